Source: an optimization exercise on an open RTL-to-GDS flow (aim: small area). Production flows keep margins and buffers that such runs may drop. Where RTL was checked, it was by simulation tests only, not by an equivalence proof against the original. Order is by start time. A run may have started before the one above it ended, and the first run may already hold edits. The series may have gaps, and a smaller design here may also do less where the tests do not look. The RTL of run 6 was laid out without a check of its function.

### design/flow/config.mk
export PLATFORM = sky130hd
export DESIGN_NAME = vision_top
export DESIGN_NICKNAME = vision_top
export VERILOG_FILES = /design/flow/design.v
export SDC_FILE = /design/flow/constraint.sdc
export NUM_CORES = 4
export LEC_CHECK = 0
export CAP_MARGIN = 20
export CORE_MARGIN = 2
export CORE_UTILIZATION = 40
export PLACE_DENSITY = 0.6
export SLEW_MARGIN = 20
### design/flow/constraint.sdc
create_clock -name core_clock -period 10.0 [get_ports {clk}]
set_input_delay 2.0000 -clock core_clock [delete_from_list [all_inputs] [get_ports {clk}]]
set_output_delay 2.0000 -clock core_clock [all_outputs]
set_load 0.01 [all_outputs]
### design/flow/design.v
module Core (
	input	i_clk,
	input	i_rst,
	input  [2:0] user_direction,
	input	reset,
	input  [1:0] Yes_or_no,
	output logic finish,
	output [1:0] random_direction,
	output [3:0] o_size,
	output	done,
	output logic [2:0] state_to_VGA,
	output  astigmatism_result,
	output  color_test_result,
	output logic start_to_send
);
logic [3:0] state_w, state_r;
logic [1:0] random_direction_w, random_direction_r;
logic [1:0] counter_w, counter_r;
logic [3:0] size_w, size_r;
logic done_w, done_r, astigmatism_w, astigmatism_r, color_test_w, color_test_r;
localparam s_user_id = 6;
localparam start = 0;
localparam O = 1;
localparam X = 2;
localparam OO = 3;
localparam XO = 4;
localparam XX = 5;
localparam astigmatism_test = 7;
localparam s_astigmatism_result = 8;
localparam color_test = 9;
localparam final_result = 10;
localparam up = 3'b000;
localparam down = 3'b001;
localparam left = 3'b010;
localparam right = 3'b011;
localparam No_signal = 3'b100;
assign random_direction = random_direction_r;
assign o_size = size_r;
assign done = done_r;
assign astigmatism_result = astigmatism_r;
assign color_test_result = color_test_r;
always_comb begin
	state_w = state_r;
	random_direction_w = random_direction_r;
	size_w = size_r;
	astigmatism_w = astigmatism_r;
	color_test_w = color_test_r;
	case (state_r) 
		s_user_id : begin
			if (Yes_or_no == 2'b10) begin
				state_w = start;
			end
			else begin
				state_w = state_r;
			end
		end
		start : begin
			if (reset == 1) begin
				state_w = state_r;
			end
			else if (user_direction == No_signal) begin
				state_w = state_r;
				random_direction_w = random_direction_r;
			end
			else if (user_direction[1:0] == random_direction_r) begin
				state_w = O;
				random_direction_w = counter_r;
			end	
			else begin
				state_w = X;
				random_direction_w = counter_r;
			end
		end
		O : begin
			if (reset == 1) begin
				state_w = start;
			end
			else if (user_direction == No_signal) begin
				state_w = state_r;
				random_direction_w = random_direction_r;
			end
			else if (user_direction[1:0] == random_direction_r) begin
				state_w = OO;
				size_w = size_r + 1;
				random_direction_w = counter_r;
			end
			else begin
				state_w = X;
				random_direction_w = counter_r;
			end
		end
		X : begin
			if (reset == 1) begin
				state_w = start;
			end
			else if (user_direction == No_signal) begin
				state_w = state_r;
				random_direction_w = random_direction_r;
			end
			else if (user_direction[1:0] == random_direction_r) begin
				state_w = XO;
				random_direction_w = counter_r;
			end
			else begin
				state_w = XX;
				if (size_r != 4'b0000)
					size_w = size_r - 1;
				else
					size_w = size_r;
				random_direction_w = counter_r;
			end
		end
		OO : begin
			if (reset == 1) begin
				state_w = start;
			end
			else if (size_r == 4'b1100) begin
				state_w = XX;
			end
			else if (user_direction == No_signal) begin
				state_w = state_r;
				random_direction_w = random_direction_r;
			end
			else if (user_direction[1:0] == random_direction_r) begin
				state_w = O;
				random_direction_w = counter_r;
			end
			else begin
				state_w = X;
				random_direction_w = counter_r;
			end
		end
		XO : begin
			if (reset == 1) begin
				state_w = start;
			end
			else if (user_direction == No_signal) begin
				state_w = state_r;
				random_direction_w = random_direction_r;
			end
			else if (user_direction[1:0] == random_direction_r) begin
				state_w = OO;
				size_w = size_r + 1;
				random_direction_w = counter_r;
			end
			else begin
				state_w = XX;
				random_direction_w = counter_r;
				if (size_r != 4'b0000)
					size_w = size_r - 1;
				else
					size_w = size_r;
			end
		end
		XX : begin
			if (reset == 1)
				state_w = start;
			else if (Yes_or_no == 2'b10)
				state_w = astigmatism_test;
			else
				state_w = state_r;
		end
		astigmatism_test : begin
			if (Yes_or_no != 2'b00)
				state_w = s_astigmatism_result;
			else
				state_w = state_r;
		end
		s_astigmatism_result : begin
			if (Yes_or_no != 2'b00)
				state_w = color_test;
			else
				state_w = state_r;
		end
		color_test : begin
			if (Yes_or_no != 2'b00)
				state_w = final_result;
			else
				state_w = state_r;
		end
		final_result : begin
			if (reset == 1)
				state_w = s_user_id;
			else
				state_w = state_r;
		end
	endcase
	finish = 0;
	if (counter_r == 2'b11)
		counter_w = 0;
	else
		counter_w = counter_r + 1;
	if (state_r == s_user_id) begin
		done_w = done_r;
		state_to_VGA = 3'b000;
		astigmatism_w = 0;
		start_to_send = 0;
		color_test_w = 0;
	end
	else if (state_r == start) begin
		size_w = 4'b0000;
		done_w = 0;
		state_to_VGA = 3'b001;
		start_to_send = 0;
	end
	else if (state_r == O) begin
		done_w = done_r;
		state_to_VGA = 3'b001;
		start_to_send = 0;
	end
	else if (state_r == X) begin
		done_w = done_r;
		state_to_VGA = 3'b001;
		start_to_send = 0;
	end
	else if (state_r == OO) begin
		start_to_send = 0;
		state_to_VGA = 3'b001;
		if (size_r == 4'b1100) begin
			done_w = 1;
		end
		else begin
			done_w = done_r;
		end
	end
	else if (state_r == XO) begin
		start_to_send = 0;
		done_w = done_r;
		state_to_VGA = 3'b001;
	end
	else if (state_r == XX) begin
		start_to_send = 0;
		state_to_VGA = 3'b001;
		done_w = 1;
	end
	else if (state_r == astigmatism_test) begin
		state_to_VGA = 3'b010;
		start_to_send = 0;
		done_w = done_r;
		if (Yes_or_no == 2'b10) 
			astigmatism_w = 1;
		else
			astigmatism_w = 0;
	end
	else if (state_r == s_astigmatism_result)begin
		state_to_VGA = 3'b011;
		start_to_send = 0;
		done_w = done_r;
	end
	else if (state_r == color_test)begin
		state_to_VGA = 3'b100;
		start_to_send = 0;
		done_w = done_r;
		if (Yes_or_no == 2'b10)
			color_test_w = 1;
		else
			color_test_w = 0;
	end
	else begin
		state_to_VGA = 3'b101;
		finish = 1;
		start_to_send = 1;
		done_w = done_r;
	end
end
always_ff @(posedge i_clk or negedge i_rst) begin
	if (!i_rst) begin
		state_r <= s_user_id;
		random_direction_r <= 2'b00;
		size_r <= 4'b0000;
		counter_r <= 2'b00;
		done_r <= 0;
		astigmatism_r <= 0;
		color_test_r <= 0;
	end
	else begin
		state_r <= state_w;
		random_direction_r <= random_direction_w;
		size_r <= size_w;
		counter_r <= counter_w;
		done_r <= done_w;
		astigmatism_r <= astigmatism_w;
		color_test_r <= color_test_w;
	end
end
endmodule
module Virtual_IR (
	input i_clk,
	input i_rst,
	input i_1,
	input i_2,
	input i_3,
	input i_4,
	input i_5,
	input i_6,
	input i_7,
	input i_8,
	input i_9,
	input i_0,
	input i_A,
	input i_B,
	input i_reset_sw,
	input i_finish,
	output o_rst,
	output [2:0] o_direction,
	output [1:0] YesOrNo_to_core,
	output [3:0] o_ID1,
	output [3:0] o_ID2,
	output [3:0] o_ID3,
	output [3:0] o_ID4
);
logic [3:0] state_r, state_w;
logic [2:0] o_direction_r, o_direction_w;
logic       o_rst_r, o_rst_w;
logic [1:0] o_yesno_r, o_yesno_w;
logic [3:0] num1_r, num1_w, num2_r, num2_w, num3_r, num3_w, num4_r, num4_w;
localparam INPUT_ID1   = 0;
localparam INPUT_ID2   = 1;
localparam INPUT_ID3   = 2;
localparam INPUT_ID4   = 3;
localparam WAIT_YES    = 4;
localparam NO_SIGNAL   = 5;
localparam UP          = 6;
localparam DOWN        = 7;
localparam LEFT        = 8;
localparam RIGHT       = 9;
localparam YES         = 10;
localparam NO          = 11;
assign o_direction = o_direction_r;
assign o_rst = o_rst_r;
assign YesOrNo_to_core = o_yesno_r;
assign o_ID1 = num1_r;
assign o_ID2 = num2_r;
assign o_ID3 = num3_r;
assign o_ID4 = num4_r;
always_comb begin
	case(state_r)
		INPUT_ID1: begin
			if(i_1 == 1) begin
				state_w = INPUT_ID2;
				o_direction_w = 3'b100;
				o_rst_w = 0;
				o_yesno_w = 2'b00;
				num1_w = 4'b0001;
				num2_w = 4'b0000;
				num3_w = 4'b0000;
				num4_w = 4'b0000;
			end
			else if(i_2 == 1) begin
				state_w = INPUT_ID2;
				o_direction_w = 3'b100;
				o_rst_w = 0;
				o_yesno_w = 2'b00;
				num1_w = 4'b0010;
				num2_w = 4'b0000;
				num3_w = 4'b0000;
				num4_w = 4'b0000;
			end
			else if(i_3 == 1) begin
				state_w = INPUT_ID2;
				o_direction_w = 3'b100;
				o_rst_w = 0;
				o_yesno_w = 2'b00;
				num1_w = 4'b0011;
				num2_w = 4'b0000;
				num3_w = 4'b0000;
				num4_w = 4'b0000;
			end
			else if(i_4 == 1) begin
				state_w = INPUT_ID2;
				o_direction_w = 3'b100;
				o_rst_w = 0;
				o_yesno_w = 2'b00;
				num1_w = 4'b0100;
				num2_w = 4'b0000;
				num3_w = 4'b0000;
				num4_w = 4'b0000;
			end
			else if(i_5 == 1) begin
				state_w = INPUT_ID2;
				o_direction_w = 3'b100;
				o_rst_w = 0;
				o_yesno_w = 2'b00;
				num1_w = 4'b0101;
				num2_w = 4'b0000;
				num3_w = 4'b0000;
				num4_w = 4'b0000;
			end
			else if(i_6 == 1) begin
				state_w = INPUT_ID2;
				o_direction_w = 3'b100;
				o_rst_w = 0;
				o_yesno_w = 2'b00;
				num1_w = 4'b0110;
				num2_w = 4'b0000;
				num3_w = 4'b0000;
				num4_w = 4'b0000;
			end
			else if(i_7 == 1) begin
				state_w = INPUT_ID2;
				o_direction_w = 3'b100;
				o_rst_w = 0;
				o_yesno_w = 2'b00;
				num1_w = 4'b0111;
				num2_w = 4'b0000;
				num3_w = 4'b0000;
				num4_w = 4'b0000;
			end
			else if(i_8 == 1) begin
				state_w = INPUT_ID2;
				o_direction_w = 3'b100;
				o_rst_w = 0;
				o_yesno_w = 2'b00;
				num1_w = 4'b1000;
				num2_w = 4'b0000;
				num3_w = 4'b0000;
				num4_w = 4'b0000;
			end
			else if(i_9 == 1) begin
				state_w = INPUT_ID2;
				o_direction_w = 3'b100;
				o_rst_w = 0;
				o_yesno_w = 2'b00;
				num1_w = 4'b1001;
				num2_w = 4'b0000;
				num3_w = 4'b0000;
				num4_w = 4'b0000;
			end
			else if(i_0 == 1) begin
				state_w = INPUT_ID2;
				o_direction_w = 3'b100;
				o_rst_w = 0;
				o_yesno_w = 2'b00;
				num1_w = 4'b1010;
				num2_w = 4'b0000;
				num3_w = 4'b0000;
				num4_w = 4'b0000;
			end
			else if(i_reset_sw == 1) begin
				state_w = INPUT_ID1;
				o_direction_w = 3'b100;
				o_rst_w = 1;
				o_yesno_w = 2'b00;
				num1_w = 4'b0000;
				num2_w = 4'b0000;
				num3_w = 4'b0000;
				num4_w = 4'b0000;
			end
			else begin
				state_w = state_r;
				o_direction_w = o_direction_r;
				o_rst_w = 0;
				o_yesno_w = 2'b00;
				num1_w = num1_r;
				num2_w = num2_r;
				num3_w = num3_r;
				num4_w = num4_r;
			end
		end
		INPUT_ID2: begin
			if(i_1 == 1) begin
				state_w = INPUT_ID3;
				o_direction_w = 3'b100;
				o_rst_w = 0;
				o_yesno_w = 2'b00;
				num1_w = num1_r;
				num2_w = 4'b0001;
				num3_w = 4'b0000;
				num4_w = 4'b0000;
			end
			else if(i_2 == 1) begin
				state_w = INPUT_ID3;
				o_direction_w = 3'b100;
				o_rst_w = 0;
				o_yesno_w = 2'b00;
				num1_w = num1_r;
				num2_w = 4'b0010;
				num3_w = 4'b0000;
				num4_w = 4'b0000;
			end
			else if(i_3 == 1) begin
				state_w = INPUT_ID3;
				o_direction_w = 3'b100;
				o_rst_w = 0;
				o_yesno_w = 2'b00;
				num1_w = num1_r;
				num2_w = 4'b0011;
				num3_w = 4'b0000;
				num4_w = 4'b0000;
			end
			else if(i_4 == 1) begin
				state_w = INPUT_ID3;
				o_direction_w = 3'b100;
				o_rst_w = 0;
				o_yesno_w = 2'b00;
				num1_w = num1_r;
				num2_w = 4'b0100;
				num3_w = 4'b0000;
				num4_w = 4'b0000;
			end
			else if(i_5 == 1) begin
				state_w = INPUT_ID3;
				o_direction_w = 3'b100;
				o_rst_w = 0;
				o_yesno_w = 2'b00;
				num1_w = num1_r;
				num2_w = 4'b0101;
				num3_w = 4'b0000;
				num4_w = 4'b0000;
			end
			else if(i_6 == 1) begin
				state_w = INPUT_ID3;
				o_direction_w = 3'b100;
				o_rst_w = 0;
				o_yesno_w = 2'b00;
				num1_w = num1_r;
				num2_w = 4'b0110;
				num3_w = 4'b0000;
				num4_w = 4'b0000;
			end
			else if(i_7 == 1) begin
				state_w = INPUT_ID3;
				o_direction_w = 3'b100;
				o_rst_w = 0;
				o_yesno_w = 2'b00;
				num1_w = num1_r;
				num2_w = 4'b0111;
				num3_w = 4'b0000;
				num4_w = 4'b0000;
			end
			else if(i_8 == 1) begin
				state_w = INPUT_ID3;
				o_direction_w = 3'b100;
				o_rst_w = 0;
				o_yesno_w = 2'b00;
				num1_w = num1_r;
				num2_w = 4'b1000;
				num3_w = 4'b0000;
				num4_w = 4'b0000;
			end
			else if(i_9 == 1) begin
				state_w = INPUT_ID3;
				o_direction_w = 3'b100;
				o_rst_w = 0;
				o_yesno_w = 2'b00;
				num1_w = num1_r;
				num2_w = 4'b1001;
				num3_w = 4'b0000;
				num4_w = 4'b0000;
			end
			else if(i_0 == 1) begin
				state_w = INPUT_ID3;
				o_direction_w = 3'b100;
				o_rst_w = 0;
				o_yesno_w = 2'b00;
				num1_w = num1_r;
				num2_w = 4'b1010;
				num3_w = 4'b0000;
				num4_w = 4'b0000;
			end
			else if(i_reset_sw == 1) begin
				state_w = INPUT_ID1;
				o_direction_w = 3'b100;
				o_rst_w = 1;
				o_yesno_w = 2'b00;
				num1_w = 4'b0000;
				num2_w = 4'b0000;
				num3_w = 4'b0000;
				num4_w = 4'b0000;
			end
			else begin
				state_w = state_r;
				o_direction_w = o_direction_r;
				o_rst_w = 0;
				o_yesno_w = 2'b00;
				num1_w = num1_r;
				num2_w = num2_r;
				num3_w = num3_r;
				num4_w = num4_r;
			end
		end
		INPUT_ID3: begin
			if(i_1 == 1) begin
				state_w = INPUT_ID4;
				o_direction_w = 3'b100;
				o_rst_w = 0;
				o_yesno_w = 2'b00;
				num1_w = num1_r;
				num2_w = num2_r;
				num3_w = 4'b0001;
				num4_w = 4'b0000;
			end
			else if(i_2 == 1) begin
				state_w = INPUT_ID4;
				o_direction_w = 3'b100;
				o_rst_w = 0;
				o_yesno_w = 2'b00;
				num1_w = num1_r;
				num2_w = num2_r;
				num3_w = 4'b0010;
				num4_w = 4'b0000;
			end
			else if(i_3 == 1) begin
				state_w = INPUT_ID4;
				o_direction_w = 3'b100;
				o_rst_w = 0;
				o_yesno_w = 2'b00;
				num1_w = num1_r;
				num2_w = num2_r;
				num3_w = 4'b0011;
				num4_w = 4'b0000;
			end
			else if(i_4 == 1) begin
				state_w = INPUT_ID4;
				o_direction_w = 3'b100;
				o_rst_w = 0;
				o_yesno_w = 2'b00;
				num1_w = num1_r;
				num2_w = num2_r;
				num3_w = 4'b0100;
				num4_w = 4'b0000;
			end
			else if(i_5 == 1) begin
				state_w = INPUT_ID4;
				o_direction_w = 3'b100;
				o_rst_w = 0;
				o_yesno_w = 2'b00;
				num1_w = num1_r;
				num2_w = num2_r;
				num3_w = 4'b0101;
				num4_w = 4'b0000;
			end
			else if(i_6 == 1) begin
				state_w = INPUT_ID4;
				o_direction_w = 3'b100;
				o_rst_w = 0;
				o_yesno_w = 2'b00;
				num1_w = num1_r;
				num2_w = num2_r;
				num3_w = 4'b0110;
				num4_w = 4'b0000;
			end
			else if(i_7 == 1) begin
				state_w = INPUT_ID4;
				o_direction_w = 3'b100;
				o_rst_w = 0;
				o_yesno_w = 2'b00;
				num1_w = num1_r;
				num2_w = num2_r;
				num3_w = 4'b0111;
				num4_w = 4'b0000;
			end
			else if(i_8 == 1) begin
				state_w = INPUT_ID4;
				o_direction_w = 3'b100;
				o_rst_w = 0;
				o_yesno_w = 2'b00;
				num1_w = num1_r;
				num2_w = num2_r;
				num3_w = 4'b1000;
				num4_w = 4'b0000;
			end
			else if(i_9 == 1) begin
				state_w = INPUT_ID4;
				o_direction_w = 3'b100;
				o_rst_w = 0;
				o_yesno_w = 2'b00;
				num1_w = num1_r;
				num2_w = num2_r;
				num3_w = 4'b1001;
				num4_w = 4'b0000;
			end
			else if(i_0 == 1) begin
				state_w = INPUT_ID4;
				o_direction_w = 3'b100;
				o_rst_w = 0;
				o_yesno_w = 2'b00;
				num1_w = num1_r;
				num2_w = num2_r;
				num3_w = 4'b1010;
				num4_w = 4'b0000;
			end
			else if(i_reset_sw == 1) begin
				state_w = INPUT_ID1;
				o_direction_w = 3'b100;
				o_rst_w = 1;
				o_yesno_w = 2'b00;
				num1_w = 4'b0000;
				num2_w = 4'b0000;
				num3_w = 4'b0000;
				num4_w = 4'b0000;
			end
			else begin
				state_w = state_r;
				o_direction_w = o_direction_r;
				o_rst_w = 0;
				o_yesno_w = 2'b00;
				num1_w = num1_r;
				num2_w = num2_r;
				num3_w = num3_r;
				num4_w = num4_r;
			end		
		end
		INPUT_ID4: begin
			if(i_1 == 1) begin
				state_w = WAIT_YES;
				o_direction_w = 3'b100;
				o_rst_w = 0;
				o_yesno_w = 2'b00;
				num1_w = num1_r;
				num2_w = num2_r;
				num3_w = num3_r;
				num4_w = 4'b0001;
			end
			else if(i_2 == 1) begin
				state_w = WAIT_YES;
				o_direction_w = 3'b100;
				o_rst_w = 0;
				o_yesno_w = 2'b00;
				num1_w = num1_r;
				num2_w = num2_r;
				num3_w = num3_r;
				num4_w = 4'b0010;
			end
			else if(i_3 == 1) begin
				state_w = WAIT_YES;
				o_direction_w = 3'b100;
				o_rst_w = 0;
				o_yesno_w = 2'b00;
				num1_w = num1_r;
				num2_w = num2_r;
				num3_w = num3_r;
				num4_w = 4'b0011;
			end
			else if(i_4 == 1) begin
				state_w = WAIT_YES;
				o_direction_w = 3'b100;
				o_rst_w = 0;
				o_yesno_w = 2'b00;
				num1_w = num1_r;
				num2_w = num2_r;
				num3_w = num3_r;
				num4_w = 4'b0100;
			end
			else if(i_5 == 1) begin
				state_w = WAIT_YES;
				o_direction_w = 3'b100;
				o_rst_w = 0;
				o_yesno_w = 2'b00;
				num1_w = num1_r;
				num2_w = num2_r;
				num3_w = num3_r;
				num4_w = 4'b0101;
			end
			else if(i_6 == 1) begin
				state_w = WAIT_YES;
				o_direction_w = 3'b100;
				o_rst_w = 0;
				o_yesno_w = 2'b00;
				num1_w = num1_r;
				num2_w = num2_r;
				num3_w = num3_r;
				num4_w = 4'b0110;
			end
			else if(i_7 == 1) begin
				state_w = WAIT_YES;
				o_direction_w = 3'b100;
				o_rst_w = 0;
				o_yesno_w = 2'b00;
				num1_w = num1_r;
				num2_w = num2_r;
				num3_w = num3_r;
				num4_w = 4'b0111;
			end
			else if(i_8 == 1) begin
				state_w = WAIT_YES;
				o_direction_w = 3'b100;
				o_rst_w = 0;
				o_yesno_w = 2'b00;
				num1_w = num1_r;
				num2_w = num2_r;
				num3_w = num3_r;
				num4_w = 4'b1000;
			end
			else if(i_9 == 1) begin
				state_w = WAIT_YES;
				o_direction_w = 3'b100;
				o_rst_w = 0;
				o_yesno_w = 2'b00;
				num1_w = num1_r;
				num2_w = num2_r;
				num3_w = num3_r;
				num4_w = 4'b1001;
			end
			else if(i_0 == 1) begin
				state_w = WAIT_YES;
				o_direction_w = 3'b100;
				o_rst_w = 0;
				o_yesno_w = 2'b00;
				num1_w = num1_r;
				num2_w = num2_r;
				num3_w = num3_r;
				num4_w = 4'b1010;
			end
			else if(i_reset_sw == 1) begin
				state_w = INPUT_ID1;
				o_direction_w = 3'b100;;
				o_rst_w = 1;
				o_yesno_w = 2'b00;
				num1_w = 4'b0000;
				num2_w = 4'b0000;
				num3_w = 4'b0000;
				num4_w = 4'b0000;
			end
			else begin
				state_w = state_r;
				o_direction_w = o_direction_r;
				o_rst_w = 0;
				o_yesno_w = 2'b00;
				num1_w = num1_r;
				num2_w = num2_r;
				num3_w = num3_r;
				num4_w = num4_r;
			end
		end
		WAIT_YES: begin
			if(i_A == 1) begin
				state_w = NO_SIGNAL;
				o_direction_w = o_direction_r;
				o_rst_w = 0;
				o_yesno_w = 2'b10;
				num1_w = num1_r;
				num2_w = num2_r;
				num3_w = num3_r;
				num4_w = num4_r;
			end
			else if(i_reset_sw == 1) begin
				state_w = INPUT_ID1;
				o_direction_w = o_direction_r;
				o_rst_w = 1;
				o_yesno_w = 2'b00;
				num1_w = 4'b0000;
				num2_w = 4'b0000;
				num3_w = 4'b0000;
				num4_w = 4'b0000;
			end
			else begin
				state_w = state_r;
				o_direction_w = o_direction_r;
				o_rst_w = 0;
				o_yesno_w = 2'b00;
				num1_w = num1_r;
				num2_w = num2_r;
				num3_w = num3_r;
				num4_w = num4_r;
			end
		end
		NO_SIGNAL: begin
			if(i_2 == 1 && i_finish == 0) begin
				state_w = UP;
				o_direction_w = 3'b000;
				o_rst_w = 0;
				o_yesno_w = 2'b00;
				num1_w = num1_r;
				num2_w = num2_r;
				num3_w = num3_r;
				num4_w = num4_r;
			end
			else if(i_8 == 1 && i_finish == 0) begin
				state_w = DOWN;
				o_direction_w = 3'b001;
				o_rst_w = 0;
				o_yesno_w = 2'b00;
				num1_w = num1_r;
				num2_w = num2_r;
				num3_w = num3_r;
				num4_w = num4_r;
			end
			else if(i_4 == 1 && i_finish == 0) begin
				state_w = LEFT;
				o_direction_w = 3'b010;
				o_rst_w = 0;
				o_yesno_w = 2'b00;
				num1_w = num1_r;
				num2_w = num2_r;
				num3_w = num3_r;
				num4_w = num4_r;
			end
			else if(i_6 == 1 && i_finish == 0) begin
				state_w = RIGHT;
				o_direction_w = 3'b011;
				o_rst_w = 0;
				o_yesno_w = 2'b00;
				num1_w = num1_r;
				num2_w = num2_r;
				num3_w = num3_r;
				num4_w = num4_r;
			end
			else if(i_A == 1 && i_finish == 0) begin
				state_w = YES;
				o_direction_w = o_direction_r;
				o_rst_w = 0;
				o_yesno_w = 2'b10;
				num1_w = num1_r;
				num2_w = num2_r;
				num3_w = num3_r;
				num4_w = num4_r;
			end
			else if(i_B == 1 && i_finish == 0) begin
				state_w = NO;
				o_direction_w = o_direction_r;
				o_rst_w = 0;
				o_yesno_w = 2'b01;
				num1_w = num1_r;
				num2_w = num2_r;
				num3_w = num3_r;
				num4_w = num4_r;
			end
			else if(i_reset_sw == 1 && i_finish == 0) begin
				state_w = NO_SIGNAL;
				o_direction_w = 3'b100;
				o_rst_w = 1;
				o_yesno_w = 2'b00;
				num1_w = num1_r;
				num2_w = num2_r;
				num3_w = num3_r;
				num4_w = num4_r;
			end
			else if(i_reset_sw == 1 && i_finish == 1) begin
				state_w = INPUT_ID1;
				o_direction_w = 3'b100;
				o_rst_w = 1;
				o_yesno_w = 2'b00;
				num1_w = 4'b0000;
				num2_w = 4'b0000;
				num3_w = 4'b0000;
				num4_w = 4'b0000;
			end
			else begin
				state_w = state_r;
				o_direction_w = o_direction_r;
				o_rst_w = 0;
				o_yesno_w = 2'b00;
				num1_w = num1_r;
				num2_w = num2_r;
				num3_w = num3_r;
				num4_w = num4_r;
			end
		end
		UP: begin
			state_w = NO_SIGNAL;
			o_direction_w = 3'b100;
			o_rst_w = 0;
			o_yesno_w = 2'b00;
			num1_w = num1_r;
			num2_w = num2_r;
			num3_w = num3_r;
			num4_w = num4_r;
		end
		DOWN:  begin
			state_w = NO_SIGNAL;
			o_direction_w = 3'b100;
			o_rst_w = 0;
			o_yesno_w = 2'b00;
			num1_w = num1_r;
			num2_w = num2_r;
			num3_w = num3_r;
			num4_w = num4_r;
		end
		LEFT:  begin
			state_w = NO_SIGNAL;
			o_direction_w = 3'b100;
			o_rst_w = 0;
			o_yesno_w = 2'b00;
			num1_w = num1_r;
			num2_w = num2_r;
			num3_w = num3_r;
			num4_w = num4_r;
		end
		RIGHT:  begin
			state_w = NO_SIGNAL;
			o_direction_w = 3'b100;
			o_rst_w = 0;
			o_yesno_w = 2'b00;
			num1_w = num1_r;
			num2_w = num2_r;
			num3_w = num3_r;
			num4_w = num4_r;
		end
		YES: begin
			state_w = NO_SIGNAL;
			o_direction_w = 3'b100;
			o_rst_w = 0;
			o_yesno_w = 2'b00;
			num1_w = num1_r;
			num2_w = num2_r;
			num3_w = num3_r;
			num4_w = num4_r;
		end
		NO: begin
			state_w = NO_SIGNAL;
			o_direction_w = 3'b100;
			o_rst_w = 0;
			o_yesno_w = 2'b00;
			num1_w = num1_r;
			num2_w = num2_r;
			num3_w = num3_r;
			num4_w = num4_r;
		end
		default: begin
			state_w = state_r;
			o_direction_w = o_direction_r;
			o_rst_w = o_rst_r;
			o_yesno_w = o_yesno_r;
			num1_w = num1_r;
			num2_w = num2_r;
			num3_w = num3_r;
			num4_w = num4_r;
		end
	endcase
end
always_ff @(posedge i_clk or negedge i_rst) begin
	if (!i_rst) begin
		state_r <= INPUT_ID1;
		o_direction_r <= 3'b100;
		o_rst_r <= 0;
		o_yesno_r <= 1'b00;
		num1_r <= 4'b0000;
		num2_r <= 4'b0000;
		num3_r <= 4'b0000;
		num4_r <= 4'b0000;
	end
	else begin
		state_r <= state_w;
		o_direction_r <= o_direction_w;
		o_rst_r <= o_rst_w;
		o_yesno_r <= o_yesno_w;
		num1_r <= num1_w;
		num2_r <= num2_w;
		num3_r <= num3_w;
		num4_r <= num4_w;
	end
end
endmodule
module vga_time_generator(
input       pixel_clk,
input       i_rst,
input [11:0]h_disp,
input [11:0]h_fporch,
input [11:0]h_sync,   
input [11:0]h_bporch,
input [11:0]v_disp,
input [11:0]v_fporch,
input [11:0]v_sync,   
input [11:0]v_bporch,
output     vga_hs,
output     vga_vs,
output     vga_blank,
output  reg[11:0]CounterY,
output  reg[11:0]CounterX
);
wire [11:0]h_total;
assign h_total = h_disp+h_fporch+h_sync+h_bporch;	
reg [11:0]h_counter;
reg VGA_HS_o;
reg VGA_BLANK_HS_o;
reg VGA_HS_n;
reg VGA_BLANK_HS_n;
always @(posedge pixel_clk or negedge i_rst)begin
if (!i_rst) h_counter <= 0;
else if (h_counter  < (h_total-1) ) h_counter <= h_counter+1;
else h_counter <= 0;
end
always @(*)begin
{VGA_BLANK_HS_n,VGA_HS_n}={VGA_BLANK_HS_o,VGA_HS_o};
case(h_counter)
                        0:{VGA_BLANK_HS_n,VGA_HS_n}=2'b01;
                 h_fporch:{VGA_BLANK_HS_n,VGA_HS_n}=2'b00;
          h_fporch+h_sync:{VGA_BLANK_HS_n,VGA_HS_n}=2'b01;
 h_fporch+h_sync+h_bporch:{VGA_BLANK_HS_n,VGA_HS_n}=2'b11;
endcase
end
always @(posedge pixel_clk or negedge i_rst)begin
if (!i_rst) {VGA_BLANK_HS_o,VGA_HS_o} <= 2'b01;
else {VGA_BLANK_HS_o,VGA_HS_o} <= {VGA_BLANK_HS_n,VGA_HS_n};
end
wire hs_rise;
assign hs_rise = ~VGA_HS_o & VGA_HS_n;
wire [11:0]v_total;
assign v_total = v_disp+v_fporch+v_sync+v_bporch;
reg [11:0]v_counter;
reg VGA_VS_o;
reg VGA_BLANK_VS_o;
always @(posedge pixel_clk or negedge i_rst)begin
if (!i_rst) v_counter <= 0;
else if (hs_rise) begin
if (v_counter < (v_total-1)) v_counter <= v_counter+1; 
else v_counter <= 0;
end
end
always @(posedge pixel_clk or negedge i_rst)begin
if (!i_rst) {VGA_BLANK_VS_o,VGA_VS_o} <= 2'b01;
else if (hs_rise) begin
case(v_counter)
                        0:{VGA_BLANK_VS_o,VGA_VS_o} <= 2'b01;
                 v_fporch:{VGA_BLANK_VS_o,VGA_VS_o} <= 2'b00;
          v_fporch+v_sync:{VGA_BLANK_VS_o,VGA_VS_o} <= 2'b01;
 v_fporch+v_sync+v_bporch:{VGA_BLANK_VS_o,VGA_VS_o} <= 2'b11;
endcase
end
end
assign vga_hs=VGA_HS_o;
assign vga_vs=VGA_VS_o;
assign vga_blank=VGA_BLANK_VS_o & VGA_BLANK_HS_o;
always @(posedge pixel_clk or negedge i_rst)begin
if (!i_rst) CounterX <= 0;
else if(!VGA_BLANK_HS_o)CounterX <= 0;
else CounterX <= CounterX+1;
end
always @(posedge pixel_clk or negedge i_rst)begin
if (!i_rst) CounterY <= 0;
else if (hs_rise) begin
if(!VGA_BLANK_VS_o)CounterY <= 0;
else CounterY <= CounterY+1;
end
end
endmodule
module VGA_SHOW_E (
	input i_clk,
	input i_rst,
	input [11:0] x,
	input [11:0] y,
	input [3:0] i_size,
	input [1:0] i_direction,
	input i_done,
	input [2:0] i_state,
	input astigmatism_or_not,
	input color_test_result,
	input [3:0] i_ID_0,
	input [3:0] i_ID_1,
	input [3:0] i_ID_2,
	input [3:0] i_ID_3,
	output o_e_chart_color
);
localparam ZERO_ONE = 0;
localparam ZERO_TWO = 1;
localparam ZERO_THREE = 2;
localparam ZERO_FOUR = 3;
localparam ZERO_FIVE = 4;
localparam ZERO_SIX = 5;
localparam ZERO_SEVEN = 6;
localparam ZERO_EIGHT = 7;
localparam ZERO_NINE = 8;
localparam ONE_ZERO = 9;
localparam ONE_TWO = 10;
localparam ONE_FIVE = 11;
localparam TWO_ZERO = 12;
localparam UP = 0;
localparam DOWN = 1;
localparam LEFT = 2;
localparam RIGHT = 3;
localparam USER_ID = 0;
localparam VISION = 1;
localparam ASTIGMATISM = 2;
localparam ASTIG_DETECT = 3;
localparam COLOR_BLIND_DETECT = 5;
localparam ZERO = 10;
localparam ONE = 1;
localparam TWO = 2;
localparam THREE = 3;
localparam FOUR = 4;
localparam FIVE = 5;
localparam SIX = 6;
localparam SEVEN = 7;
localparam EIGHT = 8;
localparam NINE = 9;
logic  o_e_chart_color_r, o_e_chart_color_w;
assign o_e_chart_color = o_e_chart_color_r;
task point_up;
	input [6:0] weight;
	input [4:0] string_up;
	input [4:0] string_middle;
	input [4:0] string_down;
	input [4:0] interval;
	input [11:0] translator_x;
	input [11:0] translator_y;
	if(x >= translator_x && x <= (translator_x + weight) &&  y>= translator_y && y <= (translator_y + weight)) begin
		if(((x >= (translator_x + string_up) && x <= (translator_x + string_up + interval)) || (x >= (translator_x + weight - string_down - interval) && x <= (translator_x + weight - string_down))) && y <= (translator_y + weight - string_up))
			o_e_chart_color_w = 1;
		else 
			o_e_chart_color_w = 0;		
	end
	else 
		o_e_chart_color_w = 1;	 
endtask
task point_down;
	input [6:0] weight;
	input [4:0] string_up;
	input [4:0] string_middle;
	input [4:0] string_down;
	input [4:0] interval;
	input [11:0] translator_x;
	input [11:0] translator_y;
	if(x >= translator_x && x <= (translator_x + weight) &&  y>= translator_y && y <= (translator_y + weight)) begin
		if(((x >= (translator_x + string_up) && x <= (translator_x + string_up + interval)) || (x >= (translator_x + weight - string_down - interval) && x <= (translator_x + weight - string_down))) && y >= (translator_y + string_up))
			o_e_chart_color_w = 1;
		else
			o_e_chart_color_w = 0;
	end
	else 
		o_e_chart_color_w = 1;	
endtask
task point_left;
	input [6:0] weight;
	input [4:0] string_up;
	input [4:0] string_middle;
	input [4:0] string_down;
	input [4:0] interval;
	input [11:0] translator_x;
	input [11:0] translator_y;
	if(x >= translator_x && x <= (translator_x + weight) &&  y>= translator_y && y <= (translator_y + weight)) begin
		if(((y >= (translator_y + string_up) && y <= (translator_y + string_up + interval)) || (y >= (translator_y + weight - string_down - interval) && y <= (translator_y + weight - string_down))) && x <= (translator_x + weight - string_up))
			o_e_chart_color_w = 1;
		else
			o_e_chart_color_w = 0;	
	end
	else 
		o_e_chart_color_w = 1;	
endtask
task point_right;
	input [6:0] weight;
	input [4:0] string_up;
	input [4:0] string_middle;
	input [4:0] string_down;
	input [4:0] interval;
	input [11:0] translator_x;
	input [11:0] translator_y;
	if(x >= translator_x && x <= (translator_x + weight) &&  y>= translator_y && y <= (translator_y + weight)) begin
		if(((y >= (translator_y + string_up) && y <= (translator_y + string_up + interval)) || (y >= (translator_y + weight - string_down - interval) && y <= (translator_y + weight - string_down))) && x >= (translator_x + string_up))
			o_e_chart_color_w = 1;
		else
			o_e_chart_color_w = 0;	
	end
	else 
		o_e_chart_color_w = 1;	
endtask							 
task user_id_number;
	input [3:0] id;
	input [11:0] translator_x;
	case(id)
		ZERO: begin	
			if(x >= (translator_x + 6) && x <= (translator_x + 33) && y >= 207 && y <= 274)
				o_e_chart_color_w = 1;
			else
				o_e_chart_color_w = 0;
		end
		ONE: begin
			if(x >= (translator_x + 17) && x <= (translator_x + 22))
				o_e_chart_color_w = 0;
			else
				o_e_chart_color_w = 1;
		end
		TWO: begin
			if((y >= 207 && y <= 237 && x <= (translator_x + 33)) || (y >= 244 && y <= 274 && x >= (translator_x + 6)))
				o_e_chart_color_w = 1;
			else 
				o_e_chart_color_w = 0;
		end
		THREE: begin
			if(((y >= 207 && y <= 237) || (y >= 244 && y <= 274)) && x <= (translator_x + 33))
				o_e_chart_color_w = 1;
			else 
				o_e_chart_color_w = 0;
		end
		FOUR: begin
			if(y >= 221 && x >= (translator_x + 17) && x <= (translator_x + 22))
				o_e_chart_color_w = 0;
			else if( y <= 243 && x <= (translator_x + 5))
				o_e_chart_color_w = 0;
			else if(((x >= (translator_x + 6) && x <= (translator_x + 21)) || (x >= (translator_x + 23))) && y <= 243 && y >= 238)
				o_e_chart_color_w = 0;
			else 
				o_e_chart_color_w = 1;
		end
		FIVE: begin 
			if((y >= 207 && y <= 237 && x >= (translator_x + 6)) || (y >= 244 && y <= 274 && x <= (translator_x + 33)))
				o_e_chart_color_w = 1;
			else 
				o_e_chart_color_w = 0;
		end
		SIX: begin
			if(y >= 207 && y <= 237 && x >= (translator_x + 6))
				o_e_chart_color_w = 1;
			else if (x >= (translator_x + 6) && x <= (translator_x + 33) && y >= 244 && y <= 274)
				o_e_chart_color_w = 1;
			else
				o_e_chart_color_w = 0;
		end
		SEVEN: begin 
			if(y <= 206 || (y >= 207 && x >= (translator_x + 34)))
				o_e_chart_color_w = 0;
			else
				o_e_chart_color_w = 1;
		end
		EIGHT: begin
			if (x >= (translator_x + 6) && x <= (translator_x + 33) && ((y >= 244 && y <= 274) || (y >= 207 && y <= 237)))
				o_e_chart_color_w = 1;
			else
				o_e_chart_color_w = 0; 
		end
		NINE: begin
			if(y >= 244 && y <= 274 && x <= (translator_x + 33))
				o_e_chart_color_w = 1;
			else if(y >= 207 && y <= 237 && x >= (translator_x + 6) && x <= (translator_x + 33))
				o_e_chart_color_w = 1;
			else 
				o_e_chart_color_w = 0;
		end
	endcase 
endtask
task show_0_1;
	if(x > 200 && x <= 300 && y > 140 && y <= 146)      
		o_e_chart_color_w = 0;
	else if(x > 200 && x <= 206 && y > 146 && y <= 237) 
		o_e_chart_color_w = 0;
	else if(x > 294 && x <= 300 && y > 146 && y <= 237) 
		o_e_chart_color_w = 0;
	else if(x > 200 && x <= 206 && y > 243 && y <= 334) 
		o_e_chart_color_w = 0;
	else if(x > 294 && x <= 300 && y > 243 && y <= 334) 
		o_e_chart_color_w = 0;
	else if(x > 200 && x <= 300 && y > 334 && y <= 340) 
		o_e_chart_color_w = 0;
	else if(x > 384 && x <= 390 && y > 146 && y <= 237) 
		o_e_chart_color_w = 0;
	else if(x > 384 && x <= 390 && y > 243 && y <= 334) 
		o_e_chart_color_w = 0;
	else if(x >= 317 && x <=322 && y > 334 && y <= 340) 
		o_e_chart_color_w = 0;
	else 
		o_e_chart_color_w = 1;
endtask
task show_0_2;
	if(x > 200 && x <= 300 && y > 140 && y <= 146)      
		o_e_chart_color_w = 0;
	else if(x > 200 && x <= 206 && y > 146 && y <= 237) 
		o_e_chart_color_w = 0;
	else if(x > 294 && x <= 300 && y > 146 && y <= 237) 
		o_e_chart_color_w = 0;
	else if(x > 200 && x <= 206 && y > 243 && y <= 334) 
		o_e_chart_color_w = 0;
	else if(x > 294 && x <= 300 && y > 243 && y <= 334) 
		o_e_chart_color_w = 0;
	else if(x > 200 && x <= 300 && y > 334 && y <= 340) 
		o_e_chart_color_w = 0;
	else if(x > 340 && x <= 440 && y > 140 && y <= 146) 
		o_e_chart_color_w = 0;
	else if(x > 434 && x <= 440 && y > 146 && y <= 237) 
		o_e_chart_color_w = 0;
	else if(x > 340 && x <= 440 && y > 237 && y <= 243) 
		o_e_chart_color_w = 0;
	else if(x > 340 && x <= 346 && y > 243 && y <= 334) 
		o_e_chart_color_w = 0;
	else if(x > 340 && x <= 440 && y > 334 && y <= 340) 
		o_e_chart_color_w = 0;
	else if(x >= 317 && x <=322 && y > 334 && y <= 340) 
		o_e_chart_color_w = 0;
	else 
		o_e_chart_color_w = 1;
endtask
task show_0_3;
	if(x > 200 && x <= 300 && y > 140 && y <= 146)      
		o_e_chart_color_w = 0;
	else if(x > 200 && x <= 206 && y > 146 && y <= 237) 
		o_e_chart_color_w = 0;
	else if(x > 294 && x <= 300 && y > 146 && y <= 237) 
		o_e_chart_color_w = 0;
	else if(x > 200 && x <= 206 && y > 243 && y <= 334) 
		o_e_chart_color_w = 0;
	else if(x > 294 && x <= 300 && y > 243 && y <= 334) 
		o_e_chart_color_w = 0;
	else if(x > 200 && x <= 300 && y > 334 && y <= 340) 
		o_e_chart_color_w = 0;
	else if(x > 340 && x <= 440 && y > 140 && y <= 146) 
		o_e_chart_color_w = 0;
	else if(x > 434 && x <= 440 && y > 146 && y <= 237) 
		o_e_chart_color_w = 0;
	else if(x > 340 && x <= 440 && y > 237 && y <= 243) 
		o_e_chart_color_w = 0;
	else if(x > 434 && x <= 440 && y > 243 && y <= 334) 
		o_e_chart_color_w = 0;
	else if(x > 340 && x <= 440 && y > 334 && y <= 340) 
		o_e_chart_color_w = 0;
	else if(x >= 317 && x <=322 && y > 334 && y <= 340) 
		o_e_chart_color_w = 0;
	else 
		o_e_chart_color_w = 1;
endtask
task show_0_4;
	if(x > 200 && x <= 300 && y > 140 && y <= 146)      
		o_e_chart_color_w = 0;
	else if(x > 200 && x <= 206 && y > 146 && y <= 237) 
		o_e_chart_color_w = 0;
	else if(x > 294 && x <= 300 && y > 146 && y <= 237) 
		o_e_chart_color_w = 0;
	else if(x > 200 && x <= 206 && y > 243 && y <= 334) 
		o_e_chart_color_w = 0;
	else if(x > 294 && x <= 300 && y > 243 && y <= 334) 
		o_e_chart_color_w = 0;
	else if(x > 200 && x <= 300 && y > 334 && y <= 340) 
		o_e_chart_color_w = 0;
	else if(x > 340 && x <= 346 && y > 146 && y <= 237) 
		o_e_chart_color_w = 0;
	else if(x > 434 && x <= 440 && y > 146 && y <= 237) 
		o_e_chart_color_w = 0;
	else if(x > 340 && x <= 440 && y > 237 && y <= 243) 
		o_e_chart_color_w = 0;
	else if(x > 434 && x <= 440 && y > 243 && y <= 334) 
		o_e_chart_color_w = 0;
	else if(x >= 317 && x <=322 && y > 334 && y <= 340) 
		o_e_chart_color_w = 0;
	else 
		o_e_chart_color_w = 1;
endtask
task show_0_5;
	if(x > 200 && x <= 300 && y > 140 && y <= 146)      
		o_e_chart_color_w = 0;
	else if(x > 200 && x <= 206 && y > 146 && y <= 237) 
		o_e_chart_color_w = 0;
	else if(x > 294 && x <= 300 && y > 146 && y <= 237) 
		o_e_chart_color_w = 0;
	else if(x > 200 && x <= 206 && y > 243 && y <= 334) 
		o_e_chart_color_w = 0;
	else if(x > 294 && x <= 300 && y > 243 && y <= 334) 
		o_e_chart_color_w = 0;
	else if(x > 200 && x <= 300 && y > 334 && y <= 340) 
		o_e_chart_color_w = 0;
	else if(x > 340 && x <= 440 && y > 140 && y <= 146) 
		o_e_chart_color_w = 0;
	else if(x > 340 && x <= 346 && y > 146 && y <= 237) 
		o_e_chart_color_w = 0;
	else if(x > 340 && x <= 440 && y > 237 && y <= 243) 
		o_e_chart_color_w = 0;
	else if(x > 434 && x <= 440 && y > 243 && y <= 334) 
		o_e_chart_color_w = 0;
	else if(x > 340 && x <= 440 && y > 334 && y <= 340) 
		o_e_chart_color_w = 0;
	else if(x >= 317 && x <=322 && y > 334 && y <= 340) 
		o_e_chart_color_w = 0;
	else 
		o_e_chart_color_w = 1;
endtask
task show_0_6;
	if(x > 200 && x <= 300 && y > 140 && y <= 146)      
		o_e_chart_color_w = 0;
	else if(x > 200 && x <= 206 && y > 146 && y <= 237) 
		o_e_chart_color_w = 0;
	else if(x > 294 && x <= 300 && y > 146 && y <= 237) 
		o_e_chart_color_w = 0;
	else if(x > 200 && x <= 206 && y > 243 && y <= 334) 
		o_e_chart_color_w = 0;
	else if(x > 294 && x <= 300 && y > 243 && y <= 334) 
		o_e_chart_color_w = 0;
	else if(x > 200 && x <= 300 && y > 334 && y <= 340) 
		o_e_chart_color_w = 0;
	else if(x > 340 && x <= 440 && y > 140 && y <= 146) 
		o_e_chart_color_w = 0;
	else if(x > 340 && x <= 346 && y > 146 && y <= 237) 
		o_e_chart_color_w = 0;
	else if(x > 340 && x <= 440 && y > 237 && y <= 243) 
		o_e_chart_color_w = 0;
	else if(x > 340 && x <= 346 && y > 243 && y <= 334) 
		o_e_chart_color_w = 0;
	else if(x > 434 && x <= 440 && y > 243 && y <= 334) 
		o_e_chart_color_w = 0;
	else if(x > 340 && x <= 440 && y > 334 && y <= 340) 
		o_e_chart_color_w = 0;
	else if(x >= 317 && x <=322 && y > 334 && y <= 340) 
		o_e_chart_color_w = 0;
	else 
		o_e_chart_color_w = 1;
endtask
task show_0_7;
	if(x > 200 && x <= 300 && y > 140 && y <= 146)      
		o_e_chart_color_w = 0;
	else if(x > 200 && x <= 206 && y > 146 && y <= 237) 
		o_e_chart_color_w = 0;
	else if(x > 294 && x <= 300 && y > 146 && y <= 237) 
		o_e_chart_color_w = 0;
	else if(x > 200 && x <= 206 && y > 243 && y <= 334) 
		o_e_chart_color_w = 0;
	else if(x > 294 && x <= 300 && y > 243 && y <= 334) 
		o_e_chart_color_w = 0;
	else if(x > 200 && x <= 300 && y > 334 && y <= 340) 
		o_e_chart_color_w = 0;
	else if(x > 340 && x <= 440 && y > 140 && y <= 146) 
		o_e_chart_color_w = 0;
	else if(x > 434 && x <= 440 && y > 146 && y <= 237) 
		o_e_chart_color_w = 0;
	else if(x > 434 && x <= 440 && y > 243 && y <= 334) 
		o_e_chart_color_w = 0;
	else if(x >= 317 && x <=322 && y > 334 && y <= 340) 
		o_e_chart_color_w = 0;
	else 
		o_e_chart_color_w = 1;
endtask
task show_0_8;
	if(x > 200 && x <= 300 && y > 140 && y <= 146)      
		o_e_chart_color_w = 0;
	else if(x > 200 && x <= 206 && y > 146 && y <= 237) 
		o_e_chart_color_w = 0;
	else if(x > 294 && x <= 300 && y > 146 && y <= 237) 
		o_e_chart_color_w = 0;
	else if(x > 200 && x <= 206 && y > 243 && y <= 334) 
		o_e_chart_color_w = 0;
	else if(x > 294 && x <= 300 && y > 243 && y <= 334) 
		o_e_chart_color_w = 0;
	else if(x > 200 && x <= 300 && y > 334 && y <= 340) 
		o_e_chart_color_w = 0;
	else if(x > 340 && x <= 440 && y > 140 && y <= 146) 
		o_e_chart_color_w = 0;
	else if(x > 340 && x <= 346 && y > 146 && y <= 237) 
		o_e_chart_color_w = 0;
	else if(x > 434 && x <= 440 && y > 146 && y <= 237) 
		o_e_chart_color_w = 0;
	else if(x > 340 && x <= 440 && y > 237 && y <= 243) 
		o_e_chart_color_w = 0;
	else if(x > 340 && x <= 346 && y > 243 && y <= 334) 
		o_e_chart_color_w = 0;
	else if(x > 434 && x <= 440 && y > 243 && y <= 334) 
		o_e_chart_color_w = 0;
	else if(x > 340 && x <= 440 && y > 334 && y <= 340) 
		o_e_chart_color_w = 0;
	else if(x >= 317 && x <=322 && y > 334 && y <= 340) 
		o_e_chart_color_w = 0;
	else 
		o_e_chart_color_w = 1;
endtask
task show_0_9;
	if(x > 200 && x <= 300 && y > 140 && y <= 146)      
		o_e_chart_color_w = 0;
	else if(x > 200 && x <= 206 && y > 146 && y <= 237) 
		o_e_chart_color_w = 0;
	else if(x > 294 && x <= 300 && y > 146 && y <= 237) 
		o_e_chart_color_w = 0;
	else if(x > 200 && x <= 206 && y > 243 && y <= 334) 
		o_e_chart_color_w = 0;
	else if(x > 294 && x <= 300 && y > 243 && y <= 334) 
		o_e_chart_color_w = 0;
	else if(x > 200 && x <= 300 && y > 334 && y <= 340) 
		o_e_chart_color_w = 0;
	else if(x > 340 && x <= 440 && y > 140 && y <= 146) 
		o_e_chart_color_w = 0;
	else if(x > 340 && x <= 346 && y > 146 && y <= 237) 
		o_e_chart_color_w = 0;
	else if(x > 434 && x <= 440 && y > 146 && y <= 237) 
		o_e_chart_color_w = 0;
	else if(x > 340 && x <= 440 && y > 237 && y <= 243) 
		o_e_chart_color_w = 0;
	else if(x > 434 && x <= 440 && y > 243 && y <= 334) 
		o_e_chart_color_w = 0;
	else if(x > 340 && x <= 440 && y > 334 && y <= 340) 
		o_e_chart_color_w = 0;
	else if(x >= 317 && x <=322 && y > 334 && y <= 340) 
		o_e_chart_color_w = 0;
	else 
		o_e_chart_color_w = 1;
endtask
task show_1_0;
	if(x > 244 && x <= 250 && y > 146 && y <= 237)      
		o_e_chart_color_w = 0;
	else if(x > 244 && x <= 250 && y > 243 && y <= 334) 
		o_e_chart_color_w = 0;
	else if(x > 340 && x <= 440 && y > 140 && y <= 146) 
		o_e_chart_color_w = 0;
	else if(x > 340 && x <= 346 && y > 146 && y <= 237) 
		o_e_chart_color_w = 0;
	else if(x > 434 && x <= 440 && y > 146 && y <= 237) 
		o_e_chart_color_w = 0;
	else if(x > 340 && x <= 346 && y > 243 && y <= 334) 
		o_e_chart_color_w = 0;
	else if(x > 434 && x <= 440 && y > 243 && y <= 334) 
		o_e_chart_color_w = 0;
	else if(x > 340 && x <= 440 && y > 334 && y <= 340) 
		o_e_chart_color_w = 0;
	else if(x >= 317 && x <=322 && y > 334 && y <= 340) 
		o_e_chart_color_w = 0;
	else 
		o_e_chart_color_w = 1;
endtask
task show_1_2;
	if(x > 244 && x <= 250 && y > 146 && y <= 237)      
		o_e_chart_color_w = 0;
	else if(x > 244 && x <= 250 && y > 243 && y <= 334) 
		o_e_chart_color_w = 0;
	else if(x > 340 && x <= 440 && y > 140 && y <= 146) 
		o_e_chart_color_w = 0;
	else if(x > 434 && x <= 440 && y > 146 && y <= 237) 
		o_e_chart_color_w = 0;
	else if(x > 340 && x <= 440 && y > 237 && y <= 243) 
		o_e_chart_color_w = 0;
	else if(x > 340 && x <= 346 && y > 243 && y <= 334) 
		o_e_chart_color_w = 0;
	else if(x > 340 && x <= 440 && y > 334 && y <= 340) 
		o_e_chart_color_w = 0;
	else if(x >= 317 && x <=322 && y > 334 && y <= 340) 
		o_e_chart_color_w = 0;
	else 
		o_e_chart_color_w = 1;
endtask
task show_1_5;
	if(x > 244 && x <= 250 && y > 146 && y <= 237)      
		o_e_chart_color_w = 0;
	else if(x > 244 && x <= 250 && y > 243 && y <= 334) 
		o_e_chart_color_w = 0;
	else if(x > 340 && x <= 440 && y > 140 && y <= 146) 
		o_e_chart_color_w = 0;
	else if(x > 340 && x <= 346 && y > 146 && y <= 237) 
		o_e_chart_color_w = 0;
	else if(x > 340 && x <= 440 && y > 237 && y <= 243) 
		o_e_chart_color_w = 0;
	else if(x > 434 && x <= 440 && y > 243 && y <= 334) 
		o_e_chart_color_w = 0;
	else if(x > 340 && x <= 440 && y > 334 && y <= 340) 
		o_e_chart_color_w = 0;
	else if(x >= 317 && x <=322 && y > 334 && y <= 340) 
		o_e_chart_color_w = 0;
	else 
		o_e_chart_color_w = 1;
endtask
task show_2_0;
	if(x > 200 && x <= 300 && y > 140 && y <= 146)      
		o_e_chart_color_w = 0;
	else if(x > 294 && x <= 300 && y > 146 && y <= 237) 
		o_e_chart_color_w = 0;
	else if(x > 200 && x <= 300 && y > 237 && y <= 243) 
		o_e_chart_color_w = 0;
	else if(x > 200 && x <= 206 && y > 243 && y <= 334) 
		o_e_chart_color_w = 0;
	else if(x > 200 && x <= 300 && y > 334 && y <= 340) 
		o_e_chart_color_w = 0;
	else if(x > 340 && x <= 440 && y > 140 && y <= 146) 
		o_e_chart_color_w = 0;
	else if(x > 340 && x <= 346 && y > 146 && y <= 237) 
		o_e_chart_color_w = 0;
	else if(x > 434 && x <= 440 && y > 146 && y <= 237) 
		o_e_chart_color_w = 0;
	else if(x > 340 && x <= 346 && y > 243 && y <= 334) 
		o_e_chart_color_w = 0;
	else if(x > 434 && x <= 440 && y > 243 && y <= 334) 
		o_e_chart_color_w = 0;
	else if(x > 340 && x <= 440 && y > 334 && y <= 340) 
		o_e_chart_color_w = 0;
	else if(x >= 317 && x <=322 && y > 334 && y <= 340) 
		o_e_chart_color_w = 0;
	else 
		o_e_chart_color_w = 1;
endtask
always_comb begin
	o_e_chart_color_w = o_e_chart_color_r;
	case (i_state)
		USER_ID: begin
			if(((x >= 51 && x <= 56) || (x >= 85 && x <= 90)) && (y >= 201 && y <=274))
				o_e_chart_color_w = 0;
			else if ((y >= 274 && y <=280) && (x >= 51 && x <= 90))
				o_e_chart_color_w = 0;
			else if((x >= 101 && x <= 140) && (y >= 201 && y <=280)) begin
				if ((x >= 106 && y >= 207 && y <= 237) || (x <= 134 && y >= 244 && y <= 273))
					o_e_chart_color_w = 1;
				else
					o_e_chart_color_w = 0;
			end
			else if((x >= 151 && x <= 190) && (y >= 201 && y <=280)) begin 
				if (x >= 156 && ((y >= 207 && y <=237) ||(y >= 244 && y <= 273) ))
					o_e_chart_color_w = 1;
				else
					o_e_chart_color_w = 0;
			end
			else if((x >= 201 && x <= 206) && (y >= 201 && y <=280))
				o_e_chart_color_w = 0;
			else if((x >= 207 && x <= 240) && (y >= 201 && y <=243)) begin
				if(x <= 234 && y >= 207 && y <=237)
					o_e_chart_color_w = 1;
				else
					o_e_chart_color_w = 0;
			end
			else if((x >= 207 && x <= 240) && (y-x >= 35) && (y-x <= 43)) begin
				if(y <= 280)
					o_e_chart_color_w = 0;
				else 
					o_e_chart_color_w = 1;
			end
			else if((x >= 261 && x <= 300) && ((y >= 201 && y <=207) || (y >= 274 && y <=280)))
				o_e_chart_color_w = 0;
			else if((x >= 277 && x <= 283) && (y >= 208 && y <=273))
				o_e_chart_color_w = 0;
			else if((x >= 344 && x <= 350) && (y >= 201 && y <=280))
				o_e_chart_color_w = 0;	
			else if(y >= 237 && y <=280 && x >=311 && x<=344) begin
				if(y >= 243 && y <=274 && x >= 317)
					o_e_chart_color_w = 1;
				else
					o_e_chart_color_w = 0;
			end
			else if(x >= 372 && x <= 378 && ((y >= 218 && y <= 224) || (y >= 256 && y <= 262)))
				o_e_chart_color_w = 0;
			else if ( y>=201 && y <= 280 && x >= 401 && x <= 590) begin
				if((i_ID_0 >= 1 && i_ID_0 <= 10) && (i_ID_1 == 0 || i_ID_1 >= 11) && (i_ID_2 == 0 || i_ID_2 >= 11) && (i_ID_3 == 0 || i_ID_3 >= 11)) begin
					if(y>=276 && y <= 280 && ((x >= 551 && x <= 590)|| ( x >= 501 && x <= 540 ) || ( x >= 451 && x <= 490 )))
						o_e_chart_color_w = 0;
					else if(y >= 201 && y <= 280 && x >= 401 && x <= 440) 
						user_id_number(i_ID_0, 401);
					else
						o_e_chart_color_w = 1;
				end
				else if((i_ID_0 >= 1 && i_ID_0 <= 10) && (i_ID_1 >= 1 && i_ID_1 <= 10) && (i_ID_2 == 0 || i_ID_2 >= 11) && (i_ID_3 == 0 || i_ID_3 >= 11)) begin
					if(y>=276 && y <= 280 && ((x >= 551 && x <= 590) || ( x >= 501 && x <= 540 )))
						o_e_chart_color_w = 0;	
					else if(y >= 201 && y <= 280 && x >= 401 && x <= 440) begin
						user_id_number(i_ID_0, 401);
					end
					else if(y >= 201 && y <= 280 && x >= 451 && x <= 490) begin
						user_id_number(i_ID_1, 451);
					end					
					else 
						o_e_chart_color_w = 1;
				end
				else if((i_ID_0 >= 1 && i_ID_0 <= 10) && (i_ID_1 >= 1 && i_ID_1 <= 10) && (i_ID_2 >= 1 && i_ID_2 <= 10) && (i_ID_3 == 0 || i_ID_3 >= 11)) begin
					if(y>=276 && y <= 280 && (x >= 551 && x <= 590))
						o_e_chart_color_w = 0;	
					else if(y >= 201 && y <= 280 && x >= 401 && x <= 440) begin
						user_id_number(i_ID_0, 401);
					end
					else if(y >= 201 && y <= 280 && x >= 451 && x <= 490) begin
						user_id_number(i_ID_1, 451);
					end						
					else if(y >= 201 && y <= 280 && x >= 501 && x <= 540) begin
						user_id_number(i_ID_2, 501);									
					end
					else 
						o_e_chart_color_w = 1;
				end
				else if((i_ID_0 >= 1 && i_ID_0 <= 10) && (i_ID_1 >= 1 && i_ID_1 <= 10) && (i_ID_2 >= 1 && i_ID_2 <= 10) && (i_ID_3 >= 1 && i_ID_3 <= 10)) begin
					if(y >= 201 && y <= 280 && x >= 401 && x <= 440) begin
						user_id_number(i_ID_0, 401);
					end
					else if(y >= 201 && y <= 280 && x >= 451 && x <= 490) begin
						user_id_number(i_ID_1, 451);
					end						
					else if(y >= 201 && y <= 280 && x >= 501 && x <= 540) begin
						user_id_number(i_ID_2, 501);									
					end
					else if(y >= 201 && y <= 280 && x >= 551 && x <= 590) begin
						user_id_number(i_ID_3, 551);
					end
					else
						o_e_chart_color_w = 1;
				end
				else begin
					if(y>=276 && y <= 280 && ((x >= 551 && x <= 590)|| ( x >= 501 && x <= 540 ) || (x >= 451 && x <= 490) || (x >= 401 && x <= 440)))
						o_e_chart_color_w = 0;
					else
						o_e_chart_color_w = 1;
				end
			end
			else 
				o_e_chart_color_w = 1;
		end
		VISION: begin
			case(i_size)
				ZERO_ONE: begin
					if(i_done == 1) begin
						show_0_1;
					end
					else begin
						case(i_direction)
							UP: 
								point_up(120,24,24,24,24,40,180);
							DOWN:
								point_down(120,24,24,24,24,40,180);
							LEFT:
								point_left(120,24,24,24,24,40,180);
							RIGHT:
								point_right(120,24,24,24,24,40,180);
						endcase
					end
					end
				ZERO_TWO: begin
					if(i_done == 1) begin
						show_0_2();
					end
					else begin
						case(i_direction)
							UP: 
								point_up(60,12,12,12,12,40,180);
							DOWN:
								point_down(60,12,12,12,12,40,180);
							LEFT:
								point_left(60,12,12,12,12,40,180);
							RIGHT:
								point_right(60,12,12,12,12,40,180);
						endcase
					end
					end
				ZERO_THREE: begin
					if(i_done == 1) begin
						show_0_3();
					end
					else begin		
						case(i_direction)
							UP: 
								point_up(40,8,8,8,8,40,180);
							DOWN:
								point_down(40,8,8,8,8,40,180);
							LEFT:
								point_left(40,8,8,8,8,40,180);
							RIGHT:
								point_right(40,8,8,8,8,40,180);
						endcase
					end
					end
				ZERO_FOUR: begin
					if(i_done == 1) begin
						show_0_4();
					end
					else begin	
					case(i_direction)
						UP: 
							point_up(30,6,6,6,6,40,180);
						DOWN:
							point_down(30,6,6,6,6,40,180);
						LEFT:
							point_left(30,6,6,6,6,40,180);
						RIGHT:
							point_right(30,6,6,6,6,40,180);
					endcase
					end
					end
				ZERO_FIVE: begin
					if(i_done == 1) begin
						show_0_5();
					end
					else begin
					case(i_direction)
						UP: 
							point_up(24,5,4,5,5,40,180);
						DOWN:
							point_down(24,5,4,5,5,40,180);
						LEFT:
							point_left(24,5,4,5,5,40,180);
						RIGHT:
							point_right(24,5,4,5,5,40,180);
					endcase
					end
					end
				ZERO_SIX: begin
					if(i_done == 1) begin
						show_0_6();
					end
					else begin
					case(i_direction)
						UP: 
							point_up(20,4,4,4,4,40,180);
						DOWN:
							point_down(20,4,4,4,4,40,180);
						LEFT:
							point_left(20,4,4,4,4,40,180);
						RIGHT:
							point_right(20,4,4,4,4,40,180);
					endcase
					end
					end
				ZERO_SEVEN: begin
					if(i_done == 1) begin
						show_0_7();
					end
					else begin
					case(i_direction)
						UP: 
							point_up(17,3,3,3,4,40,180);
						DOWN:
							point_down(17,3,3,3,4,40,180);
						LEFT:
							point_left(17,3,3,3,4,40,180);
						RIGHT:
							point_right(17,3,3,3,4,40,180);
					endcase
					end
					end
				ZERO_EIGHT: begin
					if(i_done == 1) begin
						show_0_8();
					end
					else begin
					case(i_direction)
						UP: 
							point_up(15,3,3,3,3,40,180);
						DOWN:
							point_down(15,3,3,3,3,40,180);
						LEFT:
							point_left(15,3,3,3,3,40,180);
						RIGHT:
							point_right(15,3,3,3,3,40,180);
					endcase
					end
					end
				ZERO_NINE:begin
					if(i_done == 1) begin
						show_0_9();
					end
					else begin
					case(i_direction)
						UP: 
							point_up(13,3,3,3,2,40,180);
						DOWN:
							point_down(13,3,3,3,2,40,180);
						LEFT:
							point_left(13,3,3,3,2,40,180);
						RIGHT:
							point_right(13,3,3,3,2,40,180);
					endcase
					end
					end
				ONE_ZERO: begin
					if(i_done == 1) begin
						show_1_0();
					end
					else begin
					case(i_direction)
						UP: 
							point_up(12,2,2,2,3,40,180);
						DOWN:
							point_down(12,2,2,2,3,40,180);
						LEFT:
							point_left(12,2,2,2,3,40,180);
						RIGHT:
							point_right(12,2,2,2,3,40,180);
					endcase
					end
					end
				ONE_TWO: begin
					if(i_done == 1) begin
						show_1_2();
					end
					else begin
					case(i_direction)
						UP: 
							point_up(10,2,2,2,2,40,180);
						DOWN:
							point_down(10,2,2,2,2,40,180);
						LEFT:
							point_left(10,2,2,2,2,40,180);
						RIGHT:
							point_right(10,2,2,2,2,40,180);
					endcase
					end
					end
				ONE_FIVE: begin
					if(i_done == 1) begin
						show_1_5();
					end
					else begin
					case(i_direction)
						UP: 
							point_up(8,2,2,2,1,40,180);
						DOWN:
							point_down(8,2,2,2,1,40,180);
						LEFT:
							point_left(8,2,2,2,1,40,180);
						RIGHT:
							point_right(8,2,2,2,1,40,180);
					endcase
					end
					end
				TWO_ZERO: begin
					if(i_done == 1) begin
						show_2_0();
					end
					else begin
					case(i_direction)
						UP: 
							point_up(6,1,2,1,1,40,180);
						DOWN:
							point_down(6,1,2,1,1,40,180);
						LEFT:
							point_left(6,1,2,1,1,40,180);
						RIGHT:
							point_right(6,1,2,1,1,40,180);
					endcase
					end
					end
				default: 
					o_e_chart_color_w = 100;    
			endcase
		end
		ASTIGMATISM: begin
			if(((x >= 312 && x <=314) || (x >= 318 && x <=320) || (x >= 324 && x <=326)) && (y >= 282 || y<=198))
				o_e_chart_color_w = 0;
			else if (((y >= 232 && y <=235) || (y >= 239 && y <=242) || (y >= 246 && y <=249)) && (x >= 355 || x<=285))
				o_e_chart_color_w = 0;
			else if ((((x-y) >= 68 && (x-y) <= 72) || ((x-y) >= 78 && (x-y) <= 82) || ((x-y) >= 88 && (x-y) <= 92)) )
				o_e_chart_color_w = 0;
			else if ((((x+y) >= 548 && (x+y) <= 552) || ((x+y) >= 558 && (x+y) <= 562) || ((x+y) >= 568 && (x+y) <= 572)))
				o_e_chart_color_w = 0;
			else 
				o_e_chart_color_w = 1;
		end
		ASTIG_DETECT: begin
			if(~astigmatism_or_not) begin
				if(x >= 280 && x <=360 && y <= 295 && y >= 185) begin
					if(x >= 320 && y <= 225 && (x+y) >= 538 && (x+y) <= 548)
						o_e_chart_color_w = 0;
					else if(x <= 320 && y <= 225 && (x-y) <= 98 && (x-y) >= 88)
						o_e_chart_color_w = 0;
					else if (x <= 323 && x >= 317 && y >= 225)
						o_e_chart_color_w = 0;
					else 
						o_e_chart_color_w = 1;
				end
				else
					o_e_chart_color_w = 1;
			end
			else begin
				if(x >= 265 && x <=375 && y <= 294 && y >= 186) begin
					if(x <= 272 || x >=368)
						o_e_chart_color_w = 0;
					else if((x-y) >= 74 && (x-y) <= 86)
						o_e_chart_color_w = 0;
					else
						o_e_chart_color_w = 1;
				end
				else
					o_e_chart_color_w = 1;
			end
		end
		COLOR_BLIND_DETECT: begin
			if(~color_test_result) begin
				if(x >= 280 && x <=360 && y <= 295 && y >= 185) begin
					if(x >= 320 && y <= 225 && (x+y) >= 538 && (x+y) <= 548)
						o_e_chart_color_w = 0;
					else if(x <= 320 && y <= 225 && (x-y) <= 98 && (x-y) >= 88)
						o_e_chart_color_w = 0;
					else if (x <= 323 && x >= 317 && y >= 225)
						o_e_chart_color_w = 0;
					else 
						o_e_chart_color_w = 1;
				end
				else
					o_e_chart_color_w = 1;
			end
			else begin
				if(x >= 265 && x <=375 && y <= 294 && y >= 186) begin
					if(x <= 272 || x >=368)
						o_e_chart_color_w = 0;
					else if((x-y) >= 74 && (x-y) <= 86)
						o_e_chart_color_w = 0;
					else
						o_e_chart_color_w = 1;
				end
				else
					o_e_chart_color_w = 1;
			end
		end
		default: 
			o_e_chart_color_w = 100;
	endcase
end
always_ff @(posedge i_clk or negedge i_rst) begin
	if (~i_rst) begin
		o_e_chart_color_r <= 255;
	end else begin
		o_e_chart_color_r <= o_e_chart_color_w;
	end
end
endmodule
module vga_top(
	input i_clk,
	input i_rst,
	input [3:0] i_size,
	input [1:0]	i_direction,
	input i_done,					 
	input [3:0] ID1,
	input [3:0] ID2,
	input [3:0] ID3,
	input [3:0] ID4,
	input [2:0] state_to_vga,
	input astigmatism_or_not,
	input color_test_result,
	output vga_sync,	
	output vga_h_sync,
	output vga_v_sync,
	output inDisplayArea,	
	output [7:0] vga_R,				 
	output [7:0] vga_G, 				
	output [7:0] vga_B
);
	logic [11:0] CounterX;
	logic [11:0] CounterY;
	logic pixel_show;
	logic [7:0] vga_R_buffer_w, vga_R_buffer_r, vga_G_buffer_w, vga_G_buffer_r, vga_B_buffer_w, vga_B_buffer_r;
	assign  vga_sync=1;	
	assign	vga_R = vga_R_buffer_r;
	assign	vga_G = vga_G_buffer_r;
	assign	vga_B = vga_B_buffer_r;
always_comb begin
	vga_R_buffer_w = vga_R_buffer_r;
	vga_G_buffer_w = vga_G_buffer_r;
	vga_B_buffer_w = vga_B_buffer_r;
	if(pixel_show && inDisplayArea) begin
		vga_R_buffer_w = 255;
		vga_B_buffer_w = 255;
		vga_G_buffer_w = 255;
	end
	else begin
		vga_R_buffer_w = 0;
		vga_B_buffer_w = 0;
		vga_G_buffer_w = 0;		
	end
end
	vga_time_generator vga0(
		.pixel_clk(i_clk),
		.i_rst    (i_rst),
		.h_disp   (640),
		.h_fporch (16),
		.h_sync   (96), 
		.h_bporch (48),
		.v_disp   (480),
		.v_fporch (10),
		.v_sync   (2),
		.v_bporch (33),
		.vga_hs   (vga_h_sync),
		.vga_vs   (vga_v_sync),
		.vga_blank(inDisplayArea),
		.CounterY(CounterY),
		.CounterX(CounterX) 
	);
	VGA_SHOW_E vga_show_0(
		.i_clk(i_clk),		
		.i_rst(i_rst),   				
		.x(CounterX),
		.y(CounterY),
		.i_size(i_size),
		.i_direction(i_direction),
		.i_done(i_done),
		.i_state(state_to_vga),
		.astigmatism_or_not(astigmatism_or_not),
		.color_test_result(color_test_result),		
		.i_ID_0(ID1),
		.i_ID_1(ID2),
		.i_ID_2(ID3),
		.i_ID_3(ID4),
		.o_e_chart_color(pixel_show) 	
	);
always_ff @(posedge i_clk or negedge i_rst) begin
	if (!i_rst) begin
		vga_R_buffer_r <= 0;
		vga_B_buffer_r <= 0;
		vga_G_buffer_r <= 0;
	end
	else begin
		vga_R_buffer_r <= vga_R_buffer_w;
		vga_B_buffer_r <= vga_B_buffer_w;
		vga_G_buffer_r <= vga_G_buffer_w;
	end
end
endmodule
module vision_top (
	input        clk,
	input        rst_n,
	input        key_0,
	input        key_1,
	input        key_2,
	input        key_3,
	input        key_4,
	input        key_5,
	input        key_6,
	input        key_7,
	input        key_8,
	input        key_9,
	input        key_A,
	input        key_B,
	input        key_reset,
	output       vga_hs,
	output       vga_vs,
	output       vga_de,
	output [7:0] vga_R,
	output [7:0] vga_G,
	output [7:0] vga_B,
	output [3:0] id1,
	output [3:0] id2,
	output [3:0] id3,
	output [3:0] id4,
	output [3:0] vision_size,
	output       vision_done,
	output       astigmatism_result,
	output       color_test_result,
	output       result_ready
);
	logic       ir_rst;
	logic [2:0] ir_direction;
	logic [1:0] ir_yesno;
	logic       core_finish;
	logic [1:0] core_direction;
	logic [2:0] core_state;
	Virtual_IR virtual_ir0 (
		.i_clk           (clk),
		.i_rst           (rst_n),
		.i_1             (key_1),
		.i_2             (key_2),
		.i_3             (key_3),
		.i_4             (key_4),
		.i_5             (key_5),
		.i_6             (key_6),
		.i_7             (key_7),
		.i_8             (key_8),
		.i_9             (key_9),
		.i_0             (key_0),
		.i_A             (key_A),
		.i_B             (key_B),
		.i_reset_sw      (key_reset),
		.i_finish        (core_finish),
		.o_rst           (ir_rst),
		.o_direction     (ir_direction),
		.YesOrNo_to_core (ir_yesno),
		.o_ID1           (id1),
		.o_ID2           (id2),
		.o_ID3           (id3),
		.o_ID4           (id4)
	);
	Core core0 (
		.i_clk              (clk),
		.i_rst              (rst_n),
		.user_direction     (ir_direction),
		.reset              (ir_rst),
		.Yes_or_no          (ir_yesno),
		.finish             (core_finish),
		.random_direction   (core_direction),
		.o_size             (vision_size),
		.done               (vision_done),
		.state_to_VGA       (core_state),
		.astigmatism_result (astigmatism_result),
		.color_test_result  (color_test_result),
		.start_to_send      (result_ready)
	);
	vga_top vga0 (
		.i_clk              (clk),
		.i_rst              (rst_n),
		.i_size             (vision_size),
		.i_direction        (core_direction),
		.i_done             (vision_done),
		.ID1                (id1),
		.ID2                (id2),
		.ID3                (id3),
		.ID4                (id4),
		.state_to_vga       (core_state),
		.astigmatism_or_not (astigmatism_result),
		.color_test_result  (color_test_result),
		.vga_sync           (),
		.vga_h_sync         (vga_hs),
		.vga_v_sync         (vga_vs),
		.inDisplayArea      (vga_de),
		.vga_R              (vga_R),
		.vga_G              (vga_G),
		.vga_B              (vga_B)
	);
endmodule
### design/flow/run.sh
#!/bin/bash
# synth_recipe.tcl (not shown) runs the flow's synth.tcl, then flattens the netlist and writes it again
# the make line also repeats each setting of config.mk as NAME=value (left out here)
make -C /OpenROAD-flow-scripts/flow DESIGN_CONFIG=/design/flow/config.mk WORK_HOME=/design/flow/orfs CLKGATE_MAP_FILE= SYNTH_SCRIPT=/design/flow/synth_recipe.tcl finish
==> summary.txt, run 1 <==
root buffer cell: clkbuf_16
asr flop ratio synth: 100.0%
DRT iter0 DRCs: 2935
die height: 196.6 um
Setup violations, final: 0
Primary FF master, synth: dfrtp_1
hold buffer count at cts: 0
headroom to the max-slew limit: 20.78%
Clock Pin Slew Worst Setup and Hold Paths: 80 ps
R2R cell count: 14
pin count of the biggest net entering global routing: 58
sequential cell area: 2385 um2
first-pass detailed-route iteration total: 9
Post-synth EDFFs: 0
Min-Delay Path Depth: 1
full die area: 38650 um2
min cycle time layout: 4826 ps
Syn Area/Cell: 6.815 um2
slowest CP cell: a2bb2oi_2
Worst path max stage delay: 710 ps
Worst setup SP type: flip-flop
clock sink total: 95
die width: 196.6 um
first-pass GRT wire length: 103300 um
Vias/cell: 6.998
Synth cell types: 110
FP Rows: 70
Synth Instances: 2177
Layout Nets: 2171
unrepaired setup endpoints after global routing: no
Req. time, crit path: 10310 ps
boundary pin count: 66
WHS: 457.0 ps
register bit count reported by yosys: 95
Antenna Violating Nets Remaining: 0
vias in the first global route: 16.29k
layout cell share with drive strength beyond 1: 4.853%
fmax: 207.2 MHz
routability cong.: 1.097
class of the worst hold path: reg2reg
number of synthesis warnings: 13
Clock Skews: 12.53 ps
CP Data Arrival Time: 5130 ps
CP Max Fanout: 24
Core ar.: 36610 um2
total track usage: 34.74%
final wirelength: 68630 um
Worst setup EP type: flip-flop
post-cts resize count: 0
post-synthesis sequential area ratio: 16.07%
total global routing overflow: 0
n_diodes: 0
DR vias: 17.98k
final instance area: 15730 um2
# H-tree levels: 3
Setup Crit Path Kind: reg2reg
Least-Margin Pin Slew: 1155 ps
Starting Density: 40.53%
initial antenna violation count: 1
area grow syn2layout: 5.996%
HPWL after DPL: 51330 um
area taken by multi-input logic gates: 11310 um2
number of I/O port buffers: 65
Mapped Area: 14840 um2
Final period util: 48.26%
average wire per standard cell: 26.70 um
Max Cap Viol: 0
crit path cell chain: buf_4, clkinv_1, ha_1, and3b_1, o2111ai_1, a2bb2oi_2, nor2_1, and3_1, o31a_1, nor4_1, a211o_1, a211oi_1, o211ai_1, nand4_1
Clock Path Buffers: 2
Worst-Skew Late Latency: 390 ps
TNS Setup: 0 ps
CTS tree: yes
Hold Vio Cnt, Final: 0
outcome: complete, no violations
DRC viols: 0
placed instance area: 15420 um2
post-CTS setup buffer count: 0
Pins Over Slew Limit: 0
Filler cells: 3820
TritonCTS Buffers: 9
-- worst max-delay path: cells and delay by family, from the launching register on --
kind / cells / cell delay, ps
compound gates: 6 / 1710
simple gates: 5 / 1430
buf+inv: 2 / 710
fa+ha+maj: 1 / 550
flops: 1 / 320
-- layer usage --
metal | up-vias | GRT usage (%) | wire [um]
li1 | 8000 | - | -
met2 | 1295 | 48.90 | 27720
met5 | - | 0 | 11
met1 | 8451 | 49.69 | 29350
met3 | 236 | 9.343 | 8343
met4 | 2 | 14.37 | 3202
-- sequential cells by signal, indices dropped and copies added, names as in the netlist, 2 cells and up --
name	cells
virtual_ir0.num4_r	4
virtual_ir0.num3_r	4
vga0.vga0.CounterY	12
vga0.vga0.v_counter	12
vga0.vga0.h_counter	12
vga0.vga0.CounterX	12
virtual_ir0.state_r	4
core0.state_r	4
virtual_ir0.o_direction_r	3
virtual_ir0.o_yesno_r	2
virtual_ir0.num2_r	4
virtual_ir0.num1_r	4
core0.random_direction_r	2
core0.counter_r	2
core0.size_r	4
-- logic make-up (layout without fill, tap and decap cells) --
kind of cell               count (synthesis)  count (layout)  share of synthesized area (%)
AOI/OAI and AO/OA                        773             773                          34.77
xor gates and xnor gates                  51              51                          3.011
adders and majority gates                 59              59                          5.127
buffers and inverters                    261             185                          7.742
DFF                                       95              95                          16.07
muxes                                     13              13                         0.9108
other                                      1               2                        0.02528
and+or+nand+nor                          924             924                          32.34
-- metrics by stage --
step	std cells	worst slack, ps	util [%]
floorplan	2178	6057	-
global placement	2554	5354	42.12
detailed placement	2554	5298	42.12
CTS	2570	5333	42.94
global route	2570	5028	42.96
finish	2570	5174	42.96
-- cell usage in the layout (no fill, tap or decap), types with 38 or more instances in the layout --
master and n:
nor2_1 238, nor4_1 39, dfrtp_1 89, o21ai_0 187
nand2_1 198, clkdlybuf4s50_1 64, inv_1 69, nor3_1 69
a21oi_1 174, ha_1 56, nand3_1 92, nand4_1 41
a31oi_1 38
-- path summary, 6_finish.rpt --
path | startpoint | end | slack (ps)
min in group asynchronous | rst_n | vga0.vga0.v_counter[1] | 1600
hold / removal | core0.counter_r[0] | core0.counter_r[0] | 460
setup reg to reg | vga0.vga0.CounterY[1] | vga0.vga_show_0.o_e_chart_color_r | 5170
max in group asynchronous | rst_n | virtual_ir0.num4_r[3] | 7190
hold reg to reg | core0.counter_r[0] | core0.counter_r[0] | 460
setup / recovery | vga0.vga0.CounterY[1] | vga0.vga_show_0.o_e_chart_color_r | 5170
-- synth_stat cells, drive strengths merged, types with 16 or more instances --
library cell | count | area (um2)
or3 | 21 | 131.4
o31ai | 26 | 200.2
clkbuf | 111 | 417.9
o22ai | 20 | 125.1
o2111ai | 17 | 155.1
o21ai | 199 | 996.0
nand3 | 92 | 460.4
dfrtp | 89 | 2227
xor2 | 16 | 140.1
nor4 | 45 | 336.6
and2 | 31 | 193.9
nand4 | 41 | 256.5
buf | 74 | 445.4
o211ai | 24 | 180.2
a21o | 30 | 225.2
a21oi | 174 | 870.8
nand2 | 198 | 743.2
ha | 56 | 700.7
nor3 | 72 | 375.4
a31oi | 39 | 250.2
a211oi | 34 | 265.3
nor2b | 33 | 206.5
nor4b | 18 | 185.2
nand2b | 29 | 181.4
xnor2 | 35 | 306.5
inv | 70 | 262.8
nor2 | 239 | 899.6
and3 | 22 | 137.6
-- cell type report --
class / instances / share of cell area (%)
Multi-Input combinational cell: 1822 / 71.94
Sequential cell: 95 / 15.16
Timing Repair Buffer: 93 / 5.458
Tap cell: 468 / 3.723
Inverter: 76 / 1.814
Clock buffer: 9 / 1.432
Clock inverter: 7 / 0.4694
Power of run 1 is not shown: the default activity estimate is doubtful for this run.
==> inputs of run 2 (changes only) <==
==> design/flow/design.v (replaced) <==
module Core (
	input	i_clk,
	input	i_rst,
	input  [2:0] user_direction,
	input	reset,
	input  [1:0] Yes_or_no,
	input  [1:0] i_phase,
	output logic finish,
	output [1:0] random_direction,
	output [3:0] o_size,
	output	done,
	output logic [2:0] state_to_VGA,
	output  astigmatism_result,
	output  color_test_result,
	output logic start_to_send
);
logic [3:0] state_w, state_r;
logic [1:0] random_direction_w, random_direction_r;
logic [1:0] counter_r;
assign counter_r = i_phase;
logic [3:0] size_w, size_r;
logic done_w, done_r, astigmatism_w, astigmatism_r, color_test_w, color_test_r;
localparam s_user_id = 6;
localparam start = 0;
localparam O = 1;
localparam X = 2;
localparam OO = 3;
localparam XO = 4;
localparam XX = 5;
localparam astigmatism_test = 7;
localparam s_astigmatism_result = 8;
localparam color_test = 9;
localparam final_result = 10;
localparam up = 3'b000;
localparam down = 3'b001;
localparam left = 3'b010;
localparam right = 3'b011;
localparam No_signal = 3'b100;
assign random_direction = random_direction_r;
assign o_size = size_r;
assign done = done_r;
assign astigmatism_result = astigmatism_r;
assign color_test_result = color_test_r;
always_comb begin
	state_w = state_r;
	random_direction_w = random_direction_r;
	size_w = size_r;
	astigmatism_w = astigmatism_r;
	color_test_w = color_test_r;
	case (state_r) 
		s_user_id : begin
			if (Yes_or_no == 2'b10) begin
				state_w = start;
			end
			else begin
				state_w = state_r;
			end
		end
		start : begin
			if (reset == 1) begin
				state_w = state_r;
			end
			else if (user_direction == No_signal) begin
				state_w = state_r;
				random_direction_w = random_direction_r;
			end
			else if (user_direction[1:0] == random_direction_r) begin
				state_w = O;
				random_direction_w = counter_r;
			end	
			else begin
				state_w = X;
				random_direction_w = counter_r;
			end
		end
		O : begin
			if (reset == 1) begin
				state_w = start;
			end
			else if (user_direction == No_signal) begin
				state_w = state_r;
				random_direction_w = random_direction_r;
			end
			else if (user_direction[1:0] == random_direction_r) begin
				state_w = OO;
				size_w = size_r + 1;
				random_direction_w = counter_r;
			end
			else begin
				state_w = X;
				random_direction_w = counter_r;
			end
		end
		X : begin
			if (reset == 1) begin
				state_w = start;
			end
			else if (user_direction == No_signal) begin
				state_w = state_r;
				random_direction_w = random_direction_r;
			end
			else if (user_direction[1:0] == random_direction_r) begin
				state_w = XO;
				random_direction_w = counter_r;
			end
			else begin
				state_w = XX;
				if (size_r != 4'b0000)
					size_w = size_r - 1;
				else
					size_w = size_r;
				random_direction_w = counter_r;
			end
		end
		OO : begin
			if (reset == 1) begin
				state_w = start;
			end
			else if (size_r == 4'b1100) begin
				state_w = XX;
			end
			else if (user_direction == No_signal) begin
				state_w = state_r;
				random_direction_w = random_direction_r;
			end
			else if (user_direction[1:0] == random_direction_r) begin
				state_w = O;
				random_direction_w = counter_r;
			end
			else begin
				state_w = X;
				random_direction_w = counter_r;
			end
		end
		XO : begin
			if (reset == 1) begin
				state_w = start;
			end
			else if (user_direction == No_signal) begin
				state_w = state_r;
				random_direction_w = random_direction_r;
			end
			else if (user_direction[1:0] == random_direction_r) begin
				state_w = OO;
				size_w = size_r + 1;
				random_direction_w = counter_r;
			end
			else begin
				state_w = XX;
				random_direction_w = counter_r;
				if (size_r != 4'b0000)
					size_w = size_r - 1;
				else
					size_w = size_r;
			end
		end
		XX : begin
			if (reset == 1)
				state_w = start;
			else if (Yes_or_no == 2'b10)
				state_w = astigmatism_test;
			else
				state_w = state_r;
		end
		astigmatism_test : begin
			if (Yes_or_no != 2'b00)
				state_w = s_astigmatism_result;
			else
				state_w = state_r;
		end
		s_astigmatism_result : begin
			if (Yes_or_no != 2'b00)
				state_w = color_test;
			else
				state_w = state_r;
		end
		color_test : begin
			if (Yes_or_no != 2'b00)
				state_w = final_result;
			else
				state_w = state_r;
		end
		final_result : begin
			if (reset == 1)
				state_w = s_user_id;
			else
				state_w = state_r;
		end
	endcase
	finish = 0;
	if (state_r == s_user_id) begin
		done_w = done_r;
		state_to_VGA = 3'b000;
		astigmatism_w = 0;
		start_to_send = 0;
		color_test_w = 0;
	end
	else if (state_r == start) begin
		size_w = 4'b0000;
		done_w = 0;
		state_to_VGA = 3'b001;
		start_to_send = 0;
	end
	else if (state_r == O) begin
		done_w = done_r;
		state_to_VGA = 3'b001;
		start_to_send = 0;
	end
	else if (state_r == X) begin
		done_w = done_r;
		state_to_VGA = 3'b001;
		start_to_send = 0;
	end
	else if (state_r == OO) begin
		start_to_send = 0;
		state_to_VGA = 3'b001;
		if (size_r == 4'b1100) begin
			done_w = 1;
		end
		else begin
			done_w = done_r;
		end
	end
	else if (state_r == XO) begin
		start_to_send = 0;
		done_w = done_r;
		state_to_VGA = 3'b001;
	end
	else if (state_r == XX) begin
		start_to_send = 0;
		state_to_VGA = 3'b001;
		done_w = 1;
	end
	else if (state_r == astigmatism_test) begin
		state_to_VGA = 3'b010;
		start_to_send = 0;
		done_w = done_r;
		if (Yes_or_no == 2'b10) 
			astigmatism_w = 1;
		else
			astigmatism_w = 0;
	end
	else if (state_r == s_astigmatism_result)begin
		state_to_VGA = 3'b011;
		start_to_send = 0;
		done_w = done_r;
	end
	else if (state_r == color_test)begin
		state_to_VGA = 3'b100;
		start_to_send = 0;
		done_w = done_r;
		if (Yes_or_no == 2'b10)
			color_test_w = 1;
		else
			color_test_w = 0;
	end
	else begin
		state_to_VGA = 3'b101;
		finish = 1;
		start_to_send = 1;
		done_w = done_r;
	end
end
always_ff @(posedge i_clk or negedge i_rst) begin
	if (!i_rst) begin
		state_r <= s_user_id;
		random_direction_r <= 2'b00;
		size_r <= 4'b0000;
		done_r <= 0;
		astigmatism_r <= 0;
		color_test_r <= 0;
	end
	else begin
		state_r <= state_w;
		random_direction_r <= random_direction_w;
		size_r <= size_w;
		done_r <= done_w;
		astigmatism_r <= astigmatism_w;
		color_test_r <= color_test_w;
	end
end
endmodule
module Virtual_IR (
	input i_clk,
	input i_rst,
	input i_1,
	input i_2,
	input i_3,
	input i_4,
	input i_5,
	input i_6,
	input i_7,
	input i_8,
	input i_9,
	input i_0,
	input i_A,
	input i_B,
	input i_reset_sw,
	input i_finish,
	output o_rst,
	output [2:0] o_direction,
	output [1:0] YesOrNo_to_core,
	output [3:0] o_ID1,
	output [3:0] o_ID2,
	output [3:0] o_ID3,
	output [3:0] o_ID4
);
logic [3:0] state_r, state_w;
logic [2:0] o_direction_r, o_direction_w;
logic       o_rst_r, o_rst_w;
logic [1:0] o_yesno_r, o_yesno_w;
logic [3:0] num1_r, num1_w, num2_r, num2_w, num3_r, num3_w, num4_r, num4_w;
localparam INPUT_ID1   = 0;
localparam INPUT_ID2   = 1;
localparam INPUT_ID3   = 2;
localparam INPUT_ID4   = 3;
localparam WAIT_YES    = 4;
localparam NO_SIGNAL   = 5;
localparam UP          = 6;
localparam DOWN        = 7;
localparam LEFT        = 8;
localparam RIGHT       = 9;
localparam YES         = 10;
localparam NO          = 11;
assign o_direction = o_direction_r;
assign o_rst = o_rst_r;
assign YesOrNo_to_core = o_yesno_r;
assign o_ID1 = num1_r;
assign o_ID2 = num2_r;
assign o_ID3 = num3_r;
assign o_ID4 = num4_r;
always_comb begin
	case(state_r)
		INPUT_ID1: begin
			if(i_1 == 1) begin
				state_w = INPUT_ID2;
				o_direction_w = 3'b100;
				o_rst_w = 0;
				o_yesno_w = 2'b00;
				num1_w = 4'b0001;
				num2_w = 4'b0000;
				num3_w = 4'b0000;
				num4_w = 4'b0000;
			end
			else if(i_2 == 1) begin
				state_w = INPUT_ID2;
				o_direction_w = 3'b100;
				o_rst_w = 0;
				o_yesno_w = 2'b00;
				num1_w = 4'b0010;
				num2_w = 4'b0000;
				num3_w = 4'b0000;
				num4_w = 4'b0000;
			end
			else if(i_3 == 1) begin
				state_w = INPUT_ID2;
				o_direction_w = 3'b100;
				o_rst_w = 0;
				o_yesno_w = 2'b00;
				num1_w = 4'b0011;
				num2_w = 4'b0000;
				num3_w = 4'b0000;
				num4_w = 4'b0000;
			end
			else if(i_4 == 1) begin
				state_w = INPUT_ID2;
				o_direction_w = 3'b100;
				o_rst_w = 0;
				o_yesno_w = 2'b00;
				num1_w = 4'b0100;
				num2_w = 4'b0000;
				num3_w = 4'b0000;
				num4_w = 4'b0000;
			end
			else if(i_5 == 1) begin
				state_w = INPUT_ID2;
				o_direction_w = 3'b100;
				o_rst_w = 0;
				o_yesno_w = 2'b00;
				num1_w = 4'b0101;
				num2_w = 4'b0000;
				num3_w = 4'b0000;
				num4_w = 4'b0000;
			end
			else if(i_6 == 1) begin
				state_w = INPUT_ID2;
				o_direction_w = 3'b100;
				o_rst_w = 0;
				o_yesno_w = 2'b00;
				num1_w = 4'b0110;
				num2_w = 4'b0000;
				num3_w = 4'b0000;
				num4_w = 4'b0000;
			end
			else if(i_7 == 1) begin
				state_w = INPUT_ID2;
				o_direction_w = 3'b100;
				o_rst_w = 0;
				o_yesno_w = 2'b00;
				num1_w = 4'b0111;
				num2_w = 4'b0000;
				num3_w = 4'b0000;
				num4_w = 4'b0000;
			end
			else if(i_8 == 1) begin
				state_w = INPUT_ID2;
				o_direction_w = 3'b100;
				o_rst_w = 0;
				o_yesno_w = 2'b00;
				num1_w = 4'b1000;
				num2_w = 4'b0000;
				num3_w = 4'b0000;
				num4_w = 4'b0000;
			end
			else if(i_9 == 1) begin
				state_w = INPUT_ID2;
				o_direction_w = 3'b100;
				o_rst_w = 0;
				o_yesno_w = 2'b00;
				num1_w = 4'b1001;
				num2_w = 4'b0000;
				num3_w = 4'b0000;
				num4_w = 4'b0000;
			end
			else if(i_0 == 1) begin
				state_w = INPUT_ID2;
				o_direction_w = 3'b100;
				o_rst_w = 0;
				o_yesno_w = 2'b00;
				num1_w = 4'b1010;
				num2_w = 4'b0000;
				num3_w = 4'b0000;
				num4_w = 4'b0000;
			end
			else if(i_reset_sw == 1) begin
				state_w = INPUT_ID1;
				o_direction_w = 3'b100;
				o_rst_w = 1;
				o_yesno_w = 2'b00;
				num1_w = 4'b0000;
				num2_w = 4'b0000;
				num3_w = 4'b0000;
				num4_w = 4'b0000;
			end
			else begin
				state_w = state_r;
				o_direction_w = o_direction_r;
				o_rst_w = 0;
				o_yesno_w = 2'b00;
				num1_w = num1_r;
				num2_w = num2_r;
				num3_w = num3_r;
				num4_w = num4_r;
			end
		end
		INPUT_ID2: begin
			if(i_1 == 1) begin
				state_w = INPUT_ID3;
				o_direction_w = 3'b100;
				o_rst_w = 0;
				o_yesno_w = 2'b00;
				num1_w = num1_r;
				num2_w = 4'b0001;
				num3_w = 4'b0000;
				num4_w = 4'b0000;
			end
			else if(i_2 == 1) begin
				state_w = INPUT_ID3;
				o_direction_w = 3'b100;
				o_rst_w = 0;
				o_yesno_w = 2'b00;
				num1_w = num1_r;
				num2_w = 4'b0010;
				num3_w = 4'b0000;
				num4_w = 4'b0000;
			end
			else if(i_3 == 1) begin
				state_w = INPUT_ID3;
				o_direction_w = 3'b100;
				o_rst_w = 0;
				o_yesno_w = 2'b00;
				num1_w = num1_r;
				num2_w = 4'b0011;
				num3_w = 4'b0000;
				num4_w = 4'b0000;
			end
			else if(i_4 == 1) begin
				state_w = INPUT_ID3;
				o_direction_w = 3'b100;
				o_rst_w = 0;
				o_yesno_w = 2'b00;
				num1_w = num1_r;
				num2_w = 4'b0100;
				num3_w = 4'b0000;
				num4_w = 4'b0000;
			end
			else if(i_5 == 1) begin
				state_w = INPUT_ID3;
				o_direction_w = 3'b100;
				o_rst_w = 0;
				o_yesno_w = 2'b00;
				num1_w = num1_r;
				num2_w = 4'b0101;
				num3_w = 4'b0000;
				num4_w = 4'b0000;
			end
			else if(i_6 == 1) begin
				state_w = INPUT_ID3;
				o_direction_w = 3'b100;
				o_rst_w = 0;
				o_yesno_w = 2'b00;
				num1_w = num1_r;
				num2_w = 4'b0110;
				num3_w = 4'b0000;
				num4_w = 4'b0000;
			end
			else if(i_7 == 1) begin
				state_w = INPUT_ID3;
				o_direction_w = 3'b100;
				o_rst_w = 0;
				o_yesno_w = 2'b00;
				num1_w = num1_r;
				num2_w = 4'b0111;
				num3_w = 4'b0000;
				num4_w = 4'b0000;
			end
			else if(i_8 == 1) begin
				state_w = INPUT_ID3;
				o_direction_w = 3'b100;
				o_rst_w = 0;
				o_yesno_w = 2'b00;
				num1_w = num1_r;
				num2_w = 4'b1000;
				num3_w = 4'b0000;
				num4_w = 4'b0000;
			end
			else if(i_9 == 1) begin
				state_w = INPUT_ID3;
				o_direction_w = 3'b100;
				o_rst_w = 0;
				o_yesno_w = 2'b00;
				num1_w = num1_r;
				num2_w = 4'b1001;
				num3_w = 4'b0000;
				num4_w = 4'b0000;
			end
			else if(i_0 == 1) begin
				state_w = INPUT_ID3;
				o_direction_w = 3'b100;
				o_rst_w = 0;
				o_yesno_w = 2'b00;
				num1_w = num1_r;
				num2_w = 4'b1010;
				num3_w = 4'b0000;
				num4_w = 4'b0000;
			end
			else if(i_reset_sw == 1) begin
				state_w = INPUT_ID1;
				o_direction_w = 3'b100;
				o_rst_w = 1;
				o_yesno_w = 2'b00;
				num1_w = 4'b0000;
				num2_w = 4'b0000;
				num3_w = 4'b0000;
				num4_w = 4'b0000;
			end
			else begin
				state_w = state_r;
				o_direction_w = o_direction_r;
				o_rst_w = 0;
				o_yesno_w = 2'b00;
				num1_w = num1_r;
				num2_w = num2_r;
				num3_w = num3_r;
				num4_w = num4_r;
			end
		end
		INPUT_ID3: begin
			if(i_1 == 1) begin
				state_w = INPUT_ID4;
				o_direction_w = 3'b100;
				o_rst_w = 0;
				o_yesno_w = 2'b00;
				num1_w = num1_r;
				num2_w = num2_r;
				num3_w = 4'b0001;
				num4_w = 4'b0000;
			end
			else if(i_2 == 1) begin
				state_w = INPUT_ID4;
				o_direction_w = 3'b100;
				o_rst_w = 0;
				o_yesno_w = 2'b00;
				num1_w = num1_r;
				num2_w = num2_r;
				num3_w = 4'b0010;
				num4_w = 4'b0000;
			end
			else if(i_3 == 1) begin
				state_w = INPUT_ID4;
				o_direction_w = 3'b100;
				o_rst_w = 0;
				o_yesno_w = 2'b00;
				num1_w = num1_r;
				num2_w = num2_r;
				num3_w = 4'b0011;
				num4_w = 4'b0000;
			end
			else if(i_4 == 1) begin
				state_w = INPUT_ID4;
				o_direction_w = 3'b100;
				o_rst_w = 0;
				o_yesno_w = 2'b00;
				num1_w = num1_r;
				num2_w = num2_r;
				num3_w = 4'b0100;
				num4_w = 4'b0000;
			end
			else if(i_5 == 1) begin
				state_w = INPUT_ID4;
				o_direction_w = 3'b100;
				o_rst_w = 0;
				o_yesno_w = 2'b00;
				num1_w = num1_r;
				num2_w = num2_r;
				num3_w = 4'b0101;
				num4_w = 4'b0000;
			end
			else if(i_6 == 1) begin
				state_w = INPUT_ID4;
				o_direction_w = 3'b100;
				o_rst_w = 0;
				o_yesno_w = 2'b00;
				num1_w = num1_r;
				num2_w = num2_r;
				num3_w = 4'b0110;
				num4_w = 4'b0000;
			end
			else if(i_7 == 1) begin
				state_w = INPUT_ID4;
				o_direction_w = 3'b100;
				o_rst_w = 0;
				o_yesno_w = 2'b00;
				num1_w = num1_r;
				num2_w = num2_r;
				num3_w = 4'b0111;
				num4_w = 4'b0000;
			end
			else if(i_8 == 1) begin
				state_w = INPUT_ID4;
				o_direction_w = 3'b100;
				o_rst_w = 0;
				o_yesno_w = 2'b00;
				num1_w = num1_r;
				num2_w = num2_r;
				num3_w = 4'b1000;
				num4_w = 4'b0000;
			end
			else if(i_9 == 1) begin
				state_w = INPUT_ID4;
				o_direction_w = 3'b100;
				o_rst_w = 0;
				o_yesno_w = 2'b00;
				num1_w = num1_r;
				num2_w = num2_r;
				num3_w = 4'b1001;
				num4_w = 4'b0000;
			end
			else if(i_0 == 1) begin
				state_w = INPUT_ID4;
				o_direction_w = 3'b100;
				o_rst_w = 0;
				o_yesno_w = 2'b00;
				num1_w = num1_r;
				num2_w = num2_r;
				num3_w = 4'b1010;
				num4_w = 4'b0000;
			end
			else if(i_reset_sw == 1) begin
				state_w = INPUT_ID1;
				o_direction_w = 3'b100;
				o_rst_w = 1;
				o_yesno_w = 2'b00;
				num1_w = 4'b0000;
				num2_w = 4'b0000;
				num3_w = 4'b0000;
				num4_w = 4'b0000;
			end
			else begin
				state_w = state_r;
				o_direction_w = o_direction_r;
				o_rst_w = 0;
				o_yesno_w = 2'b00;
				num1_w = num1_r;
				num2_w = num2_r;
				num3_w = num3_r;
				num4_w = num4_r;
			end		
		end
		INPUT_ID4: begin
			if(i_1 == 1) begin
				state_w = WAIT_YES;
				o_direction_w = 3'b100;
				o_rst_w = 0;
				o_yesno_w = 2'b00;
				num1_w = num1_r;
				num2_w = num2_r;
				num3_w = num3_r;
				num4_w = 4'b0001;
			end
			else if(i_2 == 1) begin
				state_w = WAIT_YES;
				o_direction_w = 3'b100;
				o_rst_w = 0;
				o_yesno_w = 2'b00;
				num1_w = num1_r;
				num2_w = num2_r;
				num3_w = num3_r;
				num4_w = 4'b0010;
			end
			else if(i_3 == 1) begin
				state_w = WAIT_YES;
				o_direction_w = 3'b100;
				o_rst_w = 0;
				o_yesno_w = 2'b00;
				num1_w = num1_r;
				num2_w = num2_r;
				num3_w = num3_r;
				num4_w = 4'b0011;
			end
			else if(i_4 == 1) begin
				state_w = WAIT_YES;
				o_direction_w = 3'b100;
				o_rst_w = 0;
				o_yesno_w = 2'b00;
				num1_w = num1_r;
				num2_w = num2_r;
				num3_w = num3_r;
				num4_w = 4'b0100;
			end
			else if(i_5 == 1) begin
				state_w = WAIT_YES;
				o_direction_w = 3'b100;
				o_rst_w = 0;
				o_yesno_w = 2'b00;
				num1_w = num1_r;
				num2_w = num2_r;
				num3_w = num3_r;
				num4_w = 4'b0101;
			end
			else if(i_6 == 1) begin
				state_w = WAIT_YES;
				o_direction_w = 3'b100;
				o_rst_w = 0;
				o_yesno_w = 2'b00;
				num1_w = num1_r;
				num2_w = num2_r;
				num3_w = num3_r;
				num4_w = 4'b0110;
			end
			else if(i_7 == 1) begin
				state_w = WAIT_YES;
				o_direction_w = 3'b100;
				o_rst_w = 0;
				o_yesno_w = 2'b00;
				num1_w = num1_r;
				num2_w = num2_r;
				num3_w = num3_r;
				num4_w = 4'b0111;
			end
			else if(i_8 == 1) begin
				state_w = WAIT_YES;
				o_direction_w = 3'b100;
				o_rst_w = 0;
				o_yesno_w = 2'b00;
				num1_w = num1_r;
				num2_w = num2_r;
				num3_w = num3_r;
				num4_w = 4'b1000;
			end
			else if(i_9 == 1) begin
				state_w = WAIT_YES;
				o_direction_w = 3'b100;
				o_rst_w = 0;
				o_yesno_w = 2'b00;
				num1_w = num1_r;
				num2_w = num2_r;
				num3_w = num3_r;
				num4_w = 4'b1001;
			end
			else if(i_0 == 1) begin
				state_w = WAIT_YES;
				o_direction_w = 3'b100;
				o_rst_w = 0;
				o_yesno_w = 2'b00;
				num1_w = num1_r;
				num2_w = num2_r;
				num3_w = num3_r;
				num4_w = 4'b1010;
			end
			else if(i_reset_sw == 1) begin
				state_w = INPUT_ID1;
				o_direction_w = 3'b100;;
				o_rst_w = 1;
				o_yesno_w = 2'b00;
				num1_w = 4'b0000;
				num2_w = 4'b0000;
				num3_w = 4'b0000;
				num4_w = 4'b0000;
			end
			else begin
				state_w = state_r;
				o_direction_w = o_direction_r;
				o_rst_w = 0;
				o_yesno_w = 2'b00;
				num1_w = num1_r;
				num2_w = num2_r;
				num3_w = num3_r;
				num4_w = num4_r;
			end
		end
		WAIT_YES: begin
			if(i_A == 1) begin
				state_w = NO_SIGNAL;
				o_direction_w = o_direction_r;
				o_rst_w = 0;
				o_yesno_w = 2'b10;
				num1_w = num1_r;
				num2_w = num2_r;
				num3_w = num3_r;
				num4_w = num4_r;
			end
			else if(i_reset_sw == 1) begin
				state_w = INPUT_ID1;
				o_direction_w = o_direction_r;
				o_rst_w = 1;
				o_yesno_w = 2'b00;
				num1_w = 4'b0000;
				num2_w = 4'b0000;
				num3_w = 4'b0000;
				num4_w = 4'b0000;
			end
			else begin
				state_w = state_r;
				o_direction_w = o_direction_r;
				o_rst_w = 0;
				o_yesno_w = 2'b00;
				num1_w = num1_r;
				num2_w = num2_r;
				num3_w = num3_r;
				num4_w = num4_r;
			end
		end
		NO_SIGNAL: begin
			if(i_2 == 1 && i_finish == 0) begin
				state_w = UP;
				o_direction_w = 3'b000;
				o_rst_w = 0;
				o_yesno_w = 2'b00;
				num1_w = num1_r;
				num2_w = num2_r;
				num3_w = num3_r;
				num4_w = num4_r;
			end
			else if(i_8 == 1 && i_finish == 0) begin
				state_w = DOWN;
				o_direction_w = 3'b001;
				o_rst_w = 0;
				o_yesno_w = 2'b00;
				num1_w = num1_r;
				num2_w = num2_r;
				num3_w = num3_r;
				num4_w = num4_r;
			end
			else if(i_4 == 1 && i_finish == 0) begin
				state_w = LEFT;
				o_direction_w = 3'b010;
				o_rst_w = 0;
				o_yesno_w = 2'b00;
				num1_w = num1_r;
				num2_w = num2_r;
				num3_w = num3_r;
				num4_w = num4_r;
			end
			else if(i_6 == 1 && i_finish == 0) begin
				state_w = RIGHT;
				o_direction_w = 3'b011;
				o_rst_w = 0;
				o_yesno_w = 2'b00;
				num1_w = num1_r;
				num2_w = num2_r;
				num3_w = num3_r;
				num4_w = num4_r;
			end
			else if(i_A == 1 && i_finish == 0) begin
				state_w = YES;
				o_direction_w = o_direction_r;
				o_rst_w = 0;
				o_yesno_w = 2'b10;
				num1_w = num1_r;
				num2_w = num2_r;
				num3_w = num3_r;
				num4_w = num4_r;
			end
			else if(i_B == 1 && i_finish == 0) begin
				state_w = NO;
				o_direction_w = o_direction_r;
				o_rst_w = 0;
				o_yesno_w = 2'b01;
				num1_w = num1_r;
				num2_w = num2_r;
				num3_w = num3_r;
				num4_w = num4_r;
			end
			else if(i_reset_sw == 1 && i_finish == 0) begin
				state_w = NO_SIGNAL;
				o_direction_w = 3'b100;
				o_rst_w = 1;
				o_yesno_w = 2'b00;
				num1_w = num1_r;
				num2_w = num2_r;
				num3_w = num3_r;
				num4_w = num4_r;
			end
			else if(i_reset_sw == 1 && i_finish == 1) begin
				state_w = INPUT_ID1;
				o_direction_w = 3'b100;
				o_rst_w = 1;
				o_yesno_w = 2'b00;
				num1_w = 4'b0000;
				num2_w = 4'b0000;
				num3_w = 4'b0000;
				num4_w = 4'b0000;
			end
			else begin
				state_w = state_r;
				o_direction_w = o_direction_r;
				o_rst_w = 0;
				o_yesno_w = 2'b00;
				num1_w = num1_r;
				num2_w = num2_r;
				num3_w = num3_r;
				num4_w = num4_r;
			end
		end
		UP: begin
			state_w = NO_SIGNAL;
			o_direction_w = 3'b100;
			o_rst_w = 0;
			o_yesno_w = 2'b00;
			num1_w = num1_r;
			num2_w = num2_r;
			num3_w = num3_r;
			num4_w = num4_r;
		end
		DOWN:  begin
			state_w = NO_SIGNAL;
			o_direction_w = 3'b100;
			o_rst_w = 0;
			o_yesno_w = 2'b00;
			num1_w = num1_r;
			num2_w = num2_r;
			num3_w = num3_r;
			num4_w = num4_r;
		end
		LEFT:  begin
			state_w = NO_SIGNAL;
			o_direction_w = 3'b100;
			o_rst_w = 0;
			o_yesno_w = 2'b00;
			num1_w = num1_r;
			num2_w = num2_r;
			num3_w = num3_r;
			num4_w = num4_r;
		end
		RIGHT:  begin
			state_w = NO_SIGNAL;
			o_direction_w = 3'b100;
			o_rst_w = 0;
			o_yesno_w = 2'b00;
			num1_w = num1_r;
			num2_w = num2_r;
			num3_w = num3_r;
			num4_w = num4_r;
		end
		YES: begin
			state_w = NO_SIGNAL;
			o_direction_w = 3'b100;
			o_rst_w = 0;
			o_yesno_w = 2'b00;
			num1_w = num1_r;
			num2_w = num2_r;
			num3_w = num3_r;
			num4_w = num4_r;
		end
		NO: begin
			state_w = NO_SIGNAL;
			o_direction_w = 3'b100;
			o_rst_w = 0;
			o_yesno_w = 2'b00;
			num1_w = num1_r;
			num2_w = num2_r;
			num3_w = num3_r;
			num4_w = num4_r;
		end
		default: begin
			state_w = state_r;
			o_direction_w = o_direction_r;
			o_rst_w = o_rst_r;
			o_yesno_w = o_yesno_r;
			num1_w = num1_r;
			num2_w = num2_r;
			num3_w = num3_r;
			num4_w = num4_r;
		end
	endcase
end
always_ff @(posedge i_clk or negedge i_rst) begin
	if (!i_rst) begin
		state_r <= INPUT_ID1;
		o_direction_r <= 3'b100;
		o_rst_r <= 0;
		o_yesno_r <= 1'b00;
		num1_r <= 4'b0000;
		num2_r <= 4'b0000;
		num3_r <= 4'b0000;
		num4_r <= 4'b0000;
	end
	else begin
		state_r <= state_w;
		o_direction_r <= o_direction_w;
		o_rst_r <= o_rst_w;
		o_yesno_r <= o_yesno_w;
		num1_r <= num1_w;
		num2_r <= num2_w;
		num3_r <= num3_w;
		num4_r <= num4_w;
	end
end
endmodule
module vga_time_generator (
	input              pixel_clk,
	input              i_rst,
	output             vga_hs,
	output             vga_vs,
	output             vga_blank,
	output logic [9:0] hx,
	output logic [9:0] vy
);
logic de_v;
wire h_end = hx[9] & hx[8] & (&hx[4:0]);             
wire h_sync = (hx == 10'd39);                        
wire v_end = vy[9] & vy[6] & vy[4] & vy[3];          
wire v_zero = (vy == 10'd555);                       
always_ff @(posedge pixel_clk or negedge i_rst) begin
	if (!i_rst) hx <= 10'd727;
	else if (h_end) hx <= 10'd0;
	else hx <= hx + 10'd1;
end
always_ff @(posedge pixel_clk or negedge i_rst) begin
	if (!i_rst) begin
		vy <= 10'd555;
		de_v <= 1'b0;
	end
	else if (h_sync) begin
		vy <= v_end ? 10'd76 : vy + 10'd1;
		if (v_end) de_v <= 1'b1;
		else if (v_zero) de_v <= 1'b0;
	end
end
assign vga_hs = ~(hx >= 10'd744 || hx <= 10'd39);
assign vga_vs = ~(vy[9] & vy[5] & vy[4] & ~vy[3] & vy[2] & vy[1]);    
assign vga_blank = de_v & (hx >= 10'd88) & (hx <= 10'd727);
endmodule
module VGA_SHOW_E (
	input        i_clk,
	input        i_rst,
	input  [9:0] hx,
	input  [9:0] vy,
	input  [3:0] i_size,
	input  [1:0] i_direction,
	input        i_done,
	input  [2:0] i_state,
	input        astigmatism_or_not,
	input        color_test_result,
	input  [3:0] i_ID_0,
	input  [3:0] i_ID_1,
	input  [3:0] i_ID_2,
	input  [3:0] i_ID_3,
	output       o_e_chart_color
);
wire signed [10:0] dd = {1'b0, hx} - {1'b0, vy};
wire        [10:0] ss = {1'b0, hx} + {1'b0, vy};
logic pix_r, pix_w;
assign o_e_chart_color = pix_r;
logic nz0, nz1, nz2, nz3, valid, sh0, sh1, sh2, sh3;
assign nz0 = |i_ID_0;
assign nz1 = |i_ID_1;
assign nz2 = |i_ID_2;
assign nz3 = |i_ID_3;
assign valid = !((!nz0 && (nz1 || nz2 || nz3)) || (!nz1 && (nz2 || nz3)) || (!nz2 && nz3));
assign sh0 = valid && nz0;
assign sh1 = valid && nz1;
assign sh2 = valid && nz2;
assign sh3 = valid && nz3;
logic in0, in1, in2, in3, xL, xM1, xC, xM2, xR;
assign in0 = ((hx >= ((401) + 88)) && (hx <= ((440) + 88)));
assign in1 = ((hx >= ((451) + 88)) && (hx <= ((490) + 88)));
assign in2 = ((hx >= ((501) + 88)) && (hx <= ((540) + 88)));
assign in3 = ((hx >= ((551) + 88)) && (hx <= ((590) + 88)));
assign xL  = ((hx >= ((401) + 88)) && (hx <= ((406) + 88))) || ((hx >= ((451) + 88)) && (hx <= ((456) + 88))) || ((hx >= ((501) + 88)) && (hx <= ((506) + 88))) || ((hx >= ((551) + 88)) && (hx <= ((556) + 88)));
assign xC  = ((hx >= ((418) + 88)) && (hx <= ((423) + 88))) || ((hx >= ((468) + 88)) && (hx <= ((473) + 88))) || ((hx >= ((518) + 88)) && (hx <= ((523) + 88))) || ((hx >= ((568) + 88)) && (hx <= ((573) + 88)));
assign xR  = ((hx >= ((435) + 88)) && (hx <= ((440) + 88))) || ((hx >= ((485) + 88)) && (hx <= ((490) + 88))) || ((hx >= ((535) + 88)) && (hx <= ((540) + 88))) || ((hx >= ((585) + 88)) && (hx <= ((590) + 88)));
assign xM1 = !xL && !xC && !xR && ((hx <= ((417) + 88)) || ((hx >= ((457) + 88)) && (hx <= ((467) + 88))) || ((hx >= ((507) + 88)) && (hx <= ((517) + 88))) || ((hx >= ((557) + 88)) && (hx <= ((567) + 88))));
assign xM2 = !xL && !xC && !xR && !xM1;
logic yT, yU1, yU2, yM, yL, yB, yUS;
assign yT  = ((vy >= ((201) + 76)) && (vy <= ((206) + 76)));
assign yU1 = ((vy >= ((207) + 76)) && (vy <= ((220) + 76)));
assign yU2 = ((vy >= ((221) + 76)) && (vy <= ((237) + 76)));
assign yM  = ((vy >= ((238) + 76)) && (vy <= ((243) + 76)));
assign yL  = ((vy >= ((244) + 76)) && (vy <= ((274) + 76)));
assign yB  = ((vy >= ((275) + 76)) && (vy <= ((280) + 76)));
assign yUS = ((vy >= ((276) + 76)) && (vy <= ((280) + 76)));
logic [3:0] dsel;
logic dshow, dwhite, id_blk;
always_comb begin
	dsel = in0 ? i_ID_0 : in1 ? i_ID_1 : in2 ? i_ID_2 : i_ID_3;
	dshow = (in0 && sh0) || (in1 && sh1) || (in2 && sh2) || (in3 && sh3);
	case (dsel)
		4'd10: dwhite = (xM1 || xC || xM2) && (yU1 || yU2 || yM || yL);
		4'd1:  dwhite = !xC;
		4'd2:  dwhite = ((yU1 || yU2) && !xR) || (yL && !xL);
		4'd3:  dwhite = (yU1 || yU2 || yL) && !xR;
		4'd4:  dwhite = !(((yU2 || yM || yL || yB) && xC) || ((yT || yU1 || yU2 || yM) && xL) || yM);
		4'd5:  dwhite = ((yU1 || yU2) && !xL) || (yL && !xR);
		4'd6:  dwhite = ((yU1 || yU2) && !xL) || (yL && (xM1 || xC || xM2));
		4'd7:  dwhite = !yT && !xR;
		4'd8:  dwhite = (xM1 || xC || xM2) && (yU1 || yU2 || yL);
		4'd9:  dwhite = (yL && !xR) || ((yU1 || yU2) && (xM1 || xC || xM2));
		default: dwhite = 1'b1;
	endcase
	id_blk = ((vy >= ((201) + 76)) && (vy <= ((280) + 76))) && (in0 || in1 || in2 || in3) && (dshow ? !dwhite : yUS);
end
logic uid_blk;
always_comb begin
	uid_blk =
		(((((hx >= ((51) + 88)) && (hx <= ((56) + 88))) || ((hx >= ((85) + 88)) && (hx <= ((90) + 88)))) && ((vy >= ((201) + 76)) && (vy <= ((274) + 76)))) || (((vy >= ((274) + 76)) && (vy <= ((280) + 76))) && ((hx >= ((51) + 88)) && (hx <= ((90) + 88))))) ||
		(((hx >= ((101) + 88)) && (hx <= ((140) + 88))) && ((vy >= ((201) + 76)) && (vy <= ((280) + 76))) && !(((hx >= ((106) + 88)) && ((vy >= ((207) + 76)) && (vy <= ((237) + 76)))) || ((hx <= ((134) + 88)) && ((vy >= ((244) + 76)) && (vy <= ((273) + 76)))))) ||
		(((hx >= ((151) + 88)) && (hx <= ((190) + 88))) && ((vy >= ((201) + 76)) && (vy <= ((280) + 76))) && !((hx >= ((156) + 88)) && (((vy >= ((207) + 76)) && (vy <= ((237) + 76))) || ((vy >= ((244) + 76)) && (vy <= ((273) + 76)))))) ||
		(((hx >= ((201) + 88)) && (hx <= ((206) + 88))) && ((vy >= ((201) + 76)) && (vy <= ((280) + 76)))) ||
		(((hx >= ((207) + 88)) && (hx <= ((240) + 88))) && ((vy >= ((201) + 76)) && (vy <= ((243) + 76))) && !((hx <= ((234) + 88)) && ((vy >= ((207) + 76)) && (vy <= ((237) + 76))))) ||
		(((hx >= ((207) + 88)) && (hx <= ((240) + 88))) && ((vy >= ((244) + 76)) && (vy <= ((280) + 76))) && ((dd >= ((-43) + 12)) && (dd <= ((-35) + 12)))) ||
		(((hx >= ((261) + 88)) && (hx <= ((300) + 88))) && (((vy >= ((201) + 76)) && (vy <= ((207) + 76))) || ((vy >= ((274) + 76)) && (vy <= ((280) + 76))))) ||
		(((hx >= ((277) + 88)) && (hx <= ((283) + 88))) && ((vy >= ((208) + 76)) && (vy <= ((273) + 76)))) ||
		(((hx >= ((344) + 88)) && (hx <= ((350) + 88))) && ((vy >= ((201) + 76)) && (vy <= ((280) + 76)))) ||
		(((vy >= ((237) + 76)) && (vy <= ((280) + 76))) && ((hx >= ((311) + 88)) && (hx <= ((344) + 88))) && !(((vy >= ((243) + 76)) && (vy <= ((274) + 76))) && (hx >= ((317) + 88)))) ||
		(((hx >= ((372) + 88)) && (hx <= ((378) + 88))) && (((vy >= ((218) + 76)) && (vy <= ((224) + 76))) || ((vy >= ((256) + 76)) && (vy <= ((262) + 76))))) ||
		id_blk;
end
logic rA, rB, rC, rD, rE;
assign rA = ((vy >= ((141) + 76)) && (vy <= ((146) + 76)));
assign rB = ((vy >= ((147) + 76)) && (vy <= ((237) + 76)));
assign rC = ((vy >= ((238) + 76)) && (vy <= ((243) + 76)));
assign rD = ((vy >= ((244) + 76)) && (vy <= ((334) + 76)));
assign rE = ((vy >= ((335) + 76)) && (vy <= ((340) + 76)));
logic lfull, l0, l1, lone, rfull, r0, r1, dot;
assign lfull = ((hx >= ((201) + 88)) && (hx <= ((300) + 88)));
assign l0 = ((hx >= ((201) + 88)) && (hx <= ((206) + 88)));
assign l1 = ((hx >= ((295) + 88)) && (hx <= ((300) + 88)));
assign lone = ((hx >= ((245) + 88)) && (hx <= ((250) + 88)));
assign rfull = ((hx >= ((341) + 88)) && (hx <= ((440) + 88)));
assign r0 = ((hx >= ((341) + 88)) && (hx <= ((346) + 88)));
assign r1 = ((hx >= ((435) + 88)) && (hx <= ((440) + 88)));
assign dot = ((hx >= ((317) + 88)) && (hx <= ((322) + 88))) && rE;
logic [6:0] seg;    
always_comb begin
	case (i_size)
		4'd0:  seg = 7'b0000000;    
		4'd1:  seg = 7'b1011101;
		4'd2:  seg = 7'b1101101;
		4'd3:  seg = 7'b0101110;
		4'd4:  seg = 7'b1101011;
		4'd5:  seg = 7'b1111011;
		4'd6:  seg = 7'b0100101;
		4'd7:  seg = 7'b1111111;
		4'd8:  seg = 7'b1101111;
		4'd9:  seg = 7'b1110111;
		4'd10: seg = 7'b1011101;
		4'd11: seg = 7'b1101011;
		default: seg = 7'b1110111;
	endcase
end
logic res_blk, left_blk, right_blk;
always_comb begin
	right_blk = (rfull && rA && seg[0]) || (r0 && rB && seg[1]) || (r1 && rB && seg[2]) ||
	            (rfull && rC && seg[3]) || (r0 && rD && seg[4]) || (r1 && rD && seg[5]) ||
	            (rfull && rE && seg[6]);
	if (i_size == 4'd12)
		left_blk = (lfull && (rA || rC || rE)) || (l1 && rB) || (l0 && rD);
	else if (i_size >= 4'd9)
		left_blk = lone && (rB || rD);
	else
		left_blk = lfull && (rA || rE || ((rB || rD) && (l0 || l1)));
	res_blk = right_blk || left_blk || dot || ((i_size == 4'd0) && ((hx >= ((385) + 88)) && (hx <= ((390) + 88))) && (rB || rD));
end
logic [6:0] w, su, sd, iv;
always_comb begin
	case (i_size)
		4'd0:  begin w = 120; su = 24; sd = 24; iv = 24; end
		4'd1:  begin w = 60;  su = 12; sd = 12; iv = 12; end
		4'd2:  begin w = 40;  su = 8;  sd = 8;  iv = 8;  end
		4'd3:  begin w = 30;  su = 6;  sd = 6;  iv = 6;  end
		4'd4:  begin w = 24;  su = 5;  sd = 5;  iv = 5;  end
		4'd5:  begin w = 20;  su = 4;  sd = 4;  iv = 4;  end
		4'd6:  begin w = 17;  su = 3;  sd = 3;  iv = 4;  end
		4'd7:  begin w = 15;  su = 3;  sd = 3;  iv = 3;  end
		4'd8:  begin w = 13;  su = 3;  sd = 3;  iv = 2;  end
		4'd9:  begin w = 12;  su = 2;  sd = 2;  iv = 3;  end
		4'd10: begin w = 10;  su = 2;  sd = 2;  iv = 2;  end
		4'd11: begin w = 8;   su = 2;  sd = 2;  iv = 1;  end
		default: begin w = 6; su = 1;  sd = 1;  iv = 1;  end
	endcase
end
logic [6:0] dx, dy, sa, eb;
logic inbox, e_lit;
always_comb begin
	dx = hx[6:0];
	dy = vy[6:0];
	inbox = (hx[9:7] == 3'b001) && (vy[9:7] == 3'b010) && (dx <= w) && (dy <= w);
	sa = i_direction[1] ? dy : dx;    
	eb = i_direction[1] ? dx : dy;    
	e_lit = ((sa >= su && sa <= su + iv) || (sa >= w - sd - iv && sa <= w - sd)) &&
	        (i_direction[0] ? (eb >= su) : (eb <= w - su));
end
logic ast_blk;
assign ast_blk =
	((((hx >= ((312) + 88)) && (hx <= ((314) + 88))) || ((hx >= ((318) + 88)) && (hx <= ((320) + 88))) || ((hx >= ((324) + 88)) && (hx <= ((326) + 88)))) && ((vy >= ((282) + 76)) || (vy <= ((198) + 76)))) ||
	((((vy >= ((232) + 76)) && (vy <= ((235) + 76))) || ((vy >= ((239) + 76)) && (vy <= ((242) + 76))) || ((vy >= ((246) + 76)) && (vy <= ((249) + 76)))) && ((hx >= ((355) + 88)) || (hx <= ((285) + 88)))) ||
	((dd >= ((68) + 12)) && (dd <= ((72) + 12))) || ((dd >= ((78) + 12)) && (dd <= ((82) + 12))) || ((dd >= ((88) + 12)) && (dd <= ((92) + 12))) ||
	((ss >= ((548) + 164)) && (ss <= ((552) + 164))) || ((ss >= ((558) + 164)) && (ss <= ((562) + 164))) || ((ss >= ((568) + 164)) && (ss <= ((572) + 164)));
logic yn_sel, yn_blk;
always_comb begin
	yn_sel = i_state[2] ? color_test_result : astigmatism_or_not;
	if (!yn_sel)
		yn_blk = ((hx >= ((280) + 88)) && (hx <= ((360) + 88))) && ((vy >= ((185) + 76)) && (vy <= ((295) + 76))) &&
		         (((hx >= ((320) + 88)) && (vy <= ((225) + 76)) && ((ss >= ((538) + 164)) && (ss <= ((548) + 164)))) ||
		          ((hx <= ((320) + 88)) && (vy <= ((225) + 76)) && ((dd >= ((88) + 12)) && (dd <= ((98) + 12)))) ||
		          (((hx >= ((317) + 88)) && (hx <= ((323) + 88))) && (vy >= ((225) + 76))));
	else
		yn_blk = ((hx >= ((265) + 88)) && (hx <= ((375) + 88))) && ((vy >= ((186) + 76)) && (vy <= ((294) + 76))) &&
		         ((hx <= ((272) + 88)) || (hx >= ((368) + 88)) || ((dd >= ((74) + 12)) && (dd <= ((86) + 12))));
end
always_comb begin
	case (i_state)
		3'd0: pix_w = !uid_blk;
		3'd1: pix_w = (i_size > 4'd12) ? 1'b0 : i_done ? !res_blk : (!inbox || e_lit);
		3'd2: pix_w = !ast_blk;
		3'd3: pix_w = !yn_blk;
		3'd5: pix_w = !yn_blk;
		default: pix_w = 1'b0;
	endcase
end
always_ff @(posedge i_clk or negedge i_rst) begin
	if (!i_rst) pix_r <= 1'b1;
	else pix_r <= pix_w;
end
endmodule
module vga_top (
	input        i_clk,
	input        i_rst,
	input  [3:0] i_size,
	input  [1:0] i_direction,
	input        i_done,
	input  [3:0] ID1,
	input  [3:0] ID2,
	input  [3:0] ID3,
	input  [3:0] ID4,
	input  [2:0] state_to_vga,
	input        astigmatism_or_not,
	input        color_test_result,
	output [1:0] phase,
	output       vga_h_sync,
	output       vga_v_sync,
	output       inDisplayArea,
	output [7:0] vga_R,
	output [7:0] vga_G,
	output [7:0] vga_B
);
	logic [9:0] hx, vy;
	logic pixel_show, pix_q;
	assign phase = {hx[1] ^ hx[0], ~hx[0]};
	vga_time_generator vga0 (
		.pixel_clk (i_clk),
		.i_rst     (i_rst),
		.vga_hs    (vga_h_sync),
		.vga_vs    (vga_v_sync),
		.vga_blank (inDisplayArea),
		.hx        (hx),
		.vy        (vy)
	);
	VGA_SHOW_E vga_show_0 (
		.i_clk              (i_clk),
		.i_rst              (i_rst),
		.hx                 (hx),
		.vy                 (vy),
		.i_size             (i_size),
		.i_direction        (i_direction),
		.i_done             (i_done),
		.i_state            (state_to_vga),
		.astigmatism_or_not (astigmatism_or_not),
		.color_test_result  (color_test_result),
		.i_ID_0             (ID1),
		.i_ID_1             (ID2),
		.i_ID_2             (ID3),
		.i_ID_3             (ID4),
		.o_e_chart_color    (pixel_show)
	);
	always_ff @(posedge i_clk or negedge i_rst) begin
		if (!i_rst) pix_q <= 1'b0;
		else pix_q <= pixel_show & inDisplayArea;
	end
	assign vga_R = {8{pix_q}};
	assign vga_G = {8{pix_q}};
	assign vga_B = {8{pix_q}};
endmodule
module vision_top (
	input        clk,
	input        rst_n,
	input        key_0,
	input        key_1,
	input        key_2,
	input        key_3,
	input        key_4,
	input        key_5,
	input        key_6,
	input        key_7,
	input        key_8,
	input        key_9,
	input        key_A,
	input        key_B,
	input        key_reset,
	output       vga_hs,
	output       vga_vs,
	output       vga_de,
	output [7:0] vga_R,
	output [7:0] vga_G,
	output [7:0] vga_B,
	output [3:0] id1,
	output [3:0] id2,
	output [3:0] id3,
	output [3:0] id4,
	output [3:0] vision_size,
	output       vision_done,
	output       astigmatism_result,
	output       color_test_result,
	output       result_ready
);
	logic       ir_rst;
	logic [2:0] ir_direction;
	logic [1:0] ir_yesno;
	logic       core_finish;
	logic [1:0] core_direction;
	logic [2:0] core_state;
	logic [1:0] phase;
	Virtual_IR virtual_ir0 (
		.i_clk           (clk),
		.i_rst           (rst_n),
		.i_1             (key_1),
		.i_2             (key_2),
		.i_3             (key_3),
		.i_4             (key_4),
		.i_5             (key_5),
		.i_6             (key_6),
		.i_7             (key_7),
		.i_8             (key_8),
		.i_9             (key_9),
		.i_0             (key_0),
		.i_A             (key_A),
		.i_B             (key_B),
		.i_reset_sw      (key_reset),
		.i_finish        (core_finish),
		.o_rst           (ir_rst),
		.o_direction     (ir_direction),
		.YesOrNo_to_core (ir_yesno),
		.o_ID1           (id1),
		.o_ID2           (id2),
		.o_ID3           (id3),
		.o_ID4           (id4)
	);
	Core core0 (
		.i_clk              (clk),
		.i_rst              (rst_n),
		.user_direction     (ir_direction),
		.reset              (ir_rst),
		.Yes_or_no          (ir_yesno),
		.i_phase            (phase),
		.finish             (core_finish),
		.random_direction   (core_direction),
		.o_size             (vision_size),
		.done               (vision_done),
		.state_to_VGA       (core_state),
		.astigmatism_result (astigmatism_result),
		.color_test_result  (color_test_result),
		.start_to_send      (result_ready)
	);
	vga_top vga0 (
		.i_clk              (clk),
		.i_rst              (rst_n),
		.i_size             (vision_size),
		.i_direction        (core_direction),
		.i_done             (vision_done),
		.ID1                (id1),
		.ID2                (id2),
		.ID3                (id3),
		.ID4                (id4),
		.state_to_vga       (core_state),
		.astigmatism_or_not (astigmatism_result),
		.color_test_result  (color_test_result),
		.phase              (phase),
		.vga_h_sync         (vga_hs),
		.vga_v_sync         (vga_vs),
		.inDisplayArea      (vga_de),
		.vga_R              (vga_R),
		.vga_G              (vga_G),
		.vga_B              (vga_B)
	);
endmodule
==> summary.txt, run 2 <==
slowest CP cell: dfrtp_1 (was a2bb2oi_2)
routability cong.: 1.047 (was 1.097)
met3 wire length: 3435 um (was 8343 um)
n_diodes: 0 (unchanged)
Clock Pin Slew Worst Setup and Hold Paths: 60 ps (was 80 ps)
number of I/O port buffers: 65 (unchanged)
Clock Path Buffers: 2 (unchanged)
Clock Skews: 17.93 ps (was 12.53 ps)
Crit. Startpoint: core0.size_r[2] (was vga0.vga0.CounterY[1])
# H-tree levels: 3 (unchanged)
FP Rows: 61 (was 70)
most frequent cell after synthesis: nand2_1 (was nor2_1)
R2R cell count: 21 (was 14)
Synth cell types: 106 (was 110)
number of synthesis warnings: 5 (was 13)
top sig layer: met4 (was met5)
Least-Margin Pin Slew: 920.1 ps (was 1155 ps)
Metal-1 WL: 17870 um (was 29350 um)
Synth Area in Adders: 12.33% (was 5.127%)
outcome: complete, no violations (unchanged)
Synth area leaders: ha_1 11%, dfrtp_1 10%, o21ai_0 6.5% (was dfrtp_1 15%, o21ai_0 6.3%, nor2_1 6.0%)
Post-Synth Simple-Gate Area: 27.97% (was 32.34%)
die width: 171.0 um (was 196.6 um)
fmax: 197.1 MHz (was 207.2 MHz)
vias in the first global route: 11.80k (was 16.29k)
area leader, netlist: ha_1 (was dfrtp_1)
Reg2Reg Setup Slack: 4930 ps (was 5170 ps)
area grow syn2layout: 8.385% (was 5.996%)
CTS tree: yes (unchanged)
HPWL after DPL: 31090 um (was 51330 um)
CP Data Arrival Time: 5340 ps (was 5130 ps)
Pins Over Slew Limit: 0 (unchanged)
Filler cells: 2869 (was 3820)
DR vias: 12.52k (was 17.98k)
headroom to the max-slew limit: 38.66% (was 20.78%)
class of the worst hold path: reg2reg (unchanged)
total track usage: 28.30% (was 34.74%)
Syn Area/Cell: 7.033 um2 (was 6.815 um2)
Layout Nets: 1680 (was 2171)
most frequent cells in the layout: 162 x nand2_1, 146 x o21ai_0, 140 x nor2_1 (was 238 x nor2_1, 198 x nand2_1, 187 x o21ai_0)
full die area: 29260 um2 (was 38650 um2)
share of the synthesized area in the top cell type: 11.43% (was 15.01%)
post-CTS setup buffer count: 0 (unchanged)
Req. time, crit path: 10260 ps (was 10310 ps)
initial antenna violation count: 0 (was 1)
Starting Density: 40.40% (was 40.53%)
Worst path max stage delay: 730 ps (was 710 ps)
die height: 171.0 um (was 196.6 um)
post-cts resize count: 0 (unchanged)
largest registers: vga0.vga0.hx (10), vga0.vga0.vy (10)
r2r startpoint: core0.size_r[2] (was vga0.vga0.CounterY[1])
most frequent CP cell: ha_1
top cells by count, synth: 162 x nand2_1, 146 x o21ai_0, 140 x nor2_1 (was 238 x nor2_1, 198 x nand2_1, 187 x o21ai_0)
hold buffer count at cts: 0 (unchanged)
Setup Crit Path Kind: reg2reg (unchanged)
sequential cell area: 1572 um2 (was 2385 um2)
Antenna Violating Nets Remaining: 0 (unchanged)
wire length on met2: 18610 um (was 27720 um)
first-pass GRT wire length: 65720 um (was 103300 um)
boundary pin count: 66 (unchanged)
Mapped Area: 11160 um2 (was 14840 um2)
crit path cell chain: inv_1, ha_1, o22ai_1, ha_1, inv_1, fa_1, xor2_1, ha_1, nor2b_1, o21ai_0, nand2b_1, a21oi_1, nand2_1, xnor2_1, ha_1, a21o_1, a31oi_1, o32ai_1, o211ai_1, a21oi_1, or4_1 (was buf_4, clkinv_1, ha_1, and3b_1, o2111ai_1, a2bb2oi_2, nor2_1, and3_1, o31a_1, nor4_1, a211o_1, a211oi_1, o211ai_1, nand4_1)
total global routing overflow: 0 (unchanged)
first-pass detailed-route iteration total: 8 (was 9)
Post-synth EDFFs: 0 (unchanged)
beginning of the worst hold path: virtual_ir0.o_direction_r[2] (was core0.counter_r[0])
XOR/XNOR share of the synthesized area: 2.668% (was 3.011%)
largest family of logic cells by synthesized area: compound AO/OA/AOI/OAI gates (unchanged)
Core ar.: 27630 um2 (was 36610 um2)
layout cell share with drive strength beyond 1: 6.398% (was 4.853%)
pin count of the biggest net entering global routing: 63 (was 58)
area taken by multi-input logic gates: 8747 um2 (was 11310 um2)
DRC viols: 0 (unchanged)
commonest non-fill, non-tap cell in the layout: nand2_1 (was nor2_1)
Worst setup SP type: flip-flop (unchanged)
Critical Path Sink: vga0.vga_show_0.pix_r (was vga0.vga_show_0.o_e_chart_color_r)
terminus of the critical flop-to-flop path: vga0.vga_show_0.pix_r (was vga0.vga_show_0.o_e_chart_color_r)
post-synthesis sequential area ratio: 14.08% (was 16.07%)
Synth Instances: 1587 (was 2177)
Worst-Skew Late Latency: 350 ps (was 390 ps)
CP Max Fanout: 23 (was 24)
Hold Vio Cnt, Final: 0 (unchanged)
root buffer cell: clkbuf_16 (unchanged)
Worst setup EP type: flip-flop (unchanged)
average wire per standard cell: 21.52 um (was 26.70 um)
Setup violations, final: 0 (unchanged)
final wirelength: 41770 um (was 68630 um)
clock sink total: 62 (was 95)
TritonCTS Buffers: 9 (unchanged)
Primary FF master, synth: dfrtp_1 (unchanged)
unrepaired setup endpoints after global routing: no (unchanged)
register bit count reported by yosys: 62 (was 95)
asr flop ratio synth: 100.0% (unchanged)
Max Cap Viol: 0 (unchanged)
TNS Setup: 0 ps (unchanged)
Final period util: 50.74% (was 48.26%)
min cycle time layout: 5074 ps (was 4826 ps)
Vias/cell: 6.452 (was 6.998)
multiplexer share of the synthesized area: 1.334% (was 0.9108%)
DRT iter0 DRCs: 1591 (was 2935)
Compound-Gate Fraction of Synth Area: 34.07% (was 34.77%)
run 2: cell types whose count changed after synthesis, moves of 16 or more:
cell      delta
nor2_1      -98
a211oi_1    -20
o21ai_0     -41
and3_1      -16
dfrtp_1     -43
nand4_1     -24
a21oi_1     -40
nor4_1      -18
nand2_1     -36
nor3_1      -28
clkbuf_1    -64
ha_1        +46
nand3_1     -38
run 2: layout make-up:
type	instances	share of cell area (%)
flip-flops and latches	62	12.99
well taps	378	3.909
clock inverters	7	0.6516
clock buffers	9	1.862
multi-input cells	1339	72.30
repair buffers	79	6.205
inverters	67	2.079
run 2: kinds of logic (layout without fill, tap and decap cells):
family / after synthesis / count (layout)
simple gates: 607 / 607
fa+ha+maj: 107 / 107
buf+inv: 186 / 162
xor+xnor: 34 / 34
mux: 14 / 14
flops: 62 / 62
compound gates: 577 / 577
run 2: worst min-delay path by stage:
stage	slack [ps]	end	depth (start not counted)
6_report	490	virtual_ir0.o_direction_r[2]	2
3_5_place_dp	490	virtual_ir0.o_direction_r[2]	2
3_3_place_gp	480	virtual_ir0.o_direction_r[2]	2
2_1_floorplan	450	virtual_ir0.o_direction_r[2]	2
4_1_cts	500	virtual_ir0.o_direction_r[2]	2
5_1_grt	520	virtual_ir0.o_direction_r[2]	2
run 2: worst max-delay path, delay by kind of cell, from the launching register on:
| family | cells | cell delay [ps] |
|---|---|---|
| fa+ha+maj | 5 | 1510 |
| buf+inv | 2 | 350 |
| flops | 1 | 730 |
| xor+xnor | 2 | 370 |
| simple gates | 4 | 740 |
| compound gates | 8 | 1290 |
run 2: routing by layer:
| layer | vias to the layer above | GRT usage (%) |
|---|---|---|
| met5 | - | 0 |
| met1 | 5845 | 38.16 |
| met2 | 685 | 44.69 |
| met4 | 0 | 12.60 |
| li1 | 5862 | - |
| met3 | 131 | 4.233 |
run 2: metrics by stage:
stage,setup WS [ps],util (%),hold WS [ps],area (um2),cells
floorplan,5566,-,450.8,11160,1587
global placement,5181,42.69,481.0,11790,1925
detailed placement,5011,42.69,486.5,11790,1925
global route,4557,43.79,516.8,12100,1941
CTS,4981,43.79,495.4,12100,1941
finish,4926,43.79,490.0,12100,1941
Power of run 2 is not shown: the default activity estimate is doubtful for this run.
==> inputs of run 3 (changes only) <==
==> design/flow/design.v (replaced) <==
module Core (
	input              i_clk,
	input              i_rst,
	input        [2:0] i_ev,
	input        [1:0] i_phase,
	output             finish,
	output       [1:0] random_direction,
	output       [3:0] o_size,
	output             done,
	output       [2:0] state_to_VGA,
	output             astigmatism_result,
	output             color_test_result,
	output             start_to_send
);
localparam S_USER_ID = 4'b0000;
localparam S_AST     = 4'b0010;
localparam S_FINAL   = 4'b0101;
localparam S_START   = 4'b1000;
localparam S_O       = 4'b1001;
localparam S_OO      = 4'b1010;
localparam S_X       = 4'b1100;
localparam S_XX      = 4'b1110;
logic [3:0] st, st_w;
logic [1:0] dir_r, dir_w;
logic [3:0] size_r, size_w;
logic done_r, done_w, ast_r, ast_w, col_r, col_w;
wire rst  = (i_ev == 3'b101);
wire ans  = ~i_ev[2];
wire hit  = (i_ev[1:0] == dir_r);
wire yes  = (i_ev == 3'b110);
wire yn   = i_ev[2] & i_ev[1];
wire [3:0] size_inc = {size_r[3] ^ (&size_r[2:0]), size_r[2] ^ (&size_r[1:0]), size_r[1] ^ size_r[0], ~size_r[0]};
wire [3:0] size_dec = {size_r[3] ^ ~(|size_r[2:0]), size_r[2] ^ ~(|size_r[1:0]), size_r[1] ^ ~size_r[0], ~size_r[0]};
wire size_12 = size_r[3] & size_r[2];    
assign random_direction = dir_r;
assign o_size = size_r;
assign done = done_r;
assign astigmatism_result = ast_r;
assign color_test_result = col_r;
assign state_to_VGA = st[3] ? 3'b001 : st[2:0];
assign finish = (st == S_FINAL);
assign start_to_send = finish;
always_comb begin
	st_w = st;
	dir_w = dir_r;
	size_w = size_r;
	done_w = done_r;
	ast_w = ast_r;
	col_w = col_r;
	if (st[3]) begin
		if (st == S_START) begin
			size_w = 4'd0;
			done_w = 1'b0;
		end
		if (st == S_XX) begin
			done_w = 1'b1;
			if (rst) st_w = S_START;
			else if (yes) st_w = S_AST;
		end
		else if (rst) begin
			if (st == S_OO && size_12) done_w = 1'b1;
			st_w = S_START;
		end
		else if (st == S_OO && size_12) begin
			done_w = 1'b1;
			st_w = S_XX;
		end
		else if (ans) begin
			dir_w = i_phase;
			if (hit) begin
				if (st[0]) begin
					st_w = S_OO;
					size_w = size_inc;
				end
				else st_w = {st[3:2], 2'b01};
			end
			else begin
				st_w = st[2] ? S_XX : S_X;
				if (st[2] && (|size_r)) size_w = size_dec;
			end
		end
	end
	else begin
		case (st[2:0])
			3'd0: begin
				ast_w = 1'b0;
				col_w = 1'b0;
				if (yes) st_w = S_START;
			end
			3'd2: begin
				ast_w = yes;
				if (yn) st_w = 4'b0011;
			end
			3'd3: if (yn) st_w = 4'b0100;
			3'd4: begin
				col_w = yes;
				if (yn) st_w = S_FINAL;
			end
			default: if (rst) st_w = S_USER_ID;
		endcase
	end
end
always_ff @(posedge i_clk or negedge i_rst) begin
	if (!i_rst) begin
		st <= S_USER_ID;
		dir_r <= 2'b00;
		size_r <= 4'd0;
		done_r <= 1'b0;
		ast_r <= 1'b0;
		col_r <= 1'b0;
	end
	else begin
		st <= st_w;
		dir_r <= dir_w;
		size_r <= size_w;
		done_r <= done_w;
		ast_r <= ast_w;
		col_r <= col_w;
	end
end
endmodule
module Virtual_IR (
	input              i_clk,
	input              i_rst,
	input              i_1,
	input              i_2,
	input              i_3,
	input              i_4,
	input              i_5,
	input              i_6,
	input              i_7,
	input              i_8,
	input              i_9,
	input              i_0,
	input              i_A,
	input              i_B,
	input              i_reset_sw,
	input              i_finish,
	output logic [2:0] o_ev,
	output logic [3:0] o_ID1,
	output logic [3:0] o_ID2,
	output logic [3:0] o_ID3,
	output logic [3:0] o_ID4
);
localparam WAIT_YES = 2'd0;
localparam ANSWER   = 2'd1;
localparam HOLD     = 2'd2;
logic [1:0] ph;
logic [3:0] digit;
logic       any_digit, full, clr, ld1, ld2, ld3, ld4;
logic [2:0] ev_w;
logic [1:0] ph_w;
always_comb begin
	any_digit = i_1 | i_2 | i_3 | i_4 | i_5 | i_6 | i_7 | i_8 | i_9 | i_0;
	if (i_1) digit = 4'd1;
	else if (i_2) digit = 4'd2;
	else if (i_3) digit = 4'd3;
	else if (i_4) digit = 4'd4;
	else if (i_5) digit = 4'd5;
	else if (i_6) digit = 4'd6;
	else if (i_7) digit = 4'd7;
	else if (i_8) digit = 4'd8;
	else if (i_9) digit = 4'd9;
	else digit = 4'd10;
	full = |o_ID4;
	ld1 = 1'b0; ld2 = 1'b0; ld3 = 1'b0; ld4 = 1'b0;
	clr = 1'b0;
	ev_w = 3'b100;
	ph_w = ph;
	if (!full) begin
		ph_w = WAIT_YES;
		if (any_digit) begin
			ld1 = ~|o_ID1;
			ld2 = (|o_ID1) & ~|o_ID2;
			ld3 = (|o_ID2) & ~|o_ID3;
			ld4 = |o_ID3;
		end
		else if (i_reset_sw) begin
			clr = 1'b1;
			ev_w = 3'b101;
		end
	end
	else if (ph == WAIT_YES) begin
		if (i_A) begin
			ph_w = ANSWER;
			ev_w = 3'b110;
		end
		else if (i_reset_sw) begin
			clr = 1'b1;
			ev_w = 3'b101;
		end
	end
	else if (ph == ANSWER) begin
		if (!i_finish) begin
			ph_w = HOLD;
			if (i_2) ev_w = 3'b000;
			else if (i_8) ev_w = 3'b001;
			else if (i_4) ev_w = 3'b010;
			else if (i_6) ev_w = 3'b011;
			else if (i_A) ev_w = 3'b110;
			else if (i_B) ev_w = 3'b111;
			else begin
				ph_w = ANSWER;
				if (i_reset_sw) ev_w = 3'b101;
			end
		end
		else if (i_reset_sw) begin
			clr = 1'b1;
			ev_w = 3'b101;
		end
	end
	else begin
		ph_w = ANSWER;
	end
end
always_ff @(posedge i_clk or negedge i_rst) begin
	if (!i_rst) begin
		ph <= WAIT_YES;
		o_ev <= 3'b100;
		o_ID1 <= 4'd0;
		o_ID2 <= 4'd0;
		o_ID3 <= 4'd0;
		o_ID4 <= 4'd0;
	end
	else begin
		ph <= ph_w;
		o_ev <= ev_w;
		if (clr) begin
			o_ID1 <= 4'd0;
			o_ID2 <= 4'd0;
			o_ID3 <= 4'd0;
			o_ID4 <= 4'd0;
		end
		else begin
			if (ld1) o_ID1 <= digit;
			if (ld2) o_ID2 <= digit;
			if (ld3) o_ID3 <= digit;
			if (ld4) o_ID4 <= digit;
		end
	end
end
endmodule
module vga_time_generator (
	input              pixel_clk,
	input              i_rst,
	output             vga_hs,
	output             vga_vs,
	output             vga_blank,
	output logic [9:0] hx,
	output logic [9:0] vy
);
logic de_v;
function automatic [9:0] inc10(input [9:0] v);
	integer i;
	logic c;
	begin
		c = 1'b1;
		for (i = 0; i < 10; i = i + 1) begin
			inc10[i] = v[i] ^ c;
			c = c & v[i];
		end
	end
endfunction
wire h_end = hx[9] & hx[8] & (&hx[4:0]);             
wire h_sync = (hx == 10'd39);                        
wire v_end = vy[9] & vy[6] & vy[4] & vy[3];          
wire v_zero = (vy == 10'd555);                       
always_ff @(posedge pixel_clk or negedge i_rst) begin
	if (!i_rst) hx <= 10'd727;
	else if (h_end) hx <= 10'd0;
	else hx <= inc10(hx);
end
always_ff @(posedge pixel_clk or negedge i_rst) begin
	if (!i_rst) begin
		vy <= 10'd555;
		de_v <= 1'b0;
	end
	else if (h_sync) begin
		vy <= v_end ? 10'd76 : inc10(vy);
		if (v_end) de_v <= 1'b1;
		else if (v_zero) de_v <= 1'b0;
	end
end
function automatic logic ge10(input [9:0] v, input [9:0] c);
	integer i;
	begin
		ge10 = 1'b1;
		for (i = 0; i < 10; i = i + 1)
			ge10 = c[i] ? (v[i] & ge10) : (v[i] | ge10);
	end
endfunction
function automatic logic le10(input [9:0] v, input [9:0] c);
	integer i;
	begin
		le10 = 1'b1;
		for (i = 0; i < 10; i = i + 1)
			le10 = c[i] ? (!v[i] | le10) : (!v[i] & le10);
	end
endfunction
assign vga_hs = ~(ge10(hx, 10'd744) | le10(hx, 10'd39));
assign vga_vs = ~(vy[9] & vy[5] & vy[4] & ~vy[3] & vy[2] & vy[1]);    
assign vga_blank = de_v & ge10(hx, 10'd88) & le10(hx, 10'd727);
endmodule
module VGA_SHOW_E (
	input        i_clk,
	input        i_rst,
	input  [9:0] hx,
	input  [9:0] vy,
	input  [3:0] i_size,
	input  [1:0] i_direction,
	input        i_done,
	input  [2:0] i_state,
	input        astigmatism_or_not,
	input        color_test_result,
	input  [3:0] i_ID_0,
	input  [3:0] i_ID_1,
	input  [3:0] i_ID_2,
	input  [3:0] i_ID_3,
	output       o_e_chart_color
);
function automatic logic ge10(input [9:0] v, input [10:0] c);
	integer i;
	begin
		ge10 = 1'b1;
		for (i = 0; i < 10; i = i + 1)
			ge10 = c[i] ? (v[i] & ge10) : (v[i] | ge10);
		if (c[10]) ge10 = 1'b0;
	end
endfunction
function automatic logic le10(input [9:0] v, input [10:0] c);
	integer i;
	begin
		le10 = 1'b1;
		for (i = 0; i < 10; i = i + 1)
			le10 = c[i] ? (!v[i] | le10) : (!v[i] & le10);
		if (c[10]) le10 = 1'b1;
	end
endfunction
function automatic [10:0] radd(input [10:0] a, input [10:0] b, input cin);
	integer i;
	logic c;
	begin
		c = cin;
		for (i = 0; i < 11; i = i + 1) begin
			radd[i] = a[i] ^ b[i] ^ c;
			c = (a[i] & b[i]) | (a[i] & c) | (b[i] & c);
		end
	end
endfunction
function automatic logic ge11(input [10:0] v, input [11:0] c);
	integer i;
	begin
		ge11 = 1'b1;
		for (i = 0; i < 11; i = i + 1)
			ge11 = c[i] ? (v[i] & ge11) : (v[i] | ge11);
		if (c[11]) ge11 = 1'b0;
	end
endfunction
function automatic logic le11(input [10:0] v, input [11:0] c);
	integer i;
	begin
		le11 = 1'b1;
		for (i = 0; i < 11; i = i + 1)
			le11 = c[i] ? (!v[i] | le11) : (!v[i] & le11);
		if (c[11]) le11 = 1'b1;
	end
endfunction
wire [10:0] dd = radd({1'b1, hx}, {1'b1, ~vy}, 1'b1);
wire [10:0] ss = radd({1'b0, hx}, {1'b0, vy}, 1'b0);
logic pix_r, pix_w;
assign o_e_chart_color = pix_r;
logic nz0, nz1, nz2, nz3, valid, sh0, sh1, sh2, sh3;
assign nz0 = |i_ID_0;
assign nz1 = |i_ID_1;
assign nz2 = |i_ID_2;
assign nz3 = |i_ID_3;
assign valid = !((!nz0 && (nz1 || nz2 || nz3)) || (!nz1 && (nz2 || nz3)) || (!nz2 && nz3));
assign sh0 = valid && nz0;
assign sh1 = valid && nz1;
assign sh2 = valid && nz2;
assign sh3 = valid && nz3;
logic in0, in1, in2, in3, xL, xM1, xC, xM2, xR;
assign in0 = (ge10(hx, (401) + 88) && le10(hx, (440) + 88));
assign in1 = (ge10(hx, (451) + 88) && le10(hx, (490) + 88));
assign in2 = (ge10(hx, (501) + 88) && le10(hx, (540) + 88));
assign in3 = (ge10(hx, (551) + 88) && le10(hx, (590) + 88));
assign xL  = (ge10(hx, (401) + 88) && le10(hx, (406) + 88)) || (ge10(hx, (451) + 88) && le10(hx, (456) + 88)) || (ge10(hx, (501) + 88) && le10(hx, (506) + 88)) || (ge10(hx, (551) + 88) && le10(hx, (556) + 88));
assign xC  = (ge10(hx, (418) + 88) && le10(hx, (423) + 88)) || (ge10(hx, (468) + 88) && le10(hx, (473) + 88)) || (ge10(hx, (518) + 88) && le10(hx, (523) + 88)) || (ge10(hx, (568) + 88) && le10(hx, (573) + 88));
assign xR  = (ge10(hx, (435) + 88) && le10(hx, (440) + 88)) || (ge10(hx, (485) + 88) && le10(hx, (490) + 88)) || (ge10(hx, (535) + 88) && le10(hx, (540) + 88)) || (ge10(hx, (585) + 88) && le10(hx, (590) + 88));
assign xM1 = !xL && !xC && !xR && (le10(hx, (417) + 88) || (ge10(hx, (457) + 88) && le10(hx, (467) + 88)) || (ge10(hx, (507) + 88) && le10(hx, (517) + 88)) || (ge10(hx, (557) + 88) && le10(hx, (567) + 88)));
assign xM2 = !xL && !xC && !xR && !xM1;
logic yT, yU1, yU2, yM, yL, yB, yUS;
assign yT  = (ge10(vy, (201) + 76) && le10(vy, (206) + 76));
assign yU1 = (ge10(vy, (207) + 76) && le10(vy, (220) + 76));
assign yU2 = (ge10(vy, (221) + 76) && le10(vy, (237) + 76));
assign yM  = (ge10(vy, (238) + 76) && le10(vy, (243) + 76));
assign yL  = (ge10(vy, (244) + 76) && le10(vy, (274) + 76));
assign yB  = (ge10(vy, (275) + 76) && le10(vy, (280) + 76));
assign yUS = (ge10(vy, (276) + 76) && le10(vy, (280) + 76));
logic [3:0] dsel;
logic dshow, dwhite, id_blk;
always_comb begin
	dsel = in0 ? i_ID_0 : in1 ? i_ID_1 : in2 ? i_ID_2 : i_ID_3;
	dshow = (in0 && sh0) || (in1 && sh1) || (in2 && sh2) || (in3 && sh3);
	case (dsel)
		4'd10: dwhite = (xM1 || xC || xM2) && (yU1 || yU2 || yM || yL);
		4'd1:  dwhite = !xC;
		4'd2:  dwhite = ((yU1 || yU2) && !xR) || (yL && !xL);
		4'd3:  dwhite = (yU1 || yU2 || yL) && !xR;
		4'd4:  dwhite = !(((yU2 || yM || yL || yB) && xC) || ((yT || yU1 || yU2 || yM) && xL) || yM);
		4'd5:  dwhite = ((yU1 || yU2) && !xL) || (yL && !xR);
		4'd6:  dwhite = ((yU1 || yU2) && !xL) || (yL && (xM1 || xC || xM2));
		4'd7:  dwhite = !yT && !xR;
		4'd8:  dwhite = (xM1 || xC || xM2) && (yU1 || yU2 || yL);
		4'd9:  dwhite = (yL && !xR) || ((yU1 || yU2) && (xM1 || xC || xM2));
		default: dwhite = 1'b1;
	endcase
	id_blk = (ge10(vy, (201) + 76) && le10(vy, (280) + 76)) && (in0 || in1 || in2 || in3) && (dshow ? !dwhite : yUS);
end
logic uid_blk;
always_comb begin
	uid_blk =
		((((ge10(hx, (51) + 88) && le10(hx, (56) + 88)) || (ge10(hx, (85) + 88) && le10(hx, (90) + 88))) && (ge10(vy, (201) + 76) && le10(vy, (274) + 76))) || ((ge10(vy, (274) + 76) && le10(vy, (280) + 76)) && (ge10(hx, (51) + 88) && le10(hx, (90) + 88)))) ||
		((ge10(hx, (101) + 88) && le10(hx, (140) + 88)) && (ge10(vy, (201) + 76) && le10(vy, (280) + 76)) && !((ge10(hx, (106) + 88) && (ge10(vy, (207) + 76) && le10(vy, (237) + 76))) || (le10(hx, (134) + 88) && (ge10(vy, (244) + 76) && le10(vy, (273) + 76))))) ||
		((ge10(hx, (151) + 88) && le10(hx, (190) + 88)) && (ge10(vy, (201) + 76) && le10(vy, (280) + 76)) && !(ge10(hx, (156) + 88) && ((ge10(vy, (207) + 76) && le10(vy, (237) + 76)) || (ge10(vy, (244) + 76) && le10(vy, (273) + 76))))) ||
		((ge10(hx, (201) + 88) && le10(hx, (206) + 88)) && (ge10(vy, (201) + 76) && le10(vy, (280) + 76))) ||
		((ge10(hx, (207) + 88) && le10(hx, (240) + 88)) && (ge10(vy, (201) + 76) && le10(vy, (243) + 76)) && !(le10(hx, (234) + 88) && (ge10(vy, (207) + 76) && le10(vy, (237) + 76)))) ||
		((ge10(hx, (207) + 88) && le10(hx, (240) + 88)) && (ge10(vy, (244) + 76) && le10(vy, (280) + 76)) && (ge11(dd, (-43) + 1036) && le11(dd, (-35) + 1036))) ||
		((ge10(hx, (261) + 88) && le10(hx, (300) + 88)) && ((ge10(vy, (201) + 76) && le10(vy, (207) + 76)) || (ge10(vy, (274) + 76) && le10(vy, (280) + 76)))) ||
		((ge10(hx, (277) + 88) && le10(hx, (283) + 88)) && (ge10(vy, (208) + 76) && le10(vy, (273) + 76))) ||
		((ge10(hx, (344) + 88) && le10(hx, (350) + 88)) && (ge10(vy, (201) + 76) && le10(vy, (280) + 76))) ||
		((ge10(vy, (237) + 76) && le10(vy, (280) + 76)) && (ge10(hx, (311) + 88) && le10(hx, (344) + 88)) && !((ge10(vy, (243) + 76) && le10(vy, (274) + 76)) && ge10(hx, (317) + 88))) ||
		((ge10(hx, (372) + 88) && le10(hx, (378) + 88)) && ((ge10(vy, (218) + 76) && le10(vy, (224) + 76)) || (ge10(vy, (256) + 76) && le10(vy, (262) + 76)))) ||
		id_blk;
end
logic rA, rB, rC, rD, rE;
assign rA = (ge10(vy, (141) + 76) && le10(vy, (146) + 76));
assign rB = (ge10(vy, (147) + 76) && le10(vy, (237) + 76));
assign rC = (ge10(vy, (238) + 76) && le10(vy, (243) + 76));
assign rD = (ge10(vy, (244) + 76) && le10(vy, (334) + 76));
assign rE = (ge10(vy, (335) + 76) && le10(vy, (340) + 76));
logic lfull, l0, l1, lone, rfull, r0, r1, dot;
assign lfull = (ge10(hx, (201) + 88) && le10(hx, (300) + 88));
assign l0 = (ge10(hx, (201) + 88) && le10(hx, (206) + 88));
assign l1 = (ge10(hx, (295) + 88) && le10(hx, (300) + 88));
assign lone = (ge10(hx, (245) + 88) && le10(hx, (250) + 88));
assign rfull = (ge10(hx, (341) + 88) && le10(hx, (440) + 88));
assign r0 = (ge10(hx, (341) + 88) && le10(hx, (346) + 88));
assign r1 = (ge10(hx, (435) + 88) && le10(hx, (440) + 88));
assign dot = (ge10(hx, (317) + 88) && le10(hx, (322) + 88)) && rE;
logic [6:0] seg;    
always_comb begin
	case (i_size)
		4'd0:  seg = 7'b0000000;    
		4'd1:  seg = 7'b1011101;
		4'd2:  seg = 7'b1101101;
		4'd3:  seg = 7'b0101110;
		4'd4:  seg = 7'b1101011;
		4'd5:  seg = 7'b1111011;
		4'd6:  seg = 7'b0100101;
		4'd7:  seg = 7'b1111111;
		4'd8:  seg = 7'b1101111;
		4'd9:  seg = 7'b1110111;
		4'd10: seg = 7'b1011101;
		4'd11: seg = 7'b1101011;
		default: seg = 7'b1110111;
	endcase
end
logic res_blk, left_blk, right_blk;
always_comb begin
	right_blk = (rfull && rA && seg[0]) || (r0 && rB && seg[1]) || (r1 && rB && seg[2]) ||
	            (rfull && rC && seg[3]) || (r0 && rD && seg[4]) || (r1 && rD && seg[5]) ||
	            (rfull && rE && seg[6]);
	if (i_size == 4'd12)
		left_blk = (lfull && (rA || rC || rE)) || (l1 && rB) || (l0 && rD);
	else if (i_size >= 4'd9)
		left_blk = lone && (rB || rD);
	else
		left_blk = lfull && (rA || rE || ((rB || rD) && (l0 || l1)));
	res_blk = right_blk || left_blk || dot || ((i_size == 4'd0) && (ge10(hx, (385) + 88) && le10(hx, (390) + 88)) && (rB || rD));
end
function automatic logic gev(input [6:0] v, input [6:0] c);    
	integer i;
	begin
		gev = 1'b1;
		for (i = 0; i < 7; i = i + 1)
			gev = (v[i] & !c[i]) | (v[i] & gev) | (!c[i] & gev);
	end
endfunction
logic [6:0] b1, b2, b3, b4, b5;
always_comb begin
	case (i_size)
		4'd0: begin b1 = 7'd24; b2 = 7'd49; b3 = 7'd72; b4 = 7'd97; b5 = 7'd121; end    
		4'd1: begin b1 = 7'd12; b2 = 7'd25; b3 = 7'd36; b4 = 7'd49; b5 = 7'd61; end    
		4'd2: begin b1 = 7'd8; b2 = 7'd17; b3 = 7'd24; b4 = 7'd33; b5 = 7'd41; end    
		4'd3: begin b1 = 7'd6; b2 = 7'd13; b3 = 7'd18; b4 = 7'd25; b5 = 7'd31; end    
		4'd4: begin b1 = 7'd5; b2 = 7'd11; b3 = 7'd14; b4 = 7'd20; b5 = 7'd25; end    
		4'd5: begin b1 = 7'd4; b2 = 7'd9; b3 = 7'd12; b4 = 7'd17; b5 = 7'd21; end    
		4'd6: begin b1 = 7'd3; b2 = 7'd8; b3 = 7'd10; b4 = 7'd15; b5 = 7'd18; end    
		4'd7: begin b1 = 7'd3; b2 = 7'd7; b3 = 7'd9; b4 = 7'd13; b5 = 7'd16; end    
		4'd8: begin b1 = 7'd3; b2 = 7'd6; b3 = 7'd8; b4 = 7'd11; b5 = 7'd14; end    
		4'd9: begin b1 = 7'd2; b2 = 7'd6; b3 = 7'd7; b4 = 7'd11; b5 = 7'd13; end    
		4'd10: begin b1 = 7'd2; b2 = 7'd5; b3 = 7'd6; b4 = 7'd9; b5 = 7'd11; end    
		4'd11: begin b1 = 7'd2; b2 = 7'd4; b3 = 7'd5; b4 = 7'd7; b5 = 7'd9; end    
		4'd12: begin b1 = 7'd1; b2 = 7'd3; b3 = 7'd4; b4 = 7'd6; b5 = 7'd7; end    
		default: begin b1 = 7'bx; b2 = 7'bx; b3 = 7'bx; b4 = 7'bx; b5 = 7'bx; end
	endcase
end
logic [6:0] sa, eb;
logic inbox, e_lit;
always_comb begin
	sa = i_direction[1] ? vy[6:0] : hx[6:0];
	eb = i_direction[1] ? hx[6:0] : vy[6:0];
	inbox = (hx[9:7] == 3'b001) && (vy[9:7] == 3'b010) && !gev(sa, b5) && !gev(eb, b5);
	e_lit = ((gev(sa, b1) && !gev(sa, b2)) || (gev(sa, b3) && !gev(sa, b4))) &&
	        (i_direction[0] ? gev(eb, b1) : !gev(eb, b4));
end
logic ast_blk;
assign ast_blk =
	(((ge10(hx, (312) + 88) && le10(hx, (314) + 88)) || (ge10(hx, (318) + 88) && le10(hx, (320) + 88)) || (ge10(hx, (324) + 88) && le10(hx, (326) + 88))) && (ge10(vy, (282) + 76) || le10(vy, (198) + 76))) ||
	(((ge10(vy, (232) + 76) && le10(vy, (235) + 76)) || (ge10(vy, (239) + 76) && le10(vy, (242) + 76)) || (ge10(vy, (246) + 76) && le10(vy, (249) + 76))) && (ge10(hx, (355) + 88) || le10(hx, (285) + 88))) ||
	(ge11(dd, (68) + 1036) && le11(dd, (72) + 1036)) || (ge11(dd, (78) + 1036) && le11(dd, (82) + 1036)) || (ge11(dd, (88) + 1036) && le11(dd, (92) + 1036)) ||
	(ge11(ss, (548) + 164) && le11(ss, (552) + 164)) || (ge11(ss, (558) + 164) && le11(ss, (562) + 164)) || (ge11(ss, (568) + 164) && le11(ss, (572) + 164));
logic yn_sel, yn_blk;
always_comb begin
	yn_sel = i_state[2] ? color_test_result : astigmatism_or_not;
	if (!yn_sel)
		yn_blk = (ge10(hx, (280) + 88) && le10(hx, (360) + 88)) && (ge10(vy, (185) + 76) && le10(vy, (295) + 76)) &&
		         ((ge10(hx, (320) + 88) && le10(vy, (225) + 76) && (ge11(ss, (538) + 164) && le11(ss, (548) + 164))) ||
		          (le10(hx, (320) + 88) && le10(vy, (225) + 76) && (ge11(dd, (88) + 1036) && le11(dd, (98) + 1036))) ||
		          ((ge10(hx, (317) + 88) && le10(hx, (323) + 88)) && ge10(vy, (225) + 76)));
	else
		yn_blk = (ge10(hx, (265) + 88) && le10(hx, (375) + 88)) && (ge10(vy, (186) + 76) && le10(vy, (294) + 76)) &&
		         (le10(hx, (272) + 88) || ge10(hx, (368) + 88) || (ge11(dd, (74) + 1036) && le11(dd, (86) + 1036)));
end
always_comb begin
	case (i_state)
		3'd0: pix_w = !uid_blk;
		3'd1: pix_w = (i_size > 4'd12) ? 1'b0 : i_done ? !res_blk : (!inbox || e_lit);
		3'd2: pix_w = !ast_blk;
		3'd3: pix_w = !yn_blk;
		3'd5: pix_w = !yn_blk;
		default: pix_w = 1'b0;
	endcase
end
always_ff @(posedge i_clk or negedge i_rst) begin
	if (!i_rst) pix_r <= 1'b1;
	else pix_r <= pix_w;
end
endmodule
module vga_top (
	input        i_clk,
	input        i_rst,
	input  [3:0] i_size,
	input  [1:0] i_direction,
	input        i_done,
	input  [3:0] ID1,
	input  [3:0] ID2,
	input  [3:0] ID3,
	input  [3:0] ID4,
	input  [2:0] state_to_vga,
	input        astigmatism_or_not,
	input        color_test_result,
	output [1:0] phase,
	output       vga_h_sync,
	output       vga_v_sync,
	output       inDisplayArea,
	output [7:0] vga_R,
	output [7:0] vga_G,
	output [7:0] vga_B
);
	logic [9:0] hx, vy;
	logic pixel_show, pix_q;
	assign phase = {hx[1] ^ hx[0], ~hx[0]};
	vga_time_generator vga0 (
		.pixel_clk (i_clk),
		.i_rst     (i_rst),
		.vga_hs    (vga_h_sync),
		.vga_vs    (vga_v_sync),
		.vga_blank (inDisplayArea),
		.hx        (hx),
		.vy        (vy)
	);
	VGA_SHOW_E vga_show_0 (
		.i_clk              (i_clk),
		.i_rst              (i_rst),
		.hx                 (hx),
		.vy                 (vy),
		.i_size             (i_size),
		.i_direction        (i_direction),
		.i_done             (i_done),
		.i_state            (state_to_vga),
		.astigmatism_or_not (astigmatism_or_not),
		.color_test_result  (color_test_result),
		.i_ID_0             (ID1),
		.i_ID_1             (ID2),
		.i_ID_2             (ID3),
		.i_ID_3             (ID4),
		.o_e_chart_color    (pixel_show)
	);
	always_ff @(posedge i_clk or negedge i_rst) begin
		if (!i_rst) pix_q <= 1'b0;
		else pix_q <= pixel_show & inDisplayArea;
	end
	assign vga_R = {8{pix_q}};
	assign vga_G = {8{pix_q}};
	assign vga_B = {8{pix_q}};
endmodule
module vision_top (
	input        clk,
	input        rst_n,
	input        key_0,
	input        key_1,
	input        key_2,
	input        key_3,
	input        key_4,
	input        key_5,
	input        key_6,
	input        key_7,
	input        key_8,
	input        key_9,
	input        key_A,
	input        key_B,
	input        key_reset,
	output       vga_hs,
	output       vga_vs,
	output       vga_de,
	output [7:0] vga_R,
	output [7:0] vga_G,
	output [7:0] vga_B,
	output [3:0] id1,
	output [3:0] id2,
	output [3:0] id3,
	output [3:0] id4,
	output [3:0] vision_size,
	output       vision_done,
	output       astigmatism_result,
	output       color_test_result,
	output       result_ready
);
	logic [2:0] ir_ev;
	logic       core_finish;
	logic [1:0] core_direction;
	logic [2:0] core_state;
	logic [1:0] phase;
	Virtual_IR virtual_ir0 (
		.i_clk      (clk),
		.i_rst      (rst_n),
		.i_1        (key_1),
		.i_2        (key_2),
		.i_3        (key_3),
		.i_4        (key_4),
		.i_5        (key_5),
		.i_6        (key_6),
		.i_7        (key_7),
		.i_8        (key_8),
		.i_9        (key_9),
		.i_0        (key_0),
		.i_A        (key_A),
		.i_B        (key_B),
		.i_reset_sw (key_reset),
		.i_finish   (core_finish),
		.o_ev       (ir_ev),
		.o_ID1      (id1),
		.o_ID2      (id2),
		.o_ID3      (id3),
		.o_ID4      (id4)
	);
	Core core0 (
		.i_clk              (clk),
		.i_rst              (rst_n),
		.i_ev               (ir_ev),
		.i_phase            (phase),
		.finish             (core_finish),
		.random_direction   (core_direction),
		.o_size             (vision_size),
		.done               (vision_done),
		.state_to_VGA       (core_state),
		.astigmatism_result (astigmatism_result),
		.color_test_result  (color_test_result),
		.start_to_send      (result_ready)
	);
	vga_top vga0 (
		.i_clk              (clk),
		.i_rst              (rst_n),
		.i_size             (vision_size),
		.i_direction        (core_direction),
		.i_done             (vision_done),
		.ID1                (id1),
		.ID2                (id2),
		.ID3                (id3),
		.ID4                (id4),
		.state_to_vga       (core_state),
		.astigmatism_or_not (astigmatism_result),
		.color_test_result  (color_test_result),
		.phase              (phase),
		.vga_h_sync         (vga_hs),
		.vga_v_sync         (vga_vs),
		.inDisplayArea      (vga_de),
		.vga_R              (vga_R),
		.vga_G              (vga_G),
		.vga_B              (vga_B)
	);
endmodule
==> summary.txt, run 3 <==
DRC viols: 0 (unchanged)
share of the synthesized area in the top cell type: 13.77% (was 11.43%)
Req. time, crit path: 10280 ps (was 10260 ps)
area leader, netlist: dfrtp_1 (was ha_1)
area taken by multi-input logic gates: 5737 um2 (was 8747 um2)
Setup violations, final: 0 (unchanged)
CP delay by family, top: adder cells (unchanged)
Primary FF master, synth: dfrtp_1 (unchanged)
pin count of the biggest net entering global routing: 58 (was 63)
TNS Setup: 0 ps (unchanged)
Worst-Skew Late Latency: 360 ps (was 350 ps)
full die area: 20670 um2 (was 29260 um2)
Worst setup SP type: flip-flop (unchanged)
asr flop ratio synth: 100.0% (unchanged)
slowest CP cell: dfstp_2 (was dfrtp_1)
Syn Area/Cell: 7.423 um2 (was 7.033 um2)
outcome: complete, no violations (unchanged)
HPWL after DPL: 20590 um (was 31090 um)
critical path buffer and inverter count: 3 (was 2)
layout cell share with drive strength beyond 1: 7.183% (was 6.398%)
total track usage: 27.89% (was 28.30%)
hold buffer count at cts: 0 (unchanged)
Antenna Violating Nets Remaining: 0 (unchanged)
most frequent CP cell: fa_1 (was ha_1)
Max Cap Viol: 0 (unchanged)
class of the worst hold path: reg2reg (unchanged)
DR vias: 8508 (was 12.52k)
Filler cells: 1991 (was 2869)
area grow syn2layout: 11.37% (was 8.385%)
Placed Instances: 1307 (was 1925)
largest registers: vga0.vga0.hx (10), vga0.vga0.vy (10) (unchanged)
top cells by count, synth: 102 x nor2_1, 94 x nand2_1, 80 x a21oi_1 (was 162 x nand2_1, 146 x o21ai_0, 140 x nor2_1)
first-pass GRT wire length: 44890 um (was 65720 um)
sequential cell area: 1444 um2 (was 1572 um2)
vias in the first global route: 7963 (was 11.80k)
Hold Vio Cnt, Final: 0 (unchanged)
final worst setup slack: 3962 ps (was 4926 ps)
TritonCTS Buffers: 9 (unchanged)
die width: 143.8 um (was 171.0 um)
CTS tree: yes (unchanged)
final wirelength: 28360 um (was 41770 um)
die height: 143.8 um (was 171.0 um)
Worst path max stage delay: 640 ps (was 730 ps)
clock sink total: 57 (was 62)
post-cts resize count: 0 (unchanged)
boundary pin count: 66 (unchanged)
initial antenna violation count: 0 (unchanged)
root buffer cell: clkbuf_16 (unchanged)
DRT iter0 DRCs: 1048 (was 1591)
headroom to the max-slew limit: 36.99% (was 38.66%)
first-pass detailed-route iteration total: 7 (was 8)
fmax: 165.6 MHz (was 197.1 MHz)
Layout Nets: 1126 (was 1680)
Pins Over Slew Limit: 0 (unchanged)
Starting Density: 40.43% (was 40.40%)
commonest non-fill, non-tap cell in the layout: nor2_1 (was nand2_1)
pre-CTS WS: 3955 ps (was 5011 ps)
Least-Margin Pin Slew: 918.9 ps (was 920.1 ps)
crit path cell chain: ha_1, inv_1, fa_1, fa_1, fa_1, fa_1, fa_1, fa_1, inv_1, fa_1, inv_1, fa_1, fa_1, nand4b_1, o21bai_1, o22ai_1, o21ai_0, a2111oi_0, o32ai_1, a211oi_2, o221ai_2 (was inv_1, ha_1, o22ai_1, ha_1, inv_1, fa_1, xor2_1, ha_1, nor2b_1, o21ai_0, nand2b_1, a21oi_1, nand2_1, xnor2_1, ha_1, a21o_1, a31oi_1, o32ai_1, o211ai_1, a21oi_1, or4_1)
most frequent cell after synthesis: nor2_1 (was nand2_1)
Worst setup EP type: flip-flop (unchanged)
Synth cell types: 94 (was 106)
Final period util: 60.38% (was 50.74%)
Synth area leaders: dfrtp_1 14%, ha_1 6.4%, a21oi_1 5.1% (was ha_1 11%, dfrtp_1 10%, o21ai_0 6.5%)
Clock Path Buffers: 2 (unchanged)
most frequent cells in the layout: 102 x nor2_1, 94 x nand2_1, 80 x a21oi_1 (was 162 x nand2_1, 146 x o21ai_0, 140 x nor2_1)
unrepaired setup endpoints after global routing: no (unchanged)
n_diodes: 0 (unchanged)
post-synthesis sequential area ratio: 18.47% (was 14.08%)
CP Data Arrival Time: 6320 ps (was 5340 ps)
total global routing overflow: 0 (unchanged)
CP Max Fanout: 9 (was 23)
average wire per standard cell: 21.43 um (was 21.52 um)
FP Rows: 51 (was 61)
Vias/cell: 6.431 (was 6.452)
number of synthesis warnings: 5 (unchanged)
# H-tree levels: 3 (unchanged)
routability cong.: 0.9882 (was 1.047)
post-CTS setup buffer count: 0 (unchanged)
Clock Pin Slew Worst Setup and Hold Paths: 60 ps (about the same)
Mapped Area: 7816 um2 (was 11160 um2)
Synth Instances: 1053 (was 1587)
number of I/O port buffers: 65 (unchanged)
Post-synth EDFFs: 0 (unchanged)
Core ar.: 19330 um2 (was 27630 um2)
fin cells: 1323 (was 1941)
min cycle time layout: 6038 ps (was 5074 ps)
Setup Crit Path Kind: reg2reg (unchanged)
Clock Skews: 11.08 ps (was 17.93 ps)
register bit count reported by yosys: 57 (was 62)
WHS: 531.8 ps (was 490.0 ps)
[run 3: metal layers]
metal / track usage, % / wire length, um / share of wire (%) / vias to the layer above
li1: - / - / - / 3916
met2: 42.08 / 12580 / 44 / 471
met5: 0 / 0 / 0 / -
met1: 39.81 / 12410 / 44 / 4056
met3: 4.465 / 2453 / 8.7 / 65
met4: 10.84 / 906 / 3.2 / 0
[run 3: tightest hold or removal path: cells and delay by family, from the launching register on]
kind | cells | cell delay [ps]
AOI/OAI and AO/OA | 1 | 60
DFF | 1 | 380
and+or+nand+nor | 1 | 60
[run 3: cell type report]
| class | instances | area share (%) |
|---|---|---|
| Sequential cell | 57 | 16.59 |
| Clock buffer | 9 | 2.587 |
| Tap cell | 265 | 3.809 |
| Multi-Input combinational cell | 859 | 65.90 |
| Clock inverter | 7 | 0.8049 |
| Timing Repair Buffer | 71 | 7.934 |
| Inverter | 55 | 2.372 |
[run 3: final timing paths]
path / startpoint / to / slack (ps) / cells after the start
worst max-delay path: vga0.vga0.vy[0] / vga0.vga_show_0.pix_r / 3960 / 21
min in group asynchronous: rst_n / vga0.vga0.hx[5] / 1810 / 2
worst min-delay path: core0.ast_r / core0.ast_r / 530 / 2
worst min register to register: core0.ast_r / core0.ast_r / 530 / 2
max in group asynchronous: rst_n / core0.size_r[0] / 7680 / 2
worst max register to register: vga0.vga0.vy[0] / vga0.vga_show_0.pix_r / 3960 / 21
[run 3: per-stage QoR]
step / area (um2) / util (%)
after CTS: 8705 / 45.02
after detailed placement: 8409 / 43.49
final: 8705 / 45.02
after floorplan: 7816 / -
after global placement: 8409 / 43.49
after global routing: 8705 / 45.02
[run 3: logic make-up (layout without fill, tap and decap cells)]
| family | after synthesis | after routing | share of synthesized area, % |
|---|---|---|---|
| buffers and inverters | 137 | 142 | 8.132 |
| xor gates and xnor gates | 4 | 4 | 0.4482 |
| and+or+nand+nor | 408 | 408 | 26.81 |
| adders and majority gates | 67 | 67 | 12.21 |
| muxes | 22 | 22 | 3.170 |
| AOI/OAI and AO/OA | 358 | 358 | 30.75 |
| DFF | 57 | 57 | 18.47 |
Power of run 3 is not shown: the default activity estimate is doubtful for this run.
==> inputs of run 4 (changes only) <==
--- a/design/flow/design.v
+++ b/design/flow/design.v
@@ -381,3 +381,3 @@
 assign sh3 = valid && nz3;
-logic in0, in1, in2, in3, xL, xM1, xC, xM2, xR;
+logic in0, in1, in2, in3, xL, xC, xR;
 assign in0 = (ge10(hx, (401) + 88) && le10(hx, (440) + 88));
@@ -389,4 +389,2 @@
 assign xR  = (ge10(hx, (435) + 88) && le10(hx, (440) + 88)) || (ge10(hx, (485) + 88) && le10(hx, (490) + 88)) || (ge10(hx, (535) + 88) && le10(hx, (540) + 88)) || (ge10(hx, (585) + 88) && le10(hx, (590) + 88));
-assign xM1 = !xL && !xC && !xR && (le10(hx, (417) + 88) || (ge10(hx, (457) + 88) && le10(hx, (467) + 88)) || (ge10(hx, (507) + 88) && le10(hx, (517) + 88)) || (ge10(hx, (557) + 88) && le10(hx, (567) + 88)));
-assign xM2 = !xL && !xC && !xR && !xM1;
 logic yT, yU1, yU2, yM, yL, yB, yUS;
@@ -405,3 +403,3 @@
 	case (dsel)
-		4'd10: dwhite = (xM1 || xC || xM2) && (yU1 || yU2 || yM || yL);
+		4'd10: dwhite = (!xL && !xR) && (yU1 || yU2 || yM || yL);
 		4'd1:  dwhite = !xC;
@@ -411,6 +409,6 @@
 		4'd5:  dwhite = ((yU1 || yU2) && !xL) || (yL && !xR);
-		4'd6:  dwhite = ((yU1 || yU2) && !xL) || (yL && (xM1 || xC || xM2));
+		4'd6:  dwhite = ((yU1 || yU2) && !xL) || (yL && (!xL && !xR));
 		4'd7:  dwhite = !yT && !xR;
-		4'd8:  dwhite = (xM1 || xC || xM2) && (yU1 || yU2 || yL);
-		4'd9:  dwhite = (yL && !xR) || ((yU1 || yU2) && (xM1 || xC || xM2));
+		4'd8:  dwhite = (!xL && !xR) && (yU1 || yU2 || yL);
+		4'd9:  dwhite = (yL && !xR) || ((yU1 || yU2) && (!xL && !xR));
 		default: dwhite = 1'b1;
@@ -489,22 +487,35 @@
 endfunction
-logic [6:0] b1, b2, b3, b4, b5;
+function automatic [7:0] rsub(input [6:0] a, input [6:0] b);    
+	integer i;
+	logic c;
+	begin
+		c = 1'b1;
+		for (i = 0; i < 7; i = i + 1) begin
+			rsub[i] = a[i] ^ !b[i] ^ c;
+			c = (a[i] & !b[i]) | (a[i] & c) | (!b[i] & c);
+		end
+		rsub[7] = c;
+	end
+endfunction
+logic [6:0] w, b1, b2;
 always_comb begin
 	case (i_size)
-		4'd0: begin b1 = 7'd24; b2 = 7'd49; b3 = 7'd72; b4 = 7'd97; b5 = 7'd121; end    
-		4'd1: begin b1 = 7'd12; b2 = 7'd25; b3 = 7'd36; b4 = 7'd49; b5 = 7'd61; end    
-		4'd2: begin b1 = 7'd8; b2 = 7'd17; b3 = 7'd24; b4 = 7'd33; b5 = 7'd41; end    
-		4'd3: begin b1 = 7'd6; b2 = 7'd13; b3 = 7'd18; b4 = 7'd25; b5 = 7'd31; end    
-		4'd4: begin b1 = 7'd5; b2 = 7'd11; b3 = 7'd14; b4 = 7'd20; b5 = 7'd25; end    
-		4'd5: begin b1 = 7'd4; b2 = 7'd9; b3 = 7'd12; b4 = 7'd17; b5 = 7'd21; end    
-		4'd6: begin b1 = 7'd3; b2 = 7'd8; b3 = 7'd10; b4 = 7'd15; b5 = 7'd18; end    
-		4'd7: begin b1 = 7'd3; b2 = 7'd7; b3 = 7'd9; b4 = 7'd13; b5 = 7'd16; end    
-		4'd8: begin b1 = 7'd3; b2 = 7'd6; b3 = 7'd8; b4 = 7'd11; b5 = 7'd14; end    
-		4'd9: begin b1 = 7'd2; b2 = 7'd6; b3 = 7'd7; b4 = 7'd11; b5 = 7'd13; end    
-		4'd10: begin b1 = 7'd2; b2 = 7'd5; b3 = 7'd6; b4 = 7'd9; b5 = 7'd11; end    
-		4'd11: begin b1 = 7'd2; b2 = 7'd4; b3 = 7'd5; b4 = 7'd7; b5 = 7'd9; end    
-		4'd12: begin b1 = 7'd1; b2 = 7'd3; b3 = 7'd4; b4 = 7'd6; b5 = 7'd7; end    
-		default: begin b1 = 7'bx; b2 = 7'bx; b3 = 7'bx; b4 = 7'bx; b5 = 7'bx; end
+		4'd0: begin w = 7'd120; b1 = 7'd24; b2 = 7'd49; end
+		4'd1: begin w = 7'd60; b1 = 7'd12; b2 = 7'd25; end
+		4'd2: begin w = 7'd40; b1 = 7'd8; b2 = 7'd17; end
+		4'd3: begin w = 7'd30; b1 = 7'd6; b2 = 7'd13; end
+		4'd4: begin w = 7'd24; b1 = 7'd5; b2 = 7'd11; end
+		4'd5: begin w = 7'd20; b1 = 7'd4; b2 = 7'd9; end
+		4'd6: begin w = 7'd17; b1 = 7'd3; b2 = 7'd8; end
+		4'd7: begin w = 7'd15; b1 = 7'd3; b2 = 7'd7; end
+		4'd8: begin w = 7'd13; b1 = 7'd3; b2 = 7'd6; end
+		4'd9: begin w = 7'd12; b1 = 7'd2; b2 = 7'd6; end
+		4'd10: begin w = 7'd10; b1 = 7'd2; b2 = 7'd5; end
+		4'd11: begin w = 7'd8; b1 = 7'd2; b2 = 7'd4; end
+		4'd12: begin w = 7'd6; b1 = 7'd1; b2 = 7'd3; end
+		default: begin w = 7'bx; b1 = 7'bx; b2 = 7'bx; end
 	endcase
 end
-logic [6:0] sa, eb;
+logic [6:0] sa, eb, ma, mb, ee;
+logic [7:0] ra, rb;
 logic inbox, e_lit;
@@ -513,5 +524,9 @@
 	eb = i_direction[1] ? hx[6:0] : vy[6:0];
-	inbox = (hx[9:7] == 3'b001) && (vy[9:7] == 3'b010) && !gev(sa, b5) && !gev(eb, b5);
-	e_lit = ((gev(sa, b1) && !gev(sa, b2)) || (gev(sa, b3) && !gev(sa, b4))) &&
-	        (i_direction[0] ? gev(eb, b1) : !gev(eb, b4));
+	ra = rsub(w, sa);
+	rb = rsub(w, eb);
+	ma = ra[6:0];
+	mb = rb[6:0];
+	inbox = (hx[9:7] == 3'b001) && (vy[9:7] == 3'b010) && ra[7] && rb[7];
+	ee = i_direction[0] ? eb : mb;
+	e_lit = ((gev(sa, b1) && !gev(sa, b2)) || (gev(ma, b1) && !gev(ma, b2))) && gev(ee, b1);
 end
==> summary.txt, run 4 <==
number of I/O port buffers: 65 (unchanged)
most frequent cell after synthesis: nor2_1 (unchanged)
Worst-Skew Late Latency: 340 ps (was 360 ps)
top cells by count, synth: 89 x nor2_1, 83 x nand2_1, 81 x o21ai_0 (was 102 x nor2_1, 94 x nand2_1, 80 x a21oi_1)
area grow syn2layout: 11.60% (was 11.37%)
Post-synth EDFFs: 0 (unchanged)
CP Max Fanout: 10 (was 9)
Min-Delay Path Depth: 1 (was 2)
total track usage: 25.28% (was 27.89%)
Synth Instances: 1009 (was 1053)
unrepaired setup endpoints after global routing: no (unchanged)
Vias/cell: 6.410 (was 6.431)
Mapped Area: 7667 um2 (was 7816 um2)
Clock Skews: 9.729 ps (was 11.08 ps)
Synth cell types: 83 (was 94)
Least-Margin Pin Slew: 1234 ps (was 918.9 ps)
R2R cell count: 20 (was 21)
vias in the first global route: 7242 (was 7963)
Compound-Gate Fraction of Synth Area: 26.40% (was 30.75%)
class of the worst hold path: reg2reg (unchanged)
largest registers: vga0.vga0.hx (10), vga0.vga0.vy (10) (unchanged)
area leader, netlist: dfrtp_1 (unchanged)
full die area: 20290 um2 (was 20670 um2)
final wirelength: 25650 um (was 28360 um)
DR vias: 8006 (was 8508)
post-CTS setup buffer count: 0 (unchanged)
asr flop ratio synth: 100.0% (unchanged)
largest family of logic cells by synthesized area: simple AND/OR/NAND/NOR gates (was compound AO/OA/AOI/OAI gates)
layout cell share with drive strength beyond 1: 6.798% (was 7.183%)
Layout Nets: 1096 (was 1126)
initial antenna violation count: 0 (unchanged)
Setup violations, final: 0 (unchanged)
Clock Path Buffers: 2 (unchanged)
die width: 142.5 um (was 143.8 um)
r2r startpoint: vga0.vga0.vy[1] (was vga0.vga0.vy[0])
first-pass GRT wire length: 40510 um (was 44890 um)
post-cts resize count: 0 (unchanged)
post-synthesis sequential area ratio: 18.83% (was 18.47%)
# H-tree levels: 3 (unchanged)
root buffer cell: clkbuf_16 (unchanged)
Starting Density: 40.85% (was 40.43%)
Post-Synth Simple-Gate Area: 26.73% (was 26.81%)
most frequent cells in the layout: 89 x nor2_1, 83 x nand2_1, 81 x o21ai_0 (was 102 x nor2_1, 94 x nand2_1, 80 x a21oi_1)
Worst setup SP type: flip-flop (unchanged)
register bit count reported by yosys: 57 (unchanged)
Antenna Violating Nets Remaining: 0 (unchanged)
first-pass detailed-route iteration total: 7 (unchanged)
Synth Area in Adders: 16.40% (was 12.21%)
Core ar.: 18770 um2 (was 19330 um2)
slowest CP cell: dfstp_2 (unchanged)
most frequent CP cell: fa_1 (unchanged)
average wire per standard cell: 20.53 um (was 21.43 um)
TNS Setup: 0 ps (unchanged)
die height: 142.5 um (was 143.8 um)
hold buffer count at cts: 0 (unchanged)
Primary FF master, synth: dfrtp_1 (unchanged)
multiplexer share of the synthesized area: 2.595% (was 3.170%)
Worst setup EP type: flip-flop (unchanged)
Clock Pin Slew Worst Setup and Hold Paths: 50 ps (was 60 ps)
Worst path max stage delay: 660 ps (was 640 ps)
Final period util: 61.41% (was 60.38%)
commonest non-fill, non-tap cell in the layout: nor2_1 (unchanged)
routability cong.: 1.001 (was 0.9882)
DRT iter0 DRCs: 1172 (was 1048)
min cycle time layout: 6141 ps (was 6038 ps)
Pins Over Slew Limit: 0 (unchanged)
Syn Area/Cell: 7.599 um2 (was 7.423 um2)
Req. time, crit path: 10240 ps (was 10280 ps)
crit path cell chain: inv_1, fa_1, fa_1, fa_1, fa_1, fa_1, fa_1, inv_1, fa_1, inv_1, fa_1, fa_1, and4b_1, o211ai_1, a221oi_1, o21ai_0, a41oi_1, o2111ai_1, nor4_1, o32ai_1 (was ha_1, inv_1, fa_1, fa_1, fa_1, fa_1, fa_1, fa_1, inv_1, fa_1, inv_1, fa_1, fa_1, nand4b_1, o21bai_1, o22ai_1, o21ai_0, a2111oi_0, o32ai_1, a211oi_2, o221ai_2)
Reg2Reg Setup Slack: 3860 ps (was 3960 ps)
Hold EP: vga0.vga0.hx[0] (was core0.ast_r)
CTS tree: yes (unchanged)
TritonCTS Buffers: 9 (unchanged)
outcome: complete, no violations (unchanged)
share of the synthesized area in the top cell type: 14.03% (was 13.77%)
FP Rows: 50 (was 51)
Setup Crit Path Kind: reg2reg (unchanged)
number of synthesis warnings: 5 (unchanged)
Synth area leaders: dfrtp_1 14%, fa_1 7.8%, ha_1 6.7% (was dfrtp_1 14%, ha_1 6.4%, a21oi_1 5.1%)
clock sink total: 57 (unchanged)
terminus of the critical flop-to-flop path: vga0.vga_show_0.pix_r (unchanged)
pin count of the biggest net entering global routing: 58 (unchanged)
DRC viols: 0 (unchanged)
total global routing overflow: 0 (unchanged)
n_diodes: 0 (unchanged)
XOR/XNOR share of the synthesized area: 0.6854% (was 0.4482%)
boundary pin count: 66 (unchanged)
CP Data Arrival Time: 6380 ps (was 6320 ps)
Max Cap Viol: 0 (unchanged)
headroom to the max-slew limit: 16.60% (was 36.99%)
HPWL after DPL: 19080 um (was 20590 um)
Hold Vio Cnt, Final: 0 (unchanged)
beginning of the worst hold path: vga0.vga0.hx[0] (was core0.ast_r)
fmax: 162.8 MHz (was 165.6 MHz)
==> run 4: changes by cell type in the layout (fill, tap and decap cells not counted), moves of 6 or more <==
cell      previous run  this run
a21oi_1             80        63
a221oi_1             7         1
a22o_1              19         8
fa_1                18        30
inv_1               47        59
inv_2                7         0
nand2_1             94        83
nand2b_1            27        20
nor2_1             102        89
nor3_1              31        43
o21ai_1             14         1
o22ai_1             14         6
==> run 4: cells by family (layout without fill, tap and decap cells) <==
kind of cell | after synthesis | count (layout)
AOI/OAI and AO/OA | 306 | 306
xor gates and xnor gates | 6 | 6
adders and majority gates | 85 | 85
buffers and inverters | 141 | 147
DFF | 57 | 57
muxes | 19 | 19
and+or+nand+nor | 395 | 395
==> run 4: through the flow <==
stage	util, %	hold slack (ps)	worst slack, ps	instances	area (um2)
floorplan	-	469.0	4334	1009	7667
global placement	43.84	515.7	4163	1233	8228
detailed placement	43.84	520.4	3930	1233	8228
CTS	45.55	538.4	3934	1249	8549
global route	45.59	570.3	3620	1249	8557
finish	45.59	535.4	3859	1249	8557
==> run 4: worst max path at each step <==
| stage | from | to | slack (ps) | cells after the start |
|---|---|---|---|---|
| 2_1_floorplan | vga0.vga0.vy[1] | vga0.vga_show_0.pix_r | 4330 | 21 |
| 3_3_place_gp | vga0.vga0.hx[1] | vga0.vga_show_0.pix_r | 4160 | 20 |
| 3_5_place_dp | vga0.vga0.vy[1] | vga0.vga_show_0.pix_r | 3930 | 20 |
| 4_1_cts | vga0.vga0.vy[1] | vga0.vga_show_0.pix_r | 3930 | 20 |
| 5_1_grt | vga0.vga0.vy[1] | vga0.vga_show_0.pix_r | 3620 | 20 |
| 6_report | vga0.vga0.vy[1] | vga0.vga_show_0.pix_r | 3860 | 20 |
==> run 4: worst max-delay path: cells and delay by family (launching register included) <==
kind	cells	cell delay, ps
compound gates	6	1220
fa+ha+maj	9	3360
buf+inv	3	280
flops	1	660
simple gates	2	530
==> run 4: area by class of cell <==
| class | instances | area, um2 |
|---|---|---|
| clock inverters | 5 | 78.83 |
| flip-flops and latches | 57 | 1444 |
| repair buffers | 69 | 675.6 |
| inverters | 62 | 232.7 |
| well taps | 234 | 292.8 |
| fillers | 1923 | 10210 |
| multi-input cells | 811 | 5590 |
| clock buffers | 11 | 242.7 |
==> run 4: routing by layer <==
metal / vias up / routed length, um / GRT usage, %
li1: 3691 / - / -
met1: 3728 / 11290 / 36.15
met2: 484 / 10890 / 37.58
met3: 103 / 2327 / 4.374
met4: 0 / 1141 / 10.53
met5: - / 0 / 0
Power of run 4 is not shown: the default activity estimate is doubtful for this run.
==> inputs of run 5 (changes only) <==
==> design/flow/flow/run.sh (new file) <==
#!/bin/bash
# Layout flow: the standard synthesis and layout, with three changes to
# how the layout is made:
#  - the port buffers are the platform's smallest buffer (buf_1),
#  - clock tree synthesis adds no dummy load cells,
#  - after global routing, cells on paths with positive slack are downsized
#    (ORFS's power recovery).
# Each step's output goes to a log file of its own in this folder; ORFS also
# keeps its per-step logs under orfs/logs.
set -euo pipefail
bash standard.sh synth > synth.log 2>&1
bash standard.sh \
	'BUFFER_PORTS_ARGS=-buffer_cell sky130_fd_sc_hd__buf_1' \
	floorplan place > place.log 2>&1
bash standard.sh \
	'BUFFER_PORTS_ARGS=-buffer_cell sky130_fd_sc_hd__buf_1' \
	'CTS_ARGS=-sink_clustering_enable -repair_clock_nets -dont_use_dummy_load -buf_list sky130_fd_sc_hd__clkbuf_8 -sink_clustering_size 30' \
	cts > cts.log 2>&1
bash standard.sh \
	'BUFFER_PORTS_ARGS=-buffer_cell sky130_fd_sc_hd__buf_1' \
	'CTS_ARGS=-sink_clustering_enable -repair_clock_nets -dont_use_dummy_load -buf_list sky130_fd_sc_hd__clkbuf_8 -sink_clustering_size 30' \
	RECOVER_POWER=100 \
	finish > finish.log 2>&1
==> design/flow/standard.sh (new file) <==
#!/bin/bash
# synth_recipe.tcl (not shown) runs the flow's synth.tcl, then flattens the netlist and writes it again
# the make line also repeats each setting of config.mk as NAME=value (left out here)
make -C /OpenROAD-flow-scripts/flow DESIGN_CONFIG=/design/flow/config.mk WORK_HOME=/design/flow/orfs CLKGATE_MAP_FILE= SYNTH_SCRIPT=/design/flow/synth_recipe.tcl "${@:-finish}"
removed: design/flow/run.sh
==> summary.txt, run 5 <==
outcome: complete, but fails checks (was complete, no violations)
Violated Checks: capacitance limit, slew limit
Setup Crit Path Kind: reg2reg (unchanged)
CTS tree: yes (unchanged)
Layout Nets: 1097 (was 1096)
Synth Instances: 1009 (unchanged)
top cells by count, synth: 89 x nor2_1, 83 x nand2_1, 81 x o21ai_0 (unchanged)
DRT iter0 DRCs: 1057 (was 1172)
Starting Density: 40.85% (unchanged)
Clock Path Buffers: 2 (unchanged)
share of the synthesized area in the top cell type: 14.03% (unchanged)
die height: 142.5 um (unchanged)
Clock Pin Slew Worst Setup and Hold Paths: 70 ps (was 50 ps)
Clock Skews: 21.25 ps (was 9.729 ps)
Pins Over Slew Limit: 58 (was 0)
class of the worst hold path: reg2reg (unchanged)
clock sink total: 57 (unchanged)
min cycle time layout: 6276 ps (was 6141 ps)
asr flop ratio synth: 100.0% (unchanged)
most frequent cell after synthesis: nor2_1 (unchanged)
area grow syn2layout: 3.737% (was 11.60%)
placed instance area: 7835 um2 (was 8228 um2)
boundary pin count: 66 (unchanged)
total track usage: 25.34% (was 25.28%)
Syn Area/Cell: 7.599 um2 (unchanged)
register bit count reported by yosys: 57 (unchanged)
full die area: 20290 um2 (unchanged)
Worst-Skew Late Latency: 360 ps (was 340 ps)
DRC viols: 0 (unchanged)
headroom to the max-slew limit: -112.9% (was 16.60%)
Synth cell types: 83 (unchanged)
Placed Instances: 1234 (was 1233)
vias in the first global route: 7291 (was 7242)
FP Rows: 50 (unchanged)
DR vias: 7984 (was 8006)
routability cong.: 1.024 (was 1.001)
largest registers: vga0.vga0.hx (10), vga0.vga0.vy (10) (unchanged)
Core ar.: 18770 um2 (unchanged)
Synth area leaders: dfrtp_1 14%, fa_1 7.8%, ha_1 6.7% (unchanged)
initial antenna violation count: 0 (unchanged)
TNS Setup: 0 ps (unchanged)
final instance area: 7954 um2 (was 8557 um2)
Least-Margin Pin Slew: 3193 ps (was 1234 ps)
Vias/cell: 6.423 (was 6.410)
post-synthesis sequential area ratio: 18.83% (unchanged)
CP Data Arrival Time: 6530 ps (was 6380 ps)
number of I/O port buffers: 65 (unchanged)
number of synthesis warnings: 5 (unchanged)
Antenna Violating Nets Remaining: 0 (unchanged)
Worst setup EP type: flip-flop (unchanged)
Primary FF master, synth: dfrtp_1 (unchanged)
Post-synth EDFFs: 0 (unchanged)
Final period util: 62.76% (was 61.41%)
area leader, netlist: dfrtp_1 (unchanged)
final wirelength: 25250 um (was 25650 um)
Mapped Area: 7667 um2 (unchanged)
n_diodes: 0 (unchanged)
total global routing overflow: 0 (unchanged)
HPWL after DPL: 18980 um (was 19080 um)
Max Cap Viol: 1 (was 0)
Req. time, crit path: 10260 ps (was 10240 ps)
fin cells: 1243 (was 1249)
# H-tree levels: 3 (unchanged)
hold buffer count at cts: 0 (unchanged)
WHS: 536.0 ps (was 535.4 ps)
post-CTS setup buffer count: 0 (unchanged)
commonest non-fill, non-tap cell in the layout: nor2_1 (unchanged)
post-cts resize count: 0 (unchanged)
root buffer cell: clkbuf_8 (was clkbuf_16)
unrepaired setup endpoints after global routing: no (unchanged)
Hold Vio Cnt, Final: 0 (unchanged)
die width: 142.5 um (unchanged)
TritonCTS Buffers: 9 (unchanged)
CP Max Fanout: 29 (was 10)
first-pass detailed-route iteration total: 6 (was 7)
fmax: 159.3 MHz (was 162.8 MHz)
Worst setup SP type: flip-flop (unchanged)
most frequent cells in the layout: 89 x nor2_1, 83 x nand2_1, 81 x o21ai_0 (unchanged)
average wire per standard cell: 20.31 um (was 20.53 um)
layout cell share with drive strength beyond 1: 5.847% (was 6.798%)
Setup violations, final: 0 (unchanged)
first-pass GRT wire length: 40680 um (was 40510 um)
pin count of the biggest net entering global routing: 58 (unchanged)
==> run 5: logic make-up (layout without fill, tap and decap cells) <==
logic type | count (synthesis) | count (layout) | synth area share [%]
AO/OA/AOI/OAI | 306 | 306 | 26.40
XOR/XNOR | 6 | 6 | 0.6854
adder cells (fa/ha/maj) | 85 | 85 | 16.40
multiplexers | 19 | 19 | 2.595
AND/OR/NAND/NOR | 395 | 395 | 26.73
flip-flops | 57 | 57 | 18.83
buffers and inverters | 141 | 141 | 8.355
==> run 5: cell type report <==
class | count | area [um2]
fill | 1980 | 10810
sequential | 57 | 1444
tap | 234 | 292.8
inverter | 62 | 232.7
clock buffer | 9 | 123.9
multi-input combinational | 811 | 5589
timing repair buffer | 70 | 271.5
==> run 5: final timing paths <==
kind                                 startpoint               endpoint  slack, ps  cells past startpoint
min in group asynchronous                 rst_n        vga0.vga0.hx[8]       2800                      2
worst max-delay path            vga0.vga0.hx[4]  vga0.vga_show_0.pix_r       3720                     17
worst min-delay path            vga0.vga0.vy[0]        vga0.vga0.vy[0]        540                      2
worst min register to register  vga0.vga0.vy[0]        vga0.vga0.vy[0]        540                      2
worst max register to register  vga0.vga0.hx[4]  vga0.vga_show_0.pix_r       3720                     17
max in group asynchronous                 rst_n            core0.ast_r       5380                      2
==> run 5: per-layer routing <==
layer,global-route usage [%],part of all wire (%),vias to the layer above
li1,-,-,3709
met5,0,0,-
met4,10.11,3.5,0
met3,4.206,8.5,70
met2,38.01,44,446
met1,36.23,44,3759
==> run 5: metrics by stage <==
step,setup slack (ps),util [%]
floorplan,4334,-
global placement,4169,41.75
detailed placement,3942,41.75
CTS,3963,42.41
global route,3447,42.38
finish,3724,42.38
==> run 5: critical path: stages (launching register included) <==
cell	delay (ps)
dfstp_1	1270
clkinv_1	690
fa_1	600
fa_1	400
fa_1	390
inv_1	80
fa_1	150
inv_1	50
fa_1	380
fa_1	430
and4b_1	280
o211ai_1	90
a221oi_1	330
o21ai_0	120
a41oi_1	420
o2111ai_1	170
nor4_1	220
o32ai_1	120
Power of run 5 is not shown: the default activity estimate is doubtful for this run.
==> inputs of run 6 (changes only) <==
--- a/design/flow/design.v
+++ b/design/flow/design.v
@@ -338,3 +338,3 @@
 endfunction
-function automatic [10:0] radd(input [10:0] a, input [10:0] b, input cin);
+function automatic [9:0] radd(input [9:0] a, input [9:0] b, input cin);
 	integer i;
@@ -343,3 +343,3 @@
 		c = cin;
-		for (i = 0; i < 11; i = i + 1) begin
+		for (i = 0; i < 10; i = i + 1) begin
 			radd[i] = a[i] ^ b[i] ^ c;
@@ -349,3 +349,3 @@
 endfunction
-function automatic logic ge11(input [10:0] v, input [11:0] c);
+function automatic logic ge11(input [9:0] v, input [11:0] c);
 	integer i;
@@ -353,8 +353,7 @@
 		ge11 = 1'b1;
-		for (i = 0; i < 11; i = i + 1)
+		for (i = 0; i < 10; i = i + 1)
 			ge11 = c[i] ? (v[i] & ge11) : (v[i] | ge11);
-		if (c[11]) ge11 = 1'b0;
 	end
 endfunction
-function automatic logic le11(input [10:0] v, input [11:0] c);
+function automatic logic le11(input [9:0] v, input [11:0] c);
 	integer i;
@@ -362,9 +361,8 @@
 		le11 = 1'b1;
-		for (i = 0; i < 11; i = i + 1)
+		for (i = 0; i < 10; i = i + 1)
 			le11 = c[i] ? (!v[i] | le11) : (!v[i] & le11);
-		if (c[11]) le11 = 1'b1;
 	end
 endfunction
-wire [10:0] dd = radd({1'b1, hx}, {1'b1, ~vy}, 1'b1);
-wire [10:0] ss = radd({1'b0, hx}, {1'b0, vy}, 1'b0);
+wire [9:0] dd = radd(hx, ~vy, 1'b1);
+wire [9:0] ss = radd(hx, vy, 1'b0);
 logic pix_r, pix_w;
@@ -425,3 +423,3 @@
 		((ge10(hx, (207) + 88) && le10(hx, (240) + 88)) && (ge10(vy, (201) + 76) && le10(vy, (243) + 76)) && !(le10(hx, (234) + 88) && (ge10(vy, (207) + 76) && le10(vy, (237) + 76)))) ||
-		((ge10(hx, (207) + 88) && le10(hx, (240) + 88)) && (ge10(vy, (244) + 76) && le10(vy, (280) + 76)) && (ge11(dd, (-43) + 1036) && le11(dd, (-35) + 1036))) ||
+		((ge10(hx, (207) + 88) && le10(hx, (240) + 88)) && (ge10(vy, (244) + 76) && le10(vy, (280) + 76)) && (ge11(dd, ((-43) + 12 + 1024) % 1024) && le11(dd, ((-35) + 12 + 1024) % 1024))) ||
 		((ge10(hx, (261) + 88) && le10(hx, (300) + 88)) && ((ge10(vy, (201) + 76) && le10(vy, (207) + 76)) || (ge10(vy, (274) + 76) && le10(vy, (280) + 76)))) ||
@@ -536,4 +534,4 @@
 	(((ge10(vy, (232) + 76) && le10(vy, (235) + 76)) || (ge10(vy, (239) + 76) && le10(vy, (242) + 76)) || (ge10(vy, (246) + 76) && le10(vy, (249) + 76))) && (ge10(hx, (355) + 88) || le10(hx, (285) + 88))) ||
-	(ge11(dd, (68) + 1036) && le11(dd, (72) + 1036)) || (ge11(dd, (78) + 1036) && le11(dd, (82) + 1036)) || (ge11(dd, (88) + 1036) && le11(dd, (92) + 1036)) ||
-	(ge11(ss, (548) + 164) && le11(ss, (552) + 164)) || (ge11(ss, (558) + 164) && le11(ss, (562) + 164)) || (ge11(ss, (568) + 164) && le11(ss, (572) + 164));
+	(ge11(dd, ((68) + 12 + 1024) % 1024) && le11(dd, ((72) + 12 + 1024) % 1024)) || (ge11(dd, ((78) + 12 + 1024) % 1024) && le11(dd, ((82) + 12 + 1024) % 1024)) || (ge11(dd, ((88) + 12 + 1024) % 1024) && le11(dd, ((92) + 12 + 1024) % 1024)) ||
+	(ge11(ss, ((548) + 164) % 1024) && le11(ss, ((552) + 164) % 1024)) || (ge11(ss, ((558) + 164) % 1024) && le11(ss, ((562) + 164) % 1024)) || (ge11(ss, ((568) + 164) % 1024) && le11(ss, ((572) + 164) % 1024));
 logic yn_sel, yn_blk;
@@ -543,4 +541,4 @@
 		yn_blk = (ge10(hx, (280) + 88) && le10(hx, (360) + 88)) && (ge10(vy, (185) + 76) && le10(vy, (295) + 76)) &&
-		         ((ge10(hx, (320) + 88) && le10(vy, (225) + 76) && (ge11(ss, (538) + 164) && le11(ss, (548) + 164))) ||
-		          (le10(hx, (320) + 88) && le10(vy, (225) + 76) && (ge11(dd, (88) + 1036) && le11(dd, (98) + 1036))) ||
+		         ((ge10(hx, (320) + 88) && le10(vy, (225) + 76) && (ge11(ss, ((538) + 164) % 1024) && le11(ss, ((548) + 164) % 1024))) ||
+		          (le10(hx, (320) + 88) && le10(vy, (225) + 76) && (ge11(dd, ((88) + 12 + 1024) % 1024) && le11(dd, ((98) + 12 + 1024) % 1024))) ||
 		          ((ge10(hx, (317) + 88) && le10(hx, (323) + 88)) && ge10(vy, (225) + 76)));
@@ -548,3 +546,3 @@
 		yn_blk = (ge10(hx, (265) + 88) && le10(hx, (375) + 88)) && (ge10(vy, (186) + 76) && le10(vy, (294) + 76)) &&
-		         (le10(hx, (272) + 88) || ge10(hx, (368) + 88) || (ge11(dd, (74) + 1036) && le11(dd, (86) + 1036)));
+		         (le10(hx, (272) + 88) || ge10(hx, (368) + 88) || (ge11(dd, ((74) + 12 + 1024) % 1024) && le11(dd, ((86) + 12 + 1024) % 1024)));
 end
==> design/flow/flow/run.sh (replaced) <==
#!/bin/bash
# Layout flow: the standard synthesis and layout, with these changes to
# how the layout is made:
#  - the buffers ABC inserted are removed at floorplan (REMOVE_ABC_BUFFERS),
#  - before placement repair, every logic cell is swapped for the smallest
#    cell of the same function (flow/downsize.tcl); repair_design then fixes
#    slew, capacitance and fanout as usual,
#  - the port buffers are the platform's smallest buffer (buf_1),
#  - clock tree synthesis uses clkbuf_8 and adds no dummy load cells.
# Each step's output goes to a log file of its own in this folder; ORFS also
# keeps its per-step logs under orfs/logs.
set -euo pipefail
KNOBS=(
	'REMOVE_ABC_BUFFERS=1'
	"PRE_RESIZE_TCL=$PWD/flow/downsize.tcl"
	'BUFFER_PORTS_ARGS=-buffer_cell sky130_fd_sc_hd__buf_1'
	'CTS_ARGS=-sink_clustering_enable -repair_clock_nets -dont_use_dummy_load -buf_list sky130_fd_sc_hd__clkbuf_8'
)
bash standard.sh synth > synth.log 2>&1
bash standard.sh "${KNOBS[@]}" floorplan > floorplan.log 2>&1
bash standard.sh "${KNOBS[@]}" place > place.log 2>&1
bash standard.sh "${KNOBS[@]}" cts > cts.log 2>&1
bash standard.sh "${KNOBS[@]}" route > route.log 2>&1
bash standard.sh "${KNOBS[@]}" finish > finish.log 2>&1
==> design/flow/flow/downsize.tcl (new file) <==
# Swap each logic cell for the smallest cell of the same function (the same
# name but for the drive-strength suffix). repair_design, which runs next in
# ORFS's resize step, then buffers or resizes whatever slew, capacitance or
# fanout needs. Flip-flops and clock cells are left as they are.
set dont_use {}
foreach p $::env(DONT_USE_CELLS) {
  foreach lc [get_lib_cells -quiet */$p] { lappend dont_use [get_name $lc] }
}
set swapped 0
set saved 0.0
foreach inst [get_cells *] {
  set ref [get_name [get_lib_cells -of_objects $inst]]
  if {![regexp {^(sky130_fd_sc_hd__[a-z0-9]+)_([0-9]+)$} $ref -> base drive]} { continue }
  if {[regexp {^sky130_fd_sc_hd__(df|sdf|edf|dl|clk|tap|fill|decap|conb|lpflow|probe)} $ref]} { continue }
  set best $ref
  set best_area [get_property [lindex [get_lib_cells */$ref] 0] area]
  foreach lc [get_lib_cells */${base}_*] {
    set name [get_name $lc]
    if {![regexp "^${base}_\[0-9\]+\$" $name]} { continue }
    if {[lsearch -exact $dont_use $name] >= 0} { continue }
    set a [get_property $lc area]
    if {$a < $best_area} { set best $name; set best_area $a }
  }
  if {$best ne $ref} {
    set saved [expr {$saved + [get_property [lindex [get_lib_cells */$ref] 0] area] - $best_area}]
    replace_cell [get_full_name $inst] $best
    incr swapped
  }
}
puts "downsize: swapped $swapped cells, [format %.1f $saved] um2 less"
==> summary.txt, run 6 <==
Post-synth EDFFs: 0 (unchanged)
Halt Stage: placement repair (3_4_place_resized)
FP Rows: 51 (was 50)
Mapped Area: 7785 um2 (was 7667 um2)
Err: [ERROR STA-2204] get_property NULL is not an object.
die width: 143.5 um (was 142.5 um)
share of the synthesized area in the top cell type: 13.82% (was 14.03%)
register bit count reported by yosys: 57 (unchanged)
number of synthesis warnings: 5 (unchanged)
most frequent cell after synthesis: nand2_1 (was nor2_1)
Starting Density: 40.40% (was 40.85%)
area leader, netlist: dfrtp_1 (unchanged)
routability cong.: 1.042 (was 1.024)
Primary FF master, synth: dfrtp_1 (unchanged)
Synth Instances: 1020 (was 1009)
Syn Area/Cell: 7.632 um2 (was 7.599 um2)
number of I/O port buffers: 65 (unchanged)
Synth cell types: 87 (was 83)
post-synthesis sequential area ratio: 18.55% (was 18.83%)
top cells by count, synth: 87 x nand2_1, 85 x nor2_1, 67 x o21ai_0 (was 89 x nor2_1, 83 x nand2_1, 81 x o21ai_0)
asr flop ratio synth: 100.0% (unchanged)
outcome: aborted with a tool error (was complete, but fails checks)
boundary pin count: 66 (unchanged)
die height: 143.5 um (was 142.5 um)
Synth area leaders: dfrtp_1 14%, fa_1 7.2%, ha_1 6.6% (was dfrtp_1 14%, fa_1 7.8%, ha_1 6.7%)
run 6: cell types whose count changed after synthesis, moves of 6 or more:
cell,delta
o211ai_1,-9
o21ai_0,-14
nand4_1,-8
a22o_1,+11
o21a_1,-6
o31ai_1,+7
nor3_1,-12
nand2b_1,+11
nand3_1,+13
maj3_1,-8
clkbuf_1,+6
run 6: logic make-up after synthesis:
group,share of synthesized area [%]
muxes,2.957
xor gates and xnor gates,0.9001
DFF,18.55
and+or+nand+nor,26.70
AOI/OAI and AO/OA,28.00
buffers and inverters,8.438
adders and majority gates,14.46
run 6: how the worst min path moves through the flow:
stage / startpoint / endpoint / slack (ps) / cells past startpoint
after global placement: core0.ast_r / core0.ast_r / 490 / 2
after floorplan: vga0.vga0.de_v / vga0.vga0.de_v / 460 / 2
run 6: metrics by stage:
step,hold WS (ps),std cells,setup WS [ps]
global placement,494.9,1274,4403
floorplan,461.9,939,4656

## re-timing with driven ports
How much do the figures lean on ideal ports? The routed layouts below were timed once more, with nothing changed but the port constraints. Step 1: set_driving_cell puts a clkbuf_16 on clk and a buf_2 on each other input, an assumption about the parent block. Step 2 also shifts input and output timing later by t, the mid clock arrival at the registers, as if the neighbouring blocks saw the same clock. Slacks: ideal ports / drivers / drivers and shift; pairs: ideal ports / drivers.
run	t (ns)	setup slack, ns	worst slew at a driven data input, ns
run 1	0.439	5.174 / 5.174 / 5.174	0.04
run 2	0.392	4.926 / 4.926 / 4.926	0.03
run 3	0.394	3.962 / 3.962 / 3.962	0.03
run 4	0.377	3.859 / 3.859 / 3.859	0.03
run 5	0.388	3.724 / 3.724 / 3.724	0.03
